From an optimization exercise on the open Yosys and OpenROAD flow, aimed at small area; shortcuts taken in it are not production practice.
Only simulation tests tie the RTL to the original design; equivalence was not proved.
Runs are listed by start time; runs that overlapped did not see each other's results, and the first one shown may already differ from the original design.
The series may have gaps, and a smaller design here may also do less where the tests do not look.

===== flow/config.mk =====
export PLATFORM = sky130hd
export DESIGN_NAME = totd_40mhz
export DESIGN_NICKNAME = totd_40mhz
export VERILOG_FILES = /design/flow/design.v
export SDC_FILE = /design/flow/constraint.sdc
export NUM_CORES = 4
export LEC_CHECK = 0
export CAP_MARGIN = 20
export CORE_MARGIN = 2
export CORE_UTILIZATION = 45
export SLEW_MARGIN = 20

===== flow/constraint.sdc =====
create_clock -name core_clock -period 8.3 [get_ports {CLK120}]
set_input_delay 1.6600 -clock core_clock [delete_from_list [all_inputs] [get_ports {CLK120}]]
set_output_delay 1.6600 -clock core_clock [all_outputs]
set_load 0.01 [all_outputs]

===== flow/design.v =====
module deconvolve_40mhz(
                        input CLK,                
                        input RST,                
                        input [1:0] ENABLE40,           
                        input [12-1:0] ADC_IN,  
                        input [6-1:0] FD,  
                        input [6-1:0] FN,  
                        output reg [12-1:0] ADC_OUT  
                        );
   reg [6+12-1:0] INT_A0;
   reg [6+12-1:0] INT_A1;
   reg [6+12-1:0] INT_A;
   reg [6+12:0] INT_B;
   reg [6+12-1:0] INT_C;
   reg [6+12+6-1:0] INT_D0;
   reg [6+12+6-1:0] INT_D1;
   reg [6+12+6-1:0] INT_D;
   reg [6+12+6:0] INT_E;
   reg [12-1:0] ADC_LIMITED;
   always @(posedge CLK) begin
      if (ENABLE40 == 0) begin
         ADC_LIMITED <= ADC_IN;
         INT_A0 <= ADC_LIMITED * FD;
         INT_B <= {ADC_LIMITED,6'b0} - INT_A;
         if (INT_B[6+12])
           INT_C <= 0;
         else
           INT_C <= INT_B[6+12-1:0];
         INT_D0 <= INT_C * FN;
         INT_E <= INT_D + (1 << 4+6-1);
         if (INT_E[6+12+4])
           ADC_OUT <= 4095;
         else
           ADC_OUT <= INT_E[6+12-1+
                            4:
                            6+4];
      end
      if (ENABLE40 == 1) begin
	 INT_A1 <= INT_A0;
	 INT_D1 <= INT_D0;
      end
      if (ENABLE40 == 2) begin
	 INT_A <= INT_A1;
	 INT_D <= INT_D1;
      end
      if (RST) begin
         ADC_LIMITED <= 0;
         INT_A0 <= 0;
         INT_A1 <= 0;
         INT_A <= 0;
         INT_B <= 0;
         INT_C <= 0;
         INT_D0 <= 0;
         INT_D1 <= 0;
         INT_D <= 0;
         INT_E <= 0;
         ADC_OUT <= 0;
      end
   end
endmodule
module integral_40mhz(
 input 					CLK,
 input 					RST,
 input [1:0] 				ENABLE40,
 input [12-1:0] 		ADC,
 input [14-3:0]	THRESHOLD,
 output reg [14-1:0] INTEGRAL
		      );
   reg [14-1+6:0] INTEGRALA;
   reg [14-1+6:0] DECAY;
   reg [14-1+6:0] DELTA;
   reg [14-1:0] INTEGRAL_DELAY[0:119];
   reg [14-1:0] DLYD_INTEGRAL;
   reg [12+6-1:0] ADCLONG;
   reg [12+6-1:0] BASELINE;
   reg [12+6-1:0] BASELINE_PLUS_HALF;
   reg [12+6-1:0] BASELINE_MINUS_HALF;
   reg [12+6-1:0] BASELINE_PLUS_ONE;
   reg [12+6-1:0] BASELINE_MINUS_ONE;
   integer              J;
   always @(posedge CLK) begin
      if (ENABLE40 == 0) begin
         INTEGRAL_DELAY[0] <= INTEGRAL;
         for (J=1; J<=119; J=J+1)
           INTEGRAL_DELAY[J] <= INTEGRAL_DELAY[J-1];
         DLYD_INTEGRAL <= INTEGRAL_DELAY[119];
	 ADCLONG[12+6-1:6] <= ADC;
	 ADCLONG[6-1:0] <= 0;
         DELTA <= ADCLONG - BASELINE;
	 if (INTEGRALA[14+6-1] == 0)
	   DECAY <= (1 << (6-1));
	 else
	   DECAY <= 0;
	 if ((INTEGRALA[14+6-1] == 1)
	     || (DLYD_INTEGRAL > {2'b00,THRESHOLD})) INTEGRALA <= 0;
	 else if (INTEGRAL[14-1:0] > {1'b0,THRESHOLD,1'b0})
	   begin
	      INTEGRALA[14+6-1:
			6] <= {1'b0,THRESHOLD,1'b0};
	      INTEGRALA[6-1:0] <= 0;
	   end
	 BASELINE_PLUS_HALF <= BASELINE + (1 << (6-1));
	 BASELINE_MINUS_HALF <= BASELINE - (1 << (6-1));
	 BASELINE_PLUS_ONE <= BASELINE + (1 << (6));
	 BASELINE_MINUS_ONE <= BASELINE - (1 << (6));
      end  
      if (ENABLE40 == 1) begin
	 INTEGRAL <= INTEGRALA[14+6-1:
			       6];     
	 INTEGRALA <= INTEGRALA + DELTA;
	 if (ADCLONG > BASELINE_PLUS_ONE)
	   BASELINE <= BASELINE +
			(4 << (6-6));
	 else if (ADCLONG > BASELINE_PLUS_HALF)
	   BASELINE <= BASELINE +
			(2 << (6-6));
	 else if (ADCLONG > BASELINE)
	   BASELINE <= BASELINE +
			(1 << (6-6));
	 else if (ADCLONG < BASELINE_MINUS_ONE)
	   BASELINE <= BASELINE - 
			(4 << (6-6));
	 else if (ADCLONG < BASELINE_MINUS_HALF)
	   BASELINE <= BASELINE - 
			(2 << (6-6));
	 else if  (ADCLONG < BASELINE)
	   BASELINE <= BASELINE - 
			(1 << (6-6));
      end
      if (ENABLE40 == 2) begin
	 if (INTEGRALA[14+6-1] == 0)
	   INTEGRALA <= INTEGRALA - DECAY;
	 else
	   INTEGRALA <= 0;
      end
      if (RST) begin
         for (J=0; J<=119; J=J+1)
           INTEGRAL_DELAY[J] <= 0;
         DLYD_INTEGRAL <= 0;
         INTEGRAL <= 0;
         INTEGRALA <= 0;
         DECAY <= 0;
         DELTA <= 0;
         ADCLONG <= 0;
         BASELINE <= 0;
         BASELINE_PLUS_HALF <= 0;
         BASELINE_MINUS_HALF <= 0;
         BASELINE_PLUS_ONE <= 0;
         BASELINE_MINUS_ONE <= 0;
      end
   end  
endmodule  
module totd_40mhz(
		  input [1:0] 				  ENABLE40,
		  input 				  CLK120,
		  input 				  RST,
		  input [12-1:0] 		  ADC0,
		  input [12-1:0] 		  ADC1,
		  input [12-1:0] 		  ADC2,
		  input [12-1:0] 		  THRES0,
		  input [12-1:0] 		  THRES1,
		  input [12-1:0] 		  THRES2,
		  input [12-1:0] 		  UP0,
		  input [12-1:0] 		  UP1,
		  input [12-1:0] 		  UP2,
		  input [2:0] 				  TRIG_ENABLE,
		  input [1:0] 				  MULTIPLICITY,
                  input [(9-2)-1:0] 		  OCCUPANCY,
                  input [6-1:0] FD,
                  input [6-1:0] FN,
                  input [14-3:0] 	  INT,
		  output reg 				  TRIG
		  );
   reg 				    SB_TRIG[2:0];
   reg [120-1:0] 	    WINDOW[2:0];
   reg [(9-2):0] 	    OCC_COUNTER[2:0];
   reg [2:0] 			    PMT_TRIG;
   reg [1:0] 			    SUM_PMT_TRIGS;
   reg [12-1:0] 	    THRES[2:0];
   reg [12-1:0] 	    UP[2:0];
   reg 				    TRIG_NOW;
   reg 				    TRIG_PREV;
   reg [12-1:0] 	    ADCD[2:0];
   reg [1:0] 			    LCL_ENABLE40;
   wire [12-1:0] 	    ADCD0;
   wire [12-1:0] 	    ADCD1;
   wire [12-1:0] 	    ADCD2;
   wire [14-1:0] INTEGRAL0;
   wire [14-1:0] INTEGRAL1;
   wire [14-1:0] INTEGRAL2;
   reg [14-1:0]  DLYD_INTEGRAL0[0:4];
   reg [14-1:0]  DLYD_INTEGRAL1[0:4];
   reg [14-1:0]  DLYD_INTEGRAL2[0:4];
   reg [14-1:0]  INTEGRAL[2:0];
   integer 			  INDEX;
   integer 			  J;
   deconvolve_40mhz deconv0(
                            .CLK(CLK120),
                            .RST(RST),
                            .ENABLE40(LCL_ENABLE40),
                            .ADC_IN(ADC0),
                            .FD(FD),
                            .FN(FN),
                            .ADC_OUT(ADCD0)
                            );
   deconvolve_40mhz deconv1(
                            .CLK(CLK120),
                            .RST(RST),
                            .ENABLE40(LCL_ENABLE40),
                            .ADC_IN(ADC1),
                            .FD(FD),
                            .FN(FN),
                            .ADC_OUT(ADCD1)
                            );
   deconvolve_40mhz deconv2(
                            .CLK(CLK120),
                            .RST(RST),
                            .ENABLE40(LCL_ENABLE40),
                            .ADC_IN(ADC2),
                            .FD(FD),
                            .FN(FN),
                            .ADC_OUT(ADCD2)
                            );
   integral_40mhz integral0(
                            .CLK(CLK120),
                            .RST(RST),
                            .ENABLE40(LCL_ENABLE40),
                            .ADC(ADC0),
			    .THRESHOLD(INT),
                            .INTEGRAL(INTEGRAL0)
                            );
   integral_40mhz integral1(
                            .CLK(CLK120),
                            .RST(RST),
                            .ENABLE40(LCL_ENABLE40),
                            .ADC(ADC1),
			    .THRESHOLD(INT),
                            .INTEGRAL(INTEGRAL1)
                            );
   integral_40mhz integral2(
                            .CLK(CLK120),
                            .RST(RST),
                            .ENABLE40(LCL_ENABLE40),
                            .ADC(ADC2),
			    .THRESHOLD(INT),
                            .INTEGRAL(INTEGRAL2)
                            );
   always @(posedge CLK120) begin
      LCL_ENABLE40 <= ENABLE40;
      if (LCL_ENABLE40 == 0) begin
         for (INDEX=0; INDEX<3; INDEX=INDEX+1) begin
	    if ((THRES[INDEX] < ADCD[INDEX]) 
                && (UP[INDEX] >= ADCD[INDEX])
                && (TRIG_ENABLE[INDEX] == 1)) 
	      PMT_TRIG[INDEX] <= 1;
	    else 
	      PMT_TRIG[INDEX] <= 0;
            WINDOW[INDEX][120-1:0]
              <= {WINDOW[INDEX][120-2:0],PMT_TRIG[INDEX]};
            if (WINDOW[INDEX][120-1] && !PMT_TRIG[INDEX])
              OCC_COUNTER[INDEX] <= OCC_COUNTER[INDEX]-1;
            else if (!WINDOW[INDEX][120-1] && PMT_TRIG[INDEX])
              OCC_COUNTER[INDEX] <= OCC_COUNTER[INDEX]+1;
            if ((OCC_COUNTER[INDEX] > OCCUPANCY) &&
		!INTEGRAL[INDEX][14-1]
                && (INTEGRAL[INDEX] > INT)) SB_TRIG[INDEX] <= 1;
            else SB_TRIG[INDEX] <= 0;
         end  
	 THRES[0] <= THRES0;
	 THRES[1] <= THRES1;
	 THRES[2] <= THRES2;
	 UP[0] <= UP0;
	 UP[1] <= UP1;
	 UP[2] <= UP2;
	 ADCD[0] <= ADCD0;
	 ADCD[1] <= ADCD1;
	 ADCD[2] <= ADCD2;
	 DLYD_INTEGRAL0[0] <= INTEGRAL0;
	 DLYD_INTEGRAL1[0] <= INTEGRAL1;
	 DLYD_INTEGRAL2[0] <= INTEGRAL2;
	 for (J=1; J<=4; J=J+1)
	   begin
	      DLYD_INTEGRAL0[J] <= DLYD_INTEGRAL0[J-1];
	      DLYD_INTEGRAL1[J] <= DLYD_INTEGRAL1[J-1];
	      DLYD_INTEGRAL2[J] <= DLYD_INTEGRAL2[J-1];
	   end
	 INTEGRAL[0] <= DLYD_INTEGRAL0[4];
	 INTEGRAL[1] <= DLYD_INTEGRAL1[4];
	 INTEGRAL[2] <= DLYD_INTEGRAL2[4];
	 SUM_PMT_TRIGS <= SB_TRIG[0] + SB_TRIG[1] + SB_TRIG[2];
	 if ((SUM_PMT_TRIGS >= MULTIPLICITY) && (MULTIPLICITY != 0)) begin
	    TRIG_NOW <= 1;
	 end
	 else
	   TRIG_NOW <= 0;
	 TRIG <= TRIG_NOW && !TRIG_PREV;
	 TRIG_PREV <= TRIG_NOW;
      end   
      if (LCL_ENABLE40 == 1)
	begin
	   if (TRIG) begin
	      OCC_COUNTER[0] <= 0;
	      OCC_COUNTER[1] <= 0;
	      OCC_COUNTER[2] <= 0;
	      WINDOW[0] <= 0;
	      WINDOW[1] <= 0;
	      WINDOW[2] <= 0;
	   end
	end
      if (LCL_ENABLE40 == 2)
	begin
	end
      if (RST) begin
         for (INDEX=0; INDEX<3; INDEX=INDEX+1) begin
            SB_TRIG[INDEX] <= 0;
            WINDOW[INDEX] <= 0;
            OCC_COUNTER[INDEX] <= 0;
            ADCD[INDEX] <= 0;
            INTEGRAL[INDEX] <= 0;
         end
         PMT_TRIG <= 0;
         SUM_PMT_TRIGS <= 0;
         TRIG_NOW <= 0;
         TRIG_PREV <= 0;
         TRIG <= 0;
         for (J=0; J<=4; J=J+1) begin
            DLYD_INTEGRAL0[J] <= 0;
            DLYD_INTEGRAL1[J] <= 0;
            DLYD_INTEGRAL2[J] <= 0;
         end
      end
   end
endmodule

===== flow/run.sh =====
#!/bin/bash
# synth_recipe.tcl (not shown) runs the flow's synth.tcl, then flattens the netlist and writes it again
# the make line also repeats each setting of config.mk as NAME=value (left out here)
make -C /OpenROAD-flow-scripts/flow DESIGN_CONFIG=/design/flow/config.mk WORK_HOME=/design/flow/orfs CLKGATE_MAP_FILE= SYNTH_SCRIPT=/design/flow/synth_recipe.tcl finish

==> run summary, run 1 <==
Critical path
The maximum net fanout on the critical path is 17. STA classifies the critical path startpoint as an input pin. The startpoint-to-endpoint class of the critical path is in -> reg.

The cell that appears most often on the critical path is sky130_fd_sc_hd__fa_1. At the worst endpoint, the arrival time is 7040 ps. The worst endpoint required time is 9180 ps. On the worst path, the slowest cell contributes a delay of ~1100 ps. STA classifies the critical path endpoint as a flip-flop.

The critical path goes through clkdlybuf4s50_1 > buf_4 > and2_1 > fa_1 > fa_1 > inv_1 > fa_1 > inv_1 > ha_1 > a311oi_1 > nand2_1 > o21ai_1 > a31oi_1 > a41o_1 > nor2_1 > nor4b_1 > nor4_1. The cell type of the slowest stage on the worst timing path is sky130_fd_sc_hd__clkdlybuf4s50_1.

Floorplanning
The height of the die is 764 um. After floorplanning, the core was divided into 279 placement rows. For this configuration, the core starts out at a cell density of 0.451. The area inside the core boundary is 0.576 sq mm. The full die area is a little under 0.6 sq mm. For this design the top-level I/O count stands at 149. The horizontal die dimension is 764 um.

Clock tree
The buffer type at the clock tree root is sky130_fd_sc_hd__clkbuf_16. The clock input transition at the sequential cells of the worst setup and hold paths is about 60 ps. Counting the buffers created by CTS gives 680. The deepest level of the CTS H-tree is 6. The clock tree from TritonCTS is built. The number of gates resized after CTS was 0.

The post-CTS repair timing setup buffer count is 0. For the worst-skew pair, the clock arrives at the later sink with an insertion delay of 1050 ps. For this design, the CTS-stage hold fixing added 0 buffers. The number of clock sinks is 6472. Counting along the longest clock path gives a buffer depth of 4.

Synth
The sequential element share of the synthesized area is 0.501. The netlist uses 96 different library cells. The synthesized flop and latch total is 6472. For this run, asynchronously set or reset flops after synthesis account for 0. The prevailing post-synth register cell is sky130_fd_sc_hd__dfxtp_1. The post-synthesis cell count is 25700. The number of nets in the synthesized netlist is 26900.

The synthesized netlist occupies a cell area of approximately 0.26 sq mm. The number of warnings reported in the yosys synthesis log is 14. The number of enable-type register cells in the synthesized netlist is 72. The per-instance average area after synthesis is between 10 and 15 sq um.

STA
Timing would allow up to 162 MHz. The final count of hold timing violations is 0. The final-report setup violation count is 0. The post-layout minimum cycle time is 6170 ps. The max-slew headroom at the worst pin is 0.215. The worst hold slack is 449 ps. The final number of max-transition violations is 0. The final clock period utilization by the worst path is 0.743. Between clock sinks in the finished design, the worst skew comes to 76.8 ps. Setup total negative slack on the finished layout was measured at 0 ps. At the pin with the least slew margin, the transition time is between 1000 and 1500 ps. Setup repair after global routing left no endpoint under its margin.

Worst hold path
The path class of the tightest hold or removal check is reg -> reg.

Cells and area
The fraction of layout instances using a drive strength above 1 is 0.0545. The area of all sequential standard cells is 0.130 sq mm. The count of placed standard cells in the final layout, fillers left out is 33500. The post-layout net count is 26400. The filler cells instantiated in the layout total 52800.

Summing all multi-input logic gate instances after layout gives 0.121 sq mm. The synthesis-to-finish area growth is 11.8%.

Flow run
The tool flagged a number of max-cap violations equal to 0.

Placed design
The total instance count after detailed placement is 32300. The congestion estimate from routability-driven global placement came to 0.827. The half-perimeter wire length of the detailed placement result is 338 mm. The count of buffers inserted at the top-level ports is between 100 and 150.

Route
The first-iteration detailed-routing DRC count is 9919. The total met3 wirelength after detailed routing is 17.2 mm. For this run, design rule violations remaining after detail routing come to 0. Dividing the detail-routed wire length by the instance count gives 15.9 um. The detailed router put a total of ~270 mm of wire on met1. The topmost layer with routed signal wires is met4. The wire length on met2 is 233 mm. The total via count after detailed routing is ~170k. Using the TritonRoute via totals, the vias-per-cell ratio works out to 4.99. The final layout contains routed wiring with a total length of roughly 530 mm. The first detailed-routing pass took 6 iterations.

The antenna violation net count after detailed routing is 0.

Global routing
Entering global routing, the biggest net connects 236 pins. The initial antenna violation count is 16. The number of global-route vias before repair was 161000. The global-route wire length before repair is 871 mm. After global routing the overflow that remains totals 0. The total global-route track usage is 0.177.

Run status
The flow ran to the end and the layout has no timing, DRC or antenna violations.
worst paths after layout:
path	startpoint	end	slack (ps)	cells past startpoint
setup / recovery	FN[3]	deconv2.INT_D0[22]	2130	17
hold / removal	deconv1.INT_B[16]	deconv1.INT_B[16]	450	2
setup reg to reg	integral2.ADCLONG[12]	deconv2.INT_A0[17]	3210	17
hold reg to reg	deconv1.INT_B[16]	deconv1.INT_B[16]	450	2
worst max-delay path: cells and delay by family:
family | cells | cell delay [ps]
compound gates | 4 | 1060
fa+ha+maj | 4 | 1860
buf+inv | 4 | 1590
simple gates | 5 | 830
layer usage:
metal / up-vias / track usage
met1: 78800 / 0.258
li1: 85500 / -
met3: 765 / 0.0215
met5: - / 0
met2: 1857 / 0.280
met4: 0 / 0.0414
per-stage QoR:
step                setup WS, ps  cell area, sq um   util
floorplan                   2350            260000      -
global placement             919            268000  0.464
detailed placement           966            268000  0.464
CTS                         2100            291000  0.504
global route                1730            291000  0.504
finish                      2130            291000  0.504
flip-flops by register name, summed over array words and instances (netlist names), 19 cells and up:
signal / flops
integral0.INTEGRAL_DELAY: 1680
integral1.INTEGRAL_DELAY: 1680
integral2.INTEGRAL_DELAY: 1680
WINDOW: 360
ADCD: 36
THRES: 36
UP: 36
OCC_COUNTER: 24
integral0.INTEGRALA: 20
integral1.INTEGRALA: 20
integral2.INTEGRALA: 20
deconv0.INT_B: 19
deconv1.INT_B: 19
deconv2.INT_B: 19
cell type report:
cell class	count	area share
antenna	6	0.0000517
clock buffer	1004	0.0696
clock inverter	218	0.00929
inverter	735	0.00950
multi-input combinational	16900	0.416
sequential	6472	0.448
tap	7727	0.0333
timing repair buffer	400	0.0139
synth_stat cells (all sizes together), types with 56 or more instances:
library cell	n	share of area
clkbuf	1165	0.017
a21o	106	0.0031
or3	59	0.0014
nor2b	72	0.0017
nor3	106	0.0020
a21oi	362	0.0070
buf	430	0.0063
o22ai	56	0.0013
mux2i	5908	0.23
ha	687	0.033
o21ai	273	0.0053
nand2	418	0.0060
nor2	6520	0.094
xor2	107	0.0036
xnor2	320	0.011
a22oi	84	0.0024
inv	722	0.010
nand3	139	0.0027
and2	486	0.012
fa	316	0.024
dfxtp	6400	0.49
a211oi	206	0.0060
nand4	73	0.0018
edfxtp	72	0.0083
cell usage in the layout, fill, tap and decap left out, types with 166 or more instances in the layout:
cell type                   instances
sky130_fd_sc_hd__a211oi_1         205
sky130_fd_sc_hd__fa_1             316
sky130_fd_sc_hd__nand2_1          416
sky130_fd_sc_hd__and2_1           484
sky130_fd_sc_hd__inv_1            718
sky130_fd_sc_hd__buf_4            198
sky130_fd_sc_hd__a21oi_1          358
sky130_fd_sc_hd__dfxtp_1         6400
sky130_fd_sc_hd__xnor2_1          320
sky130_fd_sc_hd__ha_1             684
sky130_fd_sc_hd__nor2_1          6516
sky130_fd_sc_hd__mux2i_1         5908
sky130_fd_sc_hd__o21ai_0          259
sky130_fd_sc_hd__clkbuf_8         166
sky130_fd_sc_hd__clkbuf_16        696
cells by family (layout without fill, tap and decap cells):
logic type	Yosys count	count (layout)	share of synthesized area
compound gates	1469	1469	0.0373
xor+xnor	427	427	0.0144
fa+ha+maj	1003	1003	0.0574
buf+inv	2330	2357	0.0337
flops	6472	6472	0.501
mux	5911	5911	0.228
other cells	0	6	0
simple gates	8106	8106	0.128
Power of run 1 is not shown: the default activity estimate is doubtful for this run.
==> run 2, diff against run 1 <==
==> flow/design.v (replaced) <==
module totd_40mhz(
		  input [1:0]  ENABLE40,
		  input        CLK120,
		  input        RST,
		  input [11:0] ADC0,
		  input [11:0] ADC1,
		  input [11:0] ADC2,
		  input [11:0] THRES0,
		  input [11:0] THRES1,
		  input [11:0] THRES2,
		  input [11:0] UP0,
		  input [11:0] UP1,
		  input [11:0] UP2,
		  input [2:0]  TRIG_ENABLE,
		  input [1:0]  MULTIPLICITY,
                  input [6:0]  OCCUPANCY,
                  input [5:0]  FD,
                  input [5:0]  FN,
                  input [11:0] INT,
		  output reg   TRIG
		  );
   wire ph_cap = (ENABLE40 == 2'd1);    
   wire ph_p0  = (ENABLE40 == 2'd2);    
   wire ph_p1  = (ENABLE40 == 2'd0);    
   reg [11:0] cap_x, cap_y, cap_z;
   reg        cap_v;                    
   always @(posedge CLK120) begin
      cap_z <= ADC2;
      cap_y <= ph_cap ? ADC1 : cap_z;
      cap_x <= ph_cap ? ADC0 : cap_y;
      if (ph_cap) cap_v <= !RST;
   end
   wire        sr = RST | !cap_v;        
   wire [11:0] x  = cap_x;
   reg [11:0] ap1, ap2, ap3;             
   reg [17:0] bl1, bl2, bl3;             
   reg [19:0] ia1, ia2, ia3;             
   reg        ic1, ic2, ic3;             
   reg [7:0]  oc1, oc2, oc3;             
   wire [11:0] y   = ap3;
   wire [17:0] bo  = bl3;
   wire [19:0] ao  = ia3;
   wire        co  = ic3;
   wire [7:0]  occ = oc3;
   reg [383:0] qline;
   reg [365:0] gline;
   reg [8:0]   cnt;                      
   reg [6:0]   wc;                       
   always @(posedge CLK120) begin
      if (RST)
        cnt <= 0;
      else if (cnt != 9'd384)
        cnt <= cnt + 1'b1;
   end
   wire g21  = gline[20]  & (cnt >= 9'd21);
   wire g366 = gline[365] & (cnt >= 9'd366);
   wire win_in  = qline[23]  & (cnt >= 9'd24);
   wire win_out = qline[383] & (cnt == 9'd384) & (wc == 7'd121);
   wire [17:0] dec_a = y * FD;
   wire [18:0] dec_b = {1'b0, x, 6'b0} - {1'b0, dec_a};
   wire [17:0] dec_c = dec_b[18] ? 18'd0 : dec_b[17:0];
   wire [23:0] dec_p = dec_c * FN;
   wire [23:0] dec_e = dec_p + 24'd512;
   wire [11:0] dec_y = dec_e[22] ? 12'd4095 : dec_e[21:10];
   wire [11:0] thr = ph_p0 ? THRES0 : ph_p1 ? THRES1 : THRES2;
   wire [11:0] up  = ph_p0 ? UP0    : ph_p1 ? UP1    : UP2;
   wire        en  = ph_p0 ? TRIG_ENABLE[0] : ph_p1 ? TRIG_ENABLE[1]
                   : TRIG_ENABLE[2];
   wire        qn  = !sr && en && (thr < dec_y) && (up >= dec_y);
   wire [19:0] delta = {2'b00, y, 6'b0} - {2'b00, bo};
   wire [19:0] ia_a  = (ao[19] | g366) ? 20'd0 :
                       co ? {1'b0, INT, 1'b0, 6'b0} : ao;
   wire        gn    = !sr && (ia_a[19:6] > {2'b00, INT});
   wire        cn    = ia_a[19:6] > {1'b0, INT, 1'b0};
   wire [19:0] ia_b  = ia_a + delta;
   wire [19:0] ia_c  = ia_b[19] ? 20'd0 :
                       ia_b - (ao[19] ? 20'd0 : 20'd32);
   wire [17:0] adcl = {x, 6'b0};
   wire [17:0] b_p1 = bo + 18'd64;
   wire [17:0] b_ph = bo + 18'd32;
   wire [17:0] b_m1 = bo - 18'd64;
   wire [17:0] b_mh = bo - 18'd32;
   reg  [17:0] bn;
   always @(*) begin
      if (adcl > b_p1)      bn = bo + 18'd4;
      else if (adcl > b_ph) bn = bo + 18'd2;
      else if (adcl > bo)   bn = bo + 18'd1;
      else if (adcl < b_m1) bn = bo - 18'd4;
      else if (adcl < b_mh) bn = bo - 18'd2;
      else if (adcl < bo)   bn = bo - 18'd1;
      else                  bn = bo;
   end
   wire       clr  = TRIG;              
   wire [7:0] occn = occ + win_in - win_out;
   wire       sbn  = !sr && (occ > {1'b0, OCCUPANCY}) && g21;
   always @(posedge CLK120) begin
      ap1 <= sr ? 12'd0 : x;
      bl1 <= sr ? 18'd0 : bn;
      ia1 <= sr ? 20'd0 : ia_c;
      ic1 <= sr ? 1'b0  : cn;
      oc1 <= (sr | clr) ? 8'd0 : occn;
      {ap3, ap2} <= {ap2, ap1};
      {bl3, bl2} <= {bl2, bl1};
      {ia3, ia2} <= {ia2, ia1};
      {ic3, ic2} <= {ic2, ic1};
      {oc3, oc2} <= {oc2, oc1};
      qline <= {qline[382:0], qn};
      gline <= {gline[364:0], gn};
   end
   always @(posedge CLK120) begin
      if (RST)
        wc <= 0;
      else if (ph_cap) begin
         if (clr)
           wc <= 7'd1;
         else if (wc != 7'd121)
           wc <= wc + 1'b1;
      end
   end
   reg sb_d1, sb_d2;
   reg trig_m, trig_now, trig_prev;
   always @(posedge CLK120) begin
      sb_d1 <= sbn;
      sb_d2 <= sb_d1;
      if (RST) begin
         trig_m <= 0;
         trig_now <= 0;
         trig_prev <= 0;
         TRIG <= 0;
      end else if (ph_cap) begin
         trig_m <= ({1'b0, sb_d2} + {1'b0, sb_d1} + {1'b0, sbn} >= MULTIPLICITY)
                   && (MULTIPLICITY != 2'd0);
         trig_now <= trig_m;
         trig_prev <= trig_now;
         TRIG <= trig_now && !trig_prev;
      end
   end
endmodule
==> run summary, run 2 <==
STA
The final count of hold timing violations is 0 (unchanged). The final number of max-transition violations is 0 (unchanged). The max-slew headroom at the worst pin was 0.349 (+0.134). The post-layout minimum cycle time is 10840 ps (+4670 ps).

The post-route clock skew was 37.9 ps (-39.0 ps). The worst hold slack is 302 ps (-147 ps). The setup slack of the critical path after layout was -2540 ps (-4670 ps). The actual transition at the worst max-transition pin was 967 ps (-210 ps). The final-report setup violation count came to 1 (+1). Setup repair after global routing could not meet its margin everywhere. The final clock period utilization by the worst path is 1.31 (+0.563). The maximum operating frequency is 92.3 MHz (-43%).

Synth
Sorting the synthesized cells by how often they occur yields sky130_fd_sc_hd__dfxtp_1, sky130_fd_sc_hd__nand2_1, sky130_fd_sc_hd__ha_1, sky130_fd_sc_hd__inv_1, sky130_fd_sc_hd__nor2_1. The most numerous cell in the Yosys netlist is sky130_fd_sc_hd__dfxtp_1. The synthesized flop and latch total is 986 (-85%).

The number of enable-type register cells in the synthesized netlist is 1 (-99%). The post-synthesis cell count is 2943 (-89%). Among all flip-flop cells after synthesis, the most frequent one is sky130_fd_sc_hd__dfxtp_1. The number of nets produced by synthesis was 3459 (-87%).

The async set-or-reset flop fraction in the synthesized netlist is 0 (unchanged). The fraction of synthesized cell area taken by the top area cell type is 0.581 (+0.0874). In the post-synthesis netlist, the biggest area contributors are sky130_fd_sc_hd__dfxtp_1, sky130_fd_sc_hd__ha_1, sky130_fd_sc_hd__fa_1.

The number of distinct library cells after synthesis is 85 (-11%). The per-instance average area after synthesis came to 11.5 sq um (+14%). The number of warnings reported in the yosys synthesis log came to 1 (-13). The sequential element share of the synthesized area is 0.581 (+0.0800). The cell type contributing the most total cell area after synthesis is sky130_fd_sc_hd__dfxtp_1. The netlist area before placement is 0.0340 sq mm (-87%).

Critical path
On the critical path the largest part of the delay comes from adder cells. The count of cells along the worst register-to-register path is 39 (+22). The number of cells on the critical path was 41 (+24). The critical path's largest stage delay is 550 ps (-560 ps).

The worst setup path is launched from an input pin. The cell type of the slowest stage on the worst timing path is sky130_fd_sc_hd__fa_1. The worst endpoint required time came to 8850 ps (-330 ps). The count of buffering cells on the critical path with inverters included came to 6 (+2). The worst setup path is of the in -> reg kind.

The worst endpoint data arrival time is 11390 ps (+4350 ps). The maximum net fanout on the critical path came to 7 (-10). The library cell appearing most often on the critical path is sky130_fd_sc_hd__fa_1. The capturing element type of the critical path is a flip-flop.

Cells and area
The fraction of layout instances using a drive strength above 1 is 0.146 (+0.0919). The flip-flop count of the largest register after layout is 384. qline holds more flip-flops than any other register. Leaving out fill and tap cells, the most frequent cell in the layout is sky130_fd_sc_hd__dfxtp_1. The post-layout net count is 3853 (-85%). The largest registers in the layout are qline x384, gline x366. The cell area after layout is 0.0420 sq mm (-86%). The synthesis-to-finish area growth is 23.6%. The library cells used most frequently in the layout, excluding fill and tap cells, are sky130_fd_sc_hd__dfxtp_1, sky130_fd_sc_hd__nand2_1, sky130_fd_sc_hd__ha_1, sky130_fd_sc_hd__buf_4, sky130_fd_sc_hd__inv_1.

Placed design
The placer congestion estimate is 0.882 (+6.7%). The half-perimeter wire length of the detailed placement result is 53.7 mm (-84%). The area of placed instances is 0.0381 sq mm (-86%). The count of buffers inserted at the top-level ports was 148 (unchanged).

Route
The ratio of routed vias to standard cells is 4.86 (-2.6%). The final wirelength came to 73.5 mm (-86%). The first-iteration detailed-routing DRC count came to 1037 (-90%). The iteration count of the initial detailed-routing pass was 6 (unchanged). The residual DRC count was 0 (unchanged). The average wire per cell in the routed design is 16.8 um (+5.4%). The total via count after detailed routing was 21300 (-87%). The antenna violation net count after detailed routing is 0 (unchanged).

Floorplanning
The height of the die was 279 um (-64%). The number of placed I/O pins came to 149 (unchanged). The area inside the core boundary is 0.0746 sq mm (-87%). The starting density of the core came to 0.455 (+0.00466). The number of placement rows is 100 (-64%).

The horizontal die dimension was 279 um (-64%). The full die area was 0.0777 sq mm (-87%).

Flow run
The number of max-capacitance violations reported is 0 (unchanged).

Worst hold path
The cell depth of the worst hold path came to 0 (-2). The worst min-delay path class is reg -> reg.

Global routing
The initial antenna violation count was 3 (-13). The largest net degree at the start of global routing came to 52 (-78%). The total global routing overflow is 0 (unchanged). The total global-route track usage was 0.192 (+0.0152). The number of global-route vias before repair is 22200 (-86%). The global-route wire length before repair is 119 mm (-86%).

Clock tree
The number of clock sinks is 986 (-85%). The number of CTS-inserted buffers came to 90 (-87%). The deepest level of the CTS H-tree is 3 (-3).

The buffer type at the clock tree root is sky130_fd_sc_hd__clkbuf_16. The clock input transition at the sequential cells of the worst setup and hold paths was 70 ps (about the same). The maximum clock insertion buffer count is 3 (-1). The worst-skew pair later-pin latency is 650 ps (-400 ps). The clock tree from TritonCTS is built. The number of hold buffers added after CTS was 0 (unchanged).

Run status
The run finished, with violations left. The checks that failed were negative setup slack.
run 2: cells by family after synthesis:
group / after synthesis / synth area share
buffers and inverters: 283 / 0.0315
multiplexers: 48 / 0.0143
XOR/XNOR: 124 / 0.0320
AND/OR/NAND/NOR: 760 / 0.105
flip-flops: 986 / 0.581
adder cells (fa/ha/maj): 368 / 0.162
AO/OA/AOI/OAI: 374 / 0.0736
run 2: stage by stage:
step	std cells	TNS, ps	utilization	setup slack, ps
6_report	4379	-2540	0.563	-2540
3_3_place_gp	4185	-3400	0.511	-3400
3_5_place_dp	4185	-3600	0.511	-3600
2_1_floorplan	2943	-2630	-	-2630
5_1_grt	4378	-2950	0.563	-2950
4_1_cts	4362	-2710	0.558	-2710
run 2: timing repair:
item                                    in CTS  in global routing
buffers inserted                            12                 15
cloned                                       1                  1
resized for setup                           37                 65
pin swaps                                   30                 56
endpoints found under the setup margin       1                  1
run 2: cell type report:
| cell class | count | area [sq um] |
|---|---|---|
| antenna | 1 | 2.50 |
| clock buffer | 117 | 2500 |
| clock inverter | 47 | 701 |
| fill | 6346 | 32600 |
| inverter | 212 | 798 |
| multi-input combinational | 1674 | 13800 |
| sequential | 986 | 19700 |
| tap | 969 | 1210 |
| timing repair buffer | 373 | 3260 |
run 2: path summary, 6_finish.rpt:
| kind | start | to | slack, ps |
|---|---|---|---|
| min | gline[201] | gline[202] | 300 |
| min reg2reg | gline[201] | gline[202] | 300 |
| max | FD[4] | qline[0] | -2540 |
| max reg2reg | ap3[7] | qline[0] | -1810 |
run 2: per-layer routing:
metal  vias up  global-route usage  part of all wire
li1      10600                   -                 -
met1     10200               0.266              0.48
met2       382               0.310              0.46
met3       124              0.0347             0.046
met4         4              0.0527             0.022
met5         -                   0           0.00037
Power of run 2 is not shown: the default activity estimate is doubtful for this run.
==> run 3, diff against run 2 <==
--- a/flow/design.v
+++ b/flow/design.v
@@ -42,31 +42,33 @@
    wire [19:0] ao  = ia3;
    wire        co  = ic3;
    wire [7:0]  occ = oc3;
-   reg [383:0] qline;
+   reg [382:0] qline;
    reg [365:0] gline;
    reg [8:0]   cnt;                      
    reg [6:0]   wc;                       
    always @(posedge CLK120) begin
       if (RST)
         cnt <= 0;
-      else if (cnt != 9'd384)
+      else if (cnt != 9'd383)
         cnt <= cnt + 1'b1;
    end
    wire g21  = gline[20]  & (cnt >= 9'd21);
    wire g366 = gline[365] & (cnt >= 9'd366);
-   wire win_in  = qline[23]  & (cnt >= 9'd24);
-   wire win_out = qline[383] & (cnt == 9'd384) & (wc == 7'd121);
+   wire win_in  = qline[22]  & (cnt >= 9'd23);
+   wire win_out = qline[382] & (cnt == 9'd383) & (wc == 7'd121);
    wire [17:0] dec_a = y * FD;
    wire [18:0] dec_b = {1'b0, x, 6'b0} - {1'b0, dec_a};
-   wire [17:0] dec_c = dec_b[18] ? 18'd0 : dec_b[17:0];
+   reg  [17:0] dec_c;
+   always @(posedge CLK120)
+     dec_c <= (sr | dec_b[18]) ? 18'd0 : dec_b[17:0];
    wire [23:0] dec_p = dec_c * FN;
    wire [23:0] dec_e = dec_p + 24'd512;
    wire [11:0] dec_y = dec_e[22] ? 12'd4095 : dec_e[21:10];
-   wire [11:0] thr = ph_p0 ? THRES0 : ph_p1 ? THRES1 : THRES2;
-   wire [11:0] up  = ph_p0 ? UP0    : ph_p1 ? UP1    : UP2;
-   wire        en  = ph_p0 ? TRIG_ENABLE[0] : ph_p1 ? TRIG_ENABLE[1]
+   wire [11:0] thr = ph_p1 ? THRES0 : ph_cap ? THRES1 : THRES2;
+   wire [11:0] up  = ph_p1 ? UP0    : ph_cap ? UP1    : UP2;
+   wire        en  = ph_p1 ? TRIG_ENABLE[0] : ph_cap ? TRIG_ENABLE[1]
                    : TRIG_ENABLE[2];
-   wire        qn  = !sr && en && (thr < dec_y) && (up >= dec_y);
+   wire        qn  = en && (thr < dec_y) && (up >= dec_y);
    wire [19:0] delta = {2'b00, y, 6'b0} - {2'b00, bo};
    wire [19:0] ia_a  = (ao[19] | g366) ? 20'd0 :
                        co ? {1'b0, INT, 1'b0, 6'b0} : ao;
@@ -104,7 +106,7 @@
       {ia3, ia2} <= {ia2, ia1};
       {ic3, ic2} <= {ic2, ic1};
       {oc3, oc2} <= {oc2, oc1};
-      qline <= {qline[382:0], qn};
+      qline <= {qline[381:0], qn};
       gline <= {gline[364:0], gn};
    end
    always @(posedge CLK120) begin
==> run summary, run 3 <==
Route
The total via count after detailed routing was 19700 (-7.1%). The iteration count of the initial detailed-routing pass is 5 (-1). The ratio of routed vias to standard cells is 4.81 (-0.92%). The first-iteration detailed-routing DRC count came to 1030 (-0.68%). The final wirelength is 68.9 mm (-6.3%). The average wire per cell in the routed design came to 16.8 um (about the same). The residual DRC count is 0 (unchanged). The antenna violation net count after detailed routing was 0 (unchanged).

Cells and area
The cell area after layout was 0.0397 sq mm (-5.3%). The register with the most flip-flops in the final layout is qline. The largest registers in the layout are qline x383, gline x366. The area of combinational cells with multiple inputs was 0.0128 sq mm (-6.7%). The total of fill cells in the finished design is 6329 (-0.27%).

The count of placed standard cells in the final layout, fillers left out is 4104 (-6.3%). The fraction of layout instances using a drive strength above 1 was 0.0623 (-0.0841). The area of all sequential standard cells is 0.0201 sq mm (+1.7%). From synthesis to final layout, the design area changed by 17.4%. The flip-flop count of the largest register after layout is 383 (-0.26%). The top cell types in the final layout, fill and taps aside, are sky130_fd_sc_hd__dfxtp_1, sky130_fd_sc_hd__nand2_1, sky130_fd_sc_hd__ha_1, sky130_fd_sc_hd__inv_1, sky130_fd_sc_hd__nor2_1.

The leading cell type in the layout, fill and taps excluded is sky130_fd_sc_hd__dfxtp_1. The post-layout net count came to 3570 (-7.3%).

Global routing
The largest net degree at the start of global routing was 52 (unchanged). The number of global-route vias before repair is 20700 (-6.5%). The total global-route track usage is 0.182 (-0.0103). The initial antenna violation count was 2 (-1). The total global routing overflow came to 0 (unchanged).

The global-route wire length before repair came to 112 mm (-6.2%).

Synth
The number of nets produced by synthesis is 3377 (-2.4%). The number of warnings reported in the yosys synthesis log is 1 (unchanged). Sorting the synthesized cells by how often they occur yields sky130_fd_sc_hd__dfxtp_1, sky130_fd_sc_hd__nand2_1, sky130_fd_sc_hd__ha_1, sky130_fd_sc_hd__inv_1, sky130_fd_sc_hd__nor2_1. The fraction of synthesized cell area taken by the top area cell type came to 0.593 (+0.0121). The biggest area contributor in the post-synthesis netlist is sky130_fd_sc_hd__dfxtp_1.

The netlist area before placement is 0.0338 sq mm (-0.36%). The number of enable-type register cells in the synthesized netlist was 1 (unchanged). The prevailing post-synth register cell is sky130_fd_sc_hd__dfxtp_1. The number of distinct library cells after synthesis is 76 (-11%).

The post-synthesis cell count came to 2862 (-2.8%). The per-instance average area after synthesis came to 11.8 sq um (+2.5%). The synthesized flop and latch total is 1003 (+1.7%).

The async set-or-reset flop fraction in the synthesized netlist was 0 (unchanged). The sequential element share of the synthesized area came to 0.594 (+0.0121). The most numerous cell in the Yosys netlist is sky130_fd_sc_hd__dfxtp_1. After synthesis, the cell types taking the most area are sky130_fd_sc_hd__dfxtp_1, sky130_fd_sc_hd__ha_1, sky130_fd_sc_hd__fa_1.

Critical path
The critical path's largest stage delay is 670 ps (+120 ps). The number of cells on the critical path is 25 (-39%). STA classifies the critical path startpoint as an input pin. Grouping stages by cell kind, the critical path spends the most delay in adder cells. The maximum net fanout on the critical path is 10 (+3). The worst setup slack for register-to-register paths is 1980 ps (+3790 ps). The worst setup path is of the in -> reg kind.

Among all stages on the critical path, the largest delay is contributed by sky130_fd_sc_hd__clkdlybuf4s50_1. The count of buffering cells on the critical path with inverters included is 2 (-4). The count of cells along the worst register-to-register path came to 24 (-38%). The library cell appearing most often on the critical path is sky130_fd_sc_hd__fa_1. The worst endpoint required time is 8800 ps (-50 ps). The capturing element type of the critical path is a flip-flop.

The worst endpoint data arrival time is 8110 ps (-3280 ps).

Worst hold path
The min-delay analysis places its worst path in the category reg -> reg. The cell depth of the worst hold path is 0 (unchanged).

Run status
The run finished with no timing, DRC or antenna violations.

Clock tree
The number of hold buffers added after CTS is 0 (unchanged). The deepest level of the CTS H-tree is 3 (unchanged). The clock input transition at the sequential cells of the worst setup and hold paths was 60 ps (about the same).

The post-CTS repair timing setup buffer count is 0 (-12). The number of clock sinks is 1003 (+1.7%). The number of CTS-inserted buffers came to 92 (+2.2%). The post-cts repair resize count came to 0 (-100%). The maximum clock insertion buffer count is 3 (unchanged). The root buffer cell chosen for the clock tree is sky130_fd_sc_hd__clkbuf_16. The worst-skew pair later-pin latency is 660 ps (about the same).

The clock tree from TritonCTS is built.

Placed design
The half-perimeter wire length of the detailed placement result is 49.4 mm (-8.0%). The placer congestion estimate is 0.891 (+1.1%). The area of placed instances is 0.0364 sq mm (-4.4%). The total instance count after detailed placement is 3930 (-6.1%).

The count of buffers inserted at the top-level ports came to 148 (unchanged). The worst slack after detailed placement was 111 ps (+3710 ps).

Floorplanning
The area inside the core boundary is 0.0744 sq mm (-0.17%). The starting density of the core is 0.455 (-0.000865). The height of the die is 278 um (-0.18%). The number of placement rows is 100 (unchanged). The horizontal die dimension came to 278 um (-0.18%). The full die area was 0.0774 sq mm (-0.35%). The number of placed I/O pins came to 149 (unchanged).

STA
The final-report setup violation count is 0 (-1). The post-layout minimum cycle time came to 7610 ps (-3230 ps). The final count of hold timing violations is 0 (unchanged). The setup total negative slack is 0 ps (+2540 ps). The final number of max-transition violations is 0 (unchanged). The final clock period utilization by the worst path is 0.917 (-0.389). The actual transition at the worst max-transition pin is 1100 ps (+134 ps). The maximum operating frequency is 131 MHz (+42%). The max-slew headroom at the worst pin is 0.266 (-0.0831). Setup repair after global routing left no endpoint under its margin. The setup slack of the critical path after layout came to 691 ps (+3230 ps). The post-route clock skew is 58.7 ps (+20.8 ps).

Flow run
The number of max-capacitance violations reported is 0 (unchanged).
run 3: cell count changes after synthesis, moves of 14 or more:
| cell | before | now |
|---|---|---|
| sky130_fd_sc_hd__dfxtp_1 | 985 | 1002 |
| sky130_fd_sc_hd__a21o_1 | 55 | 39 |
| sky130_fd_sc_hd__xnor2_1 | 95 | 109 |
| sky130_fd_sc_hd__nor3_1 | 78 | 38 |
| sky130_fd_sc_hd__and2_1 | 33 | 117 |
| sky130_fd_sc_hd__nand3_1 | 49 | 30 |
| sky130_fd_sc_hd__inv_1 | 204 | 181 |
run 3: cell type report:
class	instances	share of cell area
Clock inverter	39	0.0166
Timing Repair Buffer	161	0.0396
Antenna cell	3	0.000189
Sequential cell	1003	0.506
Inverter	184	0.0174
Clock buffer	132	0.0670
Tap cell	969	0.0305
Multi-Input combinational cell	1613	0.323
run 3: per-layer routing:
metal | vias to the layer above | GRT usage | part of all wire
met5 | - | 0 | 0
li1 | 9830 | - | -
met2 | 351 | 0.290 | 0.45
met1 | 9440 | 0.253 | 0.48
met3 | 123 | 0.0306 | 0.040
met4 | 0 | 0.0545 | 0.026
run 3: logic make-up (layout without fill, tap and decap cells):
| logic type | count (synthesis) | after routing | share of synthesized area |
|---|---|---|---|
| AO/OA/AOI/OAI | 343 | 343 | 0.0653 |
| multiplexers | 45 | 45 | 0.0137 |
| AND/OR/NAND/NOR | 724 | 724 | 0.103 |
| other | 0 | 3 | 0 |
| buffers and inverters | 246 | 516 | 0.0275 |
| flip-flops | 1003 | 1003 | 0.594 |
| adder cells (fa/ha/maj) | 367 | 367 | 0.162 |
| XOR/XNOR | 134 | 134 | 0.0349 |
run 3: path summary, 6_finish.rpt:
path	from	to
worst max register to register	dec_c[4]	qline[0]
worst min-delay path	gline[241]	gline[242]
worst min register to register	gline[241]	gline[242]
worst max-delay path	FN[1]	qline[0]
run 3: metrics by stage:
stage | utilization | hold WS [ps]
floorplan | - | 310
global placement | 0.489 | 310
detailed placement | 0.489 | 312
CTS | 0.534 | 277
global route | 0.534 | 286
finish | 0.534 | 285
Power of run 3 is not shown: the default activity estimate is doubtful for this run.
==> run 4, diff against run 3 <==
--- a/flow/design.v
+++ b/flow/design.v
@@ -77,21 +77,24 @@
    wire [19:0] ia_b  = ia_a + delta;
    wire [19:0] ia_c  = ia_b[19] ? 20'd0 :
                        ia_b - (ao[19] ? 20'd0 : 20'd32);
-   wire [17:0] adcl = {x, 6'b0};
-   wire [17:0] b_p1 = bo + 18'd64;
-   wire [17:0] b_ph = bo + 18'd32;
-   wire [17:0] b_m1 = bo - 18'd64;
-   wire [17:0] b_mh = bo - 18'd32;
-   reg  [17:0] bn;
-   always @(*) begin
-      if (adcl > b_p1)      bn = bo + 18'd4;
-      else if (adcl > b_ph) bn = bo + 18'd2;
-      else if (adcl > bo)   bn = bo + 18'd1;
-      else if (adcl < b_m1) bn = bo - 18'd4;
-      else if (adcl < b_mh) bn = bo - 18'd2;
-      else if (adcl < bo)   bn = bo - 18'd1;
-      else                  bn = bo;
-   end
+   wire [18:0] bd   = {1'b0, x, 6'b0} - {1'b0, bo};
+   wire        bneg = bd[18];
+   wire        xnz  = |x;
+   wire gt64 = !bneg && (|bd[17:7] || (bd[6] && |bd[5:0]));
+   wire gt32 = !bneg && (|bd[17:6] || (bd[5] && |bd[4:0]));
+   wire lt64 = bneg && !(&bd[17:6]);
+   wire lt32 = bneg && !(&bd[17:5]);
+   wire bc1 = (&bo[17:6]) ? xnz : gt64;                     
+   wire bc2 = (&bo[17:5]) ? xnz : gt32;                     
+   wire bc3 = !bneg && (|bd[17:0]);                         
+   wire bc4 = (~|bo[17:6]) ? !((&x) && (bo == 18'd0)) : lt64;  
+   wire bc5 = (~|bo[17:5]) | lt32;                          
+   wire bc6 = bneg;                                         
+   wire       bup  = bc1 | bc2 | bc3;
+   wire       bdn  = !bup & (bc4 | bc5 | bc6);
+   wire [2:0] bmag = bc1 ? 3'd4 : bc2 ? 3'd2 : bc3 ? 3'd1 :
+                     bc4 ? 3'd4 : bc5 ? 3'd2 : bc6 ? 3'd1 : 3'd0;
+   wire [17:0] bn  = bo + (bdn ? -{15'd0, bmag} : {15'd0, bmag});
    wire       clr  = TRIG;              
    wire [7:0] occn = occ + win_in - win_out;
    wire       sbn  = !sr && (occ > {1'b0, OCCUPANCY}) && g21;
--- a/flow/config.mk
+++ b/flow/config.mk
@@ -8,4 +8,5 @@
 export CAP_MARGIN = 20
 export CORE_MARGIN = 2
 export CORE_UTILIZATION = 45
+export CTS_BUF_LIST = sky130_fd_sc_hd__clkbuf_8
 export SLEW_MARGIN = 20
==> run summary, run 4 <==
Run status
The run finished with no timing, DRC or antenna violations.

Synth
sky130_fd_sc_hd__dfxtp_1 takes more of the synthesized area than any other cell. The simple-gate share of the synthesized area is 0.102 (-0.00128). The number of nets produced by synthesis is 3191 (-5.5%).

Yosys attributes the largest share of cell area to sky130_fd_sc_hd__dfxtp_1, sky130_fd_sc_hd__ha_1, sky130_fd_sc_hd__fa_1. The netlist area before placement was 0.0329 sq mm (-2.9%). The async set-or-reset flop fraction in the synthesized netlist came to 0 (unchanged). The arithmetic-cell share of the synthesized area counting full adders, half adders and majority gates is 0.153 (-0.00860). The per-instance average area after synthesis came to 12.1 sq um (+2.4%).

The number of warnings reported in the yosys synthesis log is 1 (unchanged). The prevailing post-synth register cell is sky130_fd_sc_hd__dfxtp_1. The synthesized flop and latch total was 1003 (unchanged). The fraction of synthesized cell area taken by the top area cell type is 0.611 (+0.0179). By instance count, the leading cell after synthesis is sky130_fd_sc_hd__dfxtp_1. The share of the synthesized netlist area taken by xor and xnor gates is 0.0253 (-0.00961). The number of enable-type register cells in the synthesized netlist came to 1 (unchanged). The number of distinct library cells after synthesis came to 85 (+12%). The sequential element share of the synthesized area is 0.611 (+0.0179). By area, the combinational part of the netlist is dominated by adder cells.

The multiplexer area fraction after synthesis is 0.0125 (-0.00119). The post-synthesis cell count is 2712 (-5.2%). The area fraction in compound gates after synthesis is 0.0710 (+0.00570). The commonest cells after synthesis are sky130_fd_sc_hd__dfxtp_1, sky130_fd_sc_hd__nand2_1, sky130_fd_sc_hd__ha_1, sky130_fd_sc_hd__inv_1, sky130_fd_sc_hd__nor2_1.

Clock tree
The number of CTS-inserted buffers was 149 (+62%). The number of hold buffers added after CTS is 0 (unchanged). The worst-skew pair later-pin latency is 770 ps (+110 ps). TritonCTS built the clock tree. The number of clock sinks was 1003 (unchanged). The maximum clock insertion buffer count is 3 (unchanged).

The post-cts repair resize count is 0 (unchanged). The clock input transition at the sequential cells of the worst setup and hold paths is 60 ps (about the same). The post-CTS repair timing setup buffer count was 0 (unchanged). The cell sitting at the root of the clock tree is a sky130_fd_sc_hd__clkbuf_8. The deepest level of the CTS H-tree was 4 (+1).

Critical path
The type of origin of the critical path is an input pin. The maximum net fanout on the critical path is 14 (+4). The worst setup slack for register-to-register paths is 1420 ps (-560 ps).

The capturing element type of the critical path is a flip-flop. The worst endpoint data arrival time came to 8130 ps (+20 ps). The worst endpoint required time is 8940 ps (+140 ps). The startpoint-to-endpoint class of the critical path is in -> reg.

STA
The max-slew headroom at the worst pin is 0.335 (+0.0691). The setup slack of the critical path after layout is 812 ps (+121 ps). The post-route clock skew was 44.9 ps (-13.8 ps). The post-layout minimum cycle time was 7490 ps (-121 ps). The final-report setup violation count came to 0 (unchanged). The actual transition at the worst max-transition pin is 991 ps (-110 ps).

The maximum operating frequency is 134 MHz (+1.6%). The final clock period utilization by the worst path is 0.902 (-0.0145). The setup total negative slack came to 0 ps (unchanged). Setup repair after global routing left no endpoint under its margin. The final count of hold timing violations came to 0 (unchanged). The final number of max-transition violations is 0 (unchanged).

Route
The routed metal-1 wire length came to 29.2 mm (-13%). The ratio of routed vias to standard cells is 4.73 (-1.6%). The iteration count of the initial detailed-routing pass is 7 (+2). The average wire per cell in the routed design is 14.8 um (-12%). The total via count after detailed routing came to 19100 (-3.1%). The wire length on met2 came to 25.5 mm (-17%). The residual DRC count is 0 (unchanged). The topmost layer with routed signal wires is met5. The first-iteration detailed-routing DRC count was 855 (-17%). The antenna violation net count after detailed routing came to 0 (unchanged).

The final wirelength is 59.9 mm (-13%). The total met3 wirelength after detailed routing is 3.76 mm (+36%).

Global routing
The initial antenna violation count is 7 (+5). The total global-route track usage is 0.164 (-0.0182). The total global routing overflow is 0 (unchanged).

The number of global-route vias before repair is 19700 (-5.0%). The largest net degree at the start of global routing was 51 (-1.9%). The global-route wire length before repair is 98.9 mm (-12%).

Floorplanning
The number of placed I/O pins was 149 (unchanged). The area inside the core boundary is 0.0726 sq mm (-2.5%). The number of placement rows is 99 (-1.0%). The horizontal die dimension is 274 um (-1.5%).

The height of the die is 274 um (-1.5%). The full die area is 0.0752 sq mm (-2.9%). The starting density of the core was 0.453 (-0.00199).

Cells and area
Leaving out fill and tap cells, the most frequent cell in the layout is sky130_fd_sc_hd__dfxtp_1. The post-layout net count is 3459 (-3.1%). The flip-flop count of the largest register after layout is 383 (unchanged). The fraction of layout instances using a drive strength above 1 came to 0.0860 (+0.0237). The top register by number of flip-flops is qline. In the layout the commonest cells are sky130_fd_sc_hd__dfxtp_1, sky130_fd_sc_hd__nand2_1, sky130_fd_sc_hd__ha_1, sky130_fd_sc_hd__inv_1, sky130_fd_sc_hd__clkbuf_8. The area growth from synthesis to layout is 17.2%.

The largest registers in the layout are qline x383, gline x366.

Placed design
The count of buffers inserted at the top-level ports is 148 (unchanged). The placer congestion estimate is 0.847 (-4.9%). The worst slack after detailed placement was 30.8 ps (-80.4 ps).

The half-perimeter wire length of the detailed placement result is 41.9 mm (-15%).

Worst hold path
The worst min-delay path class is reg -> reg.

Flow run
The number of max-capacitance violations reported is 0 (unchanged).
run 4: cell types whose count changed in the layout (fill, tap and decap cells not counted), moves of 10 or more:
cell,previous run,this run
sky130_fd_sc_hd__o211ai_1,15,5
sky130_fd_sc_hd__clkbuf_8,21,180
sky130_fd_sc_hd__nor2_1,160,146
sky130_fd_sc_hd__ha_1,248,211
sky130_fd_sc_hd__clkbuf_16,92,0
sky130_fd_sc_hd__nand2_1,255,238
sky130_fd_sc_hd__inv_1,181,205
sky130_fd_sc_hd__a21o_1,39,51
sky130_fd_sc_hd__a21oi_1,106,76
sky130_fd_sc_hd__clkbuf_1,19,0
sky130_fd_sc_hd__xnor2_1,109,64
run 4: worst paths after layout:
kind / from / to / cells after the start
worst max-delay path: FN[2] / qline[0] / 26
worst min-delay path: ap2[11] / ap3[11] / 0
worst max register to register: cap_x[3] / bl1[16] / 23
worst min register to register: ap2[11] / ap3[11] / 0
run 4: cells by family (layout without fill, tap and decap cells):
family / Yosys count / in the layout
flip-flops: 1003 / 1003
AND/OR/NAND/NOR: 688 / 688
AO/OA/AOI/OAI: 343 / 343
adder cells (fa/ha/maj): 331 / 331
buffers and inverters: 212 / 583
XOR/XNOR: 94 / 94
multiplexers: 41 / 41
other: 0 / 1
run 4: final cells by class:
type	instances	area, sq um
repair buffers	164	1600
well taps	959	1200
clock buffers	180	2480
clock inverters	74	556
multi-input cells	1497	12000
inverters	165	619
diodes	1	2.50
fillers	6337	34100
flip-flops and latches	1003	20100
run 4: through the flow:
| step | cell area, sq um | hold WS (ps) | cells | utilization |
|---|---|---|---|---|
| 2_1_floorplan | 32900 | 310 | 2712 | - |
| 3_3_place_gp | 35500 | 310 | 3788 | 0.489 |
| 3_5_place_dp | 35500 | 312 | 3788 | 0.489 |
| 4_1_cts | 38500 | 286 | 4042 | 0.530 |
| 5_1_grt | 38500 | 307 | 4043 | 0.530 |
| 6_report | 38500 | 291 | 4043 | 0.530 |
run 4: metal layers:
metal | up-vias | track usage
met4 | 4 | 0.0634
met2 | 470 | 0.247
met5 | - | 0
met3 | 114 | 0.0441
met1 | 8998 | 0.224
li1 | 9553 | -
run 4: critical path, stage by stage:
cell	delay, ps
sky130_fd_sc_hd__clkdlybuf4s50_1	660
sky130_fd_sc_hd__and2_1	280
sky130_fd_sc_hd__fa_1	520
sky130_fd_sc_hd__fa_1	440
sky130_fd_sc_hd__fa_1	520
sky130_fd_sc_hd__fa_1	490
sky130_fd_sc_hd__ha_1	340
sky130_fd_sc_hd__a21o_1	190
sky130_fd_sc_hd__nand2_1	60
sky130_fd_sc_hd__o21ai_0	130
sky130_fd_sc_hd__a221o_1	380
sky130_fd_sc_hd__buf_4	180
sky130_fd_sc_hd__a21o_1	150
sky130_fd_sc_hd__a211oi_1	260
sky130_fd_sc_hd__buf_4	250
sky130_fd_sc_hd__nor2_1	70
sky130_fd_sc_hd__ha_1	290
sky130_fd_sc_hd__a21o_1	160
sky130_fd_sc_hd__a21o_1	170
sky130_fd_sc_hd__a21o_1	170
sky130_fd_sc_hd__a21o_1	180
sky130_fd_sc_hd__a21oi_1	160
sky130_fd_sc_hd__o21ai_0	110
sky130_fd_sc_hd__a21o_1	180
sky130_fd_sc_hd__nand4_1	80
sky130_fd_sc_hd__a211oi_1	50
Power of run 4 is not shown: the default activity estimate is doubtful for this run.
==> run 5, diff against run 4 <==
--- a/flow/config.mk
+++ b/flow/config.mk
@@ -8,5 +8,4 @@
 export CAP_MARGIN = 20
 export CORE_MARGIN = 2
 export CORE_UTILIZATION = 45
-export CTS_BUF_LIST = sky130_fd_sc_hd__clkbuf_8
 export SLEW_MARGIN = 20
==> run summary, run 5 <==
Clock tree
The clock input transition at the sequential cells of the worst setup and hold paths was 70 ps (about the same). The number of clock sinks is 1003 (unchanged). The post-cts repair resize count is 0 (unchanged).

The clock tree from TritonCTS is built. The maximum clock insertion buffer count is 3 (unchanged). The deepest level of the CTS H-tree is 3 (-1). The post-CTS repair timing setup buffer count is 0 (unchanged).

In this run the clock root is driven by a sky130_fd_sc_hd__clkbuf_16. The number of hold buffers added after CTS is 0 (unchanged). The worst-skew pair later-pin latency came to 650 ps (-120 ps). The number of CTS-inserted buffers came to 93 (-38%).

Critical path
The count of buffering cells on the critical path with inverters included was 3 (unchanged). The worst endpoint data arrival time is 8110 ps (-20 ps). The worst setup path is captured at a flip-flop.

The number of cells on the critical path is 26 (unchanged). The count of cells along the worst register-to-register path is 24 (+4.3%). The worst endpoint required time came to 8810 ps (-130 ps). Broken down by cell family, the worst path's largest delay share belongs to adder cells. The critical path in this run is classified as in -> reg. The maximum net fanout on the critical path is 14 (unchanged).

The most numerous cell type found on the critical path is sky130_fd_sc_hd__a21o_1. The cell type of the slowest stage on the worst timing path is sky130_fd_sc_hd__clkdlybuf4s50_1. The type of origin of the critical path is an input pin.

The critical path's largest stage delay is 650 ps (about the same).

STA
The final clock period utilization by the worst path is 0.916 (+0.0136). Setup repair after global routing left no endpoint under its margin. The final number of max-transition violations was 0 (unchanged). The final-report setup violation count is 0 (unchanged). The max-slew headroom at the worst pin is 0.324 (-0.0118). The maximum operating frequency came to 132 MHz (-1.5%). The final count of hold timing violations is 0 (unchanged).

The actual transition at the worst max-transition pin came to 1010 ps (+17.6 ps). The setup total negative slack is 0 ps (unchanged). The post-route clock skew is 41.1 ps (-3.72 ps). The post-layout minimum cycle time is 7600 ps (+113 ps).

Floorplanning
The height of the die was 274 um (unchanged). The number of placed I/O pins is 149 (unchanged). The horizontal die dimension is 274 um (unchanged). The full die area came to 0.0752 sq mm (unchanged).

The area inside the core boundary is 0.0726 sq mm (unchanged). The number of placement rows is 99 (unchanged). The starting density of the core is 0.453 (unchanged).

Synth
After synthesis, the most frequently instantiated cells are sky130_fd_sc_hd__dfxtp_1, sky130_fd_sc_hd__nand2_1, sky130_fd_sc_hd__ha_1, sky130_fd_sc_hd__inv_1, sky130_fd_sc_hd__nor2_1. The prevailing post-synth register cell is sky130_fd_sc_hd__dfxtp_1. The netlist area before placement was 0.0329 sq mm (unchanged).

The number of distinct library cells after synthesis came to 85 (unchanged). The number of warnings reported in the yosys synthesis log is 1 (unchanged). The synthesized flop and latch total is 1003 (unchanged). Yosys instantiated no cell more often than sky130_fd_sc_hd__dfxtp_1.

The cell type contributing the most total cell area after synthesis is sky130_fd_sc_hd__dfxtp_1. The fraction of synthesized cell area taken by the top area cell type was 0.611 (unchanged). The post-synthesis cell count is 2712 (unchanged). The sequential element share of the synthesized area was 0.611 (unchanged). The per-instance average area after synthesis is 12.1 sq um (unchanged). The number of nets produced by synthesis is 3191 (unchanged). In the post-synthesis netlist, the biggest area contributors are sky130_fd_sc_hd__dfxtp_1, sky130_fd_sc_hd__ha_1, sky130_fd_sc_hd__fa_1. The number of enable-type register cells in the synthesized netlist is 1 (unchanged). The async set-or-reset flop fraction in the synthesized netlist is 0 (unchanged).

Cells and area
The post-layout net count was 3403 (-1.6%). The fraction of layout instances using a drive strength above 1 is 0.0690 (-0.0170). The top register by number of flip-flops is qline.

The leading cell type in the layout, fill and taps excluded is sky130_fd_sc_hd__dfxtp_1. Compared with the post-synthesis result, the final layout area differs by 17.7%. The flip-flop count of the largest register after layout is 383 (unchanged). In the final layout, the registers with the most flip-flops are qline x383, gline x366. In the layout the commonest cells are sky130_fd_sc_hd__dfxtp_1, sky130_fd_sc_hd__nand2_1, sky130_fd_sc_hd__ha_1, sky130_fd_sc_hd__inv_1, sky130_fd_sc_hd__clkdlybuf4s50_1. The number of diodes is 0 (-1).

Placed design
The half-perimeter wire length of the detailed placement result is 41.9 mm (unchanged). The count of buffers inserted at the top-level ports is 148 (unchanged). The placer congestion estimate is 0.847 (unchanged).

Route
The total via count after detailed routing is 18800 (-1.6%). The average wire per cell in the routed design is 15.0 um (+1.2%). The final wirelength came to 59.4 mm (-0.87%). The first-iteration detailed-routing DRC count was 888 (+3.9%). The iteration count of the initial detailed-routing pass came to 5 (-2). The ratio of routed vias to standard cells is 4.76 (+0.48%). The antenna violation net count after detailed routing is 0 (unchanged).

The residual DRC count is 0 (unchanged).

Global routing
The total global routing overflow is 0 (unchanged). The largest net degree at the start of global routing was 51 (unchanged). The total global-route track usage is 0.160 (-0.00328).

The initial antenna violation count is 6 (-1). The number of global-route vias before repair is 19300 (-2.2%). The global-route wire length before repair is 97.6 mm (-1.3%).

Worst hold path
The worst min-delay path class is reg -> reg. The cell depth of the worst hold path came to 0 (unchanged).

Flow run
The number of max-capacitance violations reported is 0 (unchanged).

Run status
The run finished with no timing, DRC or antenna violations.
[run 5: worst paths after layout]
check | from | to | slack [ps]
worst max register to register | cap_x[1] | bl1[16] | 1440
worst min-delay path | qline[133] | qline[134] | 290
worst min register to register | qline[133] | qline[134] | 290
worst max-delay path | FN[2] | qline[0] | 700
[run 5: layout make-up]
cell class | count | area [sq um]
Multi-Input combinational cell | 1497 | 12000
Tap cell | 959 | 1200
Clock buffer | 129 | 2660
Sequential cell | 1003 | 20100
Fill cell | 6247 | 33900
Clock inverter | 43 | 549
Inverter | 165 | 619
Timing Repair Buffer | 164 | 1600
[run 5: cell families (layout without fill, tap and decap cells)]
group           count (synthesis)  in the layout  synth area share
buf+inv                       212            501            0.0246
simple gates                  688            688             0.102
fa+ha+maj                     331            331             0.153
xor+xnor                       94             94            0.0253
mux                            41             41            0.0125
compound gates                343            343            0.0710
flops                        1003           1003             0.611
[run 5: per-layer routing]
layer | routed length, um | vias to the layer above | track usage
met3 | 3500 | 109 | 0.0356
li1 | - | 9435 | -
met2 | 25400 | 440 | 0.248
met4 | 1300 | 4 | 0.0511
met1 | 29200 | 8849 | 0.224
met5 | 27 | - | 0
[run 5: worst register-to-register path, cell delays in order, from the launching register on]
cell and delay [ps]:
sky130_fd_sc_hd__dfxtp_1 730, sky130_fd_sc_hd__ha_1 470, sky130_fd_sc_hd__a21o_1 250, sky130_fd_sc_hd__o2bb2ai_1 210
sky130_fd_sc_hd__a221oi_1 560, sky130_fd_sc_hd__mux2i_1 330, sky130_fd_sc_hd__and4b_1 290, sky130_fd_sc_hd__nand4_1 130
sky130_fd_sc_hd__a211oi_1 460, sky130_fd_sc_hd__and2_1 220, sky130_fd_sc_hd__inv_1 50, sky130_fd_sc_hd__ha_1 280
sky130_fd_sc_hd__nand2_1 50, sky130_fd_sc_hd__o21ai_0 160, sky130_fd_sc_hd__fa_1 460, sky130_fd_sc_hd__a21o_1 170
sky130_fd_sc_hd__a21oi_1 230, sky130_fd_sc_hd__o21bai_1 90, sky130_fd_sc_hd__a21o_1 200, sky130_fd_sc_hd__a21oi_1 180
sky130_fd_sc_hd__o21ai_0 150, sky130_fd_sc_hd__o41ai_1 540, sky130_fd_sc_hd__o21ai_0 240, sky130_fd_sc_hd__xnor2_1 220
sky130_fd_sc_hd__nor2_1 60
[run 5: metrics by stage]
step                area (sq um)  utilization  setup slack [ps]  hold WS (ps)  std cells
finish                     38700        0.533               699           291       3960
global route               38700        0.533               293           308       3960
CTS                        38700        0.533               714           290       3960
detailed placement         35500        0.489              30.8           312       3788
global placement           35500        0.489               100           310       3788
floorplan                  32900            -               713           310       2712
Power of run 5 is not shown: the default activity estimate is doubtful for this run.
==> run 6, diff against run 5 <==
--- a/flow/config.mk
+++ b/flow/config.mk
@@ -8,4 +8,7 @@
 export CAP_MARGIN = 20
 export CORE_MARGIN = 2
 export CORE_UTILIZATION = 45
+export CTS_BUF_LIST = sky130_fd_sc_hd__clkbuf_4
+export CTS_CLUSTER_DIAMETER = 50
+export CTS_CLUSTER_SIZE = 12
 export SLEW_MARGIN = 20
==> run summary, run 6 <==
Run status
The run finished with no timing, DRC or antenna violations.

Clock tree
The number of CTS-inserted buffers is 103 (+11%). The post-CTS repair timing setup buffer count came to 0 (unchanged). The clock input transition at the sequential cells of the worst setup and hold paths is 110 ps (+40 ps). The number of clock sinks is 1003 (unchanged). TritonCTS built the clock tree.

The maximum clock insertion buffer count is 3 (unchanged). The tree is rooted in a sky130_fd_sc_hd__clkbuf_4. The deepest level of the CTS H-tree came to 3 (unchanged). The post-cts repair resize count is 0 (unchanged). The worst-skew pair later-pin latency was 890 ps (+240 ps).

The number of hold buffers added after CTS is 0 (unchanged).

Synth
The netlist area before placement is 0.0329 sq mm (unchanged). The number of warnings reported in the yosys synthesis log was 1 (unchanged). The number of nets produced by synthesis is 3191 (unchanged). The fraction of synthesized cell area taken by the top area cell type is 0.611 (unchanged). The most common cell in the synthesized netlist is sky130_fd_sc_hd__dfxtp_1. The commonest cells after synthesis are sky130_fd_sc_hd__dfxtp_1, sky130_fd_sc_hd__nand2_1, sky130_fd_sc_hd__ha_1, sky130_fd_sc_hd__inv_1, sky130_fd_sc_hd__nor2_1.

The post-synthesis cell count is 2712 (unchanged). After synthesis, the cell types taking the most area are sky130_fd_sc_hd__dfxtp_1, sky130_fd_sc_hd__ha_1, sky130_fd_sc_hd__fa_1. The per-instance average area after synthesis was 12.1 sq um (unchanged).

The number of distinct library cells after synthesis is 85 (unchanged). The async set-or-reset flop fraction in the synthesized netlist was 0 (unchanged). The cell type contributing the most total cell area after synthesis is sky130_fd_sc_hd__dfxtp_1. The synthesized flop and latch total is 1003 (unchanged). The number of enable-type register cells in the synthesized netlist was 1 (unchanged). The sequential element share of the synthesized area is 0.611 (unchanged). The prevailing post-synth register cell is sky130_fd_sc_hd__dfxtp_1.

Cells and area
The top register by number of flip-flops is qline. The total of fill cells in the finished design came to 6471 (+3.6%). In the layout the commonest cells are sky130_fd_sc_hd__dfxtp_1, sky130_fd_sc_hd__nand2_1, sky130_fd_sc_hd__ha_1, sky130_fd_sc_hd__inv_1, sky130_fd_sc_hd__clkdlybuf4s50_1. The flip-flop count of the largest register after layout is 383 (unchanged). The library cell used most frequently in the layout, excluding fill and tap cells, is sky130_fd_sc_hd__dfxtp_1. The area of all sequential standard cells is 0.0201 sq mm (unchanged).

The fraction of layout instances using a drive strength above 1 is 0.0621 (-0.00690). The largest registers in the layout are qline x383, gline x366. The post-layout net count is 3413 (+0.29%). The area of combinational cells with multiple inputs was 0.0120 sq mm (unchanged).

From synthesis to final layout, the design area changed by 11.5%.

Critical path
In this run the critical register-to-register path is captured at bl1[16]. The reg-to-reg critical path startpoint is cap_x[3]. The worst setup slack for register-to-register paths was 1430 ps (about the same).

The critical path's largest stage delay came to 670 ps (+20 ps). The worst endpoint required time came to 9050 ps (+240 ps). The maximum net fanout on the critical path is 14 (unchanged).

The cell type of the slowest stage on the worst timing path is sky130_fd_sc_hd__clkdlybuf4s50_1. The worst setup path is captured at a flip-flop. The startpoint-to-endpoint class of the critical path is in -> reg. STA classifies the critical path startpoint as an input pin. The library cell appearing most often on the critical path is sky130_fd_sc_hd__a21o_1. The count of cells along the worst register-to-register path is 24 (unchanged). The worst endpoint data arrival time was 8140 ps (+30 ps).

Global routing
The largest net degree at the start of global routing is 51 (unchanged). The number of global-route vias before repair is 19100 (-0.96%). The total global routing overflow was 0 (unchanged).

The initial antenna violation count is 9 (+3). The global-route wire length before repair came to 96.6 mm (-1.0%). The total global-route track usage is 0.159 (-0.00176).

Worst hold path
The worst min-delay path class is reg -> reg. In this run the most critical hold path is launched from gline[332]. The end point of the worst hold path is gline[333]. The cell depth of the worst hold path is 0 (unchanged).

Route
The antenna violation net count after detailed routing came to 0 (unchanged). The ratio of routed vias to standard cells is 4.77 (+0.35%). The residual DRC count came to 0 (unchanged). The total via count after detailed routing came to 18700 (-0.49%). The wire length on met2 is 24.7 mm (-2.9%). The average wire per cell in the routed design is 14.9 um (-0.72%). The topmost layer with routed signal wires is met5. The total met3 wirelength after detailed routing was 3.40 mm (-2.9%). The final wirelength is 58.5 mm (-1.6%). The iteration count of the initial detailed-routing pass is 5 (unchanged).

The routed metal-1 wire length is 28.9 mm (-0.84%). The first-iteration detailed-routing DRC count is 809 (-8.9%).

Floorplanning
The full die area is 0.0752 sq mm (unchanged). The horizontal die dimension is 274 um (unchanged). The number of placement rows is 99 (unchanged). The starting density of the core is 0.453 (unchanged). The area inside the core boundary is 0.0726 sq mm (unchanged).

The height of the die is 274 um (unchanged). The number of placed I/O pins is 149 (unchanged).

STA
The maximum operating frequency is 135 MHz (+2.9%). The final number of max-transition violations was 0 (unchanged). The final-report setup violation count is 0 (unchanged).

The final count of hold timing violations is 0 (unchanged). The final clock period utilization by the worst path is 0.890 (-0.0259). The setup total negative slack is 0 ps (unchanged). The actual transition at the worst max-transition pin is 987 ps (-21.5 ps).

The post-route clock skew is 52.7 ps (+11.5 ps). Setup repair after global routing left no endpoint under its margin. The max-slew headroom at the worst pin is 0.338 (+0.0144). The post-layout minimum cycle time is 7390 ps (-215 ps).

Flow run
The number of max-capacitance violations reported is 0 (unchanged).

Placed design
The placer congestion estimate is 0.847 (unchanged). The half-perimeter wire length of the detailed placement result is 41.9 mm (unchanged). The count of buffers inserted at the top-level ports is 148 (unchanged).
[run 6: cell counts after synthesis]
Identical to the previous run, type by type.
[run 6: per-layer routing]
layer | up-vias | GRT usage
met1 | 8770 | 0.223
met5 | - | 0
met3 | 113 | 0.0371
li1 | 9435 | -
met4 | 6 | 0.0515
met2 | 421 | 0.241
[run 6: critical path, delay by kind of cell]
| kind | cells | cell delay (ps) |
|---|---|---|
| buf+inv | 3 | 1080 |
| simple gates | 4 | 490 |
| compound gates | 13 | 2290 |
| fa+ha+maj | 6 | 2600 |
[run 6: logic make-up (layout without fill, tap and decap cells)]
logic type / after synthesis / count (layout) / share of synthesized area
AND/OR/NAND/NOR: 688 / 688 / 0.102
buffers and inverters: 212 / 464 / 0.0246
other: 0 / 4 / 0
adder cells (fa/ha/maj): 331 / 331 / 0.153
multiplexers: 41 / 41 / 0.0125
XOR/XNOR: 94 / 94 / 0.0253
AO/OA/AOI/OAI: 343 / 343 / 0.0710
flip-flops: 1003 / 1003 / 0.611
[run 6: cell type report]
class	count	area share
well taps	959	0.0328
repair buffers	164	0.0437
inverters	165	0.0169
flip-flops and latches	1003	0.549
clock inverters	28	0.00923
multi-input cells	1497	0.326
clock buffers	107	0.0219
diodes	4	0.000273
[run 6: worst max path at each step]
stage	end	slack (ps)	from
after floorplan	qline[0]	710	FN[5]
after global placement	qline[0]	100	FN[2]
after detailed placement	qline[0]	30	FN[5]
after CTS	qline[0]	1030	FN[5]
after global routing	qline[0]	620	FN[2]
final	qline[0]	910	FN[2]
[run 6: per-stage QoR]
step / cells / setup WS [ps] / utilization / area, sq um / hold slack, ps
4_1_cts: 3923 / 1030 / 0.504 / 36600 / 277
6_report: 3927 / 914 / 0.504 / 36600 / 294
5_1_grt: 3927 / 617 / 0.504 / 36600 / 306
2_1_floorplan: 2712 / 713 / - / 32900 / 310
3_5_place_dp: 3788 / 30.8 / 0.489 / 35500 / 312
3_3_place_gp: 3788 / 100 / 0.489 / 35500 / 310
Power of run 6 is not shown: the default activity estimate is doubtful for this run.
==> run 7, diff against run 6 <==
--- a/flow/config.mk
+++ b/flow/config.mk
@@ -10,5 +10,5 @@
 export CORE_UTILIZATION = 45
 export CTS_BUF_LIST = sky130_fd_sc_hd__clkbuf_4
 export CTS_CLUSTER_DIAMETER = 50
-export CTS_CLUSTER_SIZE = 12
+export CTS_CLUSTER_SIZE = 10
 export SLEW_MARGIN = 20
==> run summary, run 7 <==
Run status
The flow ran to the end and the layout has no timing, DRC or antenna violations.

Synth
The per-instance average area after synthesis is 12.1 sq um (unchanged). The number of nets produced by synthesis is 3191 (unchanged). The number of enable-type register cells in the synthesized netlist came to 1 (unchanged). By count the netlist is led by sky130_fd_sc_hd__dfxtp_1, sky130_fd_sc_hd__nand2_1, sky130_fd_sc_hd__ha_1, sky130_fd_sc_hd__inv_1, sky130_fd_sc_hd__nor2_1. The synthesized flop and latch total is 1003 (unchanged). The number of warnings reported in the yosys synthesis log is 1 (unchanged).

The async set-or-reset flop fraction in the synthesized netlist is 0 (unchanged). After synthesis, the cell types taking the most area are sky130_fd_sc_hd__dfxtp_1, sky130_fd_sc_hd__ha_1, sky130_fd_sc_hd__fa_1. The post-synthesis cell count is 2712 (unchanged).

The number of distinct library cells after synthesis was 85 (unchanged). The most numerous cell in the Yosys netlist is sky130_fd_sc_hd__dfxtp_1. The netlist area before placement was 0.0329 sq mm (unchanged). The cell type contributing the most total cell area after synthesis is sky130_fd_sc_hd__dfxtp_1. The sequential element share of the synthesized area is 0.611 (unchanged). Among all flip-flop cells after synthesis, the most frequent one is sky130_fd_sc_hd__dfxtp_1.

The fraction of synthesized cell area taken by the top area cell type is 0.611 (unchanged).

Route
The average wire per cell in the routed design is 14.9 um (about the same). The residual DRC count is 0 (unchanged). The first-iteration detailed-routing DRC count is 899 (+11%). The antenna violation net count after detailed routing is 0 (unchanged). The final wirelength came to 58.6 mm (+0.24%).

The ratio of routed vias to standard cells is 4.79 (+0.26%). The total via count after detailed routing was 18800 (+0.44%). The iteration count of the initial detailed-routing pass is 5 (unchanged).

STA
The actual transition at the worst max-transition pin is 995 ps (+7.67 ps). The max-slew headroom at the worst pin is 0.333 (-0.00515). The worst hold slack is 271 ps (-23.6 ps).

Setup repair after global routing left no endpoint under its margin. The maximum operating frequency is 136 MHz (+0.78%). The post-layout minimum cycle time came to 7330 ps (-57.1 ps). The final count of hold timing violations is 0 (unchanged).

The final number of max-transition violations is 0 (unchanged). The final-report setup violation count is 0 (unchanged). The final clock period utilization by the worst path is 0.883 (-0.00688). The setup total negative slack is 0 ps (unchanged). The post-route clock skew is 107 ps (+54.4 ps).

Flow run
The number of max-capacitance violations reported came to 0 (unchanged).

Floorplanning
The horizontal die dimension is 274 um (unchanged). The starting density of the core is 0.453 (unchanged). The area inside the core boundary is 0.0726 sq mm (unchanged).

The number of placement rows is 99 (unchanged). The height of the die is 274 um (unchanged). The number of placed I/O pins is 149 (unchanged). The full die area is 0.0752 sq mm (unchanged).

Clock tree
The post-CTS repair timing setup buffer count is 0 (unchanged). The clock tree from TritonCTS is built. The number of clock sinks came to 1003 (unchanged). The number of hold buffers added after CTS is 0 (unchanged). The buffer type at the clock tree root is sky130_fd_sc_hd__clkbuf_4. The clock input transition at the sequential cells of the worst setup and hold paths was 100 ps (about the same). The worst-skew pair later-pin latency is 880 ps (about the same). The number of CTS-inserted buffers is 117 (+14%). The deepest level of the CTS H-tree is 3 (unchanged). The maximum clock insertion buffer count is 3 (unchanged). The post-cts repair resize count is 0 (unchanged).

Global routing
The total global routing overflow is 0 (unchanged). The initial antenna violation count is 9 (unchanged). The total global-route track usage is 0.159 (+0.000475). The number of global-route vias before repair is 19300 (+1.2%). The largest net degree at the start of global routing is 51 (unchanged).

The global-route wire length before repair is 97.0 mm (+0.39%).

Cells and area
The synthesis-to-finish area growth came to 11.4% (about the same). The leading cell type in the layout, fill and taps excluded is sky130_fd_sc_hd__dfxtp_1. The count of placed standard cells in the final layout, fillers left out was 3934 (+0.18%). The post-layout net count is 3427 (+0.41%). The fraction of layout instances using a drive strength above 1 was 0.0649 (+0.00284). The largest registers in the layout are qline x383, gline x366. More flip-flops sit in one register than any other, and that register is qline. The flip-flop count of the largest register after layout is 383 (unchanged). The library cells used most frequently in the layout, excluding fill and tap cells, are sky130_fd_sc_hd__dfxtp_1, sky130_fd_sc_hd__nand2_1, sky130_fd_sc_hd__ha_1, sky130_fd_sc_hd__inv_1, sky130_fd_sc_hd__clkdlybuf4s50_1.

Worst hold path
The path class of the tightest hold or removal check is reg -> reg.

Placed design
The total instance count after detailed placement is 3788 (unchanged). The count of buffers inserted at the top-level ports was 148 (unchanged). The placer congestion estimate came to 0.847 (unchanged). The half-perimeter wire length of the detailed placement result is 41.9 mm (unchanged).

Critical path
The worst endpoint data arrival time was 8100 ps (-40 ps). The worst endpoint required time is 9070 ps (+20 ps). The count of buffering cells on the critical path with inverters included came to 3 (unchanged). The type of origin of the critical path is an input pin.

The worst setup path is captured at a flip-flop. The critical path's largest stage delay was 650 ps (-20 ps). The slowest stage of the critical path is the sky130_fd_sc_hd__clkdlybuf4s50_1 cell. The maximum net fanout on the critical path was 14 (unchanged). The worst setup path is of the in -> reg kind.

The cell family contributing the most delay on the critical path is adder cells. By instance count, the cell type seen most on the critical path is sky130_fd_sc_hd__a21o_1.
## run 7: cell count changes in the layout (fill, tap and decap cells not counted), sizes merged
cell      delta
clkinvlp     +3
bufinv       -2
clkbuf      +15
clkinv       -2
inv          -5
diode        -2
## run 7: per-stage QoR
step	setup WS [ps]	cell area, sq um	util
global route	623	36600	0.504
CTS	1060	36600	0.504
global placement	100	35500	0.489
detailed placement	30.8	35500	0.489
finish	971	36600	0.504
floorplan	713	32900	-
## run 7: worst reg2reg max path: stages, from the launching register on
cell and delay [ps]:
sky130_fd_sc_hd__dfxtp_1 700, sky130_fd_sc_hd__ha_1 450, sky130_fd_sc_hd__a211o_1 350, sky130_fd_sc_hd__a31o_2 290, sky130_fd_sc_hd__a221oi_1 370, sky130_fd_sc_hd__nand3b_1 140, sky130_fd_sc_hd__a2111o_1 400, sky130_fd_sc_hd__nor4_1 380
sky130_fd_sc_hd__nand3_1 160, sky130_fd_sc_hd__o21ai_0 170, sky130_fd_sc_hd__nand2_1 80, sky130_fd_sc_hd__a21o_1 180, sky130_fd_sc_hd__ha_1 180, sky130_fd_sc_hd__ha_1 180, sky130_fd_sc_hd__nor2b_1 520, sky130_fd_sc_hd__ha_1 370
sky130_fd_sc_hd__inv_1 110, sky130_fd_sc_hd__o21bai_1 80, sky130_fd_sc_hd__a21o_1 200, sky130_fd_sc_hd__a21oi_1 180, sky130_fd_sc_hd__o21ai_0 150, sky130_fd_sc_hd__o41ai_1 540, sky130_fd_sc_hd__o21ai_0 240, sky130_fd_sc_hd__xnor2_1 220
sky130_fd_sc_hd__nor2_1 60
## run 7: cell families after synthesis
group                      count (synthesis)  share of synthesized area
xor gates and xnor gates                  94                     0.0253
adders and majority gates                331                      0.153
DFF                                     1003                      0.611
and+or+nand+nor                          688                      0.102
buffers and inverters                    212                     0.0246
AOI/OAI and AO/OA                        343                     0.0710
muxes                                     41                     0.0125
## run 7: worst paths after layout
| kind | startpoint | endpoint | slack (ps) | cells after the start |
|---|---|---|---|---|
| min | gline[214] | gline[215] | 270 | 0 |
| max | FN[2] | qline[0] | 970 | 26 |
| max reg2reg | cap_x[1] | bl1[16] | 1480 | 24 |
| min reg2reg | gline[214] | gline[215] | 270 | 0 |
## run 7: final cells by class
type	instances	area [sq um]
Multi-Input combinational cell	1497	12000
Timing Repair Buffer	164	1600
Inverter	165	619
Antenna cell	2	5.00
Clock buffer	122	916
Fill cell	6464	36000
Tap cell	959	1200
Clock inverter	22	196
Sequential cell	1003	20100
## run 7: routing by layer
metal | global-route usage | routed length [um]
met1 | 0.222 | 28800
met2 | 0.243 | 25000
met3 | 0.0361 | 3500
met4 | 0.0555 | 1240
met5 | 0 | 36
Power of run 7 is not shown: the default activity estimate is doubtful for this run.
==> run 8, diff against run 7 <==
==> flow/flow/run.sh (new file) <==
#!/bin/bash
export BUFFER_PORTS_ARGS="-buffer_cell sky130_fd_sc_hd__buf_1"
bash standard.sh > standard.log 2>&1
==> flow/standard.sh (new file) <==
#!/bin/bash
# synth_recipe.tcl (not shown) runs the flow's synth.tcl, then flattens the netlist and writes it again
# the make line also repeats each setting of config.mk as NAME=value (left out here)
make -C /OpenROAD-flow-scripts/flow DESIGN_CONFIG=/design/flow/config.mk WORK_HOME=/design/flow/orfs CLKGATE_MAP_FILE= SYNTH_SCRIPT=/design/flow/synth_recipe.tcl "${@:-finish}"
removed: flow/run.sh
==> run summary, run 8 <==
STA
The actual transition at the worst max-transition pin is 856 ps (-139 ps). The max-slew headroom at the worst pin is 0.429 (+0.0965). Setup repair after global routing left no endpoint under its margin. The final count of hold timing violations was 0 (unchanged). The post-route clock skew is 83.1 ps (-24.0 ps). The post-layout minimum cycle time is 7410 ps (+85.8 ps). The final-report setup violation count is 0 (unchanged). The maximum operating frequency is 135 MHz (-1.2%). The final number of max-transition violations is 0 (unchanged). The setup total negative slack is 0 ps (unchanged). The final clock period utilization by the worst path is 0.893 (+0.0103).

Clock tree
The deepest level of the CTS H-tree is 3 (unchanged). The post-cts repair resize count is 0 (unchanged). The maximum clock insertion buffer count was 3 (unchanged). The worst-skew pair later-pin latency was 890 ps (about the same). The post-CTS repair timing setup buffer count is 0 (unchanged).

The number of CTS-inserted buffers is 114 (-2.6%). The number of clock sinks came to 1003 (unchanged). The buffer type at the clock tree root is sky130_fd_sc_hd__clkbuf_4.

TritonCTS built the clock tree. The clock input transition at the sequential cells of the worst setup and hold paths is 100 ps (about the same). The number of hold buffers added after CTS is 0 (unchanged).

Floorplanning
The full die area was 0.0752 sq mm (unchanged). The number of placement rows is 99 (unchanged). The starting density of the core is 0.453 (unchanged). The number of placed I/O pins was 149 (unchanged). The height of the die came to 274 um (unchanged). The horizontal die dimension is 274 um (unchanged). The area inside the core boundary was 0.0726 sq mm (unchanged).

Critical path
The capturing element type of the critical path is a flip-flop. The worst endpoint data arrival time came to 8120 ps (+20 ps). The count of cells along the worst register-to-register path was 23 (-4.2%). The worst setup path is launched from an input pin.

The critical path in this run is classified as in -> reg. The worst endpoint required time is 9000 ps (-70 ps). The maximum net fanout on the critical path is 18 (+4).

Route
The first-iteration detailed-routing DRC count is 791 (-12%). The final wirelength came to 57.7 mm (-1.5%). The total via count after detailed routing is 18900 (+0.65%).

The average wire per cell in the routed design is 14.7 um (-1.2%). The antenna violation net count after detailed routing came to 0 (unchanged). The ratio of routed vias to standard cells came to 4.83 (+0.96%). The iteration count of the initial detailed-routing pass is 5 (unchanged).

The residual DRC count was 0 (unchanged).

Global routing
The total global routing overflow is 0 (unchanged). The largest net degree at the start of global routing is 51 (unchanged). The initial antenna violation count was 5 (-4). The total global-route track usage is 0.158 (-0.00147).

The global-route wire length before repair is 95.8 mm (-1.3%). The number of global-route vias before repair is 19400 (+0.62%).

Synth
The async set-or-reset flop fraction in the synthesized netlist was 0 (unchanged). The arithmetic-cell share of the synthesized area counting full adders, half adders and majority gates came to 0.153 (unchanged). The number of warnings reported in the yosys synthesis log is 1 (unchanged). The fraction of synthesized cell area taken by the top area cell type is 0.611 (unchanged). The post-synthesis cell count is 2712 (unchanged). The cell type contributing the most total cell area after synthesis is sky130_fd_sc_hd__dfxtp_1. The area fraction in compound gates after synthesis came to 0.0710 (unchanged). Yosys attributes the largest share of cell area to sky130_fd_sc_hd__dfxtp_1, sky130_fd_sc_hd__ha_1, sky130_fd_sc_hd__fa_1. The sequential element share of the synthesized area was 0.611 (unchanged). The number of enable-type register cells in the synthesized netlist is 1 (unchanged). The most numerous cell in the Yosys netlist is sky130_fd_sc_hd__dfxtp_1. By area, the combinational part of the netlist is dominated by adder cells. The synthesized flop and latch total is 1003 (unchanged).

The share of the synthesized netlist area taken by xor and xnor gates is 0.0253 (unchanged). For this run, the leading register cell type out of synthesis is sky130_fd_sc_hd__dfxtp_1. The simple-gate share of the synthesized area is 0.102 (unchanged).

The number of distinct library cells after synthesis is 85 (unchanged). The commonest cells after synthesis are sky130_fd_sc_hd__dfxtp_1, sky130_fd_sc_hd__nand2_1, sky130_fd_sc_hd__ha_1, sky130_fd_sc_hd__inv_1, sky130_fd_sc_hd__nor2_1. The multiplexer area fraction after synthesis came to 0.0125 (unchanged). The per-instance average area after synthesis is 12.1 sq um (unchanged).

The netlist area before placement is 0.0329 sq mm (unchanged). The number of nets produced by synthesis came to 3191 (unchanged).

Cells and area
The area of combinational cells with multiple inputs is 0.0120 sq mm (unchanged). Leaving out fill and tap cells, the most frequent cells in the layout are sky130_fd_sc_hd__dfxtp_1, sky130_fd_sc_hd__nand2_1, sky130_fd_sc_hd__ha_1, sky130_fd_sc_hd__inv_1. The post-layout net count is 3420 (-0.20%). The top register by number of flip-flops is qline.

The largest registers in the layout are qline x383, gline x366. The total of fill cells in the finished design is 6583 (+1.8%). The synthesis-to-finish area growth is 8.45%. The fraction of layout instances using a drive strength above 1 was 0.0625 (-0.00244). The flip-flop count of the largest register after layout is 383 (unchanged). The area of all sequential standard cells is 0.0201 sq mm (unchanged). The library cell used most frequently in the layout, excluding fill and tap cells, is sky130_fd_sc_hd__dfxtp_1.

Placed design
The half-perimeter wire length of the detailed placement result is 41.1 mm (-1.8%). The count of buffers inserted at the top-level ports was 148 (unchanged). The placer congestion estimate is 0.870 (+2.7%).

Worst hold path
The path class of the tightest hold or removal check is reg -> reg. The cell depth of the worst hold path is 0 (unchanged).

Flow run
The number of max-capacitance violations reported is 0 (unchanged).

Run status
The flow ran to the end and the layout has no timing, DRC or antenna violations.
run 8: path summary, 6_finish.rpt:
path / end / slack (ps) / start
setup / recovery: qline[0] / 890 / FN[2]
hold / removal: gline[206] / 280 / gline[205]
setup reg to reg: bl1[16] / 1320 / cap_x[1]
hold reg to reg: gline[206] / 280 / gline[205]
run 8: logic make-up after synthesis:
kind of cell               count (synthesis)
AOI/OAI and AO/OA                        343
buffers and inverters                    212
DFF                                     1003
xor gates and xnor gates                  94
adders and majority gates                331
and+or+nand+nor                          688
muxes                                     41
run 8: area by class of cell:
type,instances,area share
Clock buffer,119,0.0251
Sequential cell,1003,0.564
Inverter,165,0.0174
Antenna cell,2,0.000140
Tap cell,959,0.0337
Multi-Input combinational cell,1497,0.336
Timing Repair Buffer,160,0.0184
Clock inverter,17,0.00590
run 8: critical path, cell delays in order:
cell and delay, ps:
sky130_fd_sc_hd__buf_1 620, sky130_fd_sc_hd__and2_1 270, sky130_fd_sc_hd__fa_1 430, sky130_fd_sc_hd__fa_1 500, sky130_fd_sc_hd__inv_1 50, sky130_fd_sc_hd__fa_1 530
sky130_fd_sc_hd__inv_1 40, sky130_fd_sc_hd__ha_1 290, sky130_fd_sc_hd__ha_1 370, sky130_fd_sc_hd__a21o_1 200, sky130_fd_sc_hd__a21o_1 180, sky130_fd_sc_hd__nor2b_1 120
sky130_fd_sc_hd__a221o_1 350, sky130_fd_sc_hd__a2111oi_0 460, sky130_fd_sc_hd__a211oi_1 110, sky130_fd_sc_hd__o21bai_1 200, sky130_fd_sc_hd__ha_1 290, sky130_fd_sc_hd__nand2b_1 150
sky130_fd_sc_hd__a21o_1 170, sky130_fd_sc_hd__a21o_1 170, sky130_fd_sc_hd__a21o_1 180, sky130_fd_sc_hd__a21o_1 180, sky130_fd_sc_hd__a21oi_1 180, sky130_fd_sc_hd__o21ai_0 100
sky130_fd_sc_hd__a21o_1 180, sky130_fd_sc_hd__nand4_1 80, sky130_fd_sc_hd__a211oi_1 50
run 8: routing by layer:
| metal | GRT usage | up-vias | wire, um |
|---|---|---|---|
| met4 | 0.0616 | 6 | 1550 |
| met2 | 0.249 | 438 | 25300 |
| met5 | 0 | - | 35 |
| met1 | 0.211 | 8931 | 27400 |
| li1 | - | 9465 | - |
| met3 | 0.0350 | 109 | 3430 |
run 8: through the flow:
stage                     setup slack, ps  area, sq um  hold slack, ps   util  cells
after floorplan                       713        32900             310      -   2712
after global placement                266        34500             310  0.475   3783
after detailed placement              172        34500             312  0.475   3783
after CTS                            1110        35600             262  0.491   3919
after global routing                  640        35600             279  0.491   3922
final                                 885        35600             278  0.491   3922
Power of run 8 is not shown: the default activity estimate is doubtful for this run.
==> run 9, diff against run 8 <==
--- a/flow/design.v
+++ b/flow/design.v
@@ -22,6 +22,16 @@
    wire ph_cap = (ENABLE40 == 2'd1);    
    wire ph_p0  = (ENABLE40 == 2'd2);    
    wire ph_p1  = (ENABLE40 == 2'd0);    
+   function gt13(input [12:0] a, input [12:0] b);
+      integer i;
+      reg c;
+      begin
+         c = 1'b0;
+         for (i = 0; i < 13; i = i + 1)
+           c = (a[i] & ~b[i]) | (a[i] & c) | (~b[i] & c);
+         gt13 = c;
+      end
+   endfunction
    reg [11:0] cap_x, cap_y, cap_z;
    reg        cap_v;                    
    always @(posedge CLK120) begin
@@ -68,15 +78,16 @@
    wire [11:0] up  = ph_p1 ? UP0    : ph_cap ? UP1    : UP2;
    wire        en  = ph_p1 ? TRIG_ENABLE[0] : ph_cap ? TRIG_ENABLE[1]
                    : TRIG_ENABLE[2];
-   wire        qn  = en && (thr < dec_y) && (up >= dec_y);
-   wire [19:0] delta = {2'b00, y, 6'b0} - {2'b00, bo};
-   wire [19:0] ia_a  = (ao[19] | g366) ? 20'd0 :
-                       co ? {1'b0, INT, 1'b0, 6'b0} : ao;
-   wire        gn    = !sr && (ia_a[19:6] > {2'b00, INT});
-   wire        cn    = ia_a[19:6] > {1'b0, INT, 1'b0};
-   wire [19:0] ia_b  = ia_a + delta;
-   wire [19:0] ia_c  = ia_b[19] ? 20'd0 :
-                       ia_b - (ao[19] ? 20'd0 : 20'd32);
+   wire        qn  = en && gt13({1'b0, dec_y}, {1'b0, thr}) &&
+                     !gt13({1'b0, dec_y}, {1'b0, up});
+   wire        ia_r  = ao[19] | g366;    
+   wire [19:0] ia_a  = ia_r ? 20'd0 : co ? {1'b0, INT, 1'b0, 6'b0} : ao;
+   wire        gn    = !sr && !ia_r &&
+                       (co ? (INT != 12'd0) : gt13(ao[18:6], {1'b0, INT}));
+   wire        cn    = !ia_r && !co && gt13(ao[18:6], {INT, 1'b0});
+   wire [19:0] ia_b  = ia_a + {2'b00, y, 6'b0} - {2'b00, bo};
+   wire [14:0] ia_h  = ia_b[19:5] - {14'd0, !ao[19]};      
+   wire [19:0] ia_c  = ia_b[19] ? 20'd0 : {ia_h, ia_b[4:0]};
    wire [18:0] bd   = {1'b0, x, 6'b0} - {1'b0, bo};
    wire        bneg = bd[18];
    wire        xnz  = |x;
@@ -97,7 +108,7 @@
    wire [17:0] bn  = bo + (bdn ? -{15'd0, bmag} : {15'd0, bmag});
    wire       clr  = TRIG;              
    wire [7:0] occn = occ + win_in - win_out;
-   wire       sbn  = !sr && (occ > {1'b0, OCCUPANCY}) && g21;
+   wire       sbn  = !sr && gt13({5'd0, occ}, {6'd0, OCCUPANCY}) && g21;
    always @(posedge CLK120) begin
       ap1 <= sr ? 12'd0 : x;
       bl1 <= sr ? 18'd0 : bn;
==> run summary, run 9 <==
Critical path
The worst endpoint required time was 9050 ps (+50 ps). The library cell appearing most often on the critical path is sky130_fd_sc_hd__ha_1. The type of origin of the critical path is a flip-flop.

Grouping stages by cell kind, the critical path spends the most delay in compound AO/OA/AOI/OAI gates. The count of cells along the worst register-to-register path is 27 (+17%). The number of cells on the critical path was 27 (unchanged). The largest individual stage delay along the critical path comes from the cell sky130_fd_sc_hd__dfxtp_1. The critical path's largest stage delay was 680 ps (+60 ps). STA classifies the critical path endpoint as a flip-flop. The count of buffering cells on the critical path with inverters included is 1 (-2). The maximum net fanout on the critical path was 7 (-11). The worst endpoint data arrival time is 8270 ps (+150 ps). The worst setup path is of the reg -> reg kind.

Route
The residual DRC count is 0 (unchanged). The antenna violation net count after detailed routing is 0 (unchanged). The ratio of routed vias to standard cells came to 4.74 (-2.0%).

The total via count after detailed routing was 18300 (-3.6%). The first-iteration detailed-routing DRC count is 808 (+2.1%). The final wirelength was 56.4 mm (-2.3%). The iteration count of the initial detailed-routing pass is 5 (unchanged). The average wire per cell in the routed design is 14.6 um (-0.73%).

Synth
The number of warnings reported in the yosys synthesis log was 1 (unchanged). The most numerous cell in the Yosys netlist is sky130_fd_sc_hd__dfxtp_1. In the post-synthesis netlist, the biggest area contributors are sky130_fd_sc_hd__dfxtp_1, sky130_fd_sc_hd__fa_1, sky130_fd_sc_hd__ha_1. The arithmetic-cell share of the synthesized area counting full adders, half adders and majority gates was 0.147 (-0.00651).

The share of the synthesized netlist area taken by xor and xnor gates is 0.0232 (-0.00211). The number of enable-type register cells in the synthesized netlist came to 1 (unchanged). The fraction of synthesized cell area taken by the top area cell type is 0.625 (+0.0141). sky130_fd_sc_hd__dfxtp_1 takes more of the synthesized area than any other cell.

The area fraction in compound gates after synthesis was 0.0604 (-0.0106). The netlist area before placement is 0.0321 sq mm (-2.3%). The simple-gate share of the synthesized area was 0.103 (+0.00133). The combinational family with the most area after synthesis is adder cells. The number of nets produced by synthesis came to 3103 (-2.8%). The multiplexer area fraction after synthesis is 0.0107 (-0.00185). By count the netlist is led by sky130_fd_sc_hd__dfxtp_1, sky130_fd_sc_hd__nand2_1, sky130_fd_sc_hd__inv_1, sky130_fd_sc_hd__ha_1, sky130_fd_sc_hd__nor2_1. The synthesized flop and latch total is 1003 (unchanged). The sequential element share of the synthesized area was 0.626 (+0.0141). The async set-or-reset flop fraction in the synthesized netlist was 0 (unchanged).

The per-instance average area after synthesis came to 12.0 sq um (-0.83%). The number of distinct library cells after synthesis was 75 (-12%). The prevailing post-synth register cell is sky130_fd_sc_hd__dfxtp_1.

The post-synthesis cell count is 2673 (-1.4%).

Clock tree
The post-cts repair resize count is 0 (unchanged). The deepest level of the CTS H-tree came to 3 (unchanged). The number of hold buffers added after CTS came to 0 (unchanged). The number of clock sinks is 1003 (unchanged). The clock input transition at the sequential cells of the worst setup and hold paths is 110 ps (about the same). The number of CTS-inserted buffers was 114 (unchanged). The worst-skew pair later-pin latency came to 880 ps (about the same). The post-CTS repair timing setup buffer count came to 0 (unchanged).

The maximum clock insertion buffer count was 3 (unchanged). The root buffer cell chosen for the clock tree is sky130_fd_sc_hd__clkbuf_4. TritonCTS built the clock tree.

Global routing
The number of global-route vias before repair is 18900 (-2.6%). The total global-route track usage came to 0.156 (-0.00128). The largest net degree at the start of global routing was 53 (+3.9%).

The initial antenna violation count is 4 (-1). The global-route wire length before repair is 93.5 mm (-2.3%). The total global routing overflow came to 0 (unchanged).

Placed design
The half-perimeter wire length of the detailed placement result came to 39.9 mm (-3.0%). The count of buffers inserted at the top-level ports is 148 (unchanged). The placer congestion estimate is 0.854 (-1.8%).

The total instance count after detailed placement came to 3720 (-1.7%).

Run status
The flow ran to the end and the layout has no timing, DRC or antenna violations.

Cells and area
The post-layout net count is 3326 (-2.7%). The total of fill cells in the finished design is 6399 (-2.8%). The largest registers in the layout are qline x383, gline x366. The area of combinational cells with multiple inputs is 0.0111 sq mm (-7.5%). qline holds more flip-flops than any other register. The flip-flop count of the largest register after layout came to 383 (unchanged). The library cell used most frequently in the layout, excluding fill and tap cells, is sky130_fd_sc_hd__dfxtp_1. The count of placed standard cells in the final layout, fillers left out is 3858 (-1.6%). The fraction of layout instances using a drive strength above 1 is 0.0552 (-0.00729).

The area of all sequential standard cells is 0.0201 sq mm (unchanged). In the layout the commonest cells are sky130_fd_sc_hd__dfxtp_1, sky130_fd_sc_hd__nand2_1, sky130_fd_sc_hd__inv_1, sky130_fd_sc_hd__ha_1, sky130_fd_sc_hd__buf_1. The synthesis-to-finish area growth is 8.61%.

Floorplanning
The horizontal die dimension is 271 um (-1.1%). The height of the die is 271 um (-1.1%). The number of placed I/O pins is 149 (unchanged). The number of placement rows is 97 (-2.0%). The area inside the core boundary is 0.0704 sq mm (-3.0%). The starting density of the core is 0.456 (+0.00359). The full die area is 0.0735 sq mm (-2.2%).

STA
The final clock period utilization by the worst path came to 0.906 (+0.0126). The maximum operating frequency is 133 MHz (-1.4%). The actual transition at the worst max-transition pin is 979 ps (+123 ps). The final count of hold timing violations came to 0 (unchanged).

Setup repair after global routing left no endpoint under its margin. The post-route clock skew is 57.0 ps (-26.0 ps). The post-layout minimum cycle time is 7520 ps (+105 ps).

The final-report setup violation count is 0 (unchanged). The max-slew headroom at the worst pin is 0.347 (-0.0820). The setup total negative slack is 0 ps (unchanged). The final number of max-transition violations is 0 (unchanged).

The worst hold slack was 294 ps (+16.2 ps).

Flow run
The number of max-capacitance violations reported is 0 (unchanged).

Worst hold path
The worst hold path belongs to the class reg -> reg. The cell depth of the worst hold path came to 0 (unchanged).
-- run 9: final cells by class --
class,instances,area share
clock inverters,17,0.00732
inverters,210,0.0226
flip-flops and latches,1003,0.576
multi-input cells,1412,0.317
repair buffers,155,0.0175
diodes,1,0.0000718
well taps,940,0.0337
clock buffers,120,0.0258
-- run 9: worst register-to-register path, stage by stage (launching register included) --
cell and delay [ps]:
sky130_fd_sc_hd__dfxtp_1 680, sky130_fd_sc_hd__ha_1 390, sky130_fd_sc_hd__inv_1 140, sky130_fd_sc_hd__o41ai_2 90, sky130_fd_sc_hd__a21o_1 200, sky130_fd_sc_hd__a21oi_2 280
sky130_fd_sc_hd__o21a_1 250, sky130_fd_sc_hd__nor4b_1 270, sky130_fd_sc_hd__nor3_1 110, sky130_fd_sc_hd__or4b_4 590, sky130_fd_sc_hd__or2_1 290, sky130_fd_sc_hd__o21ai_2 190
sky130_fd_sc_hd__a31oi_1 110, sky130_fd_sc_hd__or2_2 300, sky130_fd_sc_hd__ha_1 190, sky130_fd_sc_hd__ha_1 170, sky130_fd_sc_hd__nor2b_1 550, sky130_fd_sc_hd__ha_1 380
sky130_fd_sc_hd__a21boi_0 140, sky130_fd_sc_hd__o21ai_0 240, sky130_fd_sc_hd__a21boi_0 180, sky130_fd_sc_hd__o21a_1 210, sky130_fd_sc_hd__o21ai_0 300, sky130_fd_sc_hd__a21oi_1 180
sky130_fd_sc_hd__o41ai_1 510, sky130_fd_sc_hd__o21ai_0 220, sky130_fd_sc_hd__xnor2_1 190, sky130_fd_sc_hd__nor2_1 60
-- run 9: path summary, 6_finish.rpt --
path                   start         end  slack, ps
hold / removal    qline[108]  qline[109]        290
setup reg to reg    cap_x[0]     bl1[16]        780
hold reg to reg   qline[108]  qline[109]        290
setup / recovery    cap_x[0]     bl1[16]        780
-- run 9: logic make-up after synthesis --
family | Yosys count
flops | 1003
buf+inv | 258
mux | 34
fa+ha+maj | 302
xor+xnor | 85
compound gates | 301
simple gates | 690
-- run 9: metal layers --
layer  GRT usage  part of all wire  up-vias
met3      0.0337             0.047      129
met2       0.258              0.46      391
met1       0.201              0.46     8624
li1            -                 -     9126
met5           0           0.00053        -
met4      0.0616             0.030        6
-- run 9: per-stage QoR --
step           instance area, sq um   util  setup slack [ps]
5_1_grt                       34900  0.495               300
3_5_place_dp                  33700  0.479               464
3_3_place_gp                  33700  0.479               577
4_1_cts                       34900  0.495               872
6_report                      34900  0.495               780
2_1_floorplan                 32100      -              1580
Power of run 9 is not shown: the default activity estimate is doubtful for this run.
==> run 10, diff against run 9 <==
--- a/flow/design.v
+++ b/flow/design.v
@@ -45,12 +45,12 @@
    reg [11:0] ap1, ap2, ap3;             
    reg [17:0] bl1, bl2, bl3;             
    reg [19:0] ia1, ia2, ia3;             
-   reg        ic1, ic2, ic3;             
+   reg        ica, icb, icc;             
+   reg [1:0]  it2;                       
+   reg        id2, id3;                  
    reg [7:0]  oc1, oc2, oc3;             
    wire [11:0] y   = ap3;
    wire [17:0] bo  = bl3;
-   wire [19:0] ao  = ia3;
-   wire        co  = ic3;
    wire [7:0]  occ = oc3;
    reg [382:0] qline;
    reg [365:0] gline;
@@ -62,7 +62,7 @@
       else if (cnt != 9'd383)
         cnt <= cnt + 1'b1;
    end
-   wire g21  = gline[20]  & (cnt >= 9'd21);
+   wire g23  = gline[22]  & (cnt >= 9'd23);
    wire g366 = gline[365] & (cnt >= 9'd366);
    wire win_in  = qline[22]  & (cnt >= 9'd23);
    wire win_out = qline[382] & (cnt == 9'd383) & (wc == 7'd121);
@@ -80,14 +80,46 @@
                    : TRIG_ENABLE[2];
    wire        qn  = en && gt13({1'b0, dec_y}, {1'b0, thr}) &&
                      !gt13({1'b0, dec_y}, {1'b0, up});
-   wire        ia_r  = ao[19] | g366;    
-   wire [19:0] ia_a  = ia_r ? 20'd0 : co ? {1'b0, INT, 1'b0, 6'b0} : ao;
-   wire        gn    = !sr && !ia_r &&
-                       (co ? (INT != 12'd0) : gt13(ao[18:6], {1'b0, INT}));
-   wire        cn    = !ia_r && !co && gt13(ao[18:6], {INT, 1'b0});
-   wire [19:0] ia_b  = ia_a + {2'b00, y, 6'b0} - {2'b00, bo};
-   wire [14:0] ia_h  = ia_b[19:5] - {14'd0, !ao[19]};      
-   wire [19:0] ia_c  = ia_b[19] ? 20'd0 : {ia_h, ia_b[4:0]};
+   function [11:0] add3_10(input [9:0] a, input [9:0] b, input [9:0] c,
+                           input kin, input ci);
+      integer i;
+      reg [9:0] s, k;
+      reg [10:0] kk;
+      reg [9:0] r;
+      reg cy;
+      begin
+         s = a ^ b ^ c;
+         k = (a & b) | (a & c) | (b & c);
+         kk = {k, kin};
+         cy = ci;
+         for (i = 0; i < 10; i = i + 1) begin
+            r[i] = s[i] ^ kk[i] ^ cy;
+            cy = (s[i] & kk[i]) | (s[i] & cy) | (kk[i] & cy);
+         end
+         add3_10 = {kk[10], cy, r};
+      end
+   endfunction
+   wire        ia_r  = ia1[19] | g366;   
+   wire [19:0] ia_a  = ia_r ? 20'd0 : icc ? {1'b0, INT, 1'b0, 6'b0} : ia1;
+   wire        gn    = !ia_r &&
+                       (icc ? (INT != 12'd0) : gt13(ia1[18:6], {1'b0, INT}));
+   wire        cn    = !ia_r && !icc && gt13(ia1[18:6], {INT, 1'b0});
+   wire [11:0] ia_lo = add3_10(ia_a[9:0], {ap1[3:0], 6'd0}, ~bl1[9:0],
+                               1'b0, 1'b1);
+   wire [11:0] ia_hs = add3_10(ia2[19:10], {2'b00, ap2[11:4]},
+                               {2'b11, ~bl2[17:10]}, it2[1], it2[0]);
+   wire [9:0]  ia_hi = ia_hs[9:0];
+   reg  [14:0] ia_h;
+   reg         ia_bw;
+   integer     ii;
+   always @(*) begin
+      ia_bw = id3;
+      for (ii = 0; ii < 15; ii = ii + 1) begin
+         ia_h[ii] = ia3[ii+5] ^ ia_bw;
+         ia_bw = ia_bw & ~ia3[ii+5];
+      end
+   end
+   wire [19:0] ia_c  = (sr | ia3[19]) ? 20'd0 : {ia_h, ia3[4:0]};
    wire [18:0] bd   = {1'b0, x, 6'b0} - {1'b0, bo};
    wire        bneg = bd[18];
    wire        xnz  = |x;
@@ -108,17 +140,22 @@
    wire [17:0] bn  = bo + (bdn ? -{15'd0, bmag} : {15'd0, bmag});
    wire       clr  = TRIG;              
    wire [7:0] occn = occ + win_in - win_out;
-   wire       sbn  = !sr && gt13({5'd0, occ}, {6'd0, OCCUPANCY}) && g21;
+   wire       sbn  = !sr && gt13({5'd0, occ}, {6'd0, OCCUPANCY}) && g23;
    always @(posedge CLK120) begin
       ap1 <= sr ? 12'd0 : x;
       bl1 <= sr ? 18'd0 : bn;
-      ia1 <= sr ? 20'd0 : ia_c;
-      ic1 <= sr ? 1'b0  : cn;
+      ia1 <= ia_c;
+      ia2 <= {ia_a[19:10], ia_lo[9:0]};
+      it2 <= ia_lo[11:10];
+      id2 <= !ia1[19];
+      ia3 <= {ia_hi, ia2[9:0]};
+      id3 <= id2;
+      ica <= cn;
+      icb <= ica;
+      icc <= sr ? 1'b0 : icb;
       oc1 <= (sr | clr) ? 8'd0 : occn;
       {ap3, ap2} <= {ap2, ap1};
       {bl3, bl2} <= {bl2, bl1};
-      {ia3, ia2} <= {ia2, ia1};
-      {ic3, ic2} <= {ic2, ic1};
       {oc3, oc2} <= {oc2, oc1};
       qline <= {qline[381:0], qn};
       gline <= {gline[364:0], gn};
==> run summary, run 10 <==
Synth
The per-instance average area after synthesis came to 12.3 sq um (+2.8%). The async set-or-reset flop fraction in the synthesized netlist is 0 (unchanged). The biggest area contributor in the post-synthesis netlist is sky130_fd_sc_hd__dfxtp_1. The prevailing post-synth register cell is sky130_fd_sc_hd__dfxtp_1. Sorting the synthesized cells by area gives the leading types as sky130_fd_sc_hd__dfxtp_1, sky130_fd_sc_hd__fa_1, sky130_fd_sc_hd__ha_1.

The number of warnings reported in the yosys synthesis log is 1 (unchanged). The sequential element share of the synthesized area was 0.630 (+0.00404). The synthesized flop and latch total is 1007 (+0.40%). The number of nets produced by synthesis is 3035 (-2.2%). The number of enable-type register cells in the synthesized netlist is 1 (unchanged). The number of distinct library cells after synthesis was 82 (+9.3%). The most numerous cell in the Yosys netlist is sky130_fd_sc_hd__dfxtp_1.

The post-synthesis cell count is 2595 (-2.9%). The commonest cells after synthesis are sky130_fd_sc_hd__dfxtp_1, sky130_fd_sc_hd__inv_1, sky130_fd_sc_hd__nand2_1, sky130_fd_sc_hd__and2_1, sky130_fd_sc_hd__fa_1. The netlist area before placement came to 0.0320 sq mm (-0.25%). The fraction of synthesized cell area taken by the top area cell type is 0.629 (+0.00404).

STA
The final clock period utilization by the worst path came to 0.882 (-0.0239). The final count of hold timing violations came to 0 (unchanged). Setup repair after global routing left no endpoint under its margin. The post-layout minimum cycle time came to 7320 ps (-198 ps). The max-slew headroom at the worst pin is 0.428 (+0.0807).

The setup total negative slack is 0 ps (unchanged). The worst hold slack is 254 ps (-40.1 ps). The maximum operating frequency is 137 MHz (+2.7%). The actual transition at the worst max-transition pin is 836 ps (-143 ps). The setup slack of the critical path after layout is 979 ps (+198 ps). The final number of max-transition violations is 0 (unchanged). The post-route clock skew is 82.3 ps (+25.2 ps). The final-report setup violation count is 0 (unchanged).

Worst hold path
The worst hold path begins at qline[257]. For hold timing, the worst endpoint is qline[258]. The cell depth of the worst hold path is 0 (unchanged). The worst min-delay path class is reg -> reg.

Clock tree
The deepest level of the CTS H-tree is 3 (unchanged). The worst-skew pair later-pin latency came to 910 ps (+30 ps). The maximum clock insertion buffer count is 3 (unchanged).

The number of clock sinks is 1007 (+0.40%). The post-cts repair resize count is 0 (unchanged). The number of CTS-inserted buffers is 114 (unchanged). The buffer type at the clock tree root is sky130_fd_sc_hd__clkbuf_4. The number of hold buffers added after CTS is 0 (unchanged). The clock tree from TritonCTS is built. The post-CTS repair timing setup buffer count is 0 (unchanged). The clock input transition at the sequential cells of the worst setup and hold paths is 100 ps (about the same).

Floorplanning
The height of the die is 271 um (-0.12%). The starting density of the core is 0.456 (about the same). The number of placement rows is 97 (unchanged). The number of placed I/O pins came to 149 (unchanged). The horizontal die dimension is 271 um (-0.12%). The full die area came to 0.0733 sq mm (-0.24%). The area inside the core boundary came to 0.0703 sq mm (-0.17%).

Critical path
The type of origin of the critical path is a flip-flop. The worst setup slack for register-to-register paths is 980 ps (+200 ps). The capturing element type of the critical path is a flip-flop. The count of cells along the worst register-to-register path is 26 (-3.7%). The worst setup path is of the reg -> reg kind. The worst endpoint required time is 9090 ps (+40 ps).

In this run the critical register-to-register path is launched from cap_x[0]. The maximum net fanout on the critical path is 7 (unchanged). In this run the critical register-to-register path is captured at bl1[14]. Tracing the worst setup path back leads to its startpoint at cap_x[0]. The worst endpoint data arrival time is 8110 ps (-160 ps).

Flow run
The number of max-capacitance violations reported is 0 (unchanged).

Cells and area
The fraction of layout instances using a drive strength above 1 is 0.0584 (+0.00322). The largest registers in the layout are qline x383, gline x366. qline holds more flip-flops than any other register.

The library cell used most frequently in the layout, excluding fill and tap cells, is sky130_fd_sc_hd__dfxtp_1. The library cells used most frequently in the layout, excluding fill and tap cells, are sky130_fd_sc_hd__dfxtp_1, sky130_fd_sc_hd__inv_1, sky130_fd_sc_hd__nand2_1, sky130_fd_sc_hd__and2_1, sky130_fd_sc_hd__fa_1. The flip-flop count of the largest register after layout is 383 (unchanged). The synthesis-to-finish area growth is 8.25%. The post-layout net count was 3264 (-1.9%).

Global routing
The initial antenna violation count is 4 (unchanged). The total global-route track usage is 0.153 (-0.00297). The largest net degree at the start of global routing is 51 (-3.8%). The global-route wire length before repair is 92.3 mm (-1.4%). The number of global-route vias before repair came to 18600 (-1.5%).

The total global routing overflow was 0 (unchanged).

Route
The total via count after detailed routing came to 17700 (-2.9%). The average wire per cell in the routed design is 14.4 um (-1.7%). The antenna violation net count after detailed routing is 0 (unchanged). The final wirelength is 54.3 mm (-3.6%). The iteration count of the initial detailed-routing pass is 6 (+1). The first-iteration detailed-routing DRC count is 831 (+2.8%). The ratio of routed vias to standard cells is 4.69 (-0.99%). The residual DRC count is 0 (unchanged).

Run status
The run finished with no timing, DRC or antenna violations.

Placed design
The half-perimeter wire length of the detailed placement result is 38.6 mm (-3.3%). The placer congestion estimate is 0.838 (-1.9%). The worst slack after detailed placement is 547 ps (+83.4 ps). The count of buffers inserted at the top-level ports is 148 (unchanged).
run 10: cells by family (layout without fill, tap and decap cells):
group / after synthesis / after routing / share of synthesized area
AO/OA/AOI/OAI: 261 / 261 / 0.0545
AND/OR/NAND/NOR: 625 / 625 / 0.0970
flip-flops: 1007 / 1007 / 0.630
multiplexers: 42 / 42 / 0.0132
XOR/XNOR: 54 / 54 / 0.0148
other: 1 / 2 / 0.000117
buffers and inverters: 291 / 538 / 0.0346
adder cells (fa/ha/maj): 314 / 314 / 0.156
run 10: through the flow:
step,instance area [sq um],std cells,utilization
floorplan,32000,2595,-
global placement,33600,3648,0.479
detailed placement,33600,3648,0.479
CTS,34700,3782,0.493
global route,34700,3783,0.493
finish,34700,3783,0.493
run 10: layout make-up:
cell class              instances  area (sq um)
clock inverters                16           150
clock buffers                 118           886
inverters                     252           946
flip-flops and latches       1007         20200
multi-input cells            1297         10800
diodes                          1          2.50
repair buffers                152           588
fillers                      6267         35600
well taps                     940          1180
run 10: per-layer routing:
metal  up-vias  share of wire  global-route usage
met5         -        0.00055                   0
met4         4          0.025              0.0525
met3       112          0.042              0.0320
met2       327           0.45               0.243
met1      8470           0.48               0.209
li1       8831              -                   -
run 10: worst max-delay path by stage:
stage / to / slack [ps] / cells after the start
2_1_floorplan: qline[0] / 1560 / 18
3_3_place_gp: qline[0] / 690 / 18
3_5_place_dp: qline[0] / 550 / 18
4_1_cts: bl1[14] / 1100 / 28
5_1_grt: bl1[14] / 280 / 28
6_report: bl1[14] / 980 / 26
run 10: critical path, stage by stage, from the launching register on:
cell                        delay (ps)
sky130_fd_sc_hd__dfxtp_1           690
sky130_fd_sc_hd__ha_1              400
sky130_fd_sc_hd__nor4bb_1          180
sky130_fd_sc_hd__a221o_1           390
sky130_fd_sc_hd__a31oi_1           300
sky130_fd_sc_hd__o21ai_1           210
sky130_fd_sc_hd__a2111oi_0         810
sky130_fd_sc_hd__o31ai_1           180
sky130_fd_sc_hd__a221oi_1          490
sky130_fd_sc_hd__nor3_1            100
sky130_fd_sc_hd__o211ai_1          240
sky130_fd_sc_hd__ha_1              190
sky130_fd_sc_hd__ha_1              220
sky130_fd_sc_hd__nor2_1            100
sky130_fd_sc_hd__a21oi_1            70
sky130_fd_sc_hd__ha_1              310
sky130_fd_sc_hd__nor2b_1           150
sky130_fd_sc_hd__o21ai_0           210
sky130_fd_sc_hd__a21boi_0          160
sky130_fd_sc_hd__o21ai_0           230
sky130_fd_sc_hd__a21boi_0          150
sky130_fd_sc_hd__o21ai_0           250
sky130_fd_sc_hd__a21boi_0          180
sky130_fd_sc_hd__o21ai_0           460
sky130_fd_sc_hd__a211oi_1          190
sky130_fd_sc_hd__o21a_1            210
sky130_fd_sc_hd__nor3_1            150
Power of run 10 is not shown: the default activity estimate is doubtful for this run.
==> run 11, diff against run 10 <==
--- a/flow/config.mk
+++ b/flow/config.mk
@@ -8,7 +8,7 @@
 export CAP_MARGIN = 20
 export CORE_MARGIN = 2
 export CORE_UTILIZATION = 45
-export CTS_BUF_LIST = sky130_fd_sc_hd__clkbuf_4
+export CTS_BUF_LIST = sky130_fd_sc_hd__clkbuf_8
 export CTS_CLUSTER_DIAMETER = 50
-export CTS_CLUSTER_SIZE = 10
+export CTS_CLUSTER_SIZE = 18
 export SLEW_MARGIN = 20
==> run summary, run 11 <==
Cells and area
In the layout the commonest cells are sky130_fd_sc_hd__dfxtp_1, sky130_fd_sc_hd__inv_1, sky130_fd_sc_hd__nand2_1, sky130_fd_sc_hd__and2_1, sky130_fd_sc_hd__fa_1. In the final layout, the registers with the most flip-flops are qline x383, gline x366. The count of placed standard cells in the final layout, fillers left out came to 3790 (+0.19%). The total of fill cells in the finished design is 6166 (-1.6%).

From synthesis to final layout, the design area changed by 11.0%. The leading cell type in the layout, fill and taps excluded is sky130_fd_sc_hd__dfxtp_1. The area of all sequential standard cells came to 0.0202 sq mm (unchanged).

The flip-flop count of the largest register after layout is 383 (unchanged). The post-layout net count came to 3233 (-0.95%). The fraction of layout instances using a drive strength above 1 is 0.0607 (+0.00231). The area of combinational cells with multiple inputs was 0.0108 sq mm (unchanged).

The top register by number of flip-flops is qline.

STA
The maximum operating frequency came to 137 MHz (+0.57%). The final number of max-transition violations came to 0 (unchanged). The final clock period utilization by the worst path is 0.877 (-0.00502). The worst hold slack is 297 ps (+42.6 ps). The setup total negative slack is 0 ps (unchanged). The actual transition at the worst max-transition pin is 878 ps (+42.3 ps).

The max-slew headroom at the worst pin is 0.399 (-0.0290). The post-route clock skew is 48.1 ps (-34.2 ps). The final-report setup violation count is 0 (unchanged). Setup repair after global routing left no endpoint under its margin. The post-layout minimum cycle time is 7280 ps (-41.7 ps). The final count of hold timing violations is 0 (unchanged).

Global routing
The met3 usage was 0.0282 (-0.00382). The total global routing overflow is 0 (unchanged). The initial antenna violation count was 4 (unchanged).

The global-route layer with the greatest usage is met2. The number of global-route vias before repair is 18400 (-1.1%). The total global-route track usage is 0.153 (-0.000835). The global-route wire length before repair is 91.8 mm (-0.53%). The routing usage on met2 is 0.243 (about the same). The largest net degree at the start of global routing is 51 (unchanged). The met1 demand-to-capacity share in global routing was 0.209 (about the same).

Synth
The per-instance average area after synthesis was 12.3 sq um (unchanged). The area fraction in compound gates after synthesis came to 0.0545 (unchanged). After synthesis, the largest family of logic cells by area is adder cells. The async set-or-reset flop fraction in the synthesized netlist is 0 (unchanged). Sorting the synthesized cells by area gives the leading types as sky130_fd_sc_hd__dfxtp_1, sky130_fd_sc_hd__fa_1, sky130_fd_sc_hd__ha_1. After synthesis, the most frequently instantiated cells are sky130_fd_sc_hd__dfxtp_1, sky130_fd_sc_hd__inv_1, sky130_fd_sc_hd__nand2_1, sky130_fd_sc_hd__and2_1, sky130_fd_sc_hd__fa_1.

The simple-gate share of the synthesized area is 0.0970 (unchanged). The share of the synthesized netlist area taken by xor and xnor gates is 0.0148 (unchanged). The number of nets produced by synthesis was 3035 (unchanged). The number of distinct library cells after synthesis is 82 (unchanged). The most common cell in the synthesized netlist is sky130_fd_sc_hd__dfxtp_1.

The post-synthesis cell count was 2595 (unchanged). The number of warnings reported in the yosys synthesis log is 1 (unchanged). The cell type contributing the most total cell area after synthesis is sky130_fd_sc_hd__dfxtp_1. The most used flip-flop cell after synthesis is sky130_fd_sc_hd__dfxtp_1. The arithmetic-cell share of the synthesized area counting full adders, half adders and majority gates was 0.156 (unchanged). The sequential element share of the synthesized area is 0.630 (unchanged). The synthesized flop and latch total is 1007 (unchanged). The netlist area before placement is 0.0320 sq mm (unchanged).

The fraction of synthesized cell area taken by the top area cell type is 0.629 (unchanged). The multiplexer area fraction after synthesis was 0.0132 (unchanged). The number of enable-type register cells in the synthesized netlist was 1 (unchanged).

Critical path
The type of origin of the critical path is a flip-flop. The worst setup slack for register-to-register paths is 1020 ps (+40 ps). The startpoint-to-endpoint class of the critical path is reg -> reg. The maximum net fanout on the critical path is 7 (unchanged).

The slowest stage of the critical path belongs to the cell sky130_fd_sc_hd__a2111oi_0. The capturing element type of the critical path is a flip-flop. The worst endpoint required time was 8930 ps (-160 ps). The critical path's largest stage delay is 840 ps (+30 ps). The cell type group with the largest total delay on the critical path is compound AO/OA/AOI/OAI gates. In this run the critical register-to-register path is captured at bl1[14]. The count of buffering cells on the critical path with inverters included is 1 (+1).

In this run the worst setup path terminates at bl1[14]. The number of cells on the critical path is 28 (+7.7%). The worst endpoint data arrival time was 7910 ps (-200 ps). The startpoint identified for the worst register-to-register timing path is cap_x[0]. The count of cells along the worst register-to-register path was 28 (+7.7%). The library cell appearing most often on the critical path is sky130_fd_sc_hd__o21ai_0.

Tracing the worst setup path back leads to its startpoint at cap_x[0].

Route
The total via count after detailed routing is 17600 (-0.54%). The first-iteration detailed-routing DRC count is 810 (-2.5%). The residual DRC count was 0 (unchanged).

The ratio of routed vias to standard cells is 4.66 (-0.72%). The iteration count of the initial detailed-routing pass is 6 (unchanged). The final wirelength is 54.5 mm (+0.24%). The antenna violation net count after detailed routing is 0 (unchanged). The average wire per cell in the routed design is 14.4 um (about the same).

Clock tree
The worst-skew pair later-pin latency is 720 ps (-190 ps). The clock tree from TritonCTS is built. The root buffer cell chosen for the clock tree is sky130_fd_sc_hd__clkbuf_8. The post-CTS repair timing setup buffer count is 0 (unchanged).

The clock input transition at the sequential cells of the worst setup and hold paths is 110 ps (about the same). The maximum clock insertion buffer count is 3 (unchanged). The number of clock sinks came to 1007 (unchanged).

The number of CTS-inserted buffers is 83 (-27%). The post-cts repair resize count is 0 (unchanged). The deepest level of the CTS H-tree is 3 (unchanged). The number of hold buffers added after CTS is 0 (unchanged).

Floorplanning
The height of the die came to 271 um (unchanged). The horizontal die dimension is 271 um (unchanged). The starting density of the core came to 0.456 (unchanged). The area inside the core boundary is 0.0703 sq mm (unchanged). The full die area is 0.0733 sq mm (unchanged). The number of placement rows is 97 (unchanged). The number of placed I/O pins is 149 (unchanged).

Worst hold path
The worst min-delay path class is reg -> reg.

Placed design
The total instance count after detailed placement was 3648 (unchanged). The count of buffers inserted at the top-level ports is 148 (unchanged). The placer congestion estimate is 0.838 (unchanged).

The half-perimeter wire length of the detailed placement result was 38.6 mm (unchanged).

Run status
The run finished with no timing, DRC or antenna violations.

Flow run
The number of max-capacitance violations reported was 0 (unchanged).
==> run 11: per-layer routing <==
metal | vias up | share of wire
met3 | 100 | 0.039
li1 | 8777 | -
met2 | 310 | 0.45
met5 | - | 0.00055
met1 | 8457 | 0.48
met4 | 4 | 0.025
==> run 11: kinds of logic (layout without fill, tap and decap cells) <==
kind of cell	after synthesis	in the layout
compound gates	261	261
buf+inv	291	545
flops	1007	1007
fa+ha+maj	314	314
xor+xnor	54	54
mux	42	42
other cells	1	2
simple gates	625	625
==> run 11: final cells by class <==
| type | instances | share of cell area |
|---|---|---|
| Multi-Input combinational cell | 1297 | 0.303 |
| Clock buffer | 93 | 0.0360 |
| Clock inverter | 48 | 0.0176 |
| Antenna cell | 1 | 0.0000704 |
| Tap cell | 940 | 0.0331 |
| Timing Repair Buffer | 152 | 0.0165 |
| Inverter | 252 | 0.0266 |
| Sequential cell | 1007 | 0.567 |
==> run 11: worst min-delay path by stage <==
stage | cells past startpoint | end | slack [ps] | startpoint
after global routing | 0 | bl3[0] | 300 | bl2[0]
after CTS | 0 | qline[258] | 290 | qline[257]
after detailed placement | 0 | gline[165] | 310 | gline[164]
after global placement | 0 | qline[214] | 310 | qline[213]
after floorplan | 0 | ap2[10] | 310 | ap1[10]
final | 0 | qline[258] | 300 | qline[257]
==> run 11: through the flow <==
| stage | utilization | worst slack (ps) | area (sq um) |
|---|---|---|---|
| 2_1_floorplan | - | 1560 | 32000 |
| 3_3_place_gp | 0.479 | 686 | 33600 |
| 3_5_place_dp | 0.479 | 547 | 33600 |
| 4_1_cts | 0.506 | 1140 | 35500 |
| 5_1_grt | 0.506 | 300 | 35500 |
| 6_report | 0.506 | 1020 | 35500 |
Power of run 11 is not shown: the default activity estimate is doubtful for this run.
==> run 12, diff against run 11 <==
--- a/flow/design.v
+++ b/flow/design.v
@@ -44,6 +44,7 @@
    wire [11:0] x  = cap_x;
    reg [11:0] ap1, ap2, ap3;             
    reg [17:0] bl1, bl2, bl3;             
+   wire [17:0] bn;                       
    reg [19:0] ia1, ia2, ia3;             
    reg        ica, icb, icc;             
    reg [1:0]  it2;                       
@@ -56,11 +57,27 @@
    reg [365:0] gline;
    reg [8:0]   cnt;                      
    reg [6:0]   wc;                       
+   reg [8:0] cnt_inc;
+   reg [6:0] wc_inc;
+   reg       inc_c;
+   integer   ci;
+   always @(*) begin
+      inc_c = 1'b1;
+      for (ci = 0; ci < 9; ci = ci + 1) begin
+         cnt_inc[ci] = cnt[ci] ^ inc_c;
+         inc_c = inc_c & cnt[ci];
+      end
+      inc_c = 1'b1;
+      for (ci = 0; ci < 7; ci = ci + 1) begin
+         wc_inc[ci] = wc[ci] ^ inc_c;
+         inc_c = inc_c & wc[ci];
+      end
+   end
    always @(posedge CLK120) begin
       if (RST)
         cnt <= 0;
       else if (cnt != 9'd383)
-        cnt <= cnt + 1'b1;
+        cnt <= cnt_inc;
    end
    wire g23  = gline[22]  & (cnt >= 9'd23);
    wire g366 = gline[365] & (cnt >= 9'd366);
@@ -104,7 +121,7 @@
    wire        gn    = !ia_r &&
                        (icc ? (INT != 12'd0) : gt13(ia1[18:6], {1'b0, INT}));
    wire        cn    = !ia_r && !icc && gt13(ia1[18:6], {INT, 1'b0});
-   wire [11:0] ia_lo = add3_10(ia_a[9:0], {ap1[3:0], 6'd0}, ~bl1[9:0],
+   wire [11:0] ia_lo = add3_10(ia_a[9:0], {ap1[3:0], 6'd0}, ~bn[9:0],
                                1'b0, 1'b1);
    wire [11:0] ia_hs = add3_10(ia2[19:10], {2'b00, ap2[11:4]},
                                {2'b11, ~bl2[17:10]}, it2[1], it2[0]);
@@ -120,30 +137,69 @@
       end
    end
    wire [19:0] ia_c  = (sr | ia3[19]) ? 20'd0 : {ia_h, ia3[4:0]};
-   wire [18:0] bd   = {1'b0, x, 6'b0} - {1'b0, bo};
-   wire        bneg = bd[18];
-   wire        xnz  = |x;
-   wire gt64 = !bneg && (|bd[17:7] || (bd[6] && |bd[5:0]));
-   wire gt32 = !bneg && (|bd[17:6] || (bd[5] && |bd[4:0]));
-   wire lt64 = bneg && !(&bd[17:6]);
-   wire lt32 = bneg && !(&bd[17:5]);
+   reg  [12:0] be;
+   reg         bcy;
+   integer     bi;
+   always @(*) begin
+      bcy = 1'b1;
+      for (bi = 0; bi < 13; bi = bi + 1) begin
+         be[bi] = (bi < 12 ? x[bi] : 1'b0) ^ ~(bi < 12 ? bo[bi+6] : 1'b0) ^ bcy;
+         bcy = ((bi < 12 ? x[bi] : 1'b0) & ~(bi < 12 ? bo[bi+6] : 1'b0)) |
+               ((bi < 12 ? x[bi] : 1'b0) & bcy) |
+               (~(bi < 12 ? bo[bi+6] : 1'b0) & bcy);
+      end
+   end
+   wire       beneg = be[12];
+   wire       bez   = ~|be;
+   wire       be1   = (be == 13'd1);
+   wire       bem1  = &be;
+   wire       blnz  = |bo[5:0];
+   wire       xnz   = |x;
+   wire gt64 = !beneg && !bez && !be1;                    
+   wire gt32 = gt64 || (be1 && !bo[5]);                   
+   wire lt64 = (beneg && !bem1) || (bem1 && blnz);        
+   wire lt32 = beneg || (bez && bo[5] && |bo[4:0]);       
    wire bc1 = (&bo[17:6]) ? xnz : gt64;                     
    wire bc2 = (&bo[17:5]) ? xnz : gt32;                     
-   wire bc3 = !bneg && (|bd[17:0]);                         
+   wire bc3 = !beneg && !bez;                               
    wire bc4 = (~|bo[17:6]) ? !((&x) && (bo == 18'd0)) : lt64;  
    wire bc5 = (~|bo[17:5]) | lt32;                          
-   wire bc6 = bneg;                                         
+   wire bc6 = beneg || (bez && blnz);                       
    wire       bup  = bc1 | bc2 | bc3;
    wire       bdn  = !bup & (bc4 | bc5 | bc6);
    wire [2:0] bmag = bc1 ? 3'd4 : bc2 ? 3'd2 : bc3 ? 3'd1 :
                      bc4 ? 3'd4 : bc5 ? 3'd2 : bc6 ? 3'd1 : 3'd0;
-   wire [17:0] bn  = bo + (bdn ? -{15'd0, bmag} : {15'd0, bmag});
+   wire [2:0] bs3  = bdn ? -bmag : bmag;
+   reg  [3:0]  bs1;
+   wire        bdn1 = bs1[3];
+   wire [3:0] blo  = {1'b0, bl1[2:0]} + {1'b0, bs1[2:0]};
+   reg  [14:0] bhi;
+   reg         bch;
+   always @(*) begin
+      bch = bdn1 ^ blo[3];
+      for (bi = 0; bi < 15; bi = bi + 1) begin
+         bhi[bi] = bl1[bi+3] ^ bch;
+         bch = bch & (bl1[bi+3] ^ bdn1);
+      end
+   end
+   assign bn = {bhi, blo[2:0]};
    wire       clr  = TRIG;              
-   wire [7:0] occn = occ + win_in - win_out;
+   wire       o_chg = win_in ^ win_out;
+   reg  [7:0] occn;
+   reg        o_c;
+   integer    oi;
+   always @(*) begin
+      o_c = o_chg;
+      for (oi = 0; oi < 8; oi = oi + 1) begin
+         occn[oi] = occ[oi] ^ o_c;
+         o_c = o_c & (occ[oi] ^ win_out);
+      end
+   end
    wire       sbn  = !sr && gt13({5'd0, occ}, {6'd0, OCCUPANCY}) && g23;
    always @(posedge CLK120) begin
       ap1 <= sr ? 12'd0 : x;
-      bl1 <= sr ? 18'd0 : bn;
+      bl1 <= sr ? 18'd0 : bo;
+      bs1 <= sr ? 4'd0 : {bdn, bs3};
       ia1 <= ia_c;
       ia2 <= {ia_a[19:10], ia_lo[9:0]};
       it2 <= ia_lo[11:10];
@@ -155,7 +211,7 @@
       icc <= sr ? 1'b0 : icb;
       oc1 <= (sr | clr) ? 8'd0 : occn;
       {ap3, ap2} <= {ap2, ap1};
-      {bl3, bl2} <= {bl2, bl1};
+      {bl3, bl2} <= {bl2, bn};
       {oc3, oc2} <= {oc2, oc1};
       qline <= {qline[381:0], qn};
       gline <= {gline[364:0], gn};
@@ -167,7 +223,7 @@
          if (clr)
            wc <= 7'd1;
          else if (wc != 7'd121)
-           wc <= wc + 1'b1;
+           wc <= wc_inc;
       end
    end
    reg sb_d1, sb_d2;
--- a/flow/config.mk
+++ b/flow/config.mk
@@ -8,7 +8,7 @@
 export CAP_MARGIN = 20
 export CORE_MARGIN = 2
 export CORE_UTILIZATION = 45
-export CTS_BUF_LIST = sky130_fd_sc_hd__clkbuf_8
+export CTS_BUF_LIST = sky130_fd_sc_hd__clkbuf_4
 export CTS_CLUSTER_DIAMETER = 50
-export CTS_CLUSTER_SIZE = 18
+export CTS_CLUSTER_SIZE = 10
 export SLEW_MARGIN = 20
==> run summary, run 12 <==
Run status
The flow ran to the end and the layout has no timing, DRC or antenna violations.

Synth
The fraction of synthesized cell area taken by the top area cell type was 0.637 (+0.00827). For this run, the leading register cell type out of synthesis is sky130_fd_sc_hd__dfxtp_1. The post-synthesis cell count came to 2538 (-2.2%). The number of nets produced by synthesis came to 2963 (-2.4%).

In the post-synthesis netlist, the cell with the most instances is sky130_fd_sc_hd__dfxtp_1. Ranked by instance count, the synthesized netlist is headed by sky130_fd_sc_hd__dfxtp_1, sky130_fd_sc_hd__inv_1, sky130_fd_sc_hd__nand2_1, sky130_fd_sc_hd__fa_1, sky130_fd_sc_hd__and2_1. The synthesized flop and latch total came to 1011 (+0.40%). The sequential element share of the synthesized area was 0.638 (+0.00828). The per-instance average area after synthesis was 12.5 sq um (+1.3%). The async set-or-reset flop fraction in the synthesized netlist came to 0 (unchanged). The number of enable-type register cells in the synthesized netlist was 1 (unchanged). The netlist area before placement came to 0.0317 sq mm (-0.91%). By area the synthesized netlist is led by sky130_fd_sc_hd__dfxtp_1, sky130_fd_sc_hd__fa_1, sky130_fd_sc_hd__ha_1. Of all cell types, the one taking the most synthesized area is sky130_fd_sc_hd__dfxtp_1. The number of warnings reported in the yosys synthesis log is 1 (unchanged). The number of distinct library cells after synthesis is 79 (-3.7%).

Global routing
The number of global-route vias before repair is 18000 (-2.5%). The initial antenna violation count is 2 (-2). The total global-route track usage came to 0.147 (-0.00532).

The largest net degree at the start of global routing is 51 (unchanged). The total global routing overflow is 0 (unchanged). The global-route wire length before repair came to 88.4 mm (-3.7%).

Critical path
In this run the critical register-to-register path is captured at bs1[1]. Among cell families on the critical path, the largest total delay comes from adder cells. In this run the critical register-to-register path is launched from cap_x[0]. The count of cells along the worst register-to-register path came to 25 (-11%). The worst setup path is captured at a flip-flop. The worst endpoint data arrival time was 8040 ps (+130 ps). For this design, the slowest cell found on the critical path is sky130_fd_sc_hd__fa_1. By startpoint and endpoint, the worst setup path is classified as reg -> reg. In this design, the critical path's most frequently occurring cell is sky130_fd_sc_hd__fa_1.

The worst endpoint required time is 9120 ps (+190 ps). The worst setup slack for register-to-register paths was 1070 ps (+50 ps). The critical path's largest stage delay is 510 ps (-330 ps). The maximum net fanout on the critical path is 4 (-3). The count of buffering cells on the critical path with inverters included came to 3 (+2). The type of origin of the critical path is a flip-flop.

Clock tree
The maximum clock insertion buffer count came to 3 (unchanged). The post-CTS repair timing setup buffer count came to 0 (unchanged). The number of hold buffers added after CTS is 0 (unchanged). The worst-skew pair later-pin latency is 900 ps (+180 ps). The deepest level of the CTS H-tree is 3 (unchanged).

The post-cts repair resize count is 0 (unchanged). The number of CTS-inserted buffers is 112 (+35%). The buffer type at the clock tree root is sky130_fd_sc_hd__clkbuf_4.

The clock input transition at the sequential cells of the worst setup and hold paths is 110 ps (about the same). The number of clock sinks came to 1011 (+0.40%). The clock tree from TritonCTS is built.

Cells and area
The leading cell type in the layout, fill and taps excluded is sky130_fd_sc_hd__dfxtp_1. The flip-flop count of the largest register after layout is 383 (unchanged). The area of combinational cells with multiple inputs was 0.0104 sq mm (-3.5%). The post-layout net count came to 3183 (-1.5%). The area of all sequential standard cells came to 0.0202 sq mm (+0.40%). The largest registers in the layout are qline x383, gline x366.

The total of fill cells in the finished design is 6368 (+3.3%). The top register by number of flip-flops is qline. The fraction of layout instances using a drive strength above 1 is 0.0613 (+0.000627).

The library cells used most frequently in the layout, excluding fill and tap cells, are sky130_fd_sc_hd__dfxtp_1, sky130_fd_sc_hd__inv_1, sky130_fd_sc_hd__nand2_1, sky130_fd_sc_hd__fa_1, sky130_fd_sc_hd__and2_1. The synthesis-to-finish area growth is 8.12%.

Worst hold path
The end point of the worst hold path is gline[219]. The cell depth of the worst hold path is 0 (unchanged). In this run the worst hold path is classified as reg -> reg. The worst hold path begins at gline[218].

Floorplanning
The number of placed I/O pins is 149 (unchanged). The area inside the core boundary was 0.0699 sq mm (-0.52%). The horizontal die dimension is 270 um (-0.45%). The full die area is 0.0727 sq mm (-0.89%). The number of placement rows is 97 (unchanged). The height of the die came to 270 um (-0.45%). The starting density of the core is 0.454 (-0.00178).

Placed design
The half-perimeter wire length of the detailed placement result is 36.6 mm (-5.2%). The count of buffers inserted at the top-level ports came to 148 (unchanged). The placer congestion estimate is 0.843 (+0.64%).

STA
The max-slew headroom at the worst pin was 0.326 (-0.0727). The final-report setup violation count came to 0 (unchanged). The maximum operating frequency came to 138 MHz (+0.72%). The actual transition at the worst max-transition pin was 1010 ps (+127 ps). The post-layout minimum cycle time came to 7230 ps (-52.1 ps).

The final clock period utilization by the worst path is 0.871 (-0.00628). The final number of max-transition violations is 0 (unchanged). The setup total negative slack came to 0 ps (unchanged). The post-route clock skew is 69.1 ps (+21.0 ps). Setup repair after global routing left no endpoint under its margin. The final count of hold timing violations came to 0 (unchanged).

Route
The final wirelength was 52.2 mm (-4.1%). The first-iteration detailed-routing DRC count was 670 (-17%). The ratio of routed vias to standard cells is 4.58 (-1.7%). The residual DRC count was 0 (unchanged).

The total via count after detailed routing is 17000 (-3.6%). The average wire per cell in the routed design is 14.1 um (-2.2%). The antenna violation net count after detailed routing is 0 (unchanged). The iteration count of the initial detailed-routing pass is 5 (-1).

Flow run
The number of max-capacitance violations reported is 0 (unchanged).
==> run 12: cell families (layout without fill, tap and decap cells) <==
family / count (synthesis) / in the layout / share of synthesized area
compound gates: 201 / 201 / 0.0430
simple gates: 624 / 624 / 0.0986
other cells: 1 / 5 / 0.000118
xor+xnor: 60 / 60 / 0.0166
buf+inv: 296 / 529 / 0.0351
flops: 1011 / 1011 / 0.638
mux: 52 / 52 / 0.0166
fa+ha+maj: 293 / 293 / 0.152
==> run 12: worst max-delay path by stage <==
stage	slack, ps	cells past startpoint	end	start
global placement	540	18	qline[0]	FN[3]
CTS	1080	25	bs1[1]	cap_x[0]
floorplan	1510	18	qline[0]	FN[0]
finish	1070	25	bs1[1]	cap_x[0]
detailed placement	340	18	qline[0]	FN[3]
global route	660	26	bs1[2]	cap_x[0]
==> run 12: area by class of cell <==
| class | instances | share of cell area |
|---|---|---|
| sequential | 1011 | 0.590 |
| multi-input combinational | 1231 | 0.302 |
| tap | 940 | 0.0343 |
| inverter | 248 | 0.0271 |
| clock buffer | 116 | 0.0254 |
| timing repair buffer | 154 | 0.0176 |
| clock inverter | 11 | 0.00295 |
| antenna | 4 | 0.000292 |
==> run 12: worst reg2reg max path, cell delays in order (launching register included) <==
cell and delay (ps):
sky130_fd_sc_hd__dfxtp_1 470, sky130_fd_sc_hd__inv_1 160, sky130_fd_sc_hd__ha_1 150, sky130_fd_sc_hd__inv_1 40, sky130_fd_sc_hd__fa_1 380, sky130_fd_sc_hd__fa_1 410
sky130_fd_sc_hd__fa_1 400, sky130_fd_sc_hd__fa_1 410, sky130_fd_sc_hd__fa_1 400, sky130_fd_sc_hd__fa_1 410, sky130_fd_sc_hd__fa_1 400, sky130_fd_sc_hd__fa_1 390
sky130_fd_sc_hd__fa_1 390, sky130_fd_sc_hd__fa_1 390, sky130_fd_sc_hd__fa_1 510, sky130_fd_sc_hd__nand4_1 100, sky130_fd_sc_hd__nor3_1 190, sky130_fd_sc_hd__a21oi_1 110
sky130_fd_sc_hd__o31ai_1 390, sky130_fd_sc_hd__nand2b_1 100, sky130_fd_sc_hd__a21oi_1 170, sky130_fd_sc_hd__o21ai_0 140, sky130_fd_sc_hd__ha_1 300, sky130_fd_sc_hd__inv_1 30
sky130_fd_sc_hd__mux2_2 250, sky130_fd_sc_hd__nor2_1 90
==> run 12: routing by layer <==
layer / part of all wire / GRT usage
met5: 0 / 0
met4: 0.017 / 0.0493
met3: 0.042 / 0.0305
met2: 0.45 / 0.233
met1: 0.49 / 0.202
==> run 12: metrics by stage <==
stage          cell area (sq um)  setup WS, ps  utilization  hold slack [ps]  cells
2_1_floorplan              31700          1510            -              310   2538
3_3_place_gp               33300           538        0.477              310   3584
3_5_place_dp               33300           335        0.477              312   3584
4_1_cts                    34300          1080        0.491              289   3711
5_1_grt                    34300           664        0.491              277   3715
6_report                   34300          1070        0.491              300   3715
Power of run 12 is not shown: the default activity estimate is doubtful for this run.
==> run 13, diff against run 12 <==
--- a/flow/config.mk
+++ b/flow/config.mk
@@ -8,7 +8,7 @@
 export CAP_MARGIN = 20
 export CORE_MARGIN = 2
 export CORE_UTILIZATION = 45
-export CTS_BUF_LIST = sky130_fd_sc_hd__clkbuf_4
-export CTS_CLUSTER_DIAMETER = 50
-export CTS_CLUSTER_SIZE = 10
+export CTS_BUF_LIST = sky130_fd_sc_hd__clkbuf_16
+export CTS_CLUSTER_DIAMETER = 60
+export CTS_CLUSTER_SIZE = 30
 export SLEW_MARGIN = 20
==> run summary, run 13 <==
Run status
The run finished with no timing, DRC or antenna violations.

Synth
By area the synthesized netlist is led by sky130_fd_sc_hd__dfxtp_1, sky130_fd_sc_hd__fa_1, sky130_fd_sc_hd__ha_1. The number of nets produced by synthesis is 2963 (unchanged). The synthesized flop and latch total is 1011 (unchanged). The fraction of synthesized cell area taken by the top area cell type is 0.637 (unchanged). The number of enable-type register cells in the synthesized netlist is 1 (unchanged). The sequential element share of the synthesized area is 0.638 (unchanged). For this run, the leading register cell type out of synthesis is sky130_fd_sc_hd__dfxtp_1. The netlist area before placement is 0.0317 sq mm (unchanged). sky130_fd_sc_hd__dfxtp_1 is the most common cell in the netlist. The number of distinct library cells after synthesis is 79 (unchanged). The async set-or-reset flop fraction in the synthesized netlist is 0 (unchanged). The per-instance average area after synthesis is 12.5 sq um (unchanged). The synthesized design spends more area on one cell type than any other, namely sky130_fd_sc_hd__dfxtp_1. The post-synthesis cell count is 2538 (unchanged).

In the synthesized netlist, the cells that appear most often are sky130_fd_sc_hd__dfxtp_1, sky130_fd_sc_hd__inv_1, sky130_fd_sc_hd__nand2_1, sky130_fd_sc_hd__fa_1, sky130_fd_sc_hd__and2_1. The number of warnings reported in the yosys synthesis log is 1 (unchanged).

STA
The post-route clock skew is 34.2 ps (-34.9 ps). The final count of hold timing violations is 0 (unchanged). The setup total negative slack is 0 ps (unchanged). The max-slew headroom at the worst pin is 0.327 (+0.000351). Setup repair after global routing left no endpoint under its margin.

The actual transition at the worst max-transition pin is 1000 ps (-4.17 ps). The final-report setup violation count is 0 (unchanged). The final clock period utilization by the worst path is 0.880 (+0.00965). The maximum operating frequency is 137 MHz (-1.1%). The final number of max-transition violations is 0 (unchanged).

The post-layout minimum cycle time was 7310 ps (+80.1 ps).

Global routing
The total global routing overflow is 0 (unchanged). The total global-route track usage is 0.145 (-0.00233). The global-route wire length before repair is 87.4 mm (-1.1%). The initial antenna violation count is 0 (-2).

The number of global-route vias before repair is 17400 (-3.2%). The largest net degree at the start of global routing came to 51 (unchanged).

Critical path
In this design, the critical path's most frequently occurring cell is sky130_fd_sc_hd__fa_1. The signal on the critical path passes through buf_1 > and2_1 > fa_1 > fa_1 > fa_1 > ha_1 > ha_1 > a2111oi_4 > o21ai_2 > a2111oi_4 > nor4_2 > nor4_4 > nor3_1 > nor3_4 > nand3_1 > a211oi_1 > nor3_1 > a2111oi_2. The worst setup path is launched from an input pin. The capturing element type of the critical path is a flip-flop.

The most critical setup path has its startpoint at FN[1]. The cell type of the slowest stage on the worst timing path is sky130_fd_sc_hd__nor4_4. In this run the critical register-to-register path is launched from cap_x[0]. The worst endpoint data arrival time is 7820 ps (-220 ps). The maximum net fanout on the critical path is 18 (+14). The worst endpoint required time is 8820 ps (-300 ps). The startpoint-to-endpoint class of the critical path is in -> reg.

The critical path's largest stage delay is 800 ps (+290 ps).

Worst hold path
The tightest min-delay check is of the reg -> reg type. The startpoint identified for the worst hold timing path is gline[263].

Route
The average wire per cell in the routed design is 14.1 um (+0.21%). The total via count after detailed routing was 16700 (-1.6%). The residual DRC count came to 0 (unchanged). The iteration count of the initial detailed-routing pass is 7 (+2). The antenna violation net count after detailed routing came to 0 (unchanged).

The first-iteration detailed-routing DRC count came to 696 (+3.9%). The final wirelength is 51.6 mm (-1.2%). The ratio of routed vias to standard cells is 4.57 (-0.17%).

Clock tree
The post-CTS repair timing setup buffer count was 0 (unchanged). The clock input transition at the sequential cells of the worst setup and hold paths is 100 ps (about the same). The maximum clock insertion buffer count came to 3 (unchanged).

The clock tree from TritonCTS is built. The worst-skew pair later-pin latency is 630 ps (-270 ps). The cell sitting at the root of the clock tree is a sky130_fd_sc_hd__clkbuf_16.

The deepest level of the CTS H-tree is 2 (-1). The number of hold buffers added after CTS was 0 (unchanged). The number of clock sinks is 1011 (unchanged). The number of CTS-inserted buffers came to 50 (-55%).

The post-cts repair resize count is 0 (unchanged).

Floorplanning
The height of the die is 270 um (unchanged). The horizontal die dimension is 270 um (unchanged). The area inside the core boundary is 0.0699 sq mm (unchanged). The starting density of the core came to 0.454 (unchanged). The number of placed I/O pins is 149 (unchanged). The full die area is 0.0727 sq mm (unchanged). The number of placement rows is 97 (unchanged).

Placed design
The count of buffers inserted at the top-level ports is 148 (unchanged). The placer congestion estimate was 0.843 (unchanged). The half-perimeter wire length of the detailed placement result was 36.6 mm (unchanged).

Cells and area
The flip-flop count of the largest register after layout is 383 (unchanged). The number of diodes came to 0 (-4). The fraction of layout instances using a drive strength above 1 was 0.0448 (-0.0165).

The top cell types in the final layout, fill and taps aside, are sky130_fd_sc_hd__dfxtp_1, sky130_fd_sc_hd__inv_1, sky130_fd_sc_hd__nand2_1, sky130_fd_sc_hd__fa_1, sky130_fd_sc_hd__and2_1. In the final layout, the registers with the most flip-flops are qline x383, gline x366. The leading cell type in the layout, fill and taps excluded is sky130_fd_sc_hd__dfxtp_1. More flip-flops sit in one register than any other, and that register is qline. Compared with the post-synthesis result, the final layout area differs by 10.6%.

The post-layout net count came to 3121 (-1.9%).

Flow run
The number of max-capacitance violations reported came to 0 (unchanged).
[run 13: cell types whose count changed in the layout (fill, tap and decap cells not counted), moves of 4 or more]
cell,change
sky130_fd_sc_hd__clkbuf_16,+50
sky130_fd_sc_hd__diode_2,-4
sky130_fd_sc_hd__bufinv_16,+4
sky130_fd_sc_hd__clkinv_16,+5
sky130_fd_sc_hd__clkbuf_4,-116
sky130_fd_sc_hd__clkinv_8,+4
sky130_fd_sc_hd__inv_12,+4
[run 13: cell families (layout without fill, tap and decap cells)]
| family | Yosys count | count (layout) | share of synthesized area |
|---|---|---|---|
| flip-flops | 1011 | 1011 | 0.638 |
| AND/OR/NAND/NOR | 624 | 624 | 0.0986 |
| buffers and inverters | 296 | 481 | 0.0351 |
| adder cells (fa/ha/maj) | 293 | 293 | 0.152 |
| AO/OA/AOI/OAI | 201 | 201 | 0.0430 |
| XOR/XNOR | 60 | 60 | 0.0166 |
| multiplexers | 52 | 52 | 0.0166 |
| other | 1 | 1 | 0.000118 |
[run 13: path summary, 6_finish.rpt]
path | end | slack, ps | cells after the start
max | qline[0] | 990 | 18
min | gline[264] | 310 | 0
max reg2reg | bs1[2] | 1030 | 26
min reg2reg | gline[264] | 310 | 0
[run 13: layout make-up]
cell class / count / area, sq um
timing repair buffer: 154 / 603
multi-input combinational: 1231 / 10400
clock buffer: 50 / 1250
tap: 940 / 1180
fill: 6225 / 34800
clock inverter: 29 / 517
inverter: 248 / 931
sequential: 1011 / 20200
[run 13: layer usage]
layer  GRT usage  part of all wire  up-vias  wire (um)
li1            -                 -     8386          -
met1       0.204              0.49     7998      25300
met2       0.232              0.45      281      23200
met3      0.0244             0.038       76       1970
met4      0.0389             0.021        0       1090
met5           0                 0        -          0
[run 13: per-stage QoR]
step	instance area [sq um]	instances	hold WS (ps)	util	setup slack [ps]
after floorplan	31700	2538	310	-	1510
after global placement	33300	3584	310	0.477	538
after detailed placement	33300	3584	312	0.477	335
after CTS	35100	3663	313	0.502	1020
after global routing	35100	3663	319	0.502	570
final	35100	3663	311	0.502	993
[run 13: critical path, delay by kind of cell]
family          cells  cell delay (ps)
compound gates      5             1480
fa+ha+maj           5             2060
buf+inv             1              670
simple gates        7             1930
Power of run 13 is not shown: the default activity estimate is doubtful for this run.
==> run 14, diff against run 13 <==
--- a/flow/config.mk
+++ b/flow/config.mk
@@ -8,7 +8,7 @@
 export CAP_MARGIN = 20
 export CORE_MARGIN = 2
 export CORE_UTILIZATION = 45
-export CTS_BUF_LIST = sky130_fd_sc_hd__clkbuf_16
-export CTS_CLUSTER_DIAMETER = 60
-export CTS_CLUSTER_SIZE = 30
+export CTS_BUF_LIST = sky130_fd_sc_hd__clkbuf_4
+export CTS_CLUSTER_DIAMETER = 35
+export CTS_CLUSTER_SIZE = 12
 export SLEW_MARGIN = 20
==> run summary, run 14 <==
Critical path
The worst setup path is captured at a flip-flop. The worst endpoint required time was 9140 ps (+320 ps). The largest individual stage delay along the critical path comes from the cell sky130_fd_sc_hd__fa_1. The worst endpoint data arrival time is 8030 ps (+210 ps). In this run the critical register-to-register path is launched from cap_x[0]. The startpoint-to-endpoint class of the critical path is reg -> reg.

The endpoint identified for the worst register-to-register timing path is bs1[2]. The worst setup slack for register-to-register paths is 1110 ps (+80 ps). The count of cells along the worst register-to-register path is 26 (unchanged). The library cell appearing most often on the critical path is sky130_fd_sc_hd__fa_1. The maximum net fanout on the critical path is 4 (-14). The critical path's largest stage delay is 510 ps (-290 ps). The worst setup path is launched from a flip-flop.

Cells and area
The total of fill cells in the finished design is 6306 (+1.3%). Compared with the post-synthesis result, the final layout area differs by 9.81%. In the final layout, the registers with the most flip-flops are qline x383, gline x366. The flip-flop count of the largest register after layout is 383 (unchanged). The top register by number of flip-flops is qline. In the layout the commonest cells are sky130_fd_sc_hd__dfxtp_1, sky130_fd_sc_hd__inv_1, sky130_fd_sc_hd__nand2_1, sky130_fd_sc_hd__fa_1, sky130_fd_sc_hd__and2_1.

The post-layout net count is 3186 (+2.1%). The fraction of layout instances using a drive strength above 1 is 0.0768 (+0.0320). Leaving out fill and tap cells, the most frequent cell in the layout is sky130_fd_sc_hd__dfxtp_1.

Synth
The sequential element share of the synthesized area is 0.638 (unchanged). The per-instance average area after synthesis came to 12.5 sq um (unchanged). The arithmetic-cell share of the synthesized area counting full adders, half adders and majority gates is 0.152 (unchanged). The area fraction in compound gates after synthesis is 0.0430 (unchanged). The number of nets produced by synthesis came to 2963 (unchanged). The post-synthesis cell count is 2538 (unchanged). The synthesized flop and latch total is 1011 (unchanged). The number of warnings reported in the yosys synthesis log was 1 (unchanged).

In the post-synthesis netlist, the biggest area contributors are sky130_fd_sc_hd__dfxtp_1, sky130_fd_sc_hd__fa_1, sky130_fd_sc_hd__ha_1. The prevailing post-synth register cell is sky130_fd_sc_hd__dfxtp_1. The netlist area before placement is 0.0317 sq mm (unchanged). The number of enable-type register cells in the synthesized netlist is 1 (unchanged). The simple-gate share of the synthesized area was 0.0986 (unchanged). The number of distinct library cells after synthesis is 79 (unchanged).

The commonest cells after synthesis are sky130_fd_sc_hd__dfxtp_1, sky130_fd_sc_hd__inv_1, sky130_fd_sc_hd__nand2_1, sky130_fd_sc_hd__fa_1, sky130_fd_sc_hd__and2_1. The fraction of synthesized cell area taken by the top area cell type is 0.637 (unchanged). The multiplexer area fraction after synthesis is 0.0166 (unchanged).

The cell type contributing the most total cell area after synthesis is sky130_fd_sc_hd__dfxtp_1. The most numerous cell in the Yosys netlist is sky130_fd_sc_hd__dfxtp_1. The share of the synthesized netlist area taken by xor and xnor gates came to 0.0166 (unchanged).

The async set-or-reset flop fraction in the synthesized netlist is 0 (unchanged). The combinational family with the most area after synthesis is adder cells.

STA
The maximum operating frequency is 139 MHz (+1.6%). The final clock period utilization by the worst path came to 0.867 (-0.0138). The worst hold slack is 298 ps (-12.9 ps).

The setup total negative slack came to 0 ps (unchanged). The final number of max-transition violations is 0 (unchanged). The final count of hold timing violations came to 0 (unchanged). Setup repair after global routing left no endpoint under its margin. The final-report setup violation count was 0 (unchanged). The actual transition at the worst max-transition pin is 1030 ps (+24.2 ps). The max-slew headroom at the worst pin is 0.313 (-0.0138). The post-route clock skew is 87.0 ps (+52.8 ps). The post-layout minimum cycle time is 7190 ps (-115 ps).

Clock tree
The maximum clock insertion buffer count came to 3 (unchanged). The clock input transition at the sequential cells of the worst setup and hold paths is 110 ps (about the same). TritonCTS built the clock tree.

The worst-skew pair later-pin latency is 910 ps (+280 ps). The number of CTS-inserted buffers is 115 (+130%). The number of clock sinks is 1011 (unchanged).

The number of hold buffers added after CTS was 0 (unchanged). The post-cts repair resize count is 0 (unchanged). CTS placed an instance of sky130_fd_sc_hd__clkbuf_4 at the clock tree root.

The post-CTS repair timing setup buffer count was 0 (unchanged). The deepest level of the CTS H-tree is 3 (+1).

Route
The first-iteration detailed-routing DRC count was 590 (-15%). The total via count after detailed routing is 17100 (+2.2%). The iteration count of the initial detailed-routing pass is 5 (-2). The residual DRC count is 0 (unchanged). The antenna violation net count after detailed routing is 0 (unchanged).

The ratio of routed vias to standard cells is 4.54 (-0.61%). The final wirelength is 52.3 mm (+1.3%). The average wire per cell in the routed design is 13.9 um (-1.5%).

Run status
The flow ran to the end and the layout has no timing, DRC or antenna violations.

Global routing
The global-route wire length before repair is 88.8 mm (+1.6%). The number of global-route vias before repair came to 18000 (+3.6%). The largest net degree at the start of global routing is 51 (unchanged).

The initial antenna violation count is 1 (+1). The total global-route track usage is 0.148 (+0.00286). The total global routing overflow is 0 (unchanged).

Worst hold path
The cell depth of the worst hold path is 0 (unchanged). The hold path startpoint is gline[313]. The path class of the tightest hold or removal check is reg -> reg.

The end point of the worst hold path is gline[314].

Floorplanning
The full die area was 0.0727 sq mm (unchanged). The horizontal die dimension is 270 um (unchanged). The number of placed I/O pins came to 149 (unchanged). The area inside the core boundary is 0.0699 sq mm (unchanged). The number of placement rows was 97 (unchanged). The starting density of the core is 0.454 (unchanged). The height of the die was 270 um (unchanged).

Placed design
The count of buffers inserted at the top-level ports came to 148 (unchanged). The placer congestion estimate is 0.843 (unchanged). The half-perimeter wire length of the detailed placement result was 36.6 mm (unchanged).

Flow run
The number of max-capacitance violations reported came to 0 (unchanged).
==> run 14: area by class of cell <==
type | instances | area, sq um | share of cell area
clock inverters | 55 | 563 | 0.0162
well taps | 940 | 1180 | 0.0337
diodes | 1 | 2.50 | 0.0000718
flip-flops and latches | 1011 | 20200 | 0.581
repair buffers | 154 | 603 | 0.0173
multi-input cells | 1231 | 10400 | 0.298
clock buffers | 127 | 953 | 0.0274
inverters | 248 | 931 | 0.0267
==> run 14: how the worst max path moves through the flow <==
stage,start,to,slack (ps)
3_5_place_dp,FN[3],qline[0],340
5_1_grt,cap_x[0],bs1[2],680
2_1_floorplan,FN[0],qline[0],1510
6_report,cap_x[0],bs1[2],1110
3_3_place_gp,FN[3],qline[0],540
4_1_cts,cap_x[0],bs1[1],1120
==> run 14: cells by family after synthesis <==
kind of cell             count (synthesis)
AO/OA/AOI/OAI                          201
other                                    1
AND/OR/NAND/NOR                        624
multiplexers                            52
XOR/XNOR                                60
flip-flops                            1011
adder cells (fa/ha/maj)                293
buffers and inverters                  296
==> run 14: layer usage <==
metal | vias to the layer above | wire [um] | track usage
met2 | 323 | 23400 | 0.231
met1 | 8114 | 25600 | 0.205
met4 | 0 | 1050 | 0.0531
li1 | 8578 | - | -
met3 | 97 | 2230 | 0.0285
met5 | - | 0 | 0
==> run 14: stage by stage <==
step | setup WS, ps | std cells | instance area, sq um | util
2_1_floorplan | 1510 | 2538 | 31700 | -
3_3_place_gp | 538 | 3584 | 33300 | 0.477
3_5_place_dp | 335 | 3584 | 33300 | 0.477
4_1_cts | 1120 | 3766 | 34900 | 0.499
5_1_grt | 679 | 3767 | 34900 | 0.499
6_report | 1110 | 3767 | 34900 | 0.499
==> run 14: worst max-delay path, delay by kind of cell, from the launching register on <==
kind / cells / cell delay, ps
adders and majority gates: 13 / 4880
AOI/OAI and AO/OA: 5 / 940
and+or+nand+nor: 5 / 570
DFF: 1 / 470
buffers and inverters: 2 / 190
xor gates and xnor gates: 1 / 120
Power of run 14 is not shown: the default activity estimate is doubtful for this run.
==> run 15, diff against run 14 <==
--- a/flow/config.mk
+++ b/flow/config.mk
@@ -7,8 +7,8 @@
 export LEC_CHECK = 0
 export CAP_MARGIN = 20
 export CORE_MARGIN = 2
-export CORE_UTILIZATION = 45
+export CORE_UTILIZATION = 65
 export CTS_BUF_LIST = sky130_fd_sc_hd__clkbuf_4
-export CTS_CLUSTER_DIAMETER = 35
-export CTS_CLUSTER_SIZE = 12
+export CTS_CLUSTER_DIAMETER = 50
+export CTS_CLUSTER_SIZE = 10
 export SLEW_MARGIN = 20
==> run summary, run 15 <==
Global routing
The total global routing overflow is 0 (unchanged). The global-route wire length before repair is 88.6 mm (-0.25%). The initial antenna violation count is 2 (+1). The met1 demand-to-capacity share in global routing is 0.296 (+0.0912). The met3 usage is 0.0404 (+0.0119). The largest net degree at the start of global routing came to 51 (unchanged). The global-route layer with the greatest usage is met2. The routing usage on met2 is 0.364 (+0.133).

The total global-route track usage is 0.220 (+0.0719). The number of global-route vias before repair is 18100 (+0.58%).

Critical path
The worst endpoint data arrival time came to 8150 ps (+120 ps). The type of origin of the critical path is a flip-flop. The startpoint-to-endpoint class of the critical path is reg -> reg. The most numerous cell type found on the critical path is sky130_fd_sc_hd__fa_1. The cell type of the slowest stage on the worst timing path is sky130_fd_sc_hd__fa_1.

STA classifies the critical path endpoint as a flip-flop. The critical path's largest stage delay is 480 ps (-30 ps). The cell type group with the largest total delay on the critical path is adder cells. The maximum net fanout on the critical path came to 5 (+1). The count of buffering cells on the critical path with inverters included came to 2 (unchanged). The worst endpoint required time came to 9150 ps (about the same).

Synth
The number of distinct library cells after synthesis was 79 (unchanged). The most numerous cell in the Yosys netlist is sky130_fd_sc_hd__dfxtp_1. The number of warnings reported in the yosys synthesis log was 1 (unchanged). The number of nets produced by synthesis is 2963 (unchanged). The per-instance average area after synthesis is 12.5 sq um (unchanged). The async set-or-reset flop fraction in the synthesized netlist was 0 (unchanged). The fraction of synthesized cell area taken by the top area cell type is 0.637 (unchanged).

In the post-synthesis netlist, the biggest area contributors are sky130_fd_sc_hd__dfxtp_1, sky130_fd_sc_hd__fa_1, sky130_fd_sc_hd__ha_1. The number of enable-type register cells in the synthesized netlist is 1 (unchanged). Ranked by instance count, the synthesized netlist is headed by sky130_fd_sc_hd__dfxtp_1, sky130_fd_sc_hd__inv_1, sky130_fd_sc_hd__nand2_1, sky130_fd_sc_hd__fa_1, sky130_fd_sc_hd__and2_1. The cell type contributing the most total cell area after synthesis is sky130_fd_sc_hd__dfxtp_1. The prevailing post-synth register cell is sky130_fd_sc_hd__dfxtp_1.

The sequential element share of the synthesized area came to 0.638 (unchanged). The post-synthesis cell count came to 2538 (unchanged). The netlist area before placement is 0.0317 sq mm (unchanged).

The synthesized flop and latch total was 1011 (unchanged).

Route
The first-iteration detailed-routing DRC count is 693 (+17%). The residual DRC count is 0 (unchanged). The iteration count of the initial detailed-routing pass is 5 (unchanged). The ratio of routed vias to standard cells was 5.07 (+12%).

The final wirelength is 53.0 mm (+1.5%). The antenna violation net count after detailed routing came to 0 (unchanged). The average wire per cell in the routed design came to 15.7 um (+13%).

The total via count after detailed routing is 17200 (+0.33%).

Cells and area
Relative to the synthesized area, the layout overhead comes to 6.99%. The area of all sequential standard cells was 0.0202 sq mm (unchanged). The fraction of layout instances using a drive strength above 1 came to 0.0621 (-0.0147). The post-layout net count is 3182 (-0.13%).

The flip-flop count of the largest register after layout was 383 (unchanged). The total of fill cells in the finished design came to 3469 (-45%). The count of placed standard cells in the final layout, fillers left out came to 3388 (-10%). The library cells used most frequently in the layout, excluding fill and tap cells, are sky130_fd_sc_hd__dfxtp_1, sky130_fd_sc_hd__inv_1, sky130_fd_sc_hd__nand2_1, sky130_fd_sc_hd__fa_1, sky130_fd_sc_hd__and2_1.

More flip-flops sit in one register than any other, and that register is qline. The largest registers in the layout are qline x383, gline x366. The leading cell type in the layout, fill and taps excluded is sky130_fd_sc_hd__dfxtp_1. The area of combinational cells with multiple inputs is 0.0104 sq mm (unchanged).

Clock tree
The number of CTS-inserted buffers came to 113 (-1.7%). The number of clock sinks was 1011 (unchanged). The worst-skew pair later-pin latency is 920 ps (about the same).

The clock tree from TritonCTS is built. The clock input transition at the sequential cells of the worst setup and hold paths came to 100 ps (about the same). The post-CTS repair timing setup buffer count came to 0 (unchanged). The deepest level of the CTS H-tree was 3 (unchanged).

The maximum clock insertion buffer count is 3 (unchanged). The post-cts repair resize count is 0 (unchanged). The number of hold buffers added after CTS came to 0 (unchanged). The buffer type at the clock tree root is sky130_fd_sc_hd__clkbuf_4.

STA
The max-slew headroom at the worst pin was 0.312 (-0.00120). The final number of max-transition violations is 0 (unchanged). The final-report setup violation count came to 0 (unchanged). The post-route clock skew is 69.1 ps (-17.9 ps).

The post-layout minimum cycle time is 7300 ps (+106 ps). The actual transition at the worst max-transition pin is 1020 ps (-1.94 ps). The final clock period utilization by the worst path came to 0.879 (+0.0127). The worst hold slack came to 290 ps (-7.72 ps). Setup repair after global routing left no endpoint under its margin. The setup total negative slack is 0 ps (unchanged). The maximum operating frequency came to 137 MHz (-1.4%). The final count of hold timing violations is 0 (unchanged).

Floorplanning
The horizontal die dimension came to 225 um (-17%). The full die area is 0.0506 sq mm (-30%). The number of placement rows was 80 (-18%). The height of the die is 225 um (-17%).

The area inside the core boundary came to 0.0479 sq mm (-31%). The number of placed I/O pins is 149 (unchanged). The starting density of the core is 0.662 (+0.208).

Placed design
The placer congestion estimate is 0.848 (+0.58%). The total instance count after detailed placement came to 3257 (-9.1%). The half-perimeter wire length of the detailed placement result is 37.7 mm (+3.2%). The count of buffers inserted at the top-level ports is 148 (unchanged).

Run status
The run finished with no timing, DRC or antenna violations.

Flow run
The number of max-capacitance violations reported came to 0 (unchanged).

Worst hold path
The worst min-delay path class is reg -> reg.
==> run 15: cell counts after synthesis <==
No cell type changed its count.
==> run 15: final timing paths <==
path | endpoint | start | cells past startpoint | slack, ps
worst max-delay path | bs1[2] | cap_x[0] | 25 | 1000
worst min-delay path | gline[194] | gline[193] | 0 | 290
worst max register to register | bs1[2] | cap_x[0] | 25 | 1000
worst min register to register | gline[194] | gline[193] | 0 | 290
==> run 15: layer usage <==
metal | up-vias | wire length, um
met3 | 82 | 2030
met4 | 0 | 968
met1 | 8238 | 24800
met5 | - | 0
met2 | 318 | 25300
li1 | 8530 | -
==> run 15: area by class of cell <==
| cell class | instances | area share |
|---|---|---|
| Antenna cell | 2 | 0.000147 |
| Tap cell | 615 | 0.0227 |
| Multi-Input combinational cell | 1231 | 0.306 |
| Sequential cell | 1011 | 0.596 |
| Clock buffer | 116 | 0.0256 |
| Inverter | 248 | 0.0274 |
| Timing Repair Buffer | 152 | 0.0173 |
| Clock inverter | 13 | 0.00497 |
==> run 15: stage by stage <==
step	area (sq um)	setup WS, ps	utilization
3_5_place_dp	32900	352	0.687
2_1_floorplan	31700	1510	-
3_3_place_gp	32900	522	0.687
5_1_grt	34000	527	0.708
6_report	34000	1000	0.708
4_1_cts	34000	1030	0.708
==> run 15: kinds of logic (layout without fill, tap and decap cells) <==
family          after synthesis  after routing  synth area share
flops                      1011           1011             0.638
simple gates                624            624            0.0986
buf+inv                     296            529            0.0351
fa+ha+maj                   293            293             0.152
compound gates              201            201            0.0430
xor+xnor                     60             60            0.0166
mux                          52             52            0.0166
other cells                   1              3          0.000118
Power of run 15 is not shown: the default activity estimate is doubtful for this run.
==> run 16, diff against run 15 <==
--- a/flow/config.mk
+++ b/flow/config.mk
@@ -7,8 +7,8 @@
 export LEC_CHECK = 0
 export CAP_MARGIN = 20
 export CORE_MARGIN = 2
-export CORE_UTILIZATION = 65
+export CORE_UTILIZATION = 45
 export CTS_BUF_LIST = sky130_fd_sc_hd__clkbuf_4
-export CTS_CLUSTER_DIAMETER = 50
+export CTS_CLUSTER_DIAMETER = 80
 export CTS_CLUSTER_SIZE = 10
 export SLEW_MARGIN = 20
==> run summary, run 16 <==
Clock tree
The number of clock sinks is 1011 (unchanged). The maximum clock insertion buffer count is 3 (unchanged). The worst-skew pair later-pin latency is 890 ps (-30 ps). The post-CTS repair timing setup buffer count is 0 (unchanged). The number of CTS-inserted buffers came to 112 (-0.88%).

The number of hold buffers added after CTS is 0 (unchanged). In this run the clock root is driven by a sky130_fd_sc_hd__clkbuf_4. The deepest level of the CTS H-tree came to 3 (unchanged). The post-cts repair resize count is 0 (unchanged). TritonCTS built the clock tree.

The clock input transition at the sequential cells of the worst setup and hold paths is 100 ps (about the same).

Cells and area
The post-layout net count is 3183 (+0.031%). The area of combinational cells with multiple inputs is 0.0104 sq mm (unchanged). The library cells used most frequently in the layout, excluding fill and tap cells, are sky130_fd_sc_hd__dfxtp_1, sky130_fd_sc_hd__inv_1, sky130_fd_sc_hd__nand2_1, sky130_fd_sc_hd__fa_1, sky130_fd_sc_hd__and2_1. The synthesis-to-finish area growth is 8.17%. The leading cell type in the layout, fill and taps excluded is sky130_fd_sc_hd__dfxtp_1. The count of placed standard cells in the final layout, fillers left out is 3711 (+9.5%). The area of all sequential standard cells came to 0.0202 sq mm (unchanged). The flip-flop count of the largest register after layout is 383 (unchanged). The fraction of layout instances using a drive strength above 1 is 0.0611 (-0.00102). The total of fill cells in the finished design was 6336 (+83%). The top register by number of flip-flops is qline. The largest registers in the layout are qline x383, gline x366.

Route
The ratio of routed vias to standard cells came to 4.60 (-9.2%). The first-iteration detailed-routing DRC count was 748 (+7.9%). The final wirelength is 52.3 mm (-1.4%). The antenna violation net count after detailed routing is 0 (unchanged). The residual DRC count came to 0 (unchanged).

The average wire per cell in the routed design is 14.1 um (-10%). The iteration count of the initial detailed-routing pass is 5 (unchanged). The total via count after detailed routing came to 17100 (-0.57%).

Floorplanning
The height of the die is 270 um (+20%). The number of placed I/O pins is 149 (unchanged). The full die area was 0.0727 sq mm (+44%). The horizontal die dimension is 270 um (+20%). The number of placement rows is 97 (+21%).

The starting density of the core is 0.454 (-0.208). The area inside the core boundary is 0.0699 sq mm (+46%).

Synth
The per-instance average area after synthesis is 12.5 sq um (unchanged). The post-synthesis cell count was 2538 (unchanged). The number of nets produced by synthesis is 2963 (unchanged).

The sequential element share of the synthesized area is 0.638 (unchanged). The fraction of synthesized cell area taken by the top area cell type was 0.637 (unchanged). The number of distinct library cells after synthesis is 79 (unchanged).

The number of warnings reported in the yosys synthesis log is 1 (unchanged). Of all cell types, the one taking the most synthesized area is sky130_fd_sc_hd__dfxtp_1. The number of enable-type register cells in the synthesized netlist is 1 (unchanged).

Yosys attributes the largest share of cell area to sky130_fd_sc_hd__dfxtp_1, sky130_fd_sc_hd__fa_1, sky130_fd_sc_hd__ha_1. The netlist area before placement is 0.0317 sq mm (unchanged). Sorting the synthesized cells by how often they occur yields sky130_fd_sc_hd__dfxtp_1, sky130_fd_sc_hd__inv_1, sky130_fd_sc_hd__nand2_1, sky130_fd_sc_hd__fa_1, sky130_fd_sc_hd__and2_1. The synthesized flop and latch total is 1011 (unchanged). The most common cell in the synthesized netlist is sky130_fd_sc_hd__dfxtp_1.

The prevailing post-synth register cell is sky130_fd_sc_hd__dfxtp_1. The async set-or-reset flop fraction in the synthesized netlist was 0 (unchanged).

STA
The final clock period utilization by the worst path is 0.874 (-0.00578). The post-route clock skew is 54.6 ps (-14.5 ps). The max-slew headroom at the worst pin is 0.327 (+0.0155). The final number of max-transition violations is 0 (unchanged). The maximum operating frequency came to 138 MHz (+0.66%). The post-layout minimum cycle time is 7250 ps (-47.9 ps). The setup total negative slack is 0 ps (unchanged).

The actual transition at the worst max-transition pin came to 1000 ps (-23.0 ps). The final-report setup violation count is 0 (unchanged). Setup repair after global routing left no endpoint under its margin. The final count of hold timing violations was 0 (unchanged).

Critical path
The worst register-to-register path ends at bs1[2]. The worst setup slack for register-to-register paths was 1050 ps (+50 ps). The startpoint-to-endpoint class of the critical path is reg -> reg.

The worst setup path is captured at a flip-flop. The type of origin of the critical path is a flip-flop. The maximum net fanout on the critical path is 5 (unchanged). The count of cells along the worst register-to-register path was 25 (unchanged).

The worst endpoint data arrival time is 8060 ps (-90 ps). The worst endpoint required time came to 9110 ps (-40 ps). The worst register-to-register path begins at cap_x[0].

Worst hold path
The hold path startpoint is qline[246]. The end point of the worst hold path is qline[247]. The worst min-delay path class is reg -> reg.

The cell depth of the worst hold path is 0 (unchanged).

Flow run
The number of max-capacitance violations reported was 0 (unchanged).

Placed design
The half-perimeter wire length of the detailed placement result is 36.6 mm (-3.1%). The count of buffers inserted at the top-level ports was 148 (unchanged). The total instance count after detailed placement is 3584 (+10%). The placer congestion estimate came to 0.843 (-0.58%).

Global routing
The number of global-route vias before repair is 18000 (-0.57%). The total global routing overflow came to 0 (unchanged). The initial antenna violation count is 3 (+1).

The global-route wire length before repair was 88.8 mm (+0.23%). The total global-route track usage is 0.148 (-0.0717). The largest net degree at the start of global routing was 51 (unchanged).

Run status
The run finished with no timing, DRC or antenna violations.
[run 16: cell counts after synthesis]
No cell type changed its count.
[run 16: cells by family after synthesis]
group | Yosys count | share of synthesized area
multiplexers | 52 | 0.0166
buffers and inverters | 296 | 0.0351
AND/OR/NAND/NOR | 624 | 0.0986
other | 1 | 0.000118
AO/OA/AOI/OAI | 201 | 0.0430
XOR/XNOR | 60 | 0.0166
flip-flops | 1011 | 0.638
adder cells (fa/ha/maj) | 293 | 0.152
[run 16: worst max-delay path by stage]
stage | slack (ps) | endpoint | cells past startpoint | start
after global placement | 540 | qline[0] | 18 | FN[3]
after global routing | 660 | bs1[2] | 26 | cap_x[0]
after CTS | 1080 | bs1[1] | 25 | cap_x[0]
after detailed placement | 340 | qline[0] | 18 | FN[3]
after floorplan | 1510 | qline[0] | 18 | FN[0]
final | 1050 | bs1[2] | 25 | cap_x[0]
[run 16: cell type report]
type                            instances  area share
Antenna cell                            3    0.000219
Clock buffer                          114      0.0249
Clock inverter                         10     0.00386
Inverter                              248      0.0271
Multi-Input combinational cell       1231       0.302
Sequential cell                      1011       0.590
Tap cell                              940      0.0343
Timing Repair Buffer                  154      0.0176
[run 16: metal layers]
layer | part of all wire | global-route usage
met2 | 0.45 | 0.234
met3 | 0.045 | 0.0305
met4 | 0.018 | 0.0484
met5 | 0.00017 | 0
met1 | 0.48 | 0.204
[run 16: worst max-delay path, stage by stage (launching register included)]
cell,delay (ps)
sky130_fd_sc_hd__dfxtp_1,480
sky130_fd_sc_hd__inv_1,160
sky130_fd_sc_hd__ha_1,150
sky130_fd_sc_hd__inv_1,40
sky130_fd_sc_hd__fa_1,380
sky130_fd_sc_hd__fa_1,410
sky130_fd_sc_hd__fa_1,400
sky130_fd_sc_hd__fa_1,420
sky130_fd_sc_hd__fa_1,400
sky130_fd_sc_hd__fa_1,410
sky130_fd_sc_hd__fa_1,400
sky130_fd_sc_hd__fa_1,390
sky130_fd_sc_hd__fa_1,400
sky130_fd_sc_hd__fa_1,390
sky130_fd_sc_hd__fa_1,460
sky130_fd_sc_hd__nor4_1,220
sky130_fd_sc_hd__nand3_1,190
sky130_fd_sc_hd__and2_1,220
sky130_fd_sc_hd__nor2_1,250
sky130_fd_sc_hd__a21boi_0,220
sky130_fd_sc_hd__o211ai_1,130
sky130_fd_sc_hd__ha_1,230
sky130_fd_sc_hd__nor2_1,120
sky130_fd_sc_hd__xnor2_1,120
sky130_fd_sc_hd__nand2_1,70
sky130_fd_sc_hd__a21oi_1,150
[run 16: per-stage QoR]
step	cell area, sq um	worst slack (ps)	utilization	hold WS (ps)
3_5_place_dp	33300	335	0.477	312
3_3_place_gp	33300	538	0.477	310
6_report	34300	1050	0.491	304
5_1_grt	34300	657	0.491	293
4_1_cts	34300	1080	0.491	292
2_1_floorplan	31700	1510	-	310
Power of run 16 is not shown: the default activity estimate is doubtful for this run.

## port drivers added, routing unchanged
The flow's constraints put no driver on any port. The routed layouts listed below were extracted and timed again, unchanged, in two steps.
Step 1 sets driving cells, clkbuf_16 on the clock port and buf_2 on the other inputs (assumed; they add their load-dependent delay and slew).
Step 2 moves the port delays by t, midway between the first and last clock arrival at a register: inputs arrive t later, outputs are due t later. That takes back most of the time a late clock gives input paths.
Slacks: no drivers / after step 1 / after step 2; pairs: no drivers / after step 1.
| run | t, ns | setup WS [ns] | worst slew at a driven data input, ns | cell pins on the clock port's net |
|---|---|---|---|---|
| run 1 | 1.135 | 2.135 / 2.227 / 1.093 | 0.19 | 1 |
| run 2 | 0.697 | -2.538 / -2.506 / -3.203 | 0.15 | 1 |
| run 3 | 0.693 | 0.691 / 0.720 / 0.028 | 0.09 | 1 |
| run 4 | 0.809 | 0.812 / 0.836 / 0.026 | 0.11 | 1 |
| run 5 | 0.688 | 0.699 / 0.725 / 0.037 | 0.11 | 1 |
| run 6 | 0.930 | 0.914 / 0.936 / 0.006 | 0.11 | 1 |
| run 7 | 0.889 | 0.971 / 0.992 / 0.103 | 0.11 | 1 |
| run 8 | 0.913 | 0.885 / 0.909 / -0.004 | 0.13 | 1 |
| run 9 | 0.900 | 0.780 / 0.780 / 0.412 | 0.11 | 1 |
| run 10 | 0.921 | 0.979 / 0.979 / 0.476 | 0.07 | 1 |
| run 11 | 0.749 | 1.021 / 1.021 / 0.467 | 0.07 | 1 |
| run 12 | 0.918 | 1.073 / 1.073 / 0.393 | 0.08 | 1 |
| run 13 | 0.669 | 0.993 / 1.022 / 0.353 | 0.08 | 1 |
| run 14 | 0.922 | 1.107 / 1.107 / 0.322 | 0.08 | 1 |
| run 15 | 0.938 | 1.002 / 1.002 / 0.298 | 0.11 | 1 |
| run 16 | 0.919 | 1.050 / 1.050 / 0.391 | 0.08 | 1 |
Met with ideal ports but missed after step 2: setup timing in run 8. For run 1, which loses most, drivers alone change the setup slack by +0.092 ns; drivers and shift together by -1.042 ns.
